Source: an optimization exercise on an open RTL-to-GDS flow (aim: small area and a short achievable clock period). Production flows keep margins and buffers that such runs may drop.
RTL that was checked went through simulation tests only; none was proved equivalent to the original.
Runs are listed by start time; runs that overlapped did not see each other's results, and the first one shown may already differ from the original design.
Some runs may be left out. An edit can pass the tests and still lose a function that they never use.
No functional check of the RTL was part of runs 1 and 2.
No activity file was given, so power comes from the tool's default toggle rates.

--- flow/design.v ---
module program_counter(clk, rst, pc_in, pc_out);
input clk;                
input rst;                
input [31:0] pc_in;       
output reg [31:0] pc_out; 
    always @(posedge clk) begin
        if (rst) begin
            pc_out <= 32'b00;  
        end else begin
            pc_out <= pc_in;  
        end
    end
endmodule
module pc_adder(pc_in, pc_next);
input [31:0] pc_in;      
output reg [31:0] pc_next;
    always @(*) begin
        pc_next = pc_in + 4;  
    end
endmodule
module pc_mux(pc_in, pc_branch, pc_select, pc_out);
input [31:0] pc_in;       
input [31:0] pc_branch;  
input pc_select;          
output reg[31:0] pc_out; 
   always @(*) begin
        if (pc_select==1'b0) begin
            pc_out = pc_in;  
        end else begin
            pc_out = pc_branch;      
        end
    end
endmodule
module Register_File(clk, rst, RegWrite,Rs1,Rs2, Rd,Write_data,read_data1, read_data2);
input clk, rst, RegWrite;
input [4:0] Rs1,Rs2, Rd;
input [31:0] Write_data;
output [31:0] read_data1, read_data2;
reg [31:0] Registers [31:0];
integer k;
always @(posedge clk) begin
if (rst) 
begin
      for (k = 0; k < 32; k = k + 1) begin
        Registers[k] <= 32'b00;
      end
    end
    else if (RegWrite && (Rd != 5'd0)) begin
      Registers[Rd] <= Write_data;
    end
  end
  assign read_data1 = (Rs1 == 5'd0) ? 32'b0 : Registers[Rs1];
  assign read_data2 = (Rs2 == 5'd0) ? 32'b0 : Registers[Rs2];
endmodule
module main_control_unit(opcode, RegWrite, MemRead, MemWrite, MemToReg, ALUSrc, Branch, ALUOp);
	 input [6:0] opcode;          
    output reg RegWrite;        
    output reg MemRead;         
    output reg MemWrite;         
    output reg MemToReg;        
    output reg ALUSrc;                      
    output reg Branch;                       
    output reg [1:0] ALUOp;       
    always @(*) begin
        case (opcode)
            7'b0110011:   
            begin  {ALUSrc, MemToReg, RegWrite, MemRead, MemWrite, Branch, ALUOp} = {1'b0, 1'b0, 1'b1, 1'b0, 1'b0, 1'b0, 2'b10};end
            7'b0010011:    
            begin {ALUSrc, MemToReg, RegWrite, MemRead, MemWrite, Branch, ALUOp} = {1'b1, 1'b0, 1'b1, 1'b0, 1'b0, 1'b0, 2'b01};end
            7'b0000011:    
            begin {ALUSrc, MemToReg, RegWrite, MemRead, MemWrite, Branch, ALUOp} = {1'b1, 1'b1, 1'b1, 1'b1, 1'b0, 1'b0, 2'b00};end
            7'b0100011:    
            begin {ALUSrc, MemToReg, RegWrite, MemRead, MemWrite, Branch, ALUOp} = {1'b1, 1'b0, 1'b0, 1'b0, 1'b1, 1'b0, 2'b00};end
            7'b1100011:    
            begin {ALUSrc, MemToReg, RegWrite, MemRead, MemWrite, Branch, ALUOp} = {1'b0, 1'b0, 1'b0, 1'b0, 1'b0, 1'b1, 2'b11};end  
            default: 
            begin {ALUSrc, MemToReg, RegWrite, MemRead, MemWrite, Branch, ALUOp} = {1'b0, 1'b0, 1'b0, 1'b0, 1'b0, 1'b0, 2'b00};end  
        endcase
    end
endmodule
module immediate_generator(instruction, imm_out);
    input [31:0] instruction;   
    output reg [31:0] imm_out;  
    always @(*) begin
        case (instruction[6:0]) 
				7'b0010011: imm_out = {{20{instruction[31]}}, instruction[31:20]};  
            7'b0000011: imm_out = {{20{instruction[31]}}, instruction[31:20]};  
            7'b0100011: imm_out = {{20{instruction[31]}}, instruction[31:25], instruction[11:7]};  
            7'b1100011: imm_out = {{20{instruction[31]}}, instruction[7], instruction[30:25], instruction[11:8], 1'b0};  
            default: imm_out = 32'b0;  
        endcase
    end
endmodule
module ALU(A, B, ALUcontrol_In, Result, Zero);
	 input [31:0] A;             
    input [31:0] B;            
    input [3:0] ALUcontrol_In;          
    output reg [31:0] Result;   
    output reg Zero;             
    always @(A or B or ALUcontrol_In) begin
        case (ALUcontrol_In)
            4'b0000: Result = A + B;           		 
            4'b0001: Result = A - B;           		 
            4'b0010: Result = A & B;           		 
            4'b0011: Result = A | B;           		 
            4'b0100: Result = A ^ B;           		 
            default: Result = 32'b0;          		
        endcase
        Zero = (Result == 32'b0) ? 1 : 0;
    end
endmodule
module ALU_Control(funct3, funct7, ALUOp,ALUcontrol_Out);        
	 input [2:0] funct3;         
    input [6:0]funct7;       
    input [1:0] ALUOp;          
    output reg [3:0] ALUcontrol_Out; 
always @(*) begin
  casez ({ALUOp, funct7, funct3})
    12'b10_0000000_000 : ALUcontrol_Out = 4'b0000;     
    12'b00_0000000_000 : ALUcontrol_Out = 4'b0000;     
    12'b00_0000000_001 : ALUcontrol_Out = 4'b0000;     
    12'b00_0000000_010 : ALUcontrol_Out = 4'b0000;     
    12'b10_0100000_000 : ALUcontrol_Out = 4'b0001;     
    12'b10_0000000_111 : ALUcontrol_Out = 4'b0010;     
    12'b10_0000000_110 : ALUcontrol_Out = 4'b0011;     
    12'b10_0000000_100 : ALUcontrol_Out = 4'b0100;     
    12'b01_???????_111 : ALUcontrol_Out = 4'b0010;     
    12'b01_???????_110 : ALUcontrol_Out = 4'b0011;     
    12'b01_???????_100 : ALUcontrol_Out = 4'b0100;     
    12'b11_???????_??? : ALUcontrol_Out = 4'b0001;     
    default            : ALUcontrol_Out = 4'b0000; 
  endcase
end
endmodule
module MUX2to1 (input0, input1, select, out);
	 input [31:0] input0;  
    input [31:0] input1;   
    input select;          
    output [31:0] out;     
    assign out = (select) ? input1 : input0;  
endmodule
module MUX2to1_DataMemory (input0, input1, select, out);
	 input [31:0] input0;  
    input [31:0] input1;
    input select;         
    output [31:0] out;     
    assign out = (select) ? input1 : input0; 
endmodule
module Branch_Adder(PC, offset, branch_target);
    input [31:0] PC;                    
    input [31:0] offset;                 
    output reg [31:0] branch_target;    
    always @(*) begin
        branch_target <= PC + (offset);  
    end
endmodule
module RISCV_Top(
		  input         clk,
		  input         rst,
		  output [31:0] imem_addr,
		  input  [31:0] imem_rdata,
		  output [31:0] dmem_addr,
		  output [31:0] dmem_wdata,
		  output        dmem_we,
		  output        dmem_re,
		  input  [31:0] dmem_rdata
		); 
wire [31:0] pc_out_wire, pc_next_wire, pc_wire, decode_wire, read_data1, regtomux, WB_wire, branch_target, immgen_wire,muxtoAlu,read_data_wire,WB_data_wire;
wire RegWrite,ALUSrc, MemRead,MemWrite,MemToReg,Branch,Zero;
wire [1:0] ALUOp_wire;
wire [3:0] ALUcontrol_wire;
assign imem_addr      = pc_out_wire;
assign decode_wire    = imem_rdata;
assign dmem_addr      = WB_wire;
assign dmem_wdata     = regtomux;
assign dmem_we        = MemWrite;
assign dmem_re        = MemRead;
assign read_data_wire = dmem_rdata;
program_counter PC(.clk(clk),.rst(rst),.pc_in(pc_wire),.pc_out(pc_out_wire));
pc_adder PC_Adder(.pc_in(pc_out_wire),.pc_next(pc_next_wire));
pc_mux pc_mux(.pc_in(pc_next_wire),.pc_branch(branch_target),.pc_select(Branch&Zero),.pc_out(pc_wire));
Register_File Reg_File(.rst(rst), .clk(clk), .RegWrite(RegWrite), .Rs1(decode_wire[19:15]), .Rs2(decode_wire[24:20]), .Rd(decode_wire[11:7]), .Write_data(WB_data_wire), .read_data1(read_data1), .read_data2(regtomux));
main_control_unit Control_Unit(.opcode(decode_wire[6:0]),.RegWrite(RegWrite),.MemRead(MemRead),.MemWrite(MemWrite),.MemToReg(MemToReg),.ALUSrc(ALUSrc),.Branch(Branch),.ALUOp(ALUOp_wire));
ALU_Control ALU_Control(.funct3(decode_wire[14:12]),.funct7(decode_wire[31:25]),.ALUOp(ALUOp_wire),.ALUcontrol_Out(ALUcontrol_wire));
ALU ALU(.A(read_data1),.B(muxtoAlu),.ALUcontrol_In(ALUcontrol_wire),.Result(WB_wire),.Zero(Zero));
immediate_generator Imm_Gen(.instruction(decode_wire),.imm_out(immgen_wire));
MUX2to1 Imm_Mux(.input0(regtomux),.input1(immgen_wire),.select(ALUSrc),.out(muxtoAlu));
MUX2to1_DataMemory WB_Mux(.input0(WB_wire),.input1(read_data_wire),.select(MemToReg),.out(WB_data_wire));
Branch_Adder Branch_Adder(.PC(pc_out_wire), .offset(immgen_wire), .branch_target(branch_target));
endmodule
--- flow/run.sh ---
#!/bin/bash
# synth_recipe.tcl (not shown) runs the flow's synth.tcl, then flattens the netlist and writes it again
# the make line also repeats each setting of config.mk as NAME=value (left out here)
make -C /OpenROAD-flow-scripts/flow DESIGN_CONFIG=/design/flow/config.mk WORK_HOME=/design/flow/orfs CLKGATE_MAP_FILE= SYNTH_SCRIPT=/design/flow/synth_recipe.tcl finish
--- flow/config.mk ---
export PLATFORM = sky130hd
export DESIGN_NAME = RISCV_Top
export DESIGN_NICKNAME = RISCV_Top
export VERILOG_FILES = /design/flow/design.v
export SDC_FILE = /design/flow/constraint.sdc
export NUM_CORES = 4
export LEC_CHECK = 0
export CAP_MARGIN = 20
export CORE_MARGIN = 2
export CORE_UTILIZATION = 40
export PLACE_DENSITY = 0.6
export SETUP_SLACK_MARGIN = 0.3
export SLEW_MARGIN = 20
--- flow/constraint.sdc ---
create_clock -name core_clock -period 10.0 [get_ports {clk}]
set_input_delay 2.0000 -clock core_clock [delete_from_list [all_inputs] [get_ports {clk}]]
set_output_delay 2.0000 -clock core_clock [all_outputs]
set_load 0.01 [all_outputs]
==> impl_metrics.csv, run 1 <==
group,metric,value,unit
sta,timing_max_transition_violations_final,0,
synth,netlist_top_cells_area,"edfxtp_1 50%, mux4_2 16%, nor2_1 6.7%, mux2i_1 5.7%, ha_1 2.6%",
power_and_ir_drop,fin_total_pwr,13.29,mW
synth,synth_enable_flop_cells,1024,
cells_and_area,layout.filler_cells,13510,
sta,finalHoldViolations,0,
setup_path,path_buf_inv,7,
cts,cts_sinks,1056,
cells_and_area,register_area,31390,um2
die,initial_standard_cell_utilization_of_the_core,0.4018,
sta,final.period_utilization,0.9764,
placed_design,place.detailed.hpwl,159.6,mm
die,core-area,153700,um2
synth,async_reset_ff_frac,0,
synth,synth-seq-area-share,0.5083,
cells_and_area,n_antenna_cell,0,
global_route,grt_first_pass_wirelength,346.3,mm
die,design.die.area,157500,um2
sta,worst_slew_margin_rel,0.2344,
setup_path,r2r.worst_path.cells,35,
die,placement_rows,144,
synth,ys_types,97,
synth,avgSynthCellArea,12.34,um2
synth,synth_top_cell_area_share,0.4980,
setup_path,timing.critical_path.to_type,"output pin",
cells_and_area,count_of_nets_after_finishing,5681,
setup_path,startpoint_type,"primary input",
synth,synth_cells,5006,
global_route,via_count_of_the_first_global_routing_pass,47140,
outcome,status,"no timing/DRC/antenna violations",
cells_and_area,post_route_cells_drive_above_1_share,0.2641,
global_route,pin_count_of_the_biggest_net_entering_global_routing,65,
routing,routed_via_density,6.347,
cells_and_area,instances_no_fill,7622,
setup_path,path_class,"primary input to output pin",
die,die_h,396.9,um
die,die_w,396.9,um
cells_and_area,multiInputGateArea,29050,um2
synth,dominantRegCellSynth,"edfxtp_1",
global_route,grt.total_usage,0.3071,
sta,clock.fmax,102.4,MHz
global_route,antenna_found_initial,7,
setup_path,cpPeakStageDelay,0.59,ns
synth,synthesis.area,61750,um2
min_path,min_delay_path_depth,2,
cts,ctsLongestPathBuffers,3,
routing,routedWlPerCell,32.26,um
cts,root_buffer,"clkbuf_16",
min_path,min-delay-start,"PC.pc_out[0]$_SDFFE_PP0P_",
routing,drtPass1Iterations,7,
routing,drt_iter0_drc,6893,
synth,top_cell_type_by_total_area_after_synthesis,"edfxtp_1",
cts,cts.reportedPaths.clkPinSlew,0.06,ns
sta,worst-slew-pin-transition,1.145,ns
cts,cts_max_level,3,
setup_path,crit_path_top_delay_cell,"or4_4",
placed_design,finalWeightedCongestion,0.9666,
synth,ys.warnings.count,9,
setup_path,critPathTopFamily,"simple AND/OR/NAND/NOR gates",
die,io-pin-count,164,
cells_and_area,layout_commonest_cell,"nor2_1",
power_and_ir_drop,vdd_ir_drop_max,154.7,uV
setup_path,required,8.00,ns
placed_design,port_buffers,163,
cts,post_cts_hold_buffer_count,0,
setup_path,crit_arrival,7.76,ns
setup_path,regToRegEndpoint,"PC.pc_out[19]$_SDFF_PP0_",
cts,tritoncts,"built",
setup_path,r2r_start,"Reg_File.Registers[18][0]$_SDFFCE_PN0P_",
power_and_ir_drop,p_per_area,178.3,nW/um2
sta,unrepaired_setup_endpoints_after_global_routing,"true",
cells_and_area,area_growth,20.74,%
cts,clk_latency,0.76,ns
setup_path,max_fo_critical_path,14,
min_path,hold_class,"register to register",
synth,synth_seq_cells,1056,
routing,ant_nets,0,
routing,drcViolationCount,0,
run,max_cap_violations,0,
cts,cts-buffers-inserted,111,
sta,total_of_endpoints_with_negative_setup_slack_in_the_final_report,0,
placed_design,post-place-cells,7372,
cells_and_area,mostFrequentLayoutCells,"1105 x nor2_1, 1024 x edfxtp_1, 549 x buf_4, 433 x mux4_2, 327 x mux2i_1",
global_route,grt_remaining_overflow,0,
sta,final.min_clock_period,9.764,ns
setup_path,r2r_setup_slack,2.51,ns
power_and_ir_drop,power.leakage,28.41,nW
min_path,hold_path_end,"PC.pc_out[0]$_SDFFE_PP0P_",
routing,route.final.wire_length,245.9,mm
routing,via_count_of_the_routed_design,48380,
sta,fin_skew,0.04413,ns
through the flow:
stage               hold WS (ns)  instance area, um2    util  worst slack (ns)  setup TNS (ns)
floorplan                 0.5105               61890       -            0.3654               0
global placement          0.5238               69550  0.4525           -0.7918          -3.663
detailed placement        0.5381               69610  0.4529           -0.6884          -2.842
CTS                       0.5481               74200  0.4828            0.3135               0
global route              0.6186               74560  0.4851           0.03584               0
finish                    0.5469               74560  0.4851            0.2356               0
worst max path at each step:
stage | start | to | slack, ns | cells past startpoint
2_1_floorplan | imem_rdata[15] | dmem_addr[31] | 0.37 | 23
3_5_place_dp | imem_rdata[20] | dmem_addr[31] | -0.69 | 24
3_3_place_gp | imem_rdata[20] | dmem_addr[31] | -0.79 | 25
5_1_grt | imem_rdata[21] | dmem_addr[31] | 0.04 | 33
6_report | imem_rdata[20] | dmem_addr[31] | 0.24 | 28
4_1_cts | imem_rdata[24] | dmem_addr[31] | 0.31 | 31
worst register-to-register path, delay by kind of cell, from the launching register on:
| family | cells | cell delay [ns] |
|---|---|---|
| multiplexers | 2 | 0.68 |
| AO/OA/AOI/OAI | 7 | 1.69 |
| flip-flops | 1 | 0.39 |
| adder cells (fa/ha/maj) | 2 | 0.53 |
| AND/OR/NAND/NOR | 12 | 2.50 |
| buffers and inverters | 11 | 1.62 |
| XOR/XNOR | 1 | 0.06 |
cell usage after synthesis, types with 6 or more instances:
cell type	count
and2_1	23
nand4_1	27
nor2b_1	42
nand3_1	53
a22oi_1	173
buf_6	31
nor4_1	15
mux2i_1	350
a22o_1	8
a31oi_1	16
xnor2_1	60
mux4_2	433
o21a_1	17
nand2b_1	87
nor3b_1	6
a211oi_1	41
buf_4	29
xor2_1	29
o221ai_1	10
buf_1	47
o21ai_0	67
a21oi_1	178
o31ai_1	6
or2_2	15
clkbuf_1	303
nand3b_1	8
nand2_1	186
o22a_1	7
and3_1	20
nor3_1	28
edfxtp_1	1024
nor2_1	1110
or3_1	16
o211ai_1	9
a21o_1	60
ha_1	128
buf_2	49
inv_1	102
or4_1	16
a211o_1	11
o22ai_1	18
dfxtp_1	32
registers in the layout, indices dropped and copies added (netlist names):
name,cells
Reg_File.Registers,1024
PC.pc_out,32
power breakdown:
| part | internal, mW | leakage, nW | switching (mW) |
|---|---|---|---|
| clock network | 2.31 | 1.72 | 1.87 |
| logic | 1.53 | 15.9 | 2.51 |
| registers | 4.99 | 10.8 | 0.0788 |
cell families (layout without fill, tap and decap cells):
group,Yosys count,count (layout),synth area share
and+or+nand+nor,1679,1679,0.1178
DFF,1056,1056,0.5083
muxes,788,788,0.2156
AOI/OAI and AO/OA,700,700,0.07805
buffers and inverters,562,1103,0.04069
adders and majority gates,130,130,0.02658
xor gates and xnor gates,90,90,0.01289
other,1,32,0.00006073
layout make-up:
class	instances	share of cell area
Tap cell	2044	0.03430
Sequential cell	1056	0.4210
Clock inverter	70	0.008794
Clock buffer	136	0.03908
Multi-Input combinational cell	3419	0.3897
Inverter	103	0.005186
Timing Repair Buffer	794	0.1019
what timing repair did:
| action | 4_1_cts | 5_1_grt |
|---|---|---|
| pin swaps | 39 | 15 |
| cloned | 10 | 0 |
| endpoints found under the setup margin | 17 | 13 |
| resized for setup | 115 | 27 |
| buffers inserted | 20 | 4 |
routing by layer:
| layer | vias up | global-route usage | share of wire |
|---|---|---|---|
| met2 | 3445 | 0.4725 | 0.45 |
| met1 | 24430 | 0.4031 | 0.36 |
| li1 | 19810 | - | - |
| met5 | - | 0 | 0.00017 |
| met3 | 689 | 0.08824 | 0.14 |
| met4 | 6 | 0.1378 | 0.052 |
==> inputs of run 2 (changes only) <==
==> flow/design.v (replaced) <==
module Register_File(clk, rst, RegWrite, Rs1, Rs2, Rd, Write_data, read_data1, read_data2);
input clk, rst, RegWrite;
input [4:0] Rs1, Rs2, Rd;
input [31:0] Write_data;
output [31:0] read_data1, read_data2;
wire [31:0] wd = Write_data & {32{~rst}};
wire [31:0] q [0:31];
assign q[0] = 32'b0;
genvar k, b;
generate
  for (k = 1; k < 32; k = k + 1) begin : row
    reg [31:0] r;
    wire en = rst | (RegWrite & (Rd == k));
    always @(posedge clk)
      if (en) r <= wd;
    assign q[k] = r;
  end
endgenerate
wire [31:0] oh1, oh2;
generate
  for (k = 0; k < 32; k = k + 1) begin : dec
    assign oh1[k] = (Rs1 == k);
    assign oh2[k] = (Rs2 == k);
  end
  for (b = 0; b < 32; b = b + 1) begin : rb
    wire [10:0] y1, y2;
    for (k = 0; k < 10; k = k + 1) begin : g
      aoi222 u1(.a1(q[3*k+1][b]), .b1(oh1[3*k+1]), .a2(q[3*k+2][b]), .b2(oh1[3*k+2]),
                .a3(q[3*k+3][b]), .b3(oh1[3*k+3]), .y(y1[k]));
      aoi222 u2(.a1(q[3*k+1][b]), .b1(oh2[3*k+1]), .a2(q[3*k+2][b]), .b2(oh2[3*k+2]),
                .a3(q[3*k+3][b]), .b3(oh2[3*k+3]), .y(y2[k]));
    end
    assign y1[10] = ~(q[31][b] & oh1[31]);
    assign y2[10] = ~(q[31][b] & oh2[31]);
    assign read_data1[b] = ~&y1;
    assign read_data2[b] = ~&y2;
  end
endgenerate
endmodule
module aoi222(a1, b1, a2, b2, a3, b3, y);
input a1, b1, a2, b2, a3, b3;
output y;
assign y = ~((a1 & b1) | (a2 & b2) | (a3 & b3));
endmodule
module RISCV_Top(
		  input         clk,
		  input         rst,
		  output [31:0] imem_addr,
		  input  [31:0] imem_rdata,
		  output [31:0] dmem_addr,
		  output [31:0] dmem_wdata,
		  output        dmem_we,
		  output        dmem_re,
		  input  [31:0] dmem_rdata
		);
wire [31:0] ins = imem_rdata;
wire [6:0]  op  = ins[6:0];
wire [2:0]  f3  = ins[14:12];
wire [6:0]  f7  = ins[31:25];
wire is_r  = (op == 7'b0110011);
wire is_i  = (op == 7'b0010011);
wire is_ld = (op == 7'b0000011);
wire is_st = (op == 7'b0100011);
wire is_br = (op == 7'b1100011);
reg  [31:0] pc;
wire [31:0] rs1v, rs2v;
wire [11:0] mimm = is_st ? {ins[31:25], ins[11:7]} : ins[31:20];
wire [31:0] addr = rs1v + {{20{mimm[11]}}, mimm};
wire [31:0] immI = {{20{ins[31]}}, ins[31:20]};
wire [31:0] opb  = is_r ? rs2v : immI;
wire        f7z  = (f7 == 7'b0000000);
wire        lsel = is_i | f7z;                    
wire        do_sub = is_r & (f7 == 7'b0100000) & (f3 == 3'b000);
wire        do_and = lsel & (f3 == 3'b111);
wire        do_or  = lsel & (f3 == 3'b110);
wire        do_xor = lsel & (f3 == 3'b100);
wire [31:0] sum  = rs1v + (opb ^ {32{do_sub}}) + {31'b0, do_sub};
wire [31:0] alu  = do_and ? (rs1v & opb) :
                   do_or  ? (rs1v | opb) :
                   do_xor ? (rs1v ^ opb) : sum;
wire [31:0] wb   = is_ld ? dmem_rdata : alu;
wire        we   = is_r | is_i | is_ld;
Register_File Reg_File(.clk(clk), .rst(rst), .RegWrite(we),
                       .Rs1(ins[19:15]), .Rs2(ins[24:20]), .Rd(ins[11:7]),
                       .Write_data(wb), .read_data1(rs1v), .read_data2(rs2v));
wire [31:0] immB   = {{20{ins[31]}}, ins[7], ins[30:25], ins[11:8], 1'b0};
wire [31:0] pc_br  = pc + immB;
wire [31:0] pc_4   = {pc[31:2] + 30'd1, pc[1:0]};
wire        taken  = is_br & (rs1v == rs2v);
wire [31:0] pc_nx  = taken ? pc_br : pc_4;
always @(posedge clk)
  if (rst) pc <= 32'b0;
  else     pc <= pc_nx;
assign imem_addr  = pc;
assign dmem_addr  = addr;
assign dmem_wdata = rs2v;
assign dmem_we    = is_st;
assign dmem_re    = is_ld;
endmodule
--- a/flow/config.mk
+++ b/flow/config.mk
@@ -13 +13,2 @@
 export SLEW_MARGIN = 20
+export SYNTH_HIERARCHICAL = 1
==> run 2 against run 1 <==
Fmax increased by 2.9%. Combinational power shrank about 30%. Utilization shrank 0.83 points. Via count decreased by 19%. Sequential share of layout area increased by 10 points. Design area fell by 22%. Clock skew is 0.0080 ns higher. Register-to-register slack improved by 1.6 ns.
==> impl_metrics.csv, run 2 <==
group,metric,value,unit
outcome,status,"no timing/DRC/antenna violations",
synth,synth_cells,3474,
routing,route.final.wire_length,182.9,mm
routing,drt_iter0_drc,8070,
cts,tritoncts,"built",
sta,finalHoldViolations,0,
power_and_ir_drop,fin_total_pwr,12.98,mW
setup_path,crit_arrival,7.49,ns
synth,synth_seq_cells,1023,
sta,fin_skew,0.05218,ns
sta,final.period_utilization,0.9491,
sta,hold_slack,0.5347,ns
setup_path,startpoint_type,"primary input",
synth,top_count_cell_post_synth,"edfxtp_1",
die,die_w,353.4,um
global_route,grt_first_pass_wirelength,260.1,mm
cells_and_area,layout_commonest_cell,"edfxtp_1",
global_route,grt.total_usage,0.2818,
routing,ant_nets,0,
synth,synth_enable_flop_cells,992,
setup_path,worstPathCellList,"dlymetal6s2s_1 -> or2_2 -> buf_4 -> nor2_4 -> buf_4 -> a222oi_1 -> nand2_1 -> a2111o_1 -> ha_1 -> a21o_1 -> a31oi_1 -> o21ai_1 -> a2111oi_1 -> o211ai_1 -> a311o_1 -> a221oi_1 -> buf_4 -> nor2_1 -> a211oi_1 -> clkdlybuf4s50_1",
setup_path,timing.critical_path.to_type,"output pin",
synth,top_cell_type_by_total_area_after_synthesis,"edfxtp_1",
placed_design,post-place-cells,5391,
cts,ctsLongestPathBuffers,3,
sta,clock.fmax,105.4,MHz
synth,ys.warnings.count,8,
cts,cts_max_level,3,
setup_path,path_buf_inv,5,
setup_path,critPathTopFamily,"compound AO/OA/AOI/OAI gates",
global_route,antenna_found_initial,10,
die,io-pin-count,164,
cts,cts.reportedPaths.clkPinSlew,0.06,ns
die,initial_standard_cell_utilization_of_the_core,0.4022,
sta,total_of_endpoints_with_negative_setup_slack_in_the_final_report,0,
cells_and_area,count_of_nets_after_finishing,4111,
routing,drcViolationCount,0,
power_and_ir_drop,p_per_area,224.3,nW/um2
cts,cts_sinks,1023,
cells_and_area,post_route_cells_drive_above_1_share,0.1354,
run,max_cap_violations,0,
sta,worst-slew-pin-transition,1.124,ns
synth,async_reset_ff_frac,0,
cts,root_buffer,"clkbuf_16",
synth,avgSynthCellArea,14.05,um2
cts,clk_latency,0.73,ns
synth,synth_top_cell_area_share,0.6101,
placed_design,port_buffers,162,
sta,fin_tns_setup,0,ns
cells_and_area,instances_no_fill,5601,
die,design.die.area,124900,um2
synth,synthTopCellsByCount,"992 x edfxtp_1, 640 x a222oi_1, 201 x nor2_1",
setup_path,worst_path_most_repeated_cell,"buf_4",
synth,dominantRegCellSynth,"edfxtp_1",
die,placement_rows,128,
global_route,grt_remaining_overflow,0,
synth,synth-seq-area-share,0.6228,
placed_design,place.detailed.hpwl,123.1,mm
cells_and_area,largest_registers,"Reg_File.row.r: 992 flops, pc: 31 flops",
routing,routed_via_density,6.971,
cells_and_area,largest_reg_flops,992,
routing,routedWlPerCell,32.66,um
synth,synthesis.area,48820,um2
routing,drtPass1Iterations,15,
setup_path,cpPeakStageDelay,0.57,ns
cells_and_area,area_growth,18.55,%
global_route,pin_count_of_the_biggest_net_entering_global_routing,51,
power_and_ir_drop,vdd_ir_drop_max,154.5,uV
power_and_ir_drop,power.leakage,20.73,nW
setup_path,path_class,"primary input to output pin",
synth,ys_types,83,
placed_design,finalWeightedCongestion,1.016,
routing,via_count_of_the_routed_design,39040,
sta,unrepaired_setup_endpoints_after_global_routing,"false",
sta,final.min_clock_period,9.491,ns
die,die_h,353.4,um
setup_path,required,8.00,ns
global_route,via_count_of_the_first_global_routing_pass,36850,
cells_and_area,final_core_util,0.4768,
min_path,hold_class,"register to register",
cells_and_area,mostFrequentLayoutCells,"992 x edfxtp_1, 640 x a222oi_1, 205 x buf_4, 175 x nand2_1, 158 x ha_1",
cells_and_area,top_register,"Reg_File.row.r",
cts,post_cts_hold_buffer_count,0,
cts,cts-buffers-inserted,104,
die,core-area,121400,um2
setup_path,max_fo_critical_path,19,
sta,timing_max_transition_violations_final,0,
setup_path,crit_path_top_delay_cell,"clkdlybuf4s50_1",
sta,worst_slew_margin_rel,0.2505,
synth,netlist_top_cells_area,"edfxtp_1 61%, a222oi_1 13%, ha_1 4.0%, nand4_1 1.9%, nor2_1 1.5%",
run 2: changes by cell type after synthesis, moves of 65 or more:
cell | previous run | this run
nor2_1 | 1110 | 201
a222oi_1 | 0 | 640
mux4_2 | 433 | 0
mux2i_1 | 350 | 32
clkbuf_1 | 303 | 59
a22oi_1 | 173 | 2
nand4_1 | 27 | 146
nand2b_1 | 87 | 22
run 2: timing repair:
item	4_1_cts	5_1_grt
gates cloned	1	0
setup buffers	7	4
setup endpoints to repair	6	8
gates resized for setup	12	11
pin swaps	9	5
run 2: path summary, 6_finish.rpt:
check             slack, ns  depth (start not counted)                              end                       startpoint
setup / recovery       0.51                         20                    dmem_addr[31]                   imem_rdata[19]
hold / removal         0.53                          2               pc[1]$_SDFFE_PP0P_               pc[1]$_SDFFE_PP0P_
setup reg to reg       4.10                         19  Reg_File.row[3].r[27]$_DFFE_PP_  Reg_File.row[16].r[6]$_DFFE_PP_
hold reg to reg        0.53                          2               pc[1]$_SDFFE_PP0P_               pc[1]$_SDFFE_PP0P_
run 2: cell families after synthesis:
logic type | count (synthesis) | synth area share
flops | 1023 | 0.6228
compound gates | 1170 | 0.2076
buf+inv | 166 | 0.01397
simple gates | 772 | 0.08008
other cells | 1 | 0.00007681
mux | 40 | 0.008406
fa+ha+maj | 161 | 0.04172
xor+xnor | 141 | 0.02529
run 2: cell type report:
| type | instances | area (um2) |
|---|---|---|
| repair buffers | 373 | 3274 |
| diodes | 3 | 7.507 |
| multi-input cells | 2286 | 18470 |
| inverters | 96 | 360.3 |
| fillers | 10630 | 63510 |
| flip-flops and latches | 1023 | 30410 |
| well taps | 1625 | 2033 |
| clock buffers | 124 | 2699 |
| clock inverters | 71 | 624.3 |
run 2: stage by stage:
step	worst slack (ns)	instance area, um2
finish	0.5093	57880
global route	0.3094	57880
CTS	0.2804	57770
detailed placement	0.01235	54360
global placement	0.05001	54350
floorplan	1.480	48820
run 2: per-module statistics from Yosys (local to each module, per instance):
module / flops+latches / cells inside / times used / cell area (um2)
Register_File: 992 / 1437 / 1 / 32640
aoi222: 0 / 1 / 640 / 10.01
RISCV_Top: 31 / 1397 / 1 / 9774
run 2: report_power, final:
group,switching [mW],internal (mW),total (mW)
Sequential,0.441,5.90,6.34
Clock,1.70,2.12,3.82
Combinational,1.85,0.965,2.82
run 2: routing by layer:
metal / up-vias / part of all wire / track usage
met5: - / 0.00026 / 0
met2: 3107 / 0.45 / 0.4412
li1: 16340 / - / -
met1: 19150 / 0.37 / 0.3777
met3: 440 / 0.14 / 0.07602
met4: 8 / 0.035 / 0.09813
run 2: worst min-delay path, cell delays in order, from the launching register on:
cell	delay, ns
dfxtp_1	0.35
mux2i_1	0.08
nor2_1	0.07
==> inputs of run 3 (changes only) <==
--- a/flow/design.v
+++ b/flow/design.v
@@ -66,9 +66,16 @@
 wire [31:0] rs1v, rs2v;
-wire [11:0] mimm = is_st ? {ins[31:25], ins[11:7]} : ins[31:20];
-wire [31:0] addr = rs1v + {{20{mimm[11]}}, mimm};
+wire [11:0] mimm = ins[5] ? {ins[31:25], ins[11:7]} : ins[31:20];
+wire [12:0] alo  = {1'b0, rs1v[11:0]} + {1'b0, mimm};
+wire [19:0] ahi  = rs1v[31:12];
+wire [19:0] ainc = ahi + 20'd1;
+wire [19:0] adec = ahi - 20'd1;
+wire        msgn = mimm[11];
+wire [19:0] ahi_c1 = msgn ? ahi  : ainc;         
+wire [19:0] ahi_c0 = msgn ? adec : ahi;          
+wire [31:0] addr = {alo[12] ? ahi_c1 : ahi_c0, alo[11:0]};
 wire [31:0] immI = {{20{ins[31]}}, ins[31:20]};
-wire [31:0] opb  = is_r ? rs2v : immI;
+wire [31:0] opb  = ins[5] ? rs2v : immI;         
 wire        f7z  = (f7 == 7'b0000000);
-wire        lsel = is_i | f7z;                    
-wire        do_sub = is_r & (f7 == 7'b0100000) & (f3 == 3'b000);
+wire        lsel = ~ins[5] | f7z;                
+wire        do_sub = ins[5] & (f7 == 7'b0100000) & (f3 == 3'b000);
 wire        do_and = lsel & (f3 == 3'b111);
@@ -77,6 +84,7 @@
 wire [31:0] sum  = rs1v + (opb ^ {32{do_sub}}) + {31'b0, do_sub};
+wire [31:0] x    = rs1v ^ opb;
 wire [31:0] alu  = do_and ? (rs1v & opb) :
                    do_or  ? (rs1v | opb) :
-                   do_xor ? (rs1v ^ opb) : sum;
-wire [31:0] wb   = is_ld ? dmem_rdata : alu;
+                   do_xor ? x : sum;
+wire [31:0] wb   = ins[4] ? alu : dmem_rdata;
 wire        we   = is_r | is_i | is_ld;
@@ -86,6 +94,4 @@
 wire [31:0] immB   = {{20{ins[31]}}, ins[7], ins[30:25], ins[11:8], 1'b0};
-wire [31:0] pc_br  = pc + immB;
-wire [31:0] pc_4   = {pc[31:2] + 30'd1, pc[1:0]};
-wire        taken  = is_br & (rs1v == rs2v);
-wire [31:0] pc_nx  = taken ? pc_br : pc_4;
+wire        taken  = is_br & ~|x;                
+wire [31:0] pc_nx  = pc + (taken ? immB : 32'd4);
 always @(posedge clk)
--- a/flow/config.mk
+++ b/flow/config.mk
@@ -11,3 +11,3 @@
 export PLACE_DENSITY = 0.6
-export SETUP_SLACK_MARGIN = 0.3
+export SETUP_SLACK_MARGIN = 2
 export SLEW_MARGIN = 20
==> run 3 against run 2 <==
Total power decreased by 9.1%. Worst hold slack improved by 0.073 ns. Utilization increased by 2.4 points. Clock power about the same. Die area decreased by 3.2%. Design area increased by 1.8%. Still clean.
==> impl_metrics.csv, run 3 <==
group,metric,value,unit
global_route,via_count_of_the_first_global_routing_pass,37390,
cells_and_area,post_route_cells_drive_above_1_share,0.2156,
synth,synth_seq_cells,1023,
synth,synthesis.area,47250,um2
routing,drcViolationCount,0,
global_route,pin_count_of_the_biggest_net_entering_global_routing,69,
sta,final.period_utilization,0.8186,
sta,clock.fmax,122.2,MHz
cells_and_area,largest_registers,"Reg_File.row.r: 992 flops, pc: 31 flops",
global_route,grt.total_usage,0.3242,
synth,top_cell_type_by_total_area_after_synthesis,"edfxtp_1",
cts,cts-buffers-inserted,103,
cells_and_area,layout_commonest_cell,"edfxtp_1",
global_route,grt_first_pass_wirelength,279.4,mm
die,design.die.area,120900,um2
global_route,antenna_found_initial,11,
cells_and_area,area_growth,24.67,%
setup_path,required,8.00,ns
synth,synth_cells,3247,
synth,synth_enable_flop_cells,992,
cts,root_buffer,"clkbuf_16",
cts,ctsLongestPathBuffers,3,
die,io-pin-count,164,
power_and_ir_drop,p_per_area,200.3,nW/um2
synth,netlist_top_cells_area,"edfxtp_1 63%, a222oi_1 14%, ha_1 3.7%, nand4_1 1.8%, a2111o_1 1.5%",
synth,async_reset_ff_frac,0,
run,max_cap_violations,0,
cells_and_area,mostFrequentLayoutCells,"992 x edfxtp_1, 640 x a222oi_1, 326 x buf_4, 168 x nand2_1, 139 x nand4_1",
synth,synth_top_cell_area_share,0.6304,
sta,unrepaired_setup_endpoints_after_global_routing,"true",
setup_path,cpPeakStageDelay,0.49,ns
cts,cts_max_level,3,
setup_path,startpoint_type,"primary input",
synth,synthTopCellsByCount,"992 x edfxtp_1, 640 x a222oi_1, 171 x nand2_1",
synth,avgSynthCellArea,14.55,um2
placed_design,finalWeightedCongestion,1.029,
sta,finalHoldViolations,0,
setup_path,crit_arrival,6.19,ns
cells_and_area,largest_reg_flops,992,
die,initial_standard_cell_utilization_of_the_core,0.4018,
cts,cts_sinks,1023,
cts,tritoncts,"built",
sta,worst_slew_margin_rel,0.2097,
synth,ys.warnings.count,8,
min_path,hold_class,"register to register",
synth,top_count_cell_post_synth,"edfxtp_1",
placed_design,port_buffers,162,
synth,synth-seq-area-share,0.6435,
synth,dominantRegCellSynth,"edfxtp_1",
die,die_h,347.7,um
placed_design,place.detailed.hpwl,126.0,mm
setup_path,critPathTopFamily,"compound AO/OA/AOI/OAI gates",
synth,ys_types,79,
setup_path,path_class,"primary input to output pin",
routing,ant_nets,0,
cells_and_area,count_of_nets_after_finishing,4075,
sta,timing_max_transition_violations_final,0,
setup_path,path_buf_inv,10,
cts,post_cts_hold_buffer_count,0,
routing,route.final.wire_length,203.8,mm
sta,fin_skew,0.06882,ns
cells_and_area,top_register,"Reg_File.row.r",
sta,total_of_endpoints_with_negative_setup_slack_in_the_final_report,0,
sta,hold_slack,0.6077,ns
setup_path,timing.critical_path.to_type,"output pin",
power_and_ir_drop,power.leakage,21.43,nW
setup_path,max_fo_critical_path,8,
die,die_w,347.7,um
global_route,grt_remaining_overflow,0,
sta,fin_tns_setup,0,ns
die,core-area,117600,um2
sta,final.min_clock_period,8.186,ns
routing,via_count_of_the_routed_design,39700,
outcome,status,"no timing/DRC/antenna violations",
routing,routed_via_density,7.227,
routing,drt_iter0_drc,8923,
die,placement_rows,126,
cts,clk_latency,0.74,ns
sta,worst-slew-pin-transition,1.185,ns
power_and_ir_drop,vdd_ir_drop_max,146.6,uV
routing,drtPass1Iterations,17,
routing,routedWlPerCell,37.10,um
cts,cts.reportedPaths.clkPinSlew,0.05,ns
setup_path,crit_path_top_delay_cell,"a2111o_1",
[run 3: per-stage QoR]
step	setup WS, ns	area (um2)	util	cells	power, mW
2_1_floorplan	2.020	47400	-	3247	6.641
3_3_place_gp	0.2483	53000	0.4507	5094	7.706
3_5_place_dp	0.1447	53010	0.4507	5094	7.730
4_1_cts	1.978	57840	0.4918	5414	11.63
5_1_grt	1.808	58910	0.5009	5491	12.10
6_report	1.814	58910	0.5009	5493	11.80
[run 3: path summary, 6_finish.rpt]
path / slack [ns] / to / start / depth (start not counted)
max: 1.81 / dmem_addr[25] / imem_rdata[18] / 25
min reg2reg: 0.61 / pc[1]$_SDFF_PP0_ / pc[1]$_SDFF_PP0_ / 2
max reg2reg: 3.91 / pc[23]$_SDFF_PP0_ / Reg_File.row[16].r[31]$_DFFE_PP_ / 19
min: 0.61 / pc[1]$_SDFF_PP0_ / pc[1]$_SDFF_PP0_ / 2
[run 3: repair_timing]
item	CTS	global route
gates resized for setup	234	119
buffers inserted	110	72
hold endpoints to repair	0	0
endpoints found under the setup margin	393	507
pin swaps	114	129
cloned	19	2
[run 3: report_power, final]
group          switching (mW)  internal, mW  leakage [nW]
Sequential              0.243          5.35          10.4
Combinational            1.55         0.802          9.47
Clock                    1.72          2.13          1.61
Total                    3.51          8.29          21.4
[run 3: area by class of cell]
type	count	area [um2]
multi-input combinational	2078	17810
sequential	1023	30410
tap	1536	1922
timing repair buffer	563	5101
clock inverter	62	584.3
clock buffer	129	2706
antenna	5	12.51
inverter	97	364.1
fill	9884	58690
[run 3: logic make-up (layout without fill, tap and decap cells)]
family	Yosys count	count (layout)	synth area share
mux	21	21	0.004634
xor+xnor	109	109	0.02020
flops	1023	1023	0.6435
fa+ha+maj	143	143	0.03834
compound gates	1093	1093	0.2041
buf+inv	166	851	0.01435
simple gates	691	711	0.07477
other cells	1	6	0.00007936
[run 3: per-module statistics from Yosys, one instance, submodules excluded]
| module | copies in the design | cells inside | cell area [um2] | flops+latches |
|---|---|---|---|---|
| RISCV_Top | 1 | 1170 | 8204 | 31 |
| Register_File | 1 | 1437 | 32640 | 992 |
| aoi222 | 640 | 1 | 10.01 | 0 |
[run 3: worst min-delay path, cell delays in order, from the launching register on]
cell	delay (ns)
dfxtp_1	0.33
ha_1	0.13
nor2b_1	0.11
[run 3: layer usage]
| layer | wire [um] | GRT usage |
|---|---|---|
| met1 | 72760 | 0.4136 |
| met2 | 87290 | 0.4793 |
| met3 | 31560 | 0.1231 |
| met4 | 12170 | 0.1683 |
| met5 | 35 | 0 |
==> inputs of run 4 (changes only) <==
--- a/flow/design.v
+++ b/flow/design.v
@@ -1,2 +1,2 @@
-module Register_File(clk, rst, RegWrite, Rs1, Rs2, Rd, Write_data, read_data1, read_data2);
+module Register_File(clk, rst, RegWrite, Rs1, Rs2, Rd, Write_data, read_data1_n, read_data2_n);
 input clk, rst, RegWrite;
@@ -4,3 +4,3 @@
 input [31:0] Write_data;
-output [31:0] read_data1, read_data2;
+output [31:0] read_data1_n, read_data2_n;
 wire [31:0] wd = Write_data & {32{~rst}};
@@ -26,2 +26,3 @@
     wire [10:0] y1, y2;
+    wire [2:0]  n1, n2;
     for (k = 0; k < 10; k = k + 1) begin : g
@@ -32,6 +33,12 @@
     end
-    assign y1[10] = ~(q[31][b] & oh1[31]);
-    assign y2[10] = ~(q[31][b] & oh2[31]);
-    assign read_data1[b] = ~&y1;
-    assign read_data2[b] = ~&y2;
+    c_nand2 t1(.a(q[31][b]), .b(oh1[31]), .y(y1[10]));
+    c_nand2 t2(.a(q[31][b]), .b(oh2[31]), .y(y2[10]));
+    c_nand4 a1(.a(y1[0]), .b(y1[1]), .c(y1[2]), .d(y1[3]), .y(n1[0]));
+    c_nand4 b1(.a(y1[4]), .b(y1[5]), .c(y1[6]), .d(y1[7]), .y(n1[1]));
+    c_nand3 c1(.a(y1[8]), .b(y1[9]), .c(y1[10]), .y(n1[2]));
+    c_nor3  d1(.a(n1[0]), .b(n1[1]), .c(n1[2]), .y(read_data1_n[b]));
+    c_nand4 a2(.a(y2[0]), .b(y2[1]), .c(y2[2]), .d(y2[3]), .y(n2[0]));
+    c_nand4 b2(.a(y2[4]), .b(y2[5]), .c(y2[6]), .d(y2[7]), .y(n2[1]));
+    c_nand3 c2(.a(y2[8]), .b(y2[9]), .c(y2[10]), .y(n2[2]));
+    c_nor3  d2(.a(n2[0]), .b(n2[1]), .c(n2[2]), .y(read_data2_n[b]));
   end
@@ -44,2 +51,351 @@
 endmodule
+module ks_add(an, b, bn, cin, s);
+input  [31:0] an, b, bn;
+input  cin;
+output [31:0] s;
+wire p0, p1, p2, p3, p4, p5, p6, p7, p8, p9, p10, p11, p12, p13, p14, p15, p16, p17, p18, p19, p20, p21, p22, p23, p24, p25, p26, p27, p28, p29, p30, p31, g0, g1, g2, g3, g4, g5, g6, g7, g8, g9, g10, g11, g12, g13, g14, g15, g16, g17, g18, g19, g20, g21, g22, g23, g24, g25, g26, g27, g28, g29, g30, g31, G1_1, G1_2, P1_2, G1_3, P1_3, G1_4, P1_4, G1_5, P1_5, G1_6, P1_6, G1_7, P1_7, G1_8, P1_8, G1_9, P1_9, G1_10, P1_10, G1_11, P1_11, G1_12, P1_12, G1_13, P1_13, G1_14, P1_14, G1_15, P1_15, G1_16, P1_16, G1_17, P1_17, G1_18, P1_18, G1_19, P1_19, G1_20, P1_20, G1_21, P1_21, G1_22, P1_22, G1_23, P1_23, G1_24, P1_24, G1_25, P1_25, G1_26, P1_26, G1_27, P1_27, G1_28, P1_28, G1_29, P1_29, G1_30, P1_30, G1_31, P1_31, g0_i, G2_2, G2_3, G2_4, P2_4, G2_5, P2_5, G2_6, P2_6, G2_7, P2_7, G2_8, P2_8, G2_9, P2_9, G2_10, P2_10, G2_11, P2_11, G2_12, P2_12, G2_13, P2_13, G2_14, P2_14, G2_15, P2_15, G2_16, P2_16, G2_17, P2_17, G2_18, P2_18, G2_19, P2_19, G2_20, P2_20, G2_21, P2_21, G2_22, P2_22, G2_23, P2_23, G2_24, P2_24, G2_25, P2_25, G2_26, P2_26, G2_27, P2_27, G2_28, P2_28, G2_29, P2_29, G2_30, P2_30, G2_31, P2_31, G3_4, G1_1_i, G3_5, G3_6, G3_7, G3_8, P3_8, G3_9, P3_9, G3_10, P3_10, G3_11, P3_11, G3_12, P3_12, G3_13, P3_13, G3_14, P3_14, G3_15, P3_15, G3_16, P3_16, G3_17, P3_17, G3_18, P3_18, G3_19, P3_19, G3_20, P3_20, G3_21, P3_21, G3_22, P3_22, G3_23, P3_23, G3_24, P3_24, G3_25, P3_25, G3_26, P3_26, G3_27, P3_27, G3_28, P3_28, G3_29, P3_29, G3_30, P3_30, G3_31, P3_31, G4_8, G4_9, G2_2_i, G4_10, G2_3_i, G4_11, G4_12, G4_13, G4_14, G4_15, G4_16, P4_16, G4_17, P4_17, G4_18, P4_18, G4_19, P4_19, G4_20, P4_20, G4_21, P4_21, G4_22, P4_22, G4_23, P4_23, G4_24, P4_24, G4_25, P4_25, G4_26, P4_26, G4_27, P4_27, G4_28, P4_28, G4_29, P4_29, G4_30, P4_30, G4_31, P4_31, G5_16, G5_17, G5_18, G5_19, G3_4_i, G5_20, G3_5_i, G5_21, G3_6_i, G5_22, G3_7_i, G5_23, G5_24, G5_25, G5_26, G5_27, G5_28, G5_29, G5_30, G5_31;
+  c_xnor2 u1(.a(an[0]), .b(b[0]), .y(p0));
+  c_xnor2 u2(.a(an[1]), .b(b[1]), .y(p1));
+  c_xnor2 u3(.a(an[2]), .b(b[2]), .y(p2));
+  c_xnor2 u4(.a(an[3]), .b(b[3]), .y(p3));
+  c_xnor2 u5(.a(an[4]), .b(b[4]), .y(p4));
+  c_xnor2 u6(.a(an[5]), .b(b[5]), .y(p5));
+  c_xnor2 u7(.a(an[6]), .b(b[6]), .y(p6));
+  c_xnor2 u8(.a(an[7]), .b(b[7]), .y(p7));
+  c_xnor2 u9(.a(an[8]), .b(b[8]), .y(p8));
+  c_xnor2 u10(.a(an[9]), .b(b[9]), .y(p9));
+  c_xnor2 u11(.a(an[10]), .b(b[10]), .y(p10));
+  c_xnor2 u12(.a(an[11]), .b(b[11]), .y(p11));
+  c_xnor2 u13(.a(an[12]), .b(b[12]), .y(p12));
+  c_xnor2 u14(.a(an[13]), .b(b[13]), .y(p13));
+  c_xnor2 u15(.a(an[14]), .b(b[14]), .y(p14));
+  c_xnor2 u16(.a(an[15]), .b(b[15]), .y(p15));
+  c_xnor2 u17(.a(an[16]), .b(b[16]), .y(p16));
+  c_xnor2 u18(.a(an[17]), .b(b[17]), .y(p17));
+  c_xnor2 u19(.a(an[18]), .b(b[18]), .y(p18));
+  c_xnor2 u20(.a(an[19]), .b(b[19]), .y(p19));
+  c_xnor2 u21(.a(an[20]), .b(b[20]), .y(p20));
+  c_xnor2 u22(.a(an[21]), .b(b[21]), .y(p21));
+  c_xnor2 u23(.a(an[22]), .b(b[22]), .y(p22));
+  c_xnor2 u24(.a(an[23]), .b(b[23]), .y(p23));
+  c_xnor2 u25(.a(an[24]), .b(b[24]), .y(p24));
+  c_xnor2 u26(.a(an[25]), .b(b[25]), .y(p25));
+  c_xnor2 u27(.a(an[26]), .b(b[26]), .y(p26));
+  c_xnor2 u28(.a(an[27]), .b(b[27]), .y(p27));
+  c_xnor2 u29(.a(an[28]), .b(b[28]), .y(p28));
+  c_xnor2 u30(.a(an[29]), .b(b[29]), .y(p29));
+  c_xnor2 u31(.a(an[30]), .b(b[30]), .y(p30));
+  c_xnor2 u32(.a(an[31]), .b(b[31]), .y(p31));
+  c_gcin u33(.an(an[0]), .bn(bn[0]), .c(cin), .y(g0));
+  c_nor2 u34(.a(an[1]), .b(bn[1]), .y(g1));
+  c_nor2 u35(.a(an[2]), .b(bn[2]), .y(g2));
+  c_nor2 u36(.a(an[3]), .b(bn[3]), .y(g3));
+  c_nor2 u37(.a(an[4]), .b(bn[4]), .y(g4));
+  c_nor2 u38(.a(an[5]), .b(bn[5]), .y(g5));
+  c_nor2 u39(.a(an[6]), .b(bn[6]), .y(g6));
+  c_nor2 u40(.a(an[7]), .b(bn[7]), .y(g7));
+  c_nor2 u41(.a(an[8]), .b(bn[8]), .y(g8));
+  c_nor2 u42(.a(an[9]), .b(bn[9]), .y(g9));
+  c_nor2 u43(.a(an[10]), .b(bn[10]), .y(g10));
+  c_nor2 u44(.a(an[11]), .b(bn[11]), .y(g11));
+  c_nor2 u45(.a(an[12]), .b(bn[12]), .y(g12));
+  c_nor2 u46(.a(an[13]), .b(bn[13]), .y(g13));
+  c_nor2 u47(.a(an[14]), .b(bn[14]), .y(g14));
+  c_nor2 u48(.a(an[15]), .b(bn[15]), .y(g15));
+  c_nor2 u49(.a(an[16]), .b(bn[16]), .y(g16));
+  c_nor2 u50(.a(an[17]), .b(bn[17]), .y(g17));
+  c_nor2 u51(.a(an[18]), .b(bn[18]), .y(g18));
+  c_nor2 u52(.a(an[19]), .b(bn[19]), .y(g19));
+  c_nor2 u53(.a(an[20]), .b(bn[20]), .y(g20));
+  c_nor2 u54(.a(an[21]), .b(bn[21]), .y(g21));
+  c_nor2 u55(.a(an[22]), .b(bn[22]), .y(g22));
+  c_nor2 u56(.a(an[23]), .b(bn[23]), .y(g23));
+  c_nor2 u57(.a(an[24]), .b(bn[24]), .y(g24));
+  c_nor2 u58(.a(an[25]), .b(bn[25]), .y(g25));
+  c_nor2 u59(.a(an[26]), .b(bn[26]), .y(g26));
+  c_nor2 u60(.a(an[27]), .b(bn[27]), .y(g27));
+  c_nor2 u61(.a(an[28]), .b(bn[28]), .y(g28));
+  c_nor2 u62(.a(an[29]), .b(bn[29]), .y(g29));
+  c_nor2 u63(.a(an[30]), .b(bn[30]), .y(g30));
+  c_nor2 u64(.a(an[31]), .b(bn[31]), .y(g31));
+  c_a21oi u65(.a1(p1), .a2(g0), .b1(g1), .y(G1_1));
+  c_a21oi u66(.a1(p2), .a2(g1), .b1(g2), .y(G1_2));
+  c_nand2 u67(.a(p2), .b(p1), .y(P1_2));
+  c_a21oi u68(.a1(p3), .a2(g2), .b1(g3), .y(G1_3));
+  c_nand2 u69(.a(p3), .b(p2), .y(P1_3));
+  c_a21oi u70(.a1(p4), .a2(g3), .b1(g4), .y(G1_4));
+  c_nand2 u71(.a(p4), .b(p3), .y(P1_4));
+  c_a21oi u72(.a1(p5), .a2(g4), .b1(g5), .y(G1_5));
+  c_nand2 u73(.a(p5), .b(p4), .y(P1_5));
+  c_a21oi u74(.a1(p6), .a2(g5), .b1(g6), .y(G1_6));
+  c_nand2 u75(.a(p6), .b(p5), .y(P1_6));
+  c_a21oi u76(.a1(p7), .a2(g6), .b1(g7), .y(G1_7));
+  c_nand2 u77(.a(p7), .b(p6), .y(P1_7));
+  c_a21oi u78(.a1(p8), .a2(g7), .b1(g8), .y(G1_8));
+  c_nand2 u79(.a(p8), .b(p7), .y(P1_8));
+  c_a21oi u80(.a1(p9), .a2(g8), .b1(g9), .y(G1_9));
+  c_nand2 u81(.a(p9), .b(p8), .y(P1_9));
+  c_a21oi u82(.a1(p10), .a2(g9), .b1(g10), .y(G1_10));
+  c_nand2 u83(.a(p10), .b(p9), .y(P1_10));
+  c_a21oi u84(.a1(p11), .a2(g10), .b1(g11), .y(G1_11));
+  c_nand2 u85(.a(p11), .b(p10), .y(P1_11));
+  c_a21oi u86(.a1(p12), .a2(g11), .b1(g12), .y(G1_12));
+  c_nand2 u87(.a(p12), .b(p11), .y(P1_12));
+  c_a21oi u88(.a1(p13), .a2(g12), .b1(g13), .y(G1_13));
+  c_nand2 u89(.a(p13), .b(p12), .y(P1_13));
+  c_a21oi u90(.a1(p14), .a2(g13), .b1(g14), .y(G1_14));
+  c_nand2 u91(.a(p14), .b(p13), .y(P1_14));
+  c_a21oi u92(.a1(p15), .a2(g14), .b1(g15), .y(G1_15));
+  c_nand2 u93(.a(p15), .b(p14), .y(P1_15));
+  c_a21oi u94(.a1(p16), .a2(g15), .b1(g16), .y(G1_16));
+  c_nand2 u95(.a(p16), .b(p15), .y(P1_16));
+  c_a21oi u96(.a1(p17), .a2(g16), .b1(g17), .y(G1_17));
+  c_nand2 u97(.a(p17), .b(p16), .y(P1_17));
+  c_a21oi u98(.a1(p18), .a2(g17), .b1(g18), .y(G1_18));
+  c_nand2 u99(.a(p18), .b(p17), .y(P1_18));
+  c_a21oi u100(.a1(p19), .a2(g18), .b1(g19), .y(G1_19));
+  c_nand2 u101(.a(p19), .b(p18), .y(P1_19));
+  c_a21oi u102(.a1(p20), .a2(g19), .b1(g20), .y(G1_20));
+  c_nand2 u103(.a(p20), .b(p19), .y(P1_20));
+  c_a21oi u104(.a1(p21), .a2(g20), .b1(g21), .y(G1_21));
+  c_nand2 u105(.a(p21), .b(p20), .y(P1_21));
+  c_a21oi u106(.a1(p22), .a2(g21), .b1(g22), .y(G1_22));
+  c_nand2 u107(.a(p22), .b(p21), .y(P1_22));
+  c_a21oi u108(.a1(p23), .a2(g22), .b1(g23), .y(G1_23));
+  c_nand2 u109(.a(p23), .b(p22), .y(P1_23));
+  c_a21oi u110(.a1(p24), .a2(g23), .b1(g24), .y(G1_24));
+  c_nand2 u111(.a(p24), .b(p23), .y(P1_24));
+  c_a21oi u112(.a1(p25), .a2(g24), .b1(g25), .y(G1_25));
+  c_nand2 u113(.a(p25), .b(p24), .y(P1_25));
+  c_a21oi u114(.a1(p26), .a2(g25), .b1(g26), .y(G1_26));
+  c_nand2 u115(.a(p26), .b(p25), .y(P1_26));
+  c_a21oi u116(.a1(p27), .a2(g26), .b1(g27), .y(G1_27));
+  c_nand2 u117(.a(p27), .b(p26), .y(P1_27));
+  c_a21oi u118(.a1(p28), .a2(g27), .b1(g28), .y(G1_28));
+  c_nand2 u119(.a(p28), .b(p27), .y(P1_28));
+  c_a21oi u120(.a1(p29), .a2(g28), .b1(g29), .y(G1_29));
+  c_nand2 u121(.a(p29), .b(p28), .y(P1_29));
+  c_a21oi u122(.a1(p30), .a2(g29), .b1(g30), .y(G1_30));
+  c_nand2 u123(.a(p30), .b(p29), .y(P1_30));
+  c_a21oi u124(.a1(p31), .a2(g30), .b1(g31), .y(G1_31));
+  c_nand2 u125(.a(p31), .b(p30), .y(P1_31));
+  c_inv u126(.a(g0), .y(g0_i));
+  c_o21ai u127(.a1(P1_2), .a2(g0_i), .b1(G1_2), .y(G2_2));
+  c_o21ai u128(.a1(P1_3), .a2(G1_1), .b1(G1_3), .y(G2_3));
+  c_o21ai u129(.a1(P1_4), .a2(G1_2), .b1(G1_4), .y(G2_4));
+  c_nor2 u130(.a(P1_4), .b(P1_2), .y(P2_4));
+  c_o21ai u131(.a1(P1_5), .a2(G1_3), .b1(G1_5), .y(G2_5));
+  c_nor2 u132(.a(P1_5), .b(P1_3), .y(P2_5));
+  c_o21ai u133(.a1(P1_6), .a2(G1_4), .b1(G1_6), .y(G2_6));
+  c_nor2 u134(.a(P1_6), .b(P1_4), .y(P2_6));
+  c_o21ai u135(.a1(P1_7), .a2(G1_5), .b1(G1_7), .y(G2_7));
+  c_nor2 u136(.a(P1_7), .b(P1_5), .y(P2_7));
+  c_o21ai u137(.a1(P1_8), .a2(G1_6), .b1(G1_8), .y(G2_8));
+  c_nor2 u138(.a(P1_8), .b(P1_6), .y(P2_8));
+  c_o21ai u139(.a1(P1_9), .a2(G1_7), .b1(G1_9), .y(G2_9));
+  c_nor2 u140(.a(P1_9), .b(P1_7), .y(P2_9));
+  c_o21ai u141(.a1(P1_10), .a2(G1_8), .b1(G1_10), .y(G2_10));
+  c_nor2 u142(.a(P1_10), .b(P1_8), .y(P2_10));
+  c_o21ai u143(.a1(P1_11), .a2(G1_9), .b1(G1_11), .y(G2_11));
+  c_nor2 u144(.a(P1_11), .b(P1_9), .y(P2_11));
+  c_o21ai u145(.a1(P1_12), .a2(G1_10), .b1(G1_12), .y(G2_12));
+  c_nor2 u146(.a(P1_12), .b(P1_10), .y(P2_12));
+  c_o21ai u147(.a1(P1_13), .a2(G1_11), .b1(G1_13), .y(G2_13));
+  c_nor2 u148(.a(P1_13), .b(P1_11), .y(P2_13));
+  c_o21ai u149(.a1(P1_14), .a2(G1_12), .b1(G1_14), .y(G2_14));
+  c_nor2 u150(.a(P1_14), .b(P1_12), .y(P2_14));
+  c_o21ai u151(.a1(P1_15), .a2(G1_13), .b1(G1_15), .y(G2_15));
+  c_nor2 u152(.a(P1_15), .b(P1_13), .y(P2_15));
+  c_o21ai u153(.a1(P1_16), .a2(G1_14), .b1(G1_16), .y(G2_16));
+  c_nor2 u154(.a(P1_16), .b(P1_14), .y(P2_16));
+  c_o21ai u155(.a1(P1_17), .a2(G1_15), .b1(G1_17), .y(G2_17));
+  c_nor2 u156(.a(P1_17), .b(P1_15), .y(P2_17));
+  c_o21ai u157(.a1(P1_18), .a2(G1_16), .b1(G1_18), .y(G2_18));
+  c_nor2 u158(.a(P1_18), .b(P1_16), .y(P2_18));
+  c_o21ai u159(.a1(P1_19), .a2(G1_17), .b1(G1_19), .y(G2_19));
+  c_nor2 u160(.a(P1_19), .b(P1_17), .y(P2_19));
+  c_o21ai u161(.a1(P1_20), .a2(G1_18), .b1(G1_20), .y(G2_20));
+  c_nor2 u162(.a(P1_20), .b(P1_18), .y(P2_20));
+  c_o21ai u163(.a1(P1_21), .a2(G1_19), .b1(G1_21), .y(G2_21));
+  c_nor2 u164(.a(P1_21), .b(P1_19), .y(P2_21));
+  c_o21ai u165(.a1(P1_22), .a2(G1_20), .b1(G1_22), .y(G2_22));
+  c_nor2 u166(.a(P1_22), .b(P1_20), .y(P2_22));
+  c_o21ai u167(.a1(P1_23), .a2(G1_21), .b1(G1_23), .y(G2_23));
+  c_nor2 u168(.a(P1_23), .b(P1_21), .y(P2_23));
+  c_o21ai u169(.a1(P1_24), .a2(G1_22), .b1(G1_24), .y(G2_24));
+  c_nor2 u170(.a(P1_24), .b(P1_22), .y(P2_24));
+  c_o21ai u171(.a1(P1_25), .a2(G1_23), .b1(G1_25), .y(G2_25));
+  c_nor2 u172(.a(P1_25), .b(P1_23), .y(P2_25));
+  c_o21ai u173(.a1(P1_26), .a2(G1_24), .b1(G1_26), .y(G2_26));
+  c_nor2 u174(.a(P1_26), .b(P1_24), .y(P2_26));
+  c_o21ai u175(.a1(P1_27), .a2(G1_25), .b1(G1_27), .y(G2_27));
+  c_nor2 u176(.a(P1_27), .b(P1_25), .y(P2_27));
+  c_o21ai u177(.a1(P1_28), .a2(G1_26), .b1(G1_28), .y(G2_28));
+  c_nor2 u178(.a(P1_28), .b(P1_26), .y(P2_28));
+  c_o21ai u179(.a1(P1_29), .a2(G1_27), .b1(G1_29), .y(G2_29));
+  c_nor2 u180(.a(P1_29), .b(P1_27), .y(P2_29));
+  c_o21ai u181(.a1(P1_30), .a2(G1_28), .b1(G1_30), .y(G2_30));
+  c_nor2 u182(.a(P1_30), .b(P1_28), .y(P2_30));
+  c_o21ai u183(.a1(P1_31), .a2(G1_29), .b1(G1_31), .y(G2_31));
+  c_nor2 u184(.a(P1_31), .b(P1_29), .y(P2_31));
+  c_a21oi u185(.a1(P2_4), .a2(g0), .b1(G2_4), .y(G3_4));
+  c_inv u186(.a(G1_1), .y(G1_1_i));
+  c_a21oi u187(.a1(P2_5), .a2(G1_1_i), .b1(G2_5), .y(G3_5));
+  c_a21oi u188(.a1(P2_6), .a2(G2_2), .b1(G2_6), .y(G3_6));
+  c_a21oi u189(.a1(P2_7), .a2(G2_3), .b1(G2_7), .y(G3_7));
+  c_a21oi u190(.a1(P2_8), .a2(G2_4), .b1(G2_8), .y(G3_8));
+  c_nand2 u191(.a(P2_8), .b(P2_4), .y(P3_8));
+  c_a21oi u192(.a1(P2_9), .a2(G2_5), .b1(G2_9), .y(G3_9));
+  c_nand2 u193(.a(P2_9), .b(P2_5), .y(P3_9));
+  c_a21oi u194(.a1(P2_10), .a2(G2_6), .b1(G2_10), .y(G3_10));
+  c_nand2 u195(.a(P2_10), .b(P2_6), .y(P3_10));
+  c_a21oi u196(.a1(P2_11), .a2(G2_7), .b1(G2_11), .y(G3_11));
+  c_nand2 u197(.a(P2_11), .b(P2_7), .y(P3_11));
+  c_a21oi u198(.a1(P2_12), .a2(G2_8), .b1(G2_12), .y(G3_12));
+  c_nand2 u199(.a(P2_12), .b(P2_8), .y(P3_12));
+  c_a21oi u200(.a1(P2_13), .a2(G2_9), .b1(G2_13), .y(G3_13));
+  c_nand2 u201(.a(P2_13), .b(P2_9), .y(P3_13));
+  c_a21oi u202(.a1(P2_14), .a2(G2_10), .b1(G2_14), .y(G3_14));
+  c_nand2 u203(.a(P2_14), .b(P2_10), .y(P3_14));
+  c_a21oi u204(.a1(P2_15), .a2(G2_11), .b1(G2_15), .y(G3_15));
+  c_nand2 u205(.a(P2_15), .b(P2_11), .y(P3_15));
+  c_a21oi u206(.a1(P2_16), .a2(G2_12), .b1(G2_16), .y(G3_16));
+  c_nand2 u207(.a(P2_16), .b(P2_12), .y(P3_16));
+  c_a21oi u208(.a1(P2_17), .a2(G2_13), .b1(G2_17), .y(G3_17));
+  c_nand2 u209(.a(P2_17), .b(P2_13), .y(P3_17));
+  c_a21oi u210(.a1(P2_18), .a2(G2_14), .b1(G2_18), .y(G3_18));
+  c_nand2 u211(.a(P2_18), .b(P2_14), .y(P3_18));
+  c_a21oi u212(.a1(P2_19), .a2(G2_15), .b1(G2_19), .y(G3_19));
+  c_nand2 u213(.a(P2_19), .b(P2_15), .y(P3_19));
+  c_a21oi u214(.a1(P2_20), .a2(G2_16), .b1(G2_20), .y(G3_20));
+  c_nand2 u215(.a(P2_20), .b(P2_16), .y(P3_20));
+  c_a21oi u216(.a1(P2_21), .a2(G2_17), .b1(G2_21), .y(G3_21));
+  c_nand2 u217(.a(P2_21), .b(P2_17), .y(P3_21));
+  c_a21oi u218(.a1(P2_22), .a2(G2_18), .b1(G2_22), .y(G3_22));
+  c_nand2 u219(.a(P2_22), .b(P2_18), .y(P3_22));
+  c_a21oi u220(.a1(P2_23), .a2(G2_19), .b1(G2_23), .y(G3_23));
+  c_nand2 u221(.a(P2_23), .b(P2_19), .y(P3_23));
+  c_a21oi u222(.a1(P2_24), .a2(G2_20), .b1(G2_24), .y(G3_24));
+  c_nand2 u223(.a(P2_24), .b(P2_20), .y(P3_24));
+  c_a21oi u224(.a1(P2_25), .a2(G2_21), .b1(G2_25), .y(G3_25));
+  c_nand2 u225(.a(P2_25), .b(P2_21), .y(P3_25));
+  c_a21oi u226(.a1(P2_26), .a2(G2_22), .b1(G2_26), .y(G3_26));
+  c_nand2 u227(.a(P2_26), .b(P2_22), .y(P3_26));
+  c_a21oi u228(.a1(P2_27), .a2(G2_23), .b1(G2_27), .y(G3_27));
+  c_nand2 u229(.a(P2_27), .b(P2_23), .y(P3_27));
+  c_a21oi u230(.a1(P2_28), .a2(G2_24), .b1(G2_28), .y(G3_28));
+  c_nand2 u231(.a(P2_28), .b(P2_24), .y(P3_28));
+  c_a21oi u232(.a1(P2_29), .a2(G2_25), .b1(G2_29), .y(G3_29));
+  c_nand2 u233(.a(P2_29), .b(P2_25), .y(P3_29));
+  c_a21oi u234(.a1(P2_30), .a2(G2_26), .b1(G2_30), .y(G3_30));
+  c_nand2 u235(.a(P2_30), .b(P2_26), .y(P3_30));
+  c_a21oi u236(.a1(P2_31), .a2(G2_27), .b1(G2_31), .y(G3_31));
+  c_nand2 u237(.a(P2_31), .b(P2_27), .y(P3_31));
+  c_o21ai u238(.a1(P3_8), .a2(g0_i), .b1(G3_8), .y(G4_8));
+  c_o21ai u239(.a1(P3_9), .a2(G1_1), .b1(G3_9), .y(G4_9));
+  c_inv u240(.a(G2_2), .y(G2_2_i));
+  c_o21ai u241(.a1(P3_10), .a2(G2_2_i), .b1(G3_10), .y(G4_10));
+  c_inv u242(.a(G2_3), .y(G2_3_i));
+  c_o21ai u243(.a1(P3_11), .a2(G2_3_i), .b1(G3_11), .y(G4_11));
+  c_o21ai u244(.a1(P3_12), .a2(G3_4), .b1(G3_12), .y(G4_12));
+  c_o21ai u245(.a1(P3_13), .a2(G3_5), .b1(G3_13), .y(G4_13));
+  c_o21ai u246(.a1(P3_14), .a2(G3_6), .b1(G3_14), .y(G4_14));
+  c_o21ai u247(.a1(P3_15), .a2(G3_7), .b1(G3_15), .y(G4_15));
+  c_o21ai u248(.a1(P3_16), .a2(G3_8), .b1(G3_16), .y(G4_16));
+  c_nor2 u249(.a(P3_16), .b(P3_8), .y(P4_16));
+  c_o21ai u250(.a1(P3_17), .a2(G3_9), .b1(G3_17), .y(G4_17));
+  c_nor2 u251(.a(P3_17), .b(P3_9), .y(P4_17));
+  c_o21ai u252(.a1(P3_18), .a2(G3_10), .b1(G3_18), .y(G4_18));
+  c_nor2 u253(.a(P3_18), .b(P3_10), .y(P4_18));
+  c_o21ai u254(.a1(P3_19), .a2(G3_11), .b1(G3_19), .y(G4_19));
+  c_nor2 u255(.a(P3_19), .b(P3_11), .y(P4_19));
+  c_o21ai u256(.a1(P3_20), .a2(G3_12), .b1(G3_20), .y(G4_20));
+  c_nor2 u257(.a(P3_20), .b(P3_12), .y(P4_20));
+  c_o21ai u258(.a1(P3_21), .a2(G3_13), .b1(G3_21), .y(G4_21));
+  c_nor2 u259(.a(P3_21), .b(P3_13), .y(P4_21));
+  c_o21ai u260(.a1(P3_22), .a2(G3_14), .b1(G3_22), .y(G4_22));
+  c_nor2 u261(.a(P3_22), .b(P3_14), .y(P4_22));
+  c_o21ai u262(.a1(P3_23), .a2(G3_15), .b1(G3_23), .y(G4_23));
+  c_nor2 u263(.a(P3_23), .b(P3_15), .y(P4_23));
+  c_o21ai u264(.a1(P3_24), .a2(G3_16), .b1(G3_24), .y(G4_24));
+  c_nor2 u265(.a(P3_24), .b(P3_16), .y(P4_24));
+  c_o21ai u266(.a1(P3_25), .a2(G3_17), .b1(G3_25), .y(G4_25));
+  c_nor2 u267(.a(P3_25), .b(P3_17), .y(P4_25));
+  c_o21ai u268(.a1(P3_26), .a2(G3_18), .b1(G3_26), .y(G4_26));
+  c_nor2 u269(.a(P3_26), .b(P3_18), .y(P4_26));
+  c_o21ai u270(.a1(P3_27), .a2(G3_19), .b1(G3_27), .y(G4_27));
+  c_nor2 u271(.a(P3_27), .b(P3_19), .y(P4_27));
+  c_o21ai u272(.a1(P3_28), .a2(G3_20), .b1(G3_28), .y(G4_28));
+  c_nor2 u273(.a(P3_28), .b(P3_20), .y(P4_28));
+  c_o21ai u274(.a1(P3_29), .a2(G3_21), .b1(G3_29), .y(G4_29));
+  c_nor2 u275(.a(P3_29), .b(P3_21), .y(P4_29));
+  c_o21ai u276(.a1(P3_30), .a2(G3_22), .b1(G3_30), .y(G4_30));
+  c_nor2 u277(.a(P3_30), .b(P3_22), .y(P4_30));
+  c_o21ai u278(.a1(P3_31), .a2(G3_23), .b1(G3_31), .y(G4_31));
+  c_nor2 u279(.a(P3_31), .b(P3_23), .y(P4_31));
+  c_a21oi u280(.a1(P4_16), .a2(g0), .b1(G4_16), .y(G5_16));
+  c_a21oi u281(.a1(P4_17), .a2(G1_1_i), .b1(G4_17), .y(G5_17));
+  c_a21oi u282(.a1(P4_18), .a2(G2_2), .b1(G4_18), .y(G5_18));
+  c_a21oi u283(.a1(P4_19), .a2(G2_3), .b1(G4_19), .y(G5_19));
+  c_inv u284(.a(G3_4), .y(G3_4_i));
+  c_a21oi u285(.a1(P4_20), .a2(G3_4_i), .b1(G4_20), .y(G5_20));
+  c_inv u286(.a(G3_5), .y(G3_5_i));
+  c_a21oi u287(.a1(P4_21), .a2(G3_5_i), .b1(G4_21), .y(G5_21));
+  c_inv u288(.a(G3_6), .y(G3_6_i));
+  c_a21oi u289(.a1(P4_22), .a2(G3_6_i), .b1(G4_22), .y(G5_22));
+  c_inv u290(.a(G3_7), .y(G3_7_i));
+  c_a21oi u291(.a1(P4_23), .a2(G3_7_i), .b1(G4_23), .y(G5_23));
+  c_a21oi u292(.a1(P4_24), .a2(G4_8), .b1(G4_24), .y(G5_24));
+  c_a21oi u293(.a1(P4_25), .a2(G4_9), .b1(G4_25), .y(G5_25));
+  c_a21oi u294(.a1(P4_26), .a2(G4_10), .b1(G4_26), .y(G5_26));
+  c_a21oi u295(.a1(P4_27), .a2(G4_11), .b1(G4_27), .y(G5_27));
+  c_a21oi u296(.a1(P4_28), .a2(G4_12), .b1(G4_28), .y(G5_28));
+  c_a21oi u297(.a1(P4_29), .a2(G4_13), .b1(G4_29), .y(G5_29));
+  c_a21oi u298(.a1(P4_30), .a2(G4_14), .b1(G4_30), .y(G5_30));
+  c_a21oi u299(.a1(P4_31), .a2(G4_15), .b1(G4_31), .y(G5_31));
+  assign s[0] = p0 ^ cin;
+  c_xor2 u300(.a(p1), .b(g0), .y(s[1]));
+  c_xnor2 u301(.a(p2), .b(G1_1), .y(s[2]));
+  c_xor2 u302(.a(p3), .b(G2_2), .y(s[3]));
+  c_xor2 u303(.a(p4), .b(G2_3), .y(s[4]));
+  c_xnor2 u304(.a(p5), .b(G3_4), .y(s[5]));
+  c_xnor2 u305(.a(p6), .b(G3_5), .y(s[6]));
+  c_xnor2 u306(.a(p7), .b(G3_6), .y(s[7]));
+  c_xnor2 u307(.a(p8), .b(G3_7), .y(s[8]));
+  c_xor2 u308(.a(p9), .b(G4_8), .y(s[9]));
+  c_xor2 u309(.a(p10), .b(G4_9), .y(s[10]));
+  c_xor2 u310(.a(p11), .b(G4_10), .y(s[11]));
+  c_xor2 u311(.a(p12), .b(G4_11), .y(s[12]));
+  c_xor2 u312(.a(p13), .b(G4_12), .y(s[13]));
+  c_xor2 u313(.a(p14), .b(G4_13), .y(s[14]));
+  c_xor2 u314(.a(p15), .b(G4_14), .y(s[15]));
+  c_xor2 u315(.a(p16), .b(G4_15), .y(s[16]));
+  c_xnor2 u316(.a(p17), .b(G5_16), .y(s[17]));
+  c_xnor2 u317(.a(p18), .b(G5_17), .y(s[18]));
+  c_xnor2 u318(.a(p19), .b(G5_18), .y(s[19]));
+  c_xnor2 u319(.a(p20), .b(G5_19), .y(s[20]));
+  c_xnor2 u320(.a(p21), .b(G5_20), .y(s[21]));
+  c_xnor2 u321(.a(p22), .b(G5_21), .y(s[22]));
+  c_xnor2 u322(.a(p23), .b(G5_22), .y(s[23]));
+  c_xnor2 u323(.a(p24), .b(G5_23), .y(s[24]));
+  c_xnor2 u324(.a(p25), .b(G5_24), .y(s[25]));
+  c_xnor2 u325(.a(p26), .b(G5_25), .y(s[26]));
+  c_xnor2 u326(.a(p27), .b(G5_26), .y(s[27]));
+  c_xnor2 u327(.a(p28), .b(G5_27), .y(s[28]));
+  c_xnor2 u328(.a(p29), .b(G5_28), .y(s[29]));
+  c_xnor2 u329(.a(p30), .b(G5_29), .y(s[30]));
+  c_xnor2 u330(.a(p31), .b(G5_30), .y(s[31]));
+endmodule
+module c_xor2(a, b, y);   input a, b; output y; assign y = a ^ b; endmodule
+module c_xnor2(a, b, y);  input a, b; output y; assign y = ~(a ^ b); endmodule
+module c_and2(a, b, y);   input a, b; output y; assign y = a & b; endmodule
+module c_nand2(a, b, y);  input a, b; output y; assign y = ~(a & b); endmodule
+module c_nor2(a, b, y);   input a, b; output y; assign y = ~(a | b); endmodule
+module c_inv(a, y);       input a; output y; assign y = ~a; endmodule
+module c_nand3(a, b, c, y); input a, b, c; output y; assign y = ~(a & b & c); endmodule
+module c_nand4(a, b, c, d, y); input a, b, c, d; output y; assign y = ~(a & b & c & d); endmodule
+module c_nor3(a, b, c, y); input a, b, c; output y; assign y = ~(a | b | c); endmodule
+module c_gcin(an, bn, c, y); input an, bn, c; output y; assign y = c ? ~(an & bn) : ~(an | bn); endmodule
+module c_a21oi(a1, a2, b1, y); input a1, a2, b1; output y; assign y = ~((a1 & a2) | b1); endmodule
+module c_o21ai(a1, a2, b1, y); input a1, a2, b1; output y; assign y = ~((a1 | a2) & b1); endmodule
 module RISCV_Top(
@@ -65,12 +421,9 @@
 reg  [31:0] pc;
-wire [31:0] rs1v, rs2v;
+wire [31:0] rs1n, rs2n;              
+wire [31:0] rs1v = ~rs1n;
+wire [31:0] rs2v = ~rs2n;
 wire [11:0] mimm = ins[5] ? {ins[31:25], ins[11:7]} : ins[31:20];
-wire [12:0] alo  = {1'b0, rs1v[11:0]} + {1'b0, mimm};
-wire [19:0] ahi  = rs1v[31:12];
-wire [19:0] ainc = ahi + 20'd1;
-wire [19:0] adec = ahi - 20'd1;
-wire        msgn = mimm[11];
-wire [19:0] ahi_c1 = msgn ? ahi  : ainc;         
-wire [19:0] ahi_c0 = msgn ? adec : ahi;          
-wire [31:0] addr = {alo[12] ? ahi_c1 : ahi_c0, alo[11:0]};
+wire [31:0] aimm = {{20{mimm[11]}}, mimm};
+wire [31:0] addr;
+ks_add add_addr(.an(rs1n), .b(aimm), .bn(~aimm), .cin(1'b0), .s(addr));
 wire [31:0] immI = {{20{ins[31]}}, ins[31:20]};
@@ -83,3 +436,5 @@
 wire        do_xor = lsel & (f3 == 3'b100);
-wire [31:0] sum  = rs1v + (opb ^ {32{do_sub}}) + {31'b0, do_sub};
+wire [31:0] bsum = opb ^ {32{do_sub}};
+wire [31:0] sum;
+ks_add add_alu(.an(rs1n), .b(bsum), .bn(~bsum), .cin(do_sub), .s(sum));
 wire [31:0] x    = rs1v ^ opb;
@@ -92,6 +447,8 @@
                        .Rs1(ins[19:15]), .Rs2(ins[24:20]), .Rd(ins[11:7]),
-                       .Write_data(wb), .read_data1(rs1v), .read_data2(rs2v));
+                       .Write_data(wb), .read_data1_n(rs1n), .read_data2_n(rs2n));
 wire [31:0] immB   = {{20{ins[31]}}, ins[7], ins[30:25], ins[11:8], 1'b0};
+wire [31:0] pc_br  = pc + immB;
+wire [31:0] pc_4   = {pc[31:2] + 30'd1, pc[1:0]};
 wire        taken  = is_br & ~|x;                
-wire [31:0] pc_nx  = pc + (taken ? immB : 32'd4);
+wire [31:0] pc_nx  = taken ? pc_br : pc_4;
 always @(posedge clk)
--- a/flow/config.mk
+++ b/flow/config.mk
@@ -9,5 +9,7 @@
 export CORE_MARGIN = 2
-export CORE_UTILIZATION = 40
-export PLACE_DENSITY = 0.6
-export SETUP_SLACK_MARGIN = 2
+export CORE_UTILIZATION = 50
+export CTS_CLUSTER_DIAMETER = 60
+export CTS_CLUSTER_SIZE = 16
+export PLACE_DENSITY = 0.66
+export SETUP_SLACK_MARGIN = 3
 export SLEW_MARGIN = 20
==> run 4 against run 3 <==
Global-route usage rose by 6.5 points. Design area rose by 7.7%. Cell count rose by 5.8%.
==> impl_metrics.csv, run 4 <==
group,metric,value,unit
synth,synthesis.area,50040,um2
die,core-area,99710,um2
routing,routedWlPerCell,35.73,um
sta,unrepaired_setup_endpoints_after_global_routing,"true",
sta,total_of_endpoints_with_negative_setup_slack_in_the_final_report,0,
sta,worst-slew-pin-transition,1.245,ns
cells_and_area,area_growth,26.80,%
cts,clk_latency,0.71,ns
synth,avgSynthCellArea,13.28,um2
sta,final.period_utilization,0.7693,
placed_design,pre_cts_ws,0.7021,ns
routing,route.final.wire_length,207.5,mm
synth,ys.warnings.count,8,
global_route,pin_count_of_the_biggest_net_entering_global_routing,84,
run,max_cap_violations,0,
cells_and_area,mostFrequentLayoutCells,"992 x edfxtp_1, 640 x a222oi_1, 359 x buf_4, 208 x nand2_1, 175 x inv_1",
setup_path,crit_arrival,5.69,ns
die,die_h,320.3,um
die,design.die.area,102600,um2
cts,post_cts_hold_buffer_count,0,
cells_and_area,largest_registers,"Reg_File.row.r: 992 flops, pc: 31 flops",
setup_path,timing.critical_path.to_type,"output pin",
die,initial_standard_cell_utilization_of_the_core,0.5018,
setup_path,max_fo_critical_path,6,
global_route,antenna_found_initial,6,
sta,hold_slack,0.4795,ns
power_and_ir_drop,p_per_area,197.5,nW/um2
cells_and_area,layout_commonest_cell,"edfxtp_1",
setup_path,required,8.00,ns
sta,fin_skew,0.06127,ns
global_route,grt_remaining_overflow,0,
min_path,hold_class,"register to register",
die,io-pin-count,164,
routing,routed_via_density,7.460,
placed_design,finalWeightedCongestion,1.011,
cells_and_area,largest_reg_flops,992,
placed_design,port_buffers,162,
routing,via_count_of_the_routed_design,43340,
sta,final.min_clock_period,7.693,ns
routing,drt_iter0_drc,10060,
cells_and_area,final_core_util,0.6363,
power_and_ir_drop,power.leakage,23.07,nW
cells_and_area,top_register,"Reg_File.row.r",
die,die_w,320.3,um
routing,drtPass1Iterations,15,
outcome,status,"no timing/DRC/antenna violations",
cts,root_buffer,"clkbuf_16",
routing,ant_nets,0,
cts,cts_sinks,1023,
placed_design,place.detailed.hpwl,126.6,mm
global_route,grt.total_usage,0.3893,
sta,clock.fmax,130.0,MHz
global_route,via_count_of_the_first_global_routing_pass,40780,
cts,cts.reportedPaths.clkPinSlew,0.07,ns
sta,worst_slew_margin_rel,0.1703,
sta,finalHoldViolations,0,
sta,timing_max_transition_violations_final,0,
power_and_ir_drop,vdd_ir_drop_max,182.6,uV
cts,tritoncts,"built",
cts,cts-buffers-inserted,83,
sta,fin_tns_setup,0,ns
cts,cts_max_level,3,
setup_path,path_class,"primary input to output pin",
synth,synth_cells,3769,
cells_and_area,post_route_cells_drive_above_1_share,0.2846,
cells_and_area,count_of_nets_after_finishing,4637,
setup_path,r2r_setup_slack,4.84,ns
setup_path,startpoint_type,"primary input",
die,placement_rows,116,
global_route,grt_first_pass_wirelength,287.6,mm
cts,ctsLongestPathBuffers,3,
sta,finalWorstSetupSlack,2.307,ns
routing,drcViolationCount,0,
power_and_ir_drop,fin_total_pwr,12.53,mW
## run 4: metrics by stage
step / instances / instance area, um2
final: 5809 / 63450
after global routing: 5806 / 63440
after CTS: 5722 / 61920
after detailed placement: 5343 / 55180
after global placement: 5342 / 55150
after floorplan: 3771 / 50360
## run 4: repair_timing
item / 4_1_cts / 5_1_grt
hold endpoints to repair: 0 / 0
endpoints found under the setup margin: 1017 / 801
buffers inserted: 244 / 79
gates cloned: 17 / 5
pin swaps: 229 / 141
resized for setup: 528 / 167
## run 4: critical path, stage by stage
cell	delay (ns)
buf_6	0.12
nand2b_4	0.23
nor3_4	0.06
buf_12	0.15
buf_12	0.14
a222oi_1	0.38
nand4_1	0.60
nor3_2	0.42
buf_6	0.19
xnor2_4	0.15
buf_12	0.15
nand2_4	0.08
nor2_4	0.23
nand2_2	0.11
o21ai_2	0.17
buf_4	0.15
xor2_1	0.17
buf_2	0.16
## run 4: layout make-up
| cell class | instances | area (um2) |
|---|---|---|
| Antenna cell | 3 | 7.507 |
| Clock buffer | 85 | 2085 |
| Clock inverter | 33 | 471.7 |
| Fill cell | 7277 | 36260 |
| Inverter | 181 | 681.9 |
| Multi-Input combinational cell | 2513 | 21560 |
| Sequential cell | 1023 | 30410 |
| Tap cell | 1298 | 1624 |
| Timing Repair Buffer | 673 | 6606 |
## run 4: final timing paths
kind	startpoint	end	cells past startpoint
worst min-delay path	pc[1]$_SDFFE_PP0P_	pc[1]$_SDFFE_PP0P_	2
worst max register to register	Reg_File.row[24].r[3]$_DFFE_PP_	Reg_File.row[15].r[25]$_DFFE_PP_	18
worst min register to register	pc[1]$_SDFFE_PP0P_	pc[1]$_SDFFE_PP0P_	2
worst max-delay path	imem_rdata[18]	dmem_addr[11]	18
## run 4: report_power, final
part | internal [mW] | total (mW) | switching (mW) | leakage (nW)
combinational | 1.26 | 3.44 | 2.18 | 11.4
sequential | 5.51 | 5.81 | 0.298 | 10.5
clock | 1.64 | 3.27 | 1.63 | 1.23
## run 4: routing by layer
metal  share of wire  GRT usage
met5         0.00071          0
met4           0.079     0.2286
met3            0.16     0.1428
met2            0.44     0.5984
met1            0.32     0.4715
==> inputs of run 5 (changes only) <==
==> flow/flow/run.sh (new file) <==
#!/bin/bash
# Own flow: the standard layout (standard.sh, unchanged synthesis), with
#  - the port buffers inserted as buf_2 cells (the resizer sizes them up
#    where timing needs it) instead of the default delay-buffer cell,
#  - clock tree synthesis without dummy balancing loads, with larger sink
#    clusters.
set -euo pipefail
export BUFFER_PORTS_ARGS="-buffer_cell sky130_fd_sc_hd__buf_2"
export CTS_ARGS="-sink_clustering_enable -repair_clock_nets -dont_use_dummy_load -sink_clustering_size 16 -sink_clustering_max_diameter 60"
bash standard.sh synth > synth.log 2>&1
bash standard.sh finish > layout.log 2>&1
==> flow/standard.sh (new file) <==
#!/bin/bash
# synth_recipe.tcl (not shown) runs the flow's synth.tcl, then flattens the netlist and writes it again
# the make line also repeats each setting of config.mk as NAME=value (left out here)
make -C /OpenROAD-flow-scripts/flow DESIGN_CONFIG=/design/flow/config.mk WORK_HOME=/design/flow/orfs CLKGATE_MAP_FILE= SYNTH_SCRIPT=/design/flow/synth_recipe.tcl "${@:-finish}"
--- a/flow/config.mk
+++ b/flow/config.mk
@@ -10,4 +10,2 @@
 export CORE_UTILIZATION = 50
-export CTS_CLUSTER_DIAMETER = 60
-export CTS_CLUSTER_SIZE = 16
 export PLACE_DENSITY = 0.66
removed: flow/run.sh
==> run 5 against run 4 <==
Fmax rose by 1.4%. First-iteration DRC count fell by 2.2%. Critical path type unchanged. Total power fell by 3.6%. Critical endpoint is now dmem_addr[10].
==> impl_metrics.csv, run 5 <==
group,metric,value,unit
sta,clock.fmax,131.8,MHz
cells_and_area,largest_registers,"Reg_File.row.r: 992 flops, pc: 31 flops",
routing,drtPass1Iterations,15,
cts,post_cts_hold_buffer_count,0,
setup_path,r2r_setup_slack,4.78,ns
placed_design,finalWeightedCongestion,0.9500,
global_route,antenna_found_initial,6,
routing,drt_iter0_drc,9836,
cells_and_area,count_of_nets_after_finishing,4585,
global_route,grt.total_usage,0.3922,
placed_design,pre_cts_ws,1.213,ns
cells_and_area,top_register,"Reg_File.row.r",
cells_and_area,layout_commonest_cell,"edfxtp_1",
setup_path,crit_arrival,5.59,ns
cells_and_area,final_core_util,0.6218,
placed_design,port_buffers,162,
synth,synthesis.area,50040,um2
cts,clk_latency,0.72,ns
routing,drcViolationCount,0,
cts,cts-buffers-inserted,86,
die,initial_standard_cell_utilization_of_the_core,0.5018,
sta,fin_skew,0.1346,ns
cells_and_area,largest_reg_flops,992,
min_path,min-delay-start,"pc[1]$_SDFFE_PP0P_",
cells_and_area,register_area,30410,um2
power_and_ir_drop,p_per_area,194.7,nW/um2
die,die_w,320.3,um
synth,avgSynthCellArea,13.28,um2
routing,via_count_of_the_routed_design,43260,
die,design.die.area,102600,um2
cts,root_buffer,"clkbuf_16",
min_path,hold_class,"register to register",
sta,finalWorstSetupSlack,2.414,ns
cells_and_area,post_route_cells_drive_above_1_share,0.2983,
sta,final.min_clock_period,7.586,ns
routing,routed_via_density,7.562,
die,die_h,320.3,um
power_and_ir_drop,power.leakage,22.69,nW
cts,cts_max_level,3,
cells_and_area,multiInputGateArea,21640,um2
cells_and_area,area_growth,23.92,%
cts,tritoncts,"built",
min_path,min_delay_path_depth,2,
sta,fin_tns_setup,0,ns
global_route,pin_count_of_the_biggest_net_entering_global_routing,65,
placed_design,placedInstanceArea,54210,um2
synth,synth_cells,3769,
power_and_ir_drop,vdd_ir_drop_max,155.4,uV
sta,unrepaired_setup_endpoints_after_global_routing,"true",
cts,cts_sinks,1023,
setup_path,r2r.worst_path.cells,16,
die,io-pin-count,164,
setup_path,timing.critical_path.to_type,"output pin",
cells_and_area,mostFrequentLayoutCells,"992 x edfxtp_1, 640 x a222oi_1, 321 x buf_4, 200 x nand2_1, 177 x inv_1",
sta,worst-slew-pin-transition,1.189,ns
cells_and_area,final_cell_area,62000,um2
global_route,grt_remaining_overflow,0,
routing,route.final.wire_length,208.0,mm
global_route,grt_first_pass_wirelength,289.5,mm
setup_path,regToRegEndpoint,"Reg_File.row[10].r[11]$_DFFE_PP_",
sta,finalHoldViolations,0,
cts,cts.reportedPaths.clkPinSlew,0.06,ns
cells_and_area,layout.filler_cells,7417,
sta,timing_max_transition_violations_final,0,
min_path,hold_path_end,"pc[1]$_SDFFE_PP0P_",
die,placement_rows,116,
setup_path,r2r_start,"Reg_File.row[13].r[6]$_DFFE_PP_",
cts,ctsLongestPathBuffers,3,
routing,ant_nets,0,
outcome,status,"no timing/DRC/antenna violations",
run,max_cap_violations,0,
sta,final.period_utilization,0.7586,
sta,total_of_endpoints_with_negative_setup_slack_in_the_final_report,0,
routing,routedWlPerCell,36.36,um
setup_path,max_fo_critical_path,6,
global_route,via_count_of_the_first_global_routing_pass,41190,
setup_path,startpoint_type,"primary input",
setup_path,required,8.00,ns
die,core-area,99710,um2
sta,worst_slew_margin_rel,0.2072,
setup_path,path_class,"primary input to output pin",
synth,ys.warnings.count,8,
placed_design,place.detailed.hpwl,126.8,mm
-- run 5: layer usage --
layer	vias to the layer above	wire [um]	track usage
met5	-	249	0.005201
met4	10	14880	0.2245
met3	896	33890	0.1468
met2	3883	91620	0.6037
met1	21010	67360	0.4740
li1	17460	-	-
-- run 5: area by class of cell --
cell class / count / area share
clock buffers: 86 / 0.03471
inverters: 181 / 0.01096
diodes: 1 / 0.00004036
multi-input cells: 2511 / 0.3490
well taps: 1298 / 0.02619
repair buffers: 620 / 0.08865
flip-flops and latches: 1023 / 0.4904
-- run 5: critical path: stages --
cell and delay, ns:
buf_16 0.11, or3b_4 0.29, nor2_4 0.09, buf_6 0.14, a222oi_1 0.41, nand4_1 0.66
nor3_4 0.34, buf_6 0.18, xnor2_4 0.18, buf_12 0.15, nand2_8 0.06, nor2_4 0.24
nand2_2 0.12, o21ai_4 0.20, buf_6 0.12, xor2_1 0.12, buf_2 0.15
-- run 5: where the power goes --
part           internal [mW]  total (mW)  leakage [nW]  switching (mW)
clock                   1.51        2.97          1.06            1.46
combinational           1.15        3.29          11.2            2.14
sequential              5.51        5.81          10.5           0.298
-- run 5: how the worst max path moves through the flow --
| stage | startpoint | end | slack, ns | depth (start not counted) |
|---|---|---|---|---|
| after floorplan | imem_rdata[24] | Reg_File.row[10].r[31]$_DFFE_PP_ | 3.00 | 21 |
| after global placement | imem_rdata[20] | Reg_File.row[14].r[15]$_DFFE_PP_ | 1.29 | 19 |
| after detailed placement | imem_rdata[20] | Reg_File.row[20].r[15]$_DFFE_PP_ | 1.21 | 20 |
| after CTS | imem_rdata[15] | dmem_addr[31] | 2.71 | 16 |
| after global routing | imem_rdata[16] | dmem_addr[31] | 2.41 | 18 |
| final | imem_rdata[15] | dmem_addr[10] | 2.41 | 17 |
-- run 5: metrics by stage --
step / cells / hold slack, ns / power [mW]
floorplan: 3771 / 0.4964 / 7.343
global placement: 5318 / 0.4961 / 8.379
detailed placement: 5318 / 0.5092 / 8.428
CTS: 5648 / 0.5208 / 11.74
global route: 5720 / 0.5524 / 12.39
finish: 5720 / 0.5047 / 12.07
-- run 5: timing repair --
item	in CTS	in global routing
buffers inserted	221	68
resized for setup	397	128
cloned	23	1
endpoints found under the setup margin	864	789
pin swaps	221	99
==> inputs of run 6 (changes only) <==
--- a/flow/flow/run.sh
+++ b/flow/flow/run.sh
@@ -8,3 +8,3 @@
 export BUFFER_PORTS_ARGS="-buffer_cell sky130_fd_sc_hd__buf_2"
-export CTS_ARGS="-sink_clustering_enable -repair_clock_nets -dont_use_dummy_load -sink_clustering_size 16 -sink_clustering_max_diameter 60"
+export CTS_ARGS="-sink_clustering_enable -repair_clock_nets -dont_use_dummy_load -sink_clustering_size 20 -sink_clustering_max_diameter 70"
 bash standard.sh synth > synth.log 2>&1
--- a/flow/config.mk
+++ b/flow/config.mk
@@ -9,6 +9,7 @@
 export CORE_MARGIN = 2
-export CORE_UTILIZATION = 50
-export PLACE_DENSITY = 0.66
-export SETUP_SLACK_MARGIN = 3
+export CORE_UTILIZATION = 45
+export PLACE_DENSITY = 0.62
+export SETUP_SLACK_MARGIN = 2.5
 export SLEW_MARGIN = 20
 export SYNTH_HIERARCHICAL = 1
+export TNS_END_PERCENT = 5
==> run 6 against run 5 <==
Non-clock buffer count decreased by 94. Sequential power about the same. Fmax decreased by 0.18%. Utilization down 8.1 points. Clock power decreased by 13%. Combinational power shrank about 10%. Flip-flop and latch count is the same. Register-to-register slack lost 0.21 ns. Synthesized cell count did not move. Critical path type unchanged. Critical endpoint is now dmem_addr[31].
==> impl_metrics.csv, run 6 <==
group,metric,value,unit
outcome,status,"no timing/DRC/antenna violations",
cells_and_area,top_register,"Reg_File.row.r",
routing,drtPass1Iterations,14,
die,die_w,337.5,um
sta,finalWorstSetupSlack,2.401,ns
die,io-pin-count,164,
cells_and_area,final_cell_area,59800,um2
cells_and_area,n_antenna_cell,0,
placed_design,place.detailed.hpwl,129.2,mm
cells_and_area,post_route_cells_drive_above_1_share,0.2594,
cts,clk_latency,0.70,ns
cells_and_area,mostFrequentLayoutCells,"992 x edfxtp_1, 640 x a222oi_1, 284 x buf_4, 226 x nand2_1, 182 x nor2_1",
sta,timing_max_transition_violations_final,0,
setup_path,path_depth,19,
global_route,pin_count_of_the_biggest_net_entering_global_routing,85,
sta,fin_tns_setup,0,ns
cells_and_area,largest_reg_flops,992,
setup_path,r2r.worst_path.cells,18,
setup_path,crit_arrival,5.60,ns
power_and_ir_drop,fin_total_pwr,11.33,mW
placed_design,placedInstanceArea,54630,um2
die,placement_rows,122,
synth,avgSynthCellArea,13.28,um2
cts,cts_sinks,1023,
global_route,grt.total_usage,0.3547,
setup_path,startpoint_type,"primary input",
synth,synth_cells,3769,
setup_path,worst_setup_path_startpoint,"imem_rdata[18]",
placed_design,port_buffers,162,
global_route,via_count_of_the_first_global_routing_pass,39210,
setup_path,path_buf_inv,7,
run,max_cap_violations,0,
cells_and_area,instances_no_fill,5805,
placed_design,pre_cts_ws,1.279,ns
sta,total_of_endpoints_with_negative_setup_slack_in_the_final_report,0,
setup_path,worst_path_most_repeated_cell,"buf_12",
power_and_ir_drop,power.leakage,21.53,nW
cells_and_area,area_growth,19.51,%
setup_path,timing.critical_path.to,"dmem_addr[31]",
routing,route.final.wire_length,209.6,mm
placed_design,post-place-cells,5513,
setup_path,timing.critical_path.to_type,"output pin",
sta,worst-slew-pin-transition,1.199,ns
cts,root_buffer,"clkbuf_16",
cells_and_area,count_of_nets_after_finishing,4481,
cts,cts-buffers-inserted,67,
cts,post_cts_hold_buffer_count,0,
cts,cts_max_level,3,
synth,synthesis.area,50040,um2
routing,drcViolationCount,0,
die,die_h,337.5,um
cts,cts.reportedPaths.clkPinSlew,0.06,ns
setup_path,regToRegEndpoint,"Reg_File.row[31].r[30]$_DFFE_PP_",
routing,routed_via_density,7.287,
sta,worst_slew_margin_rel,0.1996,
cells_and_area,layout.filler_cells,9176,
die,initial_standard_cell_utilization_of_the_core,0.4527,
synth,ys.warnings.count,8,
global_route,antenna_found_initial,9,
cells_and_area,layout_commonest_cell,"edfxtp_1",
setup_path,r2r_start,"Reg_File.row[22].r[29]$_DFFE_PP_",
routing,routedWlPerCell,36.11,um
sta,final.period_utilization,0.7599,
global_route,grt_remaining_overflow,0,
setup_path,path_class,"primary input to output pin",
sta,final.min_clock_period,7.599,ns
sta,finalHoldViolations,0,
sta,fin_skew,0.1165,ns
sta,unrepaired_setup_endpoints_after_global_routing,"true",
sta,clock.fmax,131.6,MHz
min_path,hold_class,"register to register",
power_and_ir_drop,p_per_area,189.4,nW/um2
setup_path,critPathTopFamily,"simple AND/OR/NAND/NOR gates",
power_and_ir_drop,vdd_ir_drop_max,132.4,uV
die,design.die.area,113900,um2
cts,ctsLongestPathBuffers,3,
setup_path,max_fo_critical_path,6,
routing,drt_iter0_drc,10070,
setup_path,required,8.00,ns
routing,ant_nets,0,
setup_path,r2r_setup_slack,4.57,ns
global_route,grt_first_pass_wirelength,287.5,mm
setup_path,crit_path_top_delay_cell,"nand4_1",
cts,tritoncts,"built",
setup_path,cpPeakStageDelay,0.67,ns
placed_design,finalWeightedCongestion,1.003,
routing,via_count_of_the_routed_design,42300,
die,core-area,110500,um2
cells_and_area,largest_registers,"Reg_File.row.r: 992 flops, pc: 31 flops",
setup_path,worstPathCellList,"buf_12 -> nand2b_4 -> buf_12 -> nor2_4 -> buf_12 -> buf_12 -> a222oi_1 -> nand4_1 -> nor3_4 -> buf_6 -> buf_6 -> nor2_1 -> a21oi_2 -> o21ai_2 -> a21oi_2 -> o21ai_2 -> a21oi_2 -> xnor2_1 -> buf_2",
[run 6: layout make-up]
cell class                 instances  area (um2)  share of cell area
clock buffer                      67        1677             0.02804
inverter                         181       679.4             0.01136
multi-input combinational       2520       20660              0.3456
sequential                      1023       30410              0.5085
tap                             1488        1862             0.03113
timing repair buffer             526        4508             0.07539
[run 6: worst min-delay path by stage]
stage	start	endpoint	slack, ns	cells after the start
global placement	pc[1]$_SDFFE_PP0P_	pc[1]$_SDFFE_PP0P_	0.46	2
global route	pc[1]$_SDFFE_PP0P_	pc[1]$_SDFFE_PP0P_	0.50	2
floorplan	pc[1]$_SDFFE_PP0P_	pc[1]$_SDFFE_PP0P_	0.50	2
finish	pc[1]$_SDFFE_PP0P_	pc[1]$_SDFFE_PP0P_	0.47	2
detailed placement	pc[1]$_SDFFE_PP0P_	pc[1]$_SDFFE_PP0P_	0.47	2
CTS	pc[1]$_SDFFE_PP0P_	pc[1]$_SDFFE_PP0P_	0.48	2
[run 6: repair_timing]
item	CTS	global route
pin swaps	67	90
endpoints found under the setup margin	477	828
gates resized for setup	105	145
buffers inserted	120	76
cloned	18	11
[run 6: metal layers]
layer / global-route usage / up-vias / share of wire
li1: - / 17260 / -
met1: 0.4674 / 20590 / 0.35
met2: 0.5226 / 3733 / 0.42
met3: 0.1185 / 706 / 0.16
met4: 0.1794 / 6 / 0.062
met5: 0.002128 / - / 0.00018
[run 6: metrics by stage]
step / hold WS, ns / util
6_report: 0.4742 / 0.5411
5_1_grt: 0.5032 / 0.5411
4_1_cts: 0.4760 / 0.5271
3_5_place_dp: 0.4680 / 0.4943
3_3_place_gp: 0.4585 / 0.4942
2_1_floorplan: 0.4964 / -
[run 6: report_power, final]
part | internal (mW) | leakage [nW] | switching, mW | total [mW]
logic | 0.967 | 10.2 | 1.98 | 2.95
clock network | 1.19 | 0.826 | 1.39 | 2.58
registers | 5.51 | 10.5 | 0.293 | 5.80
total | 7.67 | 21.5 | 3.66 | 11.3
[run 6: worst min-delay path: cells and delay by family, from the launching register on]
| kind | cells | cell delay [ns] |
|---|---|---|
| DFF | 1 | 0.32 |
| and+or+nand+nor | 1 | 0.06 |
| AOI/OAI and AO/OA | 1 | 0.05 |
==> inputs of run 7 (changes only) <==
==> flow/design.v: back to that of run 3 <==
==> flow/run.sh (new file) <==
#!/bin/bash
# synth_recipe.tcl (not shown) runs the flow's synth.tcl, then flattens the netlist and writes it again
# the make line also repeats each setting of config.mk as NAME=value (left out here)
make -C /OpenROAD-flow-scripts/flow DESIGN_CONFIG=/design/flow/config.mk WORK_HOME=/design/flow/orfs CLKGATE_MAP_FILE= SYNTH_SCRIPT=/design/flow/synth_recipe.tcl finish
--- a/flow/config.mk
+++ b/flow/config.mk
@@ -10,2 +10,4 @@
 export CORE_UTILIZATION = 45
+export CTS_CLUSTER_DIAMETER = 70
+export CTS_CLUSTER_SIZE = 20
 export PLACE_DENSITY = 0.62
removed: flow/flow/run.sh
removed: flow/standard.sh
==> run 7 against run 6 <==
Total power down 4.5%. Largest cell class unchanged. Synthesized area down 5.6%. Cell count down 11%. Global-route usage down 1.9 points. Clock power up 16%. Worst hold slack better by 0.12 ns. Critical path depth up 2. Combinational power down 24%. Sequential power down 3.6%. Sequential share of layout area up 2.5 points.
==> impl_metrics.csv, run 7 <==
group,metric,value,unit
outcome,status,"no timing/DRC/antenna violations",
setup_path,r2r_start,"Reg_File.row[18].r[0]$_DFFE_PP_",
sta,clock.fmax,121.9,MHz
cts,ctsLongestPathBuffers,3,
sta,fin_skew,0.03976,ns
cells_and_area,area_growth,20.73,%
routing,route.final.wire_length,187.3,mm
synth,ys_types,79,
die,design.die.area,107600,um2
synth,synth_top_cell_area_share,0.6304,
synth,ys.warnings.count,8,
min_path,min-delay-start,"pc[1]$_SDFF_PP0_",
global_route,pin_count_of_the_biggest_net_entering_global_routing,70,
setup_path,path_buf_inv,7,
setup_path,crit_path_top_delay_cell,"a222oi_1",
synth,dominantRegCellSynth,"edfxtp_1",
synth,synth_seq_cells,1023,
setup_path,r2r.worst_path.cells,21,
cts,tritoncts,"built",
sta,worst-slew-pin-transition,1.223,ns
cells_and_area,post_route_cells_drive_above_1_share,0.1968,
setup_path,worst_setup_path_startpoint,"imem_rdata[18]",
min_path,hold_class,"register to register",
cells_and_area,mostFrequentLayoutCells,"992 x edfxtp_1, 640 x a222oi_1, 282 x buf_4, 168 x nand2_1, 139 x nand4_1",
cells_and_area,largest_reg_flops,992,
global_route,met2_resource_use_gr,0.5008,
die,die_w,328.1,um
die,core-area,103800,um2
cts,post_cts_hold_buffer_count,0,
routing,ant_nets,0,
placed_design,finalWeightedCongestion,0.9711,
sta,final.period_utilization,0.8200,
synth,synth_cells,3247,
setup_path,critPathTopFamily,"compound AO/OA/AOI/OAI gates",
cells_and_area,layout.filler_cells,8353,
placed_design,port_buffers,162,
setup_path,startpoint_type,"primary input",
placed_design,place.detailed.hpwl,122.2,mm
power_and_ir_drop,p_per_area,189.7,nW/um2
sta,finalHoldViolations,0,
die,placement_rows,118,
global_route,grt.total_usage,0.3357,
cells_and_area,register_area,30410,um2
global_route,gr-usage-met1,0.4545,
synth,top_count_cell_post_synth,"edfxtp_1",
global_route,grt_remaining_overflow,0,
setup_path,path_class,"primary input to output pin",
routing,drcViolationCount,0,
setup_path,worstPathCellList,"buf_8 -> or3b_4 -> buf_4 -> nor2_4 -> buf_4 -> a222oi_1 -> nand4_1 -> a2111o_1 -> ha_4 -> o21a_1 -> nor2_2 -> a21oi_2 -> a211oi_4 -> buf_12 -> nor3_4 -> buf_6 -> buf_6 -> nand4_1 -> o21ai_1 -> xnor2_1 -> buf_2",
sta,timing_max_transition_violations_final,0,
cells_and_area,top_register,"Reg_File.row.r",
sta,fin_tns_setup,0,ns
die,initial_standard_cell_utilization_of_the_core,0.4553,
setup_path,max_fo_critical_path,8,
routing,drtPass1Iterations,15,
global_route,antenna_found_initial,9,
sta,unrepaired_setup_endpoints_after_global_routing,"true",
global_route,groute.layer.met3.usage,0.07506,
cts,cts-buffers-inserted,70,
sta,worst_slew_margin_rel,0.1838,
cells_and_area,final_cell_area,57050,um2
setup_path,timing.critical_path.to_type,"output pin",
setup_path,cpPeakStageDelay,0.56,ns
cts,cts_max_level,3,
setup_path,path_depth,21,
synth,netlist_top_cells_area,"edfxtp_1 63%, a222oi_1 14%, ha_1 3.7%, nand4_1 1.8%, a2111o_1 1.5%",
routing,routedWlPerCell,36.17,um
die,die_h,328.1,um
cells_and_area,count_of_nets_after_finishing,3969,
synth,synthTopCellsByCount,"992 x edfxtp_1, 640 x a222oi_1, 171 x nand2_1",
routing,drt_iter0_drc,9346,
cells_and_area,multiInputGateArea,17820,um2
min_path,min_delay_path_depth,2,
routing,routed_via_density,7.452,
synth,synthesis.area,47250,um2
synth,synth_enable_flop_cells,992,
run,max_cap_violations,0,
synth,synth-seq-area-share,0.6435,
cts,cts.reportedPaths.clkPinSlew,0.06,ns
sta,hold_slack,0.5969,ns
sta,final.min_clock_period,8.200,ns
global_route,grt_first_pass_wirelength,261.3,mm
power_and_ir_drop,vdd_ir_drop_max,173.0,uV
setup_path,crit_arrival,6.20,ns
synth,async_reset_ff_frac,0,
cts,root_buffer,"clkbuf_16",
die,io-pin-count,164,
cells_and_area,layout_commonest_cell,"edfxtp_1",
global_route,gr-max-usage-layer,"met2",
cts,clk_latency,0.67,ns
synth,top_cell_type_by_total_area_after_synthesis,"edfxtp_1",
power_and_ir_drop,power.leakage,20.54,nW
synth,avgSynthCellArea,14.55,um2
placed_design,placedInstanceArea,52430,um2
cts,cts_sinks,1023,
cells_and_area,largest_registers,"Reg_File.row.r: 992 flops, pc: 31 flops",
global_route,via_count_of_the_first_global_routing_pass,36530,
setup_path,required,8.00,ns
routing,via_count_of_the_routed_design,38600,
sta,total_of_endpoints_with_negative_setup_slack_in_the_final_report,0,
==> run 7: where the power goes <==
group / internal (mW) / switching, mW
combinational: 0.780 / 1.46
sequential: 5.35 / 0.247
clock: 1.45 / 1.53
total: 7.58 / 3.24
==> run 7: area by class of cell <==
cell class,count,share of cell area
multi-input combinational,2073,0.3123
inverter,97,0.006382
tap,1380,0.03027
sequential,1023,0.5330
antenna,4,0.0001755
clock buffer,80,0.03266
timing repair buffer,495,0.07909
clock inverter,27,0.006097
==> run 7: per-stage QoR <==
step                      setup WS (ns)  total power [mW]    util  instances
after floorplan                   2.475             6.651       -       3247
after global placement           0.2676             7.622  0.5051       4901
after detailed placement         0.2056             7.644  0.5052       4901
after CTS                         1.946             10.69  0.5421       5118
after global routing              1.731             11.13  0.5496       5175
final                             1.800             10.82  0.5497       5179
==> run 7: logic make-up after synthesis <==
family / synth area share
muxes: 0.004634
and+or+nand+nor: 0.07477
buffers and inverters: 0.01435
other: 0.00007936
DFF: 0.6435
adders and majority gates: 0.03834
AOI/OAI and AO/OA: 0.2041
xor gates and xnor gates: 0.02020
==> run 7: path summary, 6_finish.rpt <==
| path | slack, ns | to |
|---|---|---|
| max | 1.80 | dmem_addr[20] |
| max reg2reg | 3.95 | pc[31]$_SDFF_PP0_ |
| min reg2reg | 0.60 | pc[1]$_SDFF_PP0_ |
| min | 0.60 | pc[1]$_SDFF_PP0_ |
==> run 7: worst min-delay path: stages (launching register included) <==
cell,delay (ns)
dfxtp_1,0.33
ha_1,0.13
nor2b_1,0.10
==> run 7: per-module statistics from Yosys, one instance, submodules excluded <==
module / flops+latches / times used / cell area [um2] / cells
Register_File: 992 / 1 / 32640 / 1437
RISCV_Top: 31 / 1 / 8204 / 1170
aoi222: 0 / 640 / 10.01 / 1
==> run 7: metal layers <==
layer	vias to the layer above	part of all wire
li1	15650	-
met4	8	0.069
met1	19090	0.36
met2	3263	0.43
met5	-	0.00031
met3	581	0.14
==> run 7: timing repair <==
item | 4_1_cts | 5_1_grt
gates cloned | 11 | 6
pin swaps | 142 | 72
setup endpoints to repair | 896 | 530
buffers inserted | 99 | 49
resized for setup | 301 | 42
==> inputs of run 8 (changes only) <==
--- a/flow/design.v
+++ b/flow/design.v
@@ -1,2 +1,2 @@
-module Register_File(clk, rst, RegWrite, Rs1, Rs2, Rd, Write_data, read_data1, read_data2);
+module Register_File(clk, rst, RegWrite, Rs1, Rs2, Rd, Write_data, read_data1_n, read_data2_n);
 input clk, rst, RegWrite;
@@ -4,3 +4,3 @@
 input [31:0] Write_data;
-output [31:0] read_data1, read_data2;
+output [31:0] read_data1_n, read_data2_n;
 wire [31:0] wd = Write_data & {32{~rst}};
@@ -26,2 +26,3 @@
     wire [10:0] y1, y2;
+    wire [2:0]  n1, n2;
     for (k = 0; k < 10; k = k + 1) begin : g
@@ -32,6 +33,12 @@
     end
-    assign y1[10] = ~(q[31][b] & oh1[31]);
-    assign y2[10] = ~(q[31][b] & oh2[31]);
-    assign read_data1[b] = ~&y1;
-    assign read_data2[b] = ~&y2;
+    c_nand2 t1(.a(q[31][b]), .b(oh1[31]), .y(y1[10]));
+    c_nand2 t2(.a(q[31][b]), .b(oh2[31]), .y(y2[10]));
+    c_nand4 a1(.a(y1[0]), .b(y1[1]), .c(y1[2]), .d(y1[3]), .y(n1[0]));
+    c_nand4 b1(.a(y1[4]), .b(y1[5]), .c(y1[6]), .d(y1[7]), .y(n1[1]));
+    c_nand3 c1(.a(y1[8]), .b(y1[9]), .c(y1[10]), .y(n1[2]));
+    c_nor3  d1(.a(n1[0]), .b(n1[1]), .c(n1[2]), .y(read_data1_n[b]));
+    c_nand4 a2(.a(y2[0]), .b(y2[1]), .c(y2[2]), .d(y2[3]), .y(n2[0]));
+    c_nand4 b2(.a(y2[4]), .b(y2[5]), .c(y2[6]), .d(y2[7]), .y(n2[1]));
+    c_nand3 c2(.a(y2[8]), .b(y2[9]), .c(y2[10]), .y(n2[2]));
+    c_nor3  d2(.a(n2[0]), .b(n2[1]), .c(n2[2]), .y(read_data2_n[b]));
   end
@@ -44,2 +51,593 @@
 endmodule
+module ks_add(an, b, bn, cin, s);
+input  [31:0] an, b, bn;
+input  cin;
+output [31:0] s;
+wire p0, p1, p2, p3, p4, p5, p6, p7, p8, p9, p10, p11, p12, p13, p14, p15, p16, p17, p18, p19, p20, p21, p22, p23, p24, p25, p26, p27, p28, p29, p30, p31, g0, g1, g2, g3, g4, g5, g6, g7, g8, g9, g10, g11, g12, g13, g14, g15, g16, g17, g18, g19, g20, g21, g22, g23, g24, g25, g26, g27, g28, g29, g30, g31, G1_1, G1_2, P1_2, G1_3, P1_3, G1_4, P1_4, G1_5, P1_5, G1_6, P1_6, G1_7, P1_7, G1_8, P1_8, G1_9, P1_9, G1_10, P1_10, G1_11, P1_11, G1_12, P1_12, G1_13, P1_13, G1_14, P1_14, G1_15, P1_15, G1_16, P1_16, G1_17, P1_17, G1_18, P1_18, G1_19, P1_19, G1_20, P1_20, G1_21, P1_21, G1_22, P1_22, G1_23, P1_23, G1_24, P1_24, G1_25, P1_25, G1_26, P1_26, G1_27, P1_27, G1_28, P1_28, G1_29, P1_29, G1_30, P1_30, G1_31, P1_31, g0_i, G2_2, G2_3, G2_4, P2_4, G2_5, P2_5, G2_6, P2_6, G2_7, P2_7, G2_8, P2_8, G2_9, P2_9, G2_10, P2_10, G2_11, P2_11, G2_12, P2_12, G2_13, P2_13, G2_14, P2_14, G2_15, P2_15, G2_16, P2_16, G2_17, P2_17, G2_18, P2_18, G2_19, P2_19, G2_20, P2_20, G2_21, P2_21, G2_22, P2_22, G2_23, P2_23, G2_24, P2_24, G2_25, P2_25, G2_26, P2_26, G2_27, P2_27, G2_28, P2_28, G2_29, P2_29, G2_30, P2_30, G2_31, P2_31, G3_4, G1_1_i, G3_5, G3_6, G3_7, G3_8, P3_8, G3_9, P3_9, G3_10, P3_10, G3_11, P3_11, G3_12, P3_12, G3_13, P3_13, G3_14, P3_14, G3_15, P3_15, G3_16, P3_16, G3_17, P3_17, G3_18, P3_18, G3_19, P3_19, G3_20, P3_20, G3_21, P3_21, G3_22, P3_22, G3_23, P3_23, G3_24, P3_24, G3_25, P3_25, G3_26, P3_26, G3_27, P3_27, G3_28, P3_28, G3_29, P3_29, G3_30, P3_30, G3_31, P3_31, G4_8, G4_9, G2_2_i, G4_10, G2_3_i, G4_11, G4_12, G4_13, G4_14, G4_15, G4_16, P4_16, G4_17, P4_17, G4_18, P4_18, G4_19, P4_19, G4_20, P4_20, G4_21, P4_21, G4_22, P4_22, G4_23, P4_23, G4_24, P4_24, G4_25, P4_25, G4_26, P4_26, G4_27, P4_27, G4_28, P4_28, G4_29, P4_29, G4_30, P4_30, G4_31, P4_31, G5_16, G5_17, G5_18, G5_19, G3_4_i, G5_20, G3_5_i, G5_21, G3_6_i, G5_22, G3_7_i, G5_23, G5_24, G5_25, G5_26, G5_27, G5_28, G5_29, G5_30, G5_31;
+  c_xnor2 u1(.a(an[0]), .b(b[0]), .y(p0));
+  c_xnor2 u2(.a(an[1]), .b(b[1]), .y(p1));
+  c_xnor2 u3(.a(an[2]), .b(b[2]), .y(p2));
+  c_xnor2 u4(.a(an[3]), .b(b[3]), .y(p3));
+  c_xnor2 u5(.a(an[4]), .b(b[4]), .y(p4));
+  c_xnor2 u6(.a(an[5]), .b(b[5]), .y(p5));
+  c_xnor2 u7(.a(an[6]), .b(b[6]), .y(p6));
+  c_xnor2 u8(.a(an[7]), .b(b[7]), .y(p7));
+  c_xnor2 u9(.a(an[8]), .b(b[8]), .y(p8));
+  c_xnor2 u10(.a(an[9]), .b(b[9]), .y(p9));
+  c_xnor2 u11(.a(an[10]), .b(b[10]), .y(p10));
+  c_xnor2 u12(.a(an[11]), .b(b[11]), .y(p11));
+  c_xnor2 u13(.a(an[12]), .b(b[12]), .y(p12));
+  c_xnor2 u14(.a(an[13]), .b(b[13]), .y(p13));
+  c_xnor2 u15(.a(an[14]), .b(b[14]), .y(p14));
+  c_xnor2 u16(.a(an[15]), .b(b[15]), .y(p15));
+  c_xnor2 u17(.a(an[16]), .b(b[16]), .y(p16));
+  c_xnor2 u18(.a(an[17]), .b(b[17]), .y(p17));
+  c_xnor2 u19(.a(an[18]), .b(b[18]), .y(p18));
+  c_xnor2 u20(.a(an[19]), .b(b[19]), .y(p19));
+  c_xnor2 u21(.a(an[20]), .b(b[20]), .y(p20));
+  c_xnor2 u22(.a(an[21]), .b(b[21]), .y(p21));
+  c_xnor2 u23(.a(an[22]), .b(b[22]), .y(p22));
+  c_xnor2 u24(.a(an[23]), .b(b[23]), .y(p23));
+  c_xnor2 u25(.a(an[24]), .b(b[24]), .y(p24));
+  c_xnor2 u26(.a(an[25]), .b(b[25]), .y(p25));
+  c_xnor2 u27(.a(an[26]), .b(b[26]), .y(p26));
+  c_xnor2 u28(.a(an[27]), .b(b[27]), .y(p27));
+  c_xnor2 u29(.a(an[28]), .b(b[28]), .y(p28));
+  c_xnor2 u30(.a(an[29]), .b(b[29]), .y(p29));
+  c_xnor2 u31(.a(an[30]), .b(b[30]), .y(p30));
+  c_xnor2 u32(.a(an[31]), .b(b[31]), .y(p31));
+  c_gcin u33(.an(an[0]), .bn(bn[0]), .c(cin), .y(g0));
+  c_nor2 u34(.a(an[1]), .b(bn[1]), .y(g1));
+  c_nor2 u35(.a(an[2]), .b(bn[2]), .y(g2));
+  c_nor2 u36(.a(an[3]), .b(bn[3]), .y(g3));
+  c_nor2 u37(.a(an[4]), .b(bn[4]), .y(g4));
+  c_nor2 u38(.a(an[5]), .b(bn[5]), .y(g5));
+  c_nor2 u39(.a(an[6]), .b(bn[6]), .y(g6));
+  c_nor2 u40(.a(an[7]), .b(bn[7]), .y(g7));
+  c_nor2 u41(.a(an[8]), .b(bn[8]), .y(g8));
+  c_nor2 u42(.a(an[9]), .b(bn[9]), .y(g9));
+  c_nor2 u43(.a(an[10]), .b(bn[10]), .y(g10));
+  c_nor2 u44(.a(an[11]), .b(bn[11]), .y(g11));
+  c_nor2 u45(.a(an[12]), .b(bn[12]), .y(g12));
+  c_nor2 u46(.a(an[13]), .b(bn[13]), .y(g13));
+  c_nor2 u47(.a(an[14]), .b(bn[14]), .y(g14));
+  c_nor2 u48(.a(an[15]), .b(bn[15]), .y(g15));
+  c_nor2 u49(.a(an[16]), .b(bn[16]), .y(g16));
+  c_nor2 u50(.a(an[17]), .b(bn[17]), .y(g17));
+  c_nor2 u51(.a(an[18]), .b(bn[18]), .y(g18));
+  c_nor2 u52(.a(an[19]), .b(bn[19]), .y(g19));
+  c_nor2 u53(.a(an[20]), .b(bn[20]), .y(g20));
+  c_nor2 u54(.a(an[21]), .b(bn[21]), .y(g21));
+  c_nor2 u55(.a(an[22]), .b(bn[22]), .y(g22));
+  c_nor2 u56(.a(an[23]), .b(bn[23]), .y(g23));
+  c_nor2 u57(.a(an[24]), .b(bn[24]), .y(g24));
+  c_nor2 u58(.a(an[25]), .b(bn[25]), .y(g25));
+  c_nor2 u59(.a(an[26]), .b(bn[26]), .y(g26));
+  c_nor2 u60(.a(an[27]), .b(bn[27]), .y(g27));
+  c_nor2 u61(.a(an[28]), .b(bn[28]), .y(g28));
+  c_nor2 u62(.a(an[29]), .b(bn[29]), .y(g29));
+  c_nor2 u63(.a(an[30]), .b(bn[30]), .y(g30));
+  c_nor2 u64(.a(an[31]), .b(bn[31]), .y(g31));
+  c_a21oi u65(.a1(p1), .a2(g0), .b1(g1), .y(G1_1));
+  c_a21oi u66(.a1(p2), .a2(g1), .b1(g2), .y(G1_2));
+  c_nand2 u67(.a(p2), .b(p1), .y(P1_2));
+  c_a21oi u68(.a1(p3), .a2(g2), .b1(g3), .y(G1_3));
+  c_nand2 u69(.a(p3), .b(p2), .y(P1_3));
+  c_a21oi u70(.a1(p4), .a2(g3), .b1(g4), .y(G1_4));
+  c_nand2 u71(.a(p4), .b(p3), .y(P1_4));
+  c_a21oi u72(.a1(p5), .a2(g4), .b1(g5), .y(G1_5));
+  c_nand2 u73(.a(p5), .b(p4), .y(P1_5));
+  c_a21oi u74(.a1(p6), .a2(g5), .b1(g6), .y(G1_6));
+  c_nand2 u75(.a(p6), .b(p5), .y(P1_6));
+  c_a21oi u76(.a1(p7), .a2(g6), .b1(g7), .y(G1_7));
+  c_nand2 u77(.a(p7), .b(p6), .y(P1_7));
+  c_a21oi u78(.a1(p8), .a2(g7), .b1(g8), .y(G1_8));
+  c_nand2 u79(.a(p8), .b(p7), .y(P1_8));
+  c_a21oi u80(.a1(p9), .a2(g8), .b1(g9), .y(G1_9));
+  c_nand2 u81(.a(p9), .b(p8), .y(P1_9));
+  c_a21oi u82(.a1(p10), .a2(g9), .b1(g10), .y(G1_10));
+  c_nand2 u83(.a(p10), .b(p9), .y(P1_10));
+  c_a21oi u84(.a1(p11), .a2(g10), .b1(g11), .y(G1_11));
+  c_nand2 u85(.a(p11), .b(p10), .y(P1_11));
+  c_a21oi u86(.a1(p12), .a2(g11), .b1(g12), .y(G1_12));
+  c_nand2 u87(.a(p12), .b(p11), .y(P1_12));
+  c_a21oi u88(.a1(p13), .a2(g12), .b1(g13), .y(G1_13));
+  c_nand2 u89(.a(p13), .b(p12), .y(P1_13));
+  c_a21oi u90(.a1(p14), .a2(g13), .b1(g14), .y(G1_14));
+  c_nand2 u91(.a(p14), .b(p13), .y(P1_14));
+  c_a21oi u92(.a1(p15), .a2(g14), .b1(g15), .y(G1_15));
+  c_nand2 u93(.a(p15), .b(p14), .y(P1_15));
+  c_a21oi u94(.a1(p16), .a2(g15), .b1(g16), .y(G1_16));
+  c_nand2 u95(.a(p16), .b(p15), .y(P1_16));
+  c_a21oi u96(.a1(p17), .a2(g16), .b1(g17), .y(G1_17));
+  c_nand2 u97(.a(p17), .b(p16), .y(P1_17));
+  c_a21oi u98(.a1(p18), .a2(g17), .b1(g18), .y(G1_18));
+  c_nand2 u99(.a(p18), .b(p17), .y(P1_18));
+  c_a21oi u100(.a1(p19), .a2(g18), .b1(g19), .y(G1_19));
+  c_nand2 u101(.a(p19), .b(p18), .y(P1_19));
+  c_a21oi u102(.a1(p20), .a2(g19), .b1(g20), .y(G1_20));
+  c_nand2 u103(.a(p20), .b(p19), .y(P1_20));
+  c_a21oi u104(.a1(p21), .a2(g20), .b1(g21), .y(G1_21));
+  c_nand2 u105(.a(p21), .b(p20), .y(P1_21));
+  c_a21oi u106(.a1(p22), .a2(g21), .b1(g22), .y(G1_22));
+  c_nand2 u107(.a(p22), .b(p21), .y(P1_22));
+  c_a21oi u108(.a1(p23), .a2(g22), .b1(g23), .y(G1_23));
+  c_nand2 u109(.a(p23), .b(p22), .y(P1_23));
+  c_a21oi u110(.a1(p24), .a2(g23), .b1(g24), .y(G1_24));
+  c_nand2 u111(.a(p24), .b(p23), .y(P1_24));
+  c_a21oi u112(.a1(p25), .a2(g24), .b1(g25), .y(G1_25));
+  c_nand2 u113(.a(p25), .b(p24), .y(P1_25));
+  c_a21oi u114(.a1(p26), .a2(g25), .b1(g26), .y(G1_26));
+  c_nand2 u115(.a(p26), .b(p25), .y(P1_26));
+  c_a21oi u116(.a1(p27), .a2(g26), .b1(g27), .y(G1_27));
+  c_nand2 u117(.a(p27), .b(p26), .y(P1_27));
+  c_a21oi u118(.a1(p28), .a2(g27), .b1(g28), .y(G1_28));
+  c_nand2 u119(.a(p28), .b(p27), .y(P1_28));
+  c_a21oi u120(.a1(p29), .a2(g28), .b1(g29), .y(G1_29));
+  c_nand2 u121(.a(p29), .b(p28), .y(P1_29));
+  c_a21oi u122(.a1(p30), .a2(g29), .b1(g30), .y(G1_30));
+  c_nand2 u123(.a(p30), .b(p29), .y(P1_30));
+  c_a21oi u124(.a1(p31), .a2(g30), .b1(g31), .y(G1_31));
+  c_nand2 u125(.a(p31), .b(p30), .y(P1_31));
+  c_inv u126(.a(g0), .y(g0_i));
+  c_o21ai u127(.a1(P1_2), .a2(g0_i), .b1(G1_2), .y(G2_2));
+  c_o21ai u128(.a1(P1_3), .a2(G1_1), .b1(G1_3), .y(G2_3));
+  c_o21ai u129(.a1(P1_4), .a2(G1_2), .b1(G1_4), .y(G2_4));
+  c_nor2 u130(.a(P1_4), .b(P1_2), .y(P2_4));
+  c_o21ai u131(.a1(P1_5), .a2(G1_3), .b1(G1_5), .y(G2_5));
+  c_nor2 u132(.a(P1_5), .b(P1_3), .y(P2_5));
+  c_o21ai u133(.a1(P1_6), .a2(G1_4), .b1(G1_6), .y(G2_6));
+  c_nor2 u134(.a(P1_6), .b(P1_4), .y(P2_6));
+  c_o21ai u135(.a1(P1_7), .a2(G1_5), .b1(G1_7), .y(G2_7));
+  c_nor2 u136(.a(P1_7), .b(P1_5), .y(P2_7));
+  c_o21ai u137(.a1(P1_8), .a2(G1_6), .b1(G1_8), .y(G2_8));
+  c_nor2 u138(.a(P1_8), .b(P1_6), .y(P2_8));
+  c_o21ai u139(.a1(P1_9), .a2(G1_7), .b1(G1_9), .y(G2_9));
+  c_nor2 u140(.a(P1_9), .b(P1_7), .y(P2_9));
+  c_o21ai u141(.a1(P1_10), .a2(G1_8), .b1(G1_10), .y(G2_10));
+  c_nor2 u142(.a(P1_10), .b(P1_8), .y(P2_10));
+  c_o21ai u143(.a1(P1_11), .a2(G1_9), .b1(G1_11), .y(G2_11));
+  c_nor2 u144(.a(P1_11), .b(P1_9), .y(P2_11));
+  c_o21ai u145(.a1(P1_12), .a2(G1_10), .b1(G1_12), .y(G2_12));
+  c_nor2 u146(.a(P1_12), .b(P1_10), .y(P2_12));
+  c_o21ai u147(.a1(P1_13), .a2(G1_11), .b1(G1_13), .y(G2_13));
+  c_nor2 u148(.a(P1_13), .b(P1_11), .y(P2_13));
+  c_o21ai u149(.a1(P1_14), .a2(G1_12), .b1(G1_14), .y(G2_14));
+  c_nor2 u150(.a(P1_14), .b(P1_12), .y(P2_14));
+  c_o21ai u151(.a1(P1_15), .a2(G1_13), .b1(G1_15), .y(G2_15));
+  c_nor2 u152(.a(P1_15), .b(P1_13), .y(P2_15));
+  c_o21ai u153(.a1(P1_16), .a2(G1_14), .b1(G1_16), .y(G2_16));
+  c_nor2 u154(.a(P1_16), .b(P1_14), .y(P2_16));
+  c_o21ai u155(.a1(P1_17), .a2(G1_15), .b1(G1_17), .y(G2_17));
+  c_nor2 u156(.a(P1_17), .b(P1_15), .y(P2_17));
+  c_o21ai u157(.a1(P1_18), .a2(G1_16), .b1(G1_18), .y(G2_18));
+  c_nor2 u158(.a(P1_18), .b(P1_16), .y(P2_18));
+  c_o21ai u159(.a1(P1_19), .a2(G1_17), .b1(G1_19), .y(G2_19));
+  c_nor2 u160(.a(P1_19), .b(P1_17), .y(P2_19));
+  c_o21ai u161(.a1(P1_20), .a2(G1_18), .b1(G1_20), .y(G2_20));
+  c_nor2 u162(.a(P1_20), .b(P1_18), .y(P2_20));
+  c_o21ai u163(.a1(P1_21), .a2(G1_19), .b1(G1_21), .y(G2_21));
+  c_nor2 u164(.a(P1_21), .b(P1_19), .y(P2_21));
+  c_o21ai u165(.a1(P1_22), .a2(G1_20), .b1(G1_22), .y(G2_22));
+  c_nor2 u166(.a(P1_22), .b(P1_20), .y(P2_22));
+  c_o21ai u167(.a1(P1_23), .a2(G1_21), .b1(G1_23), .y(G2_23));
+  c_nor2 u168(.a(P1_23), .b(P1_21), .y(P2_23));
+  c_o21ai u169(.a1(P1_24), .a2(G1_22), .b1(G1_24), .y(G2_24));
+  c_nor2 u170(.a(P1_24), .b(P1_22), .y(P2_24));
+  c_o21ai u171(.a1(P1_25), .a2(G1_23), .b1(G1_25), .y(G2_25));
+  c_nor2 u172(.a(P1_25), .b(P1_23), .y(P2_25));
+  c_o21ai u173(.a1(P1_26), .a2(G1_24), .b1(G1_26), .y(G2_26));
+  c_nor2 u174(.a(P1_26), .b(P1_24), .y(P2_26));
+  c_o21ai u175(.a1(P1_27), .a2(G1_25), .b1(G1_27), .y(G2_27));
+  c_nor2 u176(.a(P1_27), .b(P1_25), .y(P2_27));
+  c_o21ai u177(.a1(P1_28), .a2(G1_26), .b1(G1_28), .y(G2_28));
+  c_nor2 u178(.a(P1_28), .b(P1_26), .y(P2_28));
+  c_o21ai u179(.a1(P1_29), .a2(G1_27), .b1(G1_29), .y(G2_29));
+  c_nor2 u180(.a(P1_29), .b(P1_27), .y(P2_29));
+  c_o21ai u181(.a1(P1_30), .a2(G1_28), .b1(G1_30), .y(G2_30));
+  c_nor2 u182(.a(P1_30), .b(P1_28), .y(P2_30));
+  c_o21ai u183(.a1(P1_31), .a2(G1_29), .b1(G1_31), .y(G2_31));
+  c_nor2 u184(.a(P1_31), .b(P1_29), .y(P2_31));
+  c_a21oi u185(.a1(P2_4), .a2(g0), .b1(G2_4), .y(G3_4));
+  c_inv u186(.a(G1_1), .y(G1_1_i));
+  c_a21oi u187(.a1(P2_5), .a2(G1_1_i), .b1(G2_5), .y(G3_5));
+  c_a21oi u188(.a1(P2_6), .a2(G2_2), .b1(G2_6), .y(G3_6));
+  c_a21oi u189(.a1(P2_7), .a2(G2_3), .b1(G2_7), .y(G3_7));
+  c_a21oi u190(.a1(P2_8), .a2(G2_4), .b1(G2_8), .y(G3_8));
+  c_nand2 u191(.a(P2_8), .b(P2_4), .y(P3_8));
+  c_a21oi u192(.a1(P2_9), .a2(G2_5), .b1(G2_9), .y(G3_9));
+  c_nand2 u193(.a(P2_9), .b(P2_5), .y(P3_9));
+  c_a21oi u194(.a1(P2_10), .a2(G2_6), .b1(G2_10), .y(G3_10));
+  c_nand2 u195(.a(P2_10), .b(P2_6), .y(P3_10));
+  c_a21oi u196(.a1(P2_11), .a2(G2_7), .b1(G2_11), .y(G3_11));
+  c_nand2 u197(.a(P2_11), .b(P2_7), .y(P3_11));
+  c_a21oi u198(.a1(P2_12), .a2(G2_8), .b1(G2_12), .y(G3_12));
+  c_nand2 u199(.a(P2_12), .b(P2_8), .y(P3_12));
+  c_a21oi u200(.a1(P2_13), .a2(G2_9), .b1(G2_13), .y(G3_13));
+  c_nand2 u201(.a(P2_13), .b(P2_9), .y(P3_13));
+  c_a21oi u202(.a1(P2_14), .a2(G2_10), .b1(G2_14), .y(G3_14));
+  c_nand2 u203(.a(P2_14), .b(P2_10), .y(P3_14));
+  c_a21oi u204(.a1(P2_15), .a2(G2_11), .b1(G2_15), .y(G3_15));
+  c_nand2 u205(.a(P2_15), .b(P2_11), .y(P3_15));
+  c_a21oi u206(.a1(P2_16), .a2(G2_12), .b1(G2_16), .y(G3_16));
+  c_nand2 u207(.a(P2_16), .b(P2_12), .y(P3_16));
+  c_a21oi u208(.a1(P2_17), .a2(G2_13), .b1(G2_17), .y(G3_17));
+  c_nand2 u209(.a(P2_17), .b(P2_13), .y(P3_17));
+  c_a21oi u210(.a1(P2_18), .a2(G2_14), .b1(G2_18), .y(G3_18));
+  c_nand2 u211(.a(P2_18), .b(P2_14), .y(P3_18));
+  c_a21oi u212(.a1(P2_19), .a2(G2_15), .b1(G2_19), .y(G3_19));
+  c_nand2 u213(.a(P2_19), .b(P2_15), .y(P3_19));
+  c_a21oi u214(.a1(P2_20), .a2(G2_16), .b1(G2_20), .y(G3_20));
+  c_nand2 u215(.a(P2_20), .b(P2_16), .y(P3_20));
+  c_a21oi u216(.a1(P2_21), .a2(G2_17), .b1(G2_21), .y(G3_21));
+  c_nand2 u217(.a(P2_21), .b(P2_17), .y(P3_21));
+  c_a21oi u218(.a1(P2_22), .a2(G2_18), .b1(G2_22), .y(G3_22));
+  c_nand2 u219(.a(P2_22), .b(P2_18), .y(P3_22));
+  c_a21oi u220(.a1(P2_23), .a2(G2_19), .b1(G2_23), .y(G3_23));
+  c_nand2 u221(.a(P2_23), .b(P2_19), .y(P3_23));
+  c_a21oi u222(.a1(P2_24), .a2(G2_20), .b1(G2_24), .y(G3_24));
+  c_nand2 u223(.a(P2_24), .b(P2_20), .y(P3_24));
+  c_a21oi u224(.a1(P2_25), .a2(G2_21), .b1(G2_25), .y(G3_25));
+  c_nand2 u225(.a(P2_25), .b(P2_21), .y(P3_25));
+  c_a21oi u226(.a1(P2_26), .a2(G2_22), .b1(G2_26), .y(G3_26));
+  c_nand2 u227(.a(P2_26), .b(P2_22), .y(P3_26));
+  c_a21oi u228(.a1(P2_27), .a2(G2_23), .b1(G2_27), .y(G3_27));
+  c_nand2 u229(.a(P2_27), .b(P2_23), .y(P3_27));
+  c_a21oi u230(.a1(P2_28), .a2(G2_24), .b1(G2_28), .y(G3_28));
+  c_nand2 u231(.a(P2_28), .b(P2_24), .y(P3_28));
+  c_a21oi u232(.a1(P2_29), .a2(G2_25), .b1(G2_29), .y(G3_29));
+  c_nand2 u233(.a(P2_29), .b(P2_25), .y(P3_29));
+  c_a21oi u234(.a1(P2_30), .a2(G2_26), .b1(G2_30), .y(G3_30));
+  c_nand2 u235(.a(P2_30), .b(P2_26), .y(P3_30));
+  c_a21oi u236(.a1(P2_31), .a2(G2_27), .b1(G2_31), .y(G3_31));
+  c_nand2 u237(.a(P2_31), .b(P2_27), .y(P3_31));
+  c_o21ai u238(.a1(P3_8), .a2(g0_i), .b1(G3_8), .y(G4_8));
+  c_o21ai u239(.a1(P3_9), .a2(G1_1), .b1(G3_9), .y(G4_9));
+  c_inv u240(.a(G2_2), .y(G2_2_i));
+  c_o21ai u241(.a1(P3_10), .a2(G2_2_i), .b1(G3_10), .y(G4_10));
+  c_inv u242(.a(G2_3), .y(G2_3_i));
+  c_o21ai u243(.a1(P3_11), .a2(G2_3_i), .b1(G3_11), .y(G4_11));
+  c_o21ai u244(.a1(P3_12), .a2(G3_4), .b1(G3_12), .y(G4_12));
+  c_o21ai u245(.a1(P3_13), .a2(G3_5), .b1(G3_13), .y(G4_13));
+  c_o21ai u246(.a1(P3_14), .a2(G3_6), .b1(G3_14), .y(G4_14));
+  c_o21ai u247(.a1(P3_15), .a2(G3_7), .b1(G3_15), .y(G4_15));
+  c_o21ai u248(.a1(P3_16), .a2(G3_8), .b1(G3_16), .y(G4_16));
+  c_nor2 u249(.a(P3_16), .b(P3_8), .y(P4_16));
+  c_o21ai u250(.a1(P3_17), .a2(G3_9), .b1(G3_17), .y(G4_17));
+  c_nor2 u251(.a(P3_17), .b(P3_9), .y(P4_17));
+  c_o21ai u252(.a1(P3_18), .a2(G3_10), .b1(G3_18), .y(G4_18));
+  c_nor2 u253(.a(P3_18), .b(P3_10), .y(P4_18));
+  c_o21ai u254(.a1(P3_19), .a2(G3_11), .b1(G3_19), .y(G4_19));
+  c_nor2 u255(.a(P3_19), .b(P3_11), .y(P4_19));
+  c_o21ai u256(.a1(P3_20), .a2(G3_12), .b1(G3_20), .y(G4_20));
+  c_nor2 u257(.a(P3_20), .b(P3_12), .y(P4_20));
+  c_o21ai u258(.a1(P3_21), .a2(G3_13), .b1(G3_21), .y(G4_21));
+  c_nor2 u259(.a(P3_21), .b(P3_13), .y(P4_21));
+  c_o21ai u260(.a1(P3_22), .a2(G3_14), .b1(G3_22), .y(G4_22));
+  c_nor2 u261(.a(P3_22), .b(P3_14), .y(P4_22));
+  c_o21ai u262(.a1(P3_23), .a2(G3_15), .b1(G3_23), .y(G4_23));
+  c_nor2 u263(.a(P3_23), .b(P3_15), .y(P4_23));
+  c_o21ai u264(.a1(P3_24), .a2(G3_16), .b1(G3_24), .y(G4_24));
+  c_nor2 u265(.a(P3_24), .b(P3_16), .y(P4_24));
+  c_o21ai u266(.a1(P3_25), .a2(G3_17), .b1(G3_25), .y(G4_25));
+  c_nor2 u267(.a(P3_25), .b(P3_17), .y(P4_25));
+  c_o21ai u268(.a1(P3_26), .a2(G3_18), .b1(G3_26), .y(G4_26));
+  c_nor2 u269(.a(P3_26), .b(P3_18), .y(P4_26));
+  c_o21ai u270(.a1(P3_27), .a2(G3_19), .b1(G3_27), .y(G4_27));
+  c_nor2 u271(.a(P3_27), .b(P3_19), .y(P4_27));
+  c_o21ai u272(.a1(P3_28), .a2(G3_20), .b1(G3_28), .y(G4_28));
+  c_nor2 u273(.a(P3_28), .b(P3_20), .y(P4_28));
+  c_o21ai u274(.a1(P3_29), .a2(G3_21), .b1(G3_29), .y(G4_29));
+  c_nor2 u275(.a(P3_29), .b(P3_21), .y(P4_29));
+  c_o21ai u276(.a1(P3_30), .a2(G3_22), .b1(G3_30), .y(G4_30));
+  c_nor2 u277(.a(P3_30), .b(P3_22), .y(P4_30));
+  c_o21ai u278(.a1(P3_31), .a2(G3_23), .b1(G3_31), .y(G4_31));
+  c_nor2 u279(.a(P3_31), .b(P3_23), .y(P4_31));
+  c_a21oi u280(.a1(P4_16), .a2(g0), .b1(G4_16), .y(G5_16));
+  c_a21oi u281(.a1(P4_17), .a2(G1_1_i), .b1(G4_17), .y(G5_17));
+  c_a21oi u282(.a1(P4_18), .a2(G2_2), .b1(G4_18), .y(G5_18));
+  c_a21oi u283(.a1(P4_19), .a2(G2_3), .b1(G4_19), .y(G5_19));
+  c_inv u284(.a(G3_4), .y(G3_4_i));
+  c_a21oi u285(.a1(P4_20), .a2(G3_4_i), .b1(G4_20), .y(G5_20));
+  c_inv u286(.a(G3_5), .y(G3_5_i));
+  c_a21oi u287(.a1(P4_21), .a2(G3_5_i), .b1(G4_21), .y(G5_21));
+  c_inv u288(.a(G3_6), .y(G3_6_i));
+  c_a21oi u289(.a1(P4_22), .a2(G3_6_i), .b1(G4_22), .y(G5_22));
+  c_inv u290(.a(G3_7), .y(G3_7_i));
+  c_a21oi u291(.a1(P4_23), .a2(G3_7_i), .b1(G4_23), .y(G5_23));
+  c_a21oi u292(.a1(P4_24), .a2(G4_8), .b1(G4_24), .y(G5_24));
+  c_a21oi u293(.a1(P4_25), .a2(G4_9), .b1(G4_25), .y(G5_25));
+  c_a21oi u294(.a1(P4_26), .a2(G4_10), .b1(G4_26), .y(G5_26));
+  c_a21oi u295(.a1(P4_27), .a2(G4_11), .b1(G4_27), .y(G5_27));
+  c_a21oi u296(.a1(P4_28), .a2(G4_12), .b1(G4_28), .y(G5_28));
+  c_a21oi u297(.a1(P4_29), .a2(G4_13), .b1(G4_29), .y(G5_29));
+  c_a21oi u298(.a1(P4_30), .a2(G4_14), .b1(G4_30), .y(G5_30));
+  c_a21oi u299(.a1(P4_31), .a2(G4_15), .b1(G4_31), .y(G5_31));
+  assign s[0] = p0 ^ cin;
+  c_xor2 u300(.a(p1), .b(g0), .y(s[1]));
+  c_xnor2 u301(.a(p2), .b(G1_1), .y(s[2]));
+  c_xor2 u302(.a(p3), .b(G2_2), .y(s[3]));
+  c_xor2 u303(.a(p4), .b(G2_3), .y(s[4]));
+  c_xnor2 u304(.a(p5), .b(G3_4), .y(s[5]));
+  c_xnor2 u305(.a(p6), .b(G3_5), .y(s[6]));
+  c_xnor2 u306(.a(p7), .b(G3_6), .y(s[7]));
+  c_xnor2 u307(.a(p8), .b(G3_7), .y(s[8]));
+  c_xor2 u308(.a(p9), .b(G4_8), .y(s[9]));
+  c_xor2 u309(.a(p10), .b(G4_9), .y(s[10]));
+  c_xor2 u310(.a(p11), .b(G4_10), .y(s[11]));
+  c_xor2 u311(.a(p12), .b(G4_11), .y(s[12]));
+  c_xor2 u312(.a(p13), .b(G4_12), .y(s[13]));
+  c_xor2 u313(.a(p14), .b(G4_13), .y(s[14]));
+  c_xor2 u314(.a(p15), .b(G4_14), .y(s[15]));
+  c_xor2 u315(.a(p16), .b(G4_15), .y(s[16]));
+  c_xnor2 u316(.a(p17), .b(G5_16), .y(s[17]));
+  c_xnor2 u317(.a(p18), .b(G5_17), .y(s[18]));
+  c_xnor2 u318(.a(p19), .b(G5_18), .y(s[19]));
+  c_xnor2 u319(.a(p20), .b(G5_19), .y(s[20]));
+  c_xnor2 u320(.a(p21), .b(G5_20), .y(s[21]));
+  c_xnor2 u321(.a(p22), .b(G5_21), .y(s[22]));
+  c_xnor2 u322(.a(p23), .b(G5_22), .y(s[23]));
+  c_xnor2 u323(.a(p24), .b(G5_23), .y(s[24]));
+  c_xnor2 u324(.a(p25), .b(G5_24), .y(s[25]));
+  c_xnor2 u325(.a(p26), .b(G5_25), .y(s[26]));
+  c_xnor2 u326(.a(p27), .b(G5_26), .y(s[27]));
+  c_xnor2 u327(.a(p28), .b(G5_27), .y(s[28]));
+  c_xnor2 u328(.a(p29), .b(G5_28), .y(s[29]));
+  c_xnor2 u329(.a(p30), .b(G5_29), .y(s[30]));
+  c_xnor2 u330(.a(p31), .b(G5_30), .y(s[31]));
+endmodule
+module hc_add(an, b, bn, cin, s);
+input  [31:0] an, b, bn;
+input  cin;
+output [31:0] s;
+wire p0, p1, p2, p3, p4, p5, p6, p7, p8, p9, p10, p11, p12, p13, p14, p15, p16, p17, p18, p19, p20, p21, p22, p23, p24, p25, p26, p27, p28, p29, p30, p31, g0, g1, g2, g3, g4, g5, g6, g7, g8, g9, g10, g11, g12, g13, g14, g15, g16, g17, g18, g19, g20, g21, g22, g23, g24, g25, g26, g27, g28, g29, g30, g31, G1_1, G1_3, P1_3, G1_5, P1_5, G1_7, P1_7, G1_9, P1_9, G1_11, P1_11, G1_13, P1_13, G1_15, P1_15, G1_17, P1_17, G1_19, P1_19, G1_21, P1_21, G1_23, P1_23, G1_25, P1_25, G1_27, P1_27, G1_29, P1_29, G1_31, P1_31, G2_3, G2_5, P2_5, G2_7, P2_7, G2_9, P2_9, G2_11, P2_11, G2_13, P2_13, G2_15, P2_15, G2_17, P2_17, G2_19, P2_19, G2_21, P2_21, G2_23, P2_23, G2_25, P2_25, G2_27, P2_27, G2_29, P2_29, G2_31, P2_31, G1_1_i, G3_5, G3_7, G3_9, P3_9, G3_11, P3_11, G3_13, P3_13, G3_15, P3_15, G3_17, P3_17, G3_19, P3_19, G3_21, P3_21, G3_23, P3_23, G3_25, P3_25, G3_27, P3_27, G3_29, P3_29, G3_31, P3_31, G4_9, G2_3_i, G4_11, G4_13, G4_15, G4_17, P4_17, G4_19, P4_19, G4_21, P4_21, G4_23, P4_23, G4_25, P4_25, G4_27, P4_27, G4_29, P4_29, G4_31, P4_31, G5_17, G5_19, G3_5_i, G5_21, G3_7_i, G5_23, G5_25, G5_27, G5_29, G5_31, G6_2, G6_4, G6_6, G6_8, G6_10, G6_12, G6_14, G6_16, G5_17_i, G6_18, G5_19_i, G6_20, G5_21_i, G6_22, G5_23_i, G6_24, G5_25_i, G6_26, G5_27_i, G6_28, G5_29_i, G6_30;
+  c_xnor2 u1(.a(an[0]), .b(b[0]), .y(p0));
+  c_xnor2 u2(.a(an[1]), .b(b[1]), .y(p1));
+  c_xnor2 u3(.a(an[2]), .b(b[2]), .y(p2));
+  c_xnor2 u4(.a(an[3]), .b(b[3]), .y(p3));
+  c_xnor2 u5(.a(an[4]), .b(b[4]), .y(p4));
+  c_xnor2 u6(.a(an[5]), .b(b[5]), .y(p5));
+  c_xnor2 u7(.a(an[6]), .b(b[6]), .y(p6));
+  c_xnor2 u8(.a(an[7]), .b(b[7]), .y(p7));
+  c_xnor2 u9(.a(an[8]), .b(b[8]), .y(p8));
+  c_xnor2 u10(.a(an[9]), .b(b[9]), .y(p9));
+  c_xnor2 u11(.a(an[10]), .b(b[10]), .y(p10));
+  c_xnor2 u12(.a(an[11]), .b(b[11]), .y(p11));
+  c_xnor2 u13(.a(an[12]), .b(b[12]), .y(p12));
+  c_xnor2 u14(.a(an[13]), .b(b[13]), .y(p13));
+  c_xnor2 u15(.a(an[14]), .b(b[14]), .y(p14));
+  c_xnor2 u16(.a(an[15]), .b(b[15]), .y(p15));
+  c_xnor2 u17(.a(an[16]), .b(b[16]), .y(p16));
+  c_xnor2 u18(.a(an[17]), .b(b[17]), .y(p17));
+  c_xnor2 u19(.a(an[18]), .b(b[18]), .y(p18));
+  c_xnor2 u20(.a(an[19]), .b(b[19]), .y(p19));
+  c_xnor2 u21(.a(an[20]), .b(b[20]), .y(p20));
+  c_xnor2 u22(.a(an[21]), .b(b[21]), .y(p21));
+  c_xnor2 u23(.a(an[22]), .b(b[22]), .y(p22));
+  c_xnor2 u24(.a(an[23]), .b(b[23]), .y(p23));
+  c_xnor2 u25(.a(an[24]), .b(b[24]), .y(p24));
+  c_xnor2 u26(.a(an[25]), .b(b[25]), .y(p25));
+  c_xnor2 u27(.a(an[26]), .b(b[26]), .y(p26));
+  c_xnor2 u28(.a(an[27]), .b(b[27]), .y(p27));
+  c_xnor2 u29(.a(an[28]), .b(b[28]), .y(p28));
+  c_xnor2 u30(.a(an[29]), .b(b[29]), .y(p29));
+  c_xnor2 u31(.a(an[30]), .b(b[30]), .y(p30));
+  c_xnor2 u32(.a(an[31]), .b(b[31]), .y(p31));
+  c_gcin u33(.an(an[0]), .bn(bn[0]), .c(cin), .y(g0));
+  c_nor2 u34(.a(an[1]), .b(bn[1]), .y(g1));
+  c_nor2 u35(.a(an[2]), .b(bn[2]), .y(g2));
+  c_nor2 u36(.a(an[3]), .b(bn[3]), .y(g3));
+  c_nor2 u37(.a(an[4]), .b(bn[4]), .y(g4));
+  c_nor2 u38(.a(an[5]), .b(bn[5]), .y(g5));
+  c_nor2 u39(.a(an[6]), .b(bn[6]), .y(g6));
+  c_nor2 u40(.a(an[7]), .b(bn[7]), .y(g7));
+  c_nor2 u41(.a(an[8]), .b(bn[8]), .y(g8));
+  c_nor2 u42(.a(an[9]), .b(bn[9]), .y(g9));
+  c_nor2 u43(.a(an[10]), .b(bn[10]), .y(g10));
+  c_nor2 u44(.a(an[11]), .b(bn[11]), .y(g11));
+  c_nor2 u45(.a(an[12]), .b(bn[12]), .y(g12));
+  c_nor2 u46(.a(an[13]), .b(bn[13]), .y(g13));
+  c_nor2 u47(.a(an[14]), .b(bn[14]), .y(g14));
+  c_nor2 u48(.a(an[15]), .b(bn[15]), .y(g15));
+  c_nor2 u49(.a(an[16]), .b(bn[16]), .y(g16));
+  c_nor2 u50(.a(an[17]), .b(bn[17]), .y(g17));
+  c_nor2 u51(.a(an[18]), .b(bn[18]), .y(g18));
+  c_nor2 u52(.a(an[19]), .b(bn[19]), .y(g19));
+  c_nor2 u53(.a(an[20]), .b(bn[20]), .y(g20));
+  c_nor2 u54(.a(an[21]), .b(bn[21]), .y(g21));
+  c_nor2 u55(.a(an[22]), .b(bn[22]), .y(g22));
+  c_nor2 u56(.a(an[23]), .b(bn[23]), .y(g23));
+  c_nor2 u57(.a(an[24]), .b(bn[24]), .y(g24));
+  c_nor2 u58(.a(an[25]), .b(bn[25]), .y(g25));
+  c_nor2 u59(.a(an[26]), .b(bn[26]), .y(g26));
+  c_nor2 u60(.a(an[27]), .b(bn[27]), .y(g27));
+  c_nor2 u61(.a(an[28]), .b(bn[28]), .y(g28));
+  c_nor2 u62(.a(an[29]), .b(bn[29]), .y(g29));
+  c_nor2 u63(.a(an[30]), .b(bn[30]), .y(g30));
+  c_nor2 u64(.a(an[31]), .b(bn[31]), .y(g31));
+  c_a21oi u65(.a1(p1), .a2(g0), .b1(g1), .y(G1_1));
+  c_a21oi u66(.a1(p3), .a2(g2), .b1(g3), .y(G1_3));
+  c_nand2 u67(.a(p3), .b(p2), .y(P1_3));
+  c_a21oi u68(.a1(p5), .a2(g4), .b1(g5), .y(G1_5));
+  c_nand2 u69(.a(p5), .b(p4), .y(P1_5));
+  c_a21oi u70(.a1(p7), .a2(g6), .b1(g7), .y(G1_7));
+  c_nand2 u71(.a(p7), .b(p6), .y(P1_7));
+  c_a21oi u72(.a1(p9), .a2(g8), .b1(g9), .y(G1_9));
+  c_nand2 u73(.a(p9), .b(p8), .y(P1_9));
+  c_a21oi u74(.a1(p11), .a2(g10), .b1(g11), .y(G1_11));
+  c_nand2 u75(.a(p11), .b(p10), .y(P1_11));
+  c_a21oi u76(.a1(p13), .a2(g12), .b1(g13), .y(G1_13));
+  c_nand2 u77(.a(p13), .b(p12), .y(P1_13));
+  c_a21oi u78(.a1(p15), .a2(g14), .b1(g15), .y(G1_15));
+  c_nand2 u79(.a(p15), .b(p14), .y(P1_15));
+  c_a21oi u80(.a1(p17), .a2(g16), .b1(g17), .y(G1_17));
+  c_nand2 u81(.a(p17), .b(p16), .y(P1_17));
+  c_a21oi u82(.a1(p19), .a2(g18), .b1(g19), .y(G1_19));
+  c_nand2 u83(.a(p19), .b(p18), .y(P1_19));
+  c_a21oi u84(.a1(p21), .a2(g20), .b1(g21), .y(G1_21));
+  c_nand2 u85(.a(p21), .b(p20), .y(P1_21));
+  c_a21oi u86(.a1(p23), .a2(g22), .b1(g23), .y(G1_23));
+  c_nand2 u87(.a(p23), .b(p22), .y(P1_23));
+  c_a21oi u88(.a1(p25), .a2(g24), .b1(g25), .y(G1_25));
+  c_nand2 u89(.a(p25), .b(p24), .y(P1_25));
+  c_a21oi u90(.a1(p27), .a2(g26), .b1(g27), .y(G1_27));
+  c_nand2 u91(.a(p27), .b(p26), .y(P1_27));
+  c_a21oi u92(.a1(p29), .a2(g28), .b1(g29), .y(G1_29));
+  c_nand2 u93(.a(p29), .b(p28), .y(P1_29));
+  c_a21oi u94(.a1(p31), .a2(g30), .b1(g31), .y(G1_31));
+  c_nand2 u95(.a(p31), .b(p30), .y(P1_31));
+  c_o21ai u96(.a1(P1_3), .a2(G1_1), .b1(G1_3), .y(G2_3));
+  c_o21ai u97(.a1(P1_5), .a2(G1_3), .b1(G1_5), .y(G2_5));
+  c_nor2 u98(.a(P1_5), .b(P1_3), .y(P2_5));
+  c_o21ai u99(.a1(P1_7), .a2(G1_5), .b1(G1_7), .y(G2_7));
+  c_nor2 u100(.a(P1_7), .b(P1_5), .y(P2_7));
+  c_o21ai u101(.a1(P1_9), .a2(G1_7), .b1(G1_9), .y(G2_9));
+  c_nor2 u102(.a(P1_9), .b(P1_7), .y(P2_9));
+  c_o21ai u103(.a1(P1_11), .a2(G1_9), .b1(G1_11), .y(G2_11));
+  c_nor2 u104(.a(P1_11), .b(P1_9), .y(P2_11));
+  c_o21ai u105(.a1(P1_13), .a2(G1_11), .b1(G1_13), .y(G2_13));
+  c_nor2 u106(.a(P1_13), .b(P1_11), .y(P2_13));
+  c_o21ai u107(.a1(P1_15), .a2(G1_13), .b1(G1_15), .y(G2_15));
+  c_nor2 u108(.a(P1_15), .b(P1_13), .y(P2_15));
+  c_o21ai u109(.a1(P1_17), .a2(G1_15), .b1(G1_17), .y(G2_17));
+  c_nor2 u110(.a(P1_17), .b(P1_15), .y(P2_17));
+  c_o21ai u111(.a1(P1_19), .a2(G1_17), .b1(G1_19), .y(G2_19));
+  c_nor2 u112(.a(P1_19), .b(P1_17), .y(P2_19));
+  c_o21ai u113(.a1(P1_21), .a2(G1_19), .b1(G1_21), .y(G2_21));
+  c_nor2 u114(.a(P1_21), .b(P1_19), .y(P2_21));
+  c_o21ai u115(.a1(P1_23), .a2(G1_21), .b1(G1_23), .y(G2_23));
+  c_nor2 u116(.a(P1_23), .b(P1_21), .y(P2_23));
+  c_o21ai u117(.a1(P1_25), .a2(G1_23), .b1(G1_25), .y(G2_25));
+  c_nor2 u118(.a(P1_25), .b(P1_23), .y(P2_25));
+  c_o21ai u119(.a1(P1_27), .a2(G1_25), .b1(G1_27), .y(G2_27));
+  c_nor2 u120(.a(P1_27), .b(P1_25), .y(P2_27));
+  c_o21ai u121(.a1(P1_29), .a2(G1_27), .b1(G1_29), .y(G2_29));
+  c_nor2 u122(.a(P1_29), .b(P1_27), .y(P2_29));
+  c_o21ai u123(.a1(P1_31), .a2(G1_29), .b1(G1_31), .y(G2_31));
+  c_nor2 u124(.a(P1_31), .b(P1_29), .y(P2_31));
+  c_inv u125(.a(G1_1), .y(G1_1_i));
+  c_a21oi u126(.a1(P2_5), .a2(G1_1_i), .b1(G2_5), .y(G3_5));
+  c_a21oi u127(.a1(P2_7), .a2(G2_3), .b1(G2_7), .y(G3_7));
+  c_a21oi u128(.a1(P2_9), .a2(G2_5), .b1(G2_9), .y(G3_9));
+  c_nand2 u129(.a(P2_9), .b(P2_5), .y(P3_9));
+  c_a21oi u130(.a1(P2_11), .a2(G2_7), .b1(G2_11), .y(G3_11));
+  c_nand2 u131(.a(P2_11), .b(P2_7), .y(P3_11));
+  c_a21oi u132(.a1(P2_13), .a2(G2_9), .b1(G2_13), .y(G3_13));
+  c_nand2 u133(.a(P2_13), .b(P2_9), .y(P3_13));
+  c_a21oi u134(.a1(P2_15), .a2(G2_11), .b1(G2_15), .y(G3_15));
+  c_nand2 u135(.a(P2_15), .b(P2_11), .y(P3_15));
+  c_a21oi u136(.a1(P2_17), .a2(G2_13), .b1(G2_17), .y(G3_17));
+  c_nand2 u137(.a(P2_17), .b(P2_13), .y(P3_17));
+  c_a21oi u138(.a1(P2_19), .a2(G2_15), .b1(G2_19), .y(G3_19));
+  c_nand2 u139(.a(P2_19), .b(P2_15), .y(P3_19));
+  c_a21oi u140(.a1(P2_21), .a2(G2_17), .b1(G2_21), .y(G3_21));
+  c_nand2 u141(.a(P2_21), .b(P2_17), .y(P3_21));
+  c_a21oi u142(.a1(P2_23), .a2(G2_19), .b1(G2_23), .y(G3_23));
+  c_nand2 u143(.a(P2_23), .b(P2_19), .y(P3_23));
+  c_a21oi u144(.a1(P2_25), .a2(G2_21), .b1(G2_25), .y(G3_25));
+  c_nand2 u145(.a(P2_25), .b(P2_21), .y(P3_25));
+  c_a21oi u146(.a1(P2_27), .a2(G2_23), .b1(G2_27), .y(G3_27));
+  c_nand2 u147(.a(P2_27), .b(P2_23), .y(P3_27));
+  c_a21oi u148(.a1(P2_29), .a2(G2_25), .b1(G2_29), .y(G3_29));
+  c_nand2 u149(.a(P2_29), .b(P2_25), .y(P3_29));
+  c_a21oi u150(.a1(P2_31), .a2(G2_27), .b1(G2_31), .y(G3_31));
+  c_nand2 u151(.a(P2_31), .b(P2_27), .y(P3_31));
+  c_o21ai u152(.a1(P3_9), .a2(G1_1), .b1(G3_9), .y(G4_9));
+  c_inv u153(.a(G2_3), .y(G2_3_i));
+  c_o21ai u154(.a1(P3_11), .a2(G2_3_i), .b1(G3_11), .y(G4_11));
+  c_o21ai u155(.a1(P3_13), .a2(G3_5), .b1(G3_13), .y(G4_13));
+  c_o21ai u156(.a1(P3_15), .a2(G3_7), .b1(G3_15), .y(G4_15));
+  c_o21ai u157(.a1(P3_17), .a2(G3_9), .b1(G3_17), .y(G4_17));
+  c_nor2 u158(.a(P3_17), .b(P3_9), .y(P4_17));
+  c_o21ai u159(.a1(P3_19), .a2(G3_11), .b1(G3_19), .y(G4_19));
+  c_nor2 u160(.a(P3_19), .b(P3_11), .y(P4_19));
+  c_o21ai u161(.a1(P3_21), .a2(G3_13), .b1(G3_21), .y(G4_21));
+  c_nor2 u162(.a(P3_21), .b(P3_13), .y(P4_21));
+  c_o21ai u163(.a1(P3_23), .a2(G3_15), .b1(G3_23), .y(G4_23));
+  c_nor2 u164(.a(P3_23), .b(P3_15), .y(P4_23));
+  c_o21ai u165(.a1(P3_25), .a2(G3_17), .b1(G3_25), .y(G4_25));
+  c_nor2 u166(.a(P3_25), .b(P3_17), .y(P4_25));
+  c_o21ai u167(.a1(P3_27), .a2(G3_19), .b1(G3_27), .y(G4_27));
+  c_nor2 u168(.a(P3_27), .b(P3_19), .y(P4_27));
+  c_o21ai u169(.a1(P3_29), .a2(G3_21), .b1(G3_29), .y(G4_29));
+  c_nor2 u170(.a(P3_29), .b(P3_21), .y(P4_29));
+  c_o21ai u171(.a1(P3_31), .a2(G3_23), .b1(G3_31), .y(G4_31));
+  c_nor2 u172(.a(P3_31), .b(P3_23), .y(P4_31));
+  c_a21oi u173(.a1(P4_17), .a2(G1_1_i), .b1(G4_17), .y(G5_17));
+  c_a21oi u174(.a1(P4_19), .a2(G2_3), .b1(G4_19), .y(G5_19));
+  c_inv u175(.a(G3_5), .y(G3_5_i));
+  c_a21oi u176(.a1(P4_21), .a2(G3_5_i), .b1(G4_21), .y(G5_21));
+  c_inv u177(.a(G3_7), .y(G3_7_i));
+  c_a21oi u178(.a1(P4_23), .a2(G3_7_i), .b1(G4_23), .y(G5_23));
+  c_a21oi u179(.a1(P4_25), .a2(G4_9), .b1(G4_25), .y(G5_25));
+  c_a21oi u180(.a1(P4_27), .a2(G4_11), .b1(G4_27), .y(G5_27));
+  c_a21oi u181(.a1(P4_29), .a2(G4_13), .b1(G4_29), .y(G5_29));
+  c_a21oi u182(.a1(P4_31), .a2(G4_15), .b1(G4_31), .y(G5_31));
+  c_a21oi u183(.a1(p2), .a2(G1_1_i), .b1(g2), .y(G6_2));
+  c_a21oi u184(.a1(p4), .a2(G2_3), .b1(g4), .y(G6_4));
+  c_a21oi u185(.a1(p6), .a2(G3_5_i), .b1(g6), .y(G6_6));
+  c_a21oi u186(.a1(p8), .a2(G3_7_i), .b1(g8), .y(G6_8));
+  c_a21oi u187(.a1(p10), .a2(G4_9), .b1(g10), .y(G6_10));
+  c_a21oi u188(.a1(p12), .a2(G4_11), .b1(g12), .y(G6_12));
+  c_a21oi u189(.a1(p14), .a2(G4_13), .b1(g14), .y(G6_14));
+  c_a21oi u190(.a1(p16), .a2(G4_15), .b1(g16), .y(G6_16));
+  c_inv u191(.a(G5_17), .y(G5_17_i));
+  c_a21oi u192(.a1(p18), .a2(G5_17_i), .b1(g18), .y(G6_18));
+  c_inv u193(.a(G5_19), .y(G5_19_i));
+  c_a21oi u194(.a1(p20), .a2(G5_19_i), .b1(g20), .y(G6_20));
+  c_inv u195(.a(G5_21), .y(G5_21_i));
+  c_a21oi u196(.a1(p22), .a2(G5_21_i), .b1(g22), .y(G6_22));
+  c_inv u197(.a(G5_23), .y(G5_23_i));
+  c_a21oi u198(.a1(p24), .a2(G5_23_i), .b1(g24), .y(G6_24));
+  c_inv u199(.a(G5_25), .y(G5_25_i));
+  c_a21oi u200(.a1(p26), .a2(G5_25_i), .b1(g26), .y(G6_26));
+  c_inv u201(.a(G5_27), .y(G5_27_i));
+  c_a21oi u202(.a1(p28), .a2(G5_27_i), .b1(g28), .y(G6_28));
+  c_inv u203(.a(G5_29), .y(G5_29_i));
+  c_a21oi u204(.a1(p30), .a2(G5_29_i), .b1(g30), .y(G6_30));
+  assign s[0] = p0 ^ cin;
+  c_xor2 u205(.a(p1), .b(g0), .y(s[1]));
+  c_xnor2 u206(.a(p2), .b(G1_1), .y(s[2]));
+  c_xnor2 u207(.a(p3), .b(G6_2), .y(s[3]));
+  c_xor2 u208(.a(p4), .b(G2_3), .y(s[4]));
+  c_xnor2 u209(.a(p5), .b(G6_4), .y(s[5]));
+  c_xnor2 u210(.a(p6), .b(G3_5), .y(s[6]));
+  c_xnor2 u211(.a(p7), .b(G6_6), .y(s[7]));
+  c_xnor2 u212(.a(p8), .b(G3_7), .y(s[8]));
+  c_xnor2 u213(.a(p9), .b(G6_8), .y(s[9]));
+  c_xor2 u214(.a(p10), .b(G4_9), .y(s[10]));
+  c_xnor2 u215(.a(p11), .b(G6_10), .y(s[11]));
+  c_xor2 u216(.a(p12), .b(G4_11), .y(s[12]));
+  c_xnor2 u217(.a(p13), .b(G6_12), .y(s[13]));
+  c_xor2 u218(.a(p14), .b(G4_13), .y(s[14]));
+  c_xnor2 u219(.a(p15), .b(G6_14), .y(s[15]));
+  c_xor2 u220(.a(p16), .b(G4_15), .y(s[16]));
+  c_xnor2 u221(.a(p17), .b(G6_16), .y(s[17]));
+  c_xnor2 u222(.a(p18), .b(G5_17), .y(s[18]));
+  c_xnor2 u223(.a(p19), .b(G6_18), .y(s[19]));
+  c_xnor2 u224(.a(p20), .b(G5_19), .y(s[20]));
+  c_xnor2 u225(.a(p21), .b(G6_20), .y(s[21]));
+  c_xnor2 u226(.a(p22), .b(G5_21), .y(s[22]));
+  c_xnor2 u227(.a(p23), .b(G6_22), .y(s[23]));
+  c_xnor2 u228(.a(p24), .b(G5_23), .y(s[24]));
+  c_xnor2 u229(.a(p25), .b(G6_24), .y(s[25]));
+  c_xnor2 u230(.a(p26), .b(G5_25), .y(s[26]));
+  c_xnor2 u231(.a(p27), .b(G6_26), .y(s[27]));
+  c_xnor2 u232(.a(p28), .b(G5_27), .y(s[28]));
+  c_xnor2 u233(.a(p29), .b(G6_28), .y(s[29]));
+  c_xnor2 u234(.a(p30), .b(G5_29), .y(s[30]));
+  c_xnor2 u235(.a(p31), .b(G6_30), .y(s[31]));
+endmodule
+module c_xor2(a, b, y);   input a, b; output y; assign y = a ^ b; endmodule
+module c_xnor2(a, b, y);  input a, b; output y; assign y = ~(a ^ b); endmodule
+module c_and2(a, b, y);   input a, b; output y; assign y = a & b; endmodule
+module c_nand2(a, b, y);  input a, b; output y; assign y = ~(a & b); endmodule
+module c_nor2(a, b, y);   input a, b; output y; assign y = ~(a | b); endmodule
+module c_inv(a, y);       input a; output y; assign y = ~a; endmodule
+module c_nand3(a, b, c, y); input a, b, c; output y; assign y = ~(a & b & c); endmodule
+module c_nand4(a, b, c, d, y); input a, b, c, d; output y; assign y = ~(a & b & c & d); endmodule
+module c_nor3(a, b, c, y); input a, b, c; output y; assign y = ~(a | b | c); endmodule
+module c_gcin(an, bn, c, y); input an, bn, c; output y; assign y = c ? ~(an & bn) : ~(an | bn); endmodule
+module c_a21oi(a1, a2, b1, y); input a1, a2, b1; output y; assign y = ~((a1 & a2) | b1); endmodule
+module c_o21ai(a1, a2, b1, y); input a1, a2, b1; output y; assign y = ~((a1 | a2) & b1); endmodule
 module RISCV_Top(
@@ -65,12 +663,9 @@
 reg  [31:0] pc;
-wire [31:0] rs1v, rs2v;
+wire [31:0] rs1n, rs2n;              
+wire [31:0] rs1v = ~rs1n;
+wire [31:0] rs2v = ~rs2n;
 wire [11:0] mimm = ins[5] ? {ins[31:25], ins[11:7]} : ins[31:20];
-wire [12:0] alo  = {1'b0, rs1v[11:0]} + {1'b0, mimm};
-wire [19:0] ahi  = rs1v[31:12];
-wire [19:0] ainc = ahi + 20'd1;
-wire [19:0] adec = ahi - 20'd1;
-wire        msgn = mimm[11];
-wire [19:0] ahi_c1 = msgn ? ahi  : ainc;         
-wire [19:0] ahi_c0 = msgn ? adec : ahi;          
-wire [31:0] addr = {alo[12] ? ahi_c1 : ahi_c0, alo[11:0]};
+wire [31:0] aimm = {{20{mimm[11]}}, mimm};
+wire [31:0] addr;
+ks_add add_addr(.an(rs1n), .b(aimm), .bn(~aimm), .cin(1'b0), .s(addr));
 wire [31:0] immI = {{20{ins[31]}}, ins[31:20]};
@@ -83,3 +678,5 @@
 wire        do_xor = lsel & (f3 == 3'b100);
-wire [31:0] sum  = rs1v + (opb ^ {32{do_sub}}) + {31'b0, do_sub};
+wire [31:0] bsum = opb ^ {32{do_sub}};
+wire [31:0] sum;
+hc_add add_alu(.an(rs1n), .b(bsum), .bn(~bsum), .cin(do_sub), .s(sum));
 wire [31:0] x    = rs1v ^ opb;
@@ -92,6 +689,8 @@
                        .Rs1(ins[19:15]), .Rs2(ins[24:20]), .Rd(ins[11:7]),
-                       .Write_data(wb), .read_data1(rs1v), .read_data2(rs2v));
+                       .Write_data(wb), .read_data1_n(rs1n), .read_data2_n(rs2n));
 wire [31:0] immB   = {{20{ins[31]}}, ins[7], ins[30:25], ins[11:8], 1'b0};
+wire [31:0] pc_br  = pc + immB;
+wire [31:0] pc_4   = {pc[31:2] + 30'd1, pc[1:0]};
 wire        taken  = is_br & ~|x;                
-wire [31:0] pc_nx  = pc + (taken ? immB : 32'd4);
+wire [31:0] pc_nx  = taken ? pc_br : pc_4;
 always @(posedge clk)
==> flow/flow/run.sh (new file) <==
#!/bin/bash
# Own flow: the standard layout (standard.sh, unchanged synthesis), with
#  - the port buffers inserted as buf_2 cells (the resizer sizes them up
#    where timing needs it) instead of the default delay-buffer cell,
#  - clock tree synthesis without dummy balancing loads, with larger sink
#    clusters.
set -euo pipefail
export BUFFER_PORTS_ARGS="-buffer_cell sky130_fd_sc_hd__buf_2"
export CTS_ARGS="-sink_clustering_enable -repair_clock_nets -dont_use_dummy_load -sink_clustering_size 20 -sink_clustering_max_diameter 70"
bash standard.sh synth > synth.log 2>&1
bash standard.sh finish > layout.log 2>&1
==> flow/standard.sh (new file) <==
#!/bin/bash
# synth_recipe.tcl (not shown) runs the flow's synth.tcl, then flattens the netlist and writes it again
# the make line also repeats each setting of config.mk as NAME=value (left out here)
make -C /OpenROAD-flow-scripts/flow DESIGN_CONFIG=/design/flow/config.mk WORK_HOME=/design/flow/orfs CLKGATE_MAP_FILE= SYNTH_SCRIPT=/design/flow/synth_recipe.tcl "${@:-finish}"
--- a/flow/config.mk
+++ b/flow/config.mk
@@ -10,4 +10,2 @@
 export CORE_UTILIZATION = 45
-export CTS_CLUSTER_DIAMETER = 70
-export CTS_CLUSTER_SIZE = 20
 export PLACE_DENSITY = 0.62
@@ -16,2 +14,2 @@
 export SYNTH_HIERARCHICAL = 1
-export TNS_END_PERCENT = 5
+export TNS_END_PERCENT = 0
removed: flow/run.sh
==> run 8 against run 7 <==
Utilization is 0.65 points lower. Routed wire length is 2.8% higher. Critical path depth is 3 lower. Global-route usage is 0.90 points lower. Cell count is 9.0% higher. Via count is 5.8% higher. First-iteration DRC count is 3.3% lower. Sequential power is 4% higher. Combinational power is 26% higher. Design area is 3.8% higher. Critical path type unchanged. Critical endpoint is now dmem_addr[28]. Largest power group unchanged. Highest routed layer unchanged.
==> impl_metrics.csv, run 8 <==
group,metric,value,unit
synth,ys.warnings.count,8,
cells_and_area,largest_registers,"Reg_File.row.r: 992 flops, pc: 31 flops",
sta,fin_tns_setup,0,ns
die,io-pin-count,164,
routing,route.final.wire_length,192.6,mm
cts,cts_max_level,3,
sta,final.period_utilization,0.7631,
synth,synth_cells,3674,
sta,fin_skew,0.08308,ns
cts,cts_sinks,1023,
cts,cts.reportedPaths.clkPinSlew,0.08,ns
synth,synthesis.area,49540,um2
sta,final.min_clock_period,7.631,ns
outcome,status,"no timing/DRC/antenna violations",
cells_and_area,top_register,"Reg_File.row.r",
power_and_ir_drop,p_per_area,189.5,nW/um2
cells_and_area,count_of_nets_after_finishing,4396,
die,die_h,335.8,um
global_route,grt_remaining_overflow,0,
min_path,hold_path_end,"pc[1]$_SDFFE_PP0P_",
cells_and_area,layout_commonest_cell,"edfxtp_1",
routing,drtPass1Iterations,15,
synth,avgSynthCellArea,13.48,um2
die,placement_rows,121,
sta,clock.fmax,131.0,MHz
placed_design,placedInstanceArea,53620,um2
routing,ant_nets,0,
run,max_cap_violations,0,
setup_path,r2r.worst_path.cells,18,
setup_path,path_class,"primary input to output pin",
cts,ctsLongestPathBuffers,3,
setup_path,startpoint_type,"primary input",
placed_design,port_buffers,162,
global_route,via_count_of_the_first_global_routing_pass,37270,
sta,total_of_endpoints_with_negative_setup_slack_in_the_final_report,0,
cts,clk_latency,0.67,ns
die,initial_standard_cell_utilization_of_the_core,0.4544,
global_route,pin_count_of_the_biggest_net_entering_global_routing,83,
die,core-area,109000,um2
cts,root_buffer,"clkbuf_16",
cells_and_area,area_growth,19.52,%
power_and_ir_drop,vdd_ir_drop_max,121.2,uV
setup_path,max_fo_critical_path,7,
setup_path,crit_arrival,5.63,ns
global_route,antenna_found_initial,2,
sta,worst_slew_margin_rel,0.2157,
routing,drcViolationCount,0,
sta,unrepaired_setup_endpoints_after_global_routing,"true",
routing,via_count_of_the_routed_design,40830,
placed_design,pre_cts_ws,1.371,ns
setup_path,r2r_start,"Reg_File.row[22].r[6]$_DFFE_PP_",
sta,worst-slew-pin-transition,1.176,ns
min_path,min-delay-start,"pc[1]$_SDFFE_PP0P_",
cts,tritoncts,"built",
min_path,min_delay_path_depth,2,
die,die_w,335.8,um
sta,timing_max_transition_violations_final,0,
die,design.die.area,112700,um2
setup_path,regToRegEndpoint,"Reg_File.row[31].r[28]$_DFFE_PP_",
routing,routedWlPerCell,34.11,um
cells_and_area,mostFrequentLayoutCells,"992 x edfxtp_1, 640 x a222oi_1, 294 x buf_4, 194 x nand2_1, 180 x inv_1",
global_route,grt_first_pass_wirelength,267.6,mm
setup_path,r2r_setup_slack,4.57,ns
placed_design,place.detailed.hpwl,120.2,mm
routing,routed_via_density,7.231,
cells_and_area,post_route_cells_drive_above_1_share,0.2628,
min_path,hold_class,"register to register",
sta,finalHoldViolations,0,
placed_design,finalWeightedCongestion,0.9257,
global_route,grt.total_usage,0.3267,
setup_path,required,8.00,ns
cells_and_area,layout.filler_cells,8895,
routing,drt_iter0_drc,9040,
cts,cts-buffers-inserted,68,
power_and_ir_drop,power.leakage,21.37,nW
setup_path,timing.critical_path.to_type,"output pin",
sta,finalWorstSetupSlack,2.369,ns
cts,post_cts_hold_buffer_count,0,
cells_and_area,final_cell_area,59200,um2
cells_and_area,largest_reg_flops,992,
-- run 8: repair_timing --
item	4_1_cts	5_1_grt
hold endpoints to repair	0	0
resized for setup	160	147
setup endpoints to repair	552	762
pin swaps	92	127
setup buffers	130	114
gates cloned	19	8
-- run 8: area by class of cell --
cell class                 count  area, um2  share of cell area
sequential                  1023      30410              0.5136
antenna                        1      2.502          0.00004227
tap                         1414       1769             0.02988
multi-input combinational   2423      20290              0.3427
timing repair buffer         534       4343             0.07336
inverter                     184      690.7             0.01167
clock buffer                  68       1702             0.02874
-- run 8: worst max-delay path by stage --
stage	start	endpoint	slack [ns]
after floorplan	imem_rdata[19]	dmem_addr[31]	2.25
after global placement	imem_rdata[15]	dmem_addr[15]	1.40
final	imem_rdata[18]	dmem_addr[28]	2.37
after detailed placement	imem_rdata[15]	dmem_addr[27]	1.37
after global routing	imem_rdata[18]	dmem_addr[26]	2.38
after CTS	imem_rdata[15]	dmem_addr[30]	2.46
-- run 8: metal layers --
layer | wire (um) | up-vias | global-route usage
met5 | 47 | - | 0
met1 | 69330 | 20200 | 0.4373
met2 | 86430 | 3234 | 0.5044
li1 | - | 16930 | -
met4 | 8376 | 4 | 0.1092
met3 | 28420 | 470 | 0.1033
-- run 8: stage by stage --
stage          hold WS (ns)  total power, mW    util  instances
6_report             0.5405            11.22  0.5431       5647
5_1_grt              0.5546            11.57  0.5431       5646
4_1_cts              0.5354            10.97  0.5277       5524
3_5_place_dp         0.5257            8.270  0.4919       5307
3_3_place_gp         0.5148            8.220  0.4916       5307
2_1_floorplan        0.4964            7.241       -       3676
-- run 8: report_power, final --
group	internal [mW]	switching (mW)
logic	0.968	1.86
registers	5.50	0.286
clock network	1.21	1.39
-- run 8: critical path, cell delays in order --
cell and delay, ns:
buf_6 0.12, nand2b_4 0.15, buf_12 0.13, nor2_4 0.04
buf_4 0.17, buf_4 0.18, a222oi_1 0.36, nand4_1 0.58
nor3_2 0.30, buf_6 0.21, xnor2_2 0.20, nand2_2 0.17
nor2_2 0.20, nand2_1 0.16, o21ai_2 0.24, a21oi_2 0.11
xnor2_1 0.15, buf_2 0.15
==> inputs of run 9 (changes only) <==
==> flow/design.v: back to that of run 4 <==
--- a/flow/config.mk
+++ b/flow/config.mk
@@ -11,3 +11,3 @@
 export PLACE_DENSITY = 0.62
-export SETUP_SLACK_MARGIN = 2.5
+export SETUP_SLACK_MARGIN = 3
 export SLEW_MARGIN = 20
==> run 9 against run 8 <==
Critical endpoint is now dmem_addr[13]. Fmax shrank 0.19%. Clock skew grew 0.037 ns. Still clean. Flip-flop and latch count is the same. Sequential share of layout area shrank 0.12 points.
==> impl_metrics.csv, run 9 <==
group,metric,value,unit
sta,finalWorstSetupSlack,2.354,ns
cells_and_area,mostFrequentLayoutCells,"992 x edfxtp_1, 640 x a222oi_1, 306 x buf_4, 223 x nand2_1, 179 x nor2_1",
cts,clk_latency,0.69,ns
sta,fin_skew,0.1203,ns
cells_and_area,count_of_nets_after_finishing,4465,
sta,worst-slew-pin-transition,1.115,ns
cts,cts.reportedPaths.clkPinSlew,0.06,ns
die,io-pin-count,164,
global_route,grt_first_pass_wirelength,279.0,mm
sta,final.min_clock_period,7.646,ns
cells_and_area,layout_commonest_cell,"edfxtp_1",
setup_path,critPathTopFamily,"simple AND/OR/NAND/NOR gates",
sta,clock.fmax,130.8,MHz
cts,tritoncts,"built",
die,design.die.area,113900,um2
sta,final.period_utilization,0.7646,
sta,finalHoldViolations,0,
run,max_cap_violations,0,
synth,ys.warnings.count,8,
power_and_ir_drop,sequential_power_share,0.511,
placed_design,place.detailed.hpwl,128.7,mm
global_route,via_count_of_the_first_global_routing_pass,38770,
cells_and_area,largest_registers,"Reg_File.row.r: 992 flops, pc: 31 flops",
global_route,pin_count_of_the_biggest_net_entering_global_routing,65,
global_route,grt_remaining_overflow,0,
cts,ctsLongestPathBuffers,3,
sta,hold_slack,0.4738,ns
synth,synth_cells,3769,
synth,avgSynthCellArea,13.28,um2
power_and_ir_drop,power.clock.fraction,0.230,
cells_and_area,instances_no_fill,5792,
outcome,status,"no timing/DRC/antenna violations",
die,placement_rows,122,
cts,cts_max_level,3,
power_and_ir_drop,p_per_area,191.5,nW/um2
routing,route.final.wire_length,202.1,mm
sta,fin_tns_setup,0,ns
cells_and_area,area_growth,18.60,%
cts,cts_sinks,1023,
sta,unrepaired_setup_endpoints_after_global_routing,"true",
global_route,antenna_found_initial,7,
cells_and_area,final_core_util,0.5369,
setup_path,timing.critical_path.to,"dmem_addr[13]",
sta,timing_max_transition_violations_final,0,
sta,total_of_endpoints_with_negative_setup_slack_in_the_final_report,0,
cells_and_area,post_route_cells_drive_above_1_share,0.2565,
setup_path,crit_path_top_delay_cell,"nand4_1",
setup_path,crit_arrival,5.65,ns
setup_path,regToRegEndpoint,"Reg_File.row[11].r[24]$_DFFE_PP_",
setup_path,path_class,"primary input to output pin",
cts,post_cts_hold_buffer_count,0,
power_and_ir_drop,vdd_ir_drop_max,123.5,uV
routing,routedWlPerCell,34.89,um
setup_path,path_depth,17,
placed_design,port_buffers,162,
cts,cts-buffers-inserted,69,
global_route,grt.total_usage,0.3438,
routing,routed_via_density,7.227,
setup_path,path_buf_inv,6,
setup_path,cpPeakStageDelay,0.54,ns
power_and_ir_drop,share_of_total_power_consumed_by_net_switching,0.3224,
power_and_ir_drop,p_sw,3.664,mW
setup_path,r2r.worst_path.cells,18,
placed_design,post-place-cells,5524,
die,initial_standard_cell_utilization_of_the_core,0.4527,
cells_and_area,layout.filler_cells,9179,
power_and_ir_drop,combinationalPowerShare,0.259,
setup_path,max_fo_critical_path,6,
setup_path,timing.critical_path.to_type,"output pin",
placed_design,pre_cts_ws,1.367,ns
setup_path,r2r_start,"Reg_File.row[13].r[22]$_DFFE_PP_",
die,core-area,110500,um2
setup_path,required,8.00,ns
cells_and_area,largest_reg_flops,992,
power_and_ir_drop,cell_internal_pwr,7.700,mW
routing,drcViolationCount,0,
cts,root_buffer,"clkbuf_16",
die,die_h,337.5,um
routing,drt_iter0_drc,9667,
placed_design,finalWeightedCongestion,0.9773,
synth,synthesis.area,50040,um2
routing,via_count_of_the_routed_design,41860,
routing,drtPass1Iterations,13,
min_path,hold_class,"register to register",
power_and_ir_drop,power.leakage,21.36,nW
setup_path,worst_setup_path_startpoint,"imem_rdata[15]",
setup_path,r2r_setup_slack,4.50,ns
routing,ant_nets,0,
setup_path,startpoint_type,"primary input",
setup_path,worst_path_most_repeated_cell,"buf_4",
sta,worst_slew_margin_rel,0.2565,
die,die_w,337.5,um
cells_and_area,top_register,"Reg_File.row.r",
setup_path,worstPathCellList,"buf_16 -> or3b_4 -> buf_4 -> nor2_4 -> a222oi_1 -> nand4_1 -> nor3_4 -> buf_4 -> buf_4 -> nor2_1 -> a21oi_2 -> o21ai_1 -> a21oi_4 -> o21ai_2 -> buf_4 -> xor2_1 -> buf_2",
==> run 9: cell count changes in the layout (fill, tap and decap cells not counted), moves of 10 or more <==
cell,change
buf_6,-15
nor2_1,+19
nor3_2,+10
buf_4,+12
nand2_1,+29
a21oi_2,+22
o21ai_1,+30
nor3_4,-10
==> run 9: worst min path at each step <==
stage                       startpoint                  to  slack, ns  cells after the start
floorplan           pc[1]$_SDFFE_PP0P_  pc[1]$_SDFFE_PP0P_       0.50                      2
global placement    pc[1]$_SDFFE_PP0P_  pc[1]$_SDFFE_PP0P_       0.46                      2
detailed placement  pc[1]$_SDFFE_PP0P_  pc[1]$_SDFFE_PP0P_       0.47                      2
CTS                 pc[1]$_SDFFE_PP0P_  pc[1]$_SDFFE_PP0P_       0.47                      2
global route        pc[1]$_SDFFE_PP0P_  pc[1]$_SDFFE_PP0P_       0.50                      2
finish              pc[1]$_SDFFE_PP0P_  pc[1]$_SDFFE_PP0P_       0.47                      2
==> run 9: per-stage QoR <==
stage,power (mW),instance area (um2)
after detailed placement,8.452,54630
after CTS,11.16,58500
after floorplan,7.342,50330
after global routing,11.72,59330
final,11.36,59340
after global placement,8.421,54610
==> run 9: metal layers <==
layer,share of wire,track usage
met1,0.35,0.4464
met3,0.16,0.1256
met5,0.0011,0.002979
met2,0.43,0.5163
met4,0.055,0.1515
==> run 9: final cells by class <==
cell class | count | area [um2] | area share
inverters | 181 | 679.4 | 0.01145
flip-flops and latches | 1023 | 30410 | 0.5125
well taps | 1488 | 1862 | 0.03137
clock buffers | 69 | 1727 | 0.02910
diodes | 3 | 7.507 | 0.0001265
multi-input cells | 2503 | 20500 | 0.3455
repair buffers | 525 | 4151 | 0.06996
==> run 9: what timing repair did <==
item / in CTS / in global routing
cloned: 10 / 0
pin swaps: 85 / 78
resized for setup: 146 / 101
buffers inserted: 139 / 47
setup endpoints to repair: 944 / 953
==> run 9: worst min-delay path, delay by kind of cell, from the launching register on <==
kind,cells,cell delay (ns)
compound gates,1,0.05
simple gates,1,0.05
flops,1,0.32
==> run 9: power groups by stage <==
stage                     Combinational, mW  Sequential (mW)  Clock (mW)
final                                  2.94             5.81        2.61
after global routing                   3.11             5.86        2.76
after CTS                              2.76             5.79        2.62
after detailed placement               2.57             5.88           0
after global placement                 2.56             5.86           0
after floorplan                        1.54             5.80           0
==> inputs of run 10 (changes only) <==
==> flow/design.v: back to that of run 8 <==
--- a/flow/flow/run.sh
+++ b/flow/flow/run.sh
@@ -8,3 +8,3 @@
 export BUFFER_PORTS_ARGS="-buffer_cell sky130_fd_sc_hd__buf_2"
-export CTS_ARGS="-sink_clustering_enable -repair_clock_nets -dont_use_dummy_load -sink_clustering_size 20 -sink_clustering_max_diameter 70"
+export CTS_ARGS="-sink_clustering_enable -repair_clock_nets -dont_use_dummy_load -sink_clustering_size 24 -sink_clustering_max_diameter 80"
 bash standard.sh synth > synth.log 2>&1
--- a/flow/config.mk
+++ b/flow/config.mk
@@ -9,5 +9,5 @@
 export CORE_MARGIN = 2
-export CORE_UTILIZATION = 45
-export PLACE_DENSITY = 0.62
-export SETUP_SLACK_MARGIN = 3
+export CORE_UTILIZATION = 48
+export PLACE_DENSITY = 0.64
+export SETUP_SLACK_MARGIN = 2.5
 export SLEW_MARGIN = 20
==> run 10 against run 9 <==
Clock power fell by 11%. Largest cell class unchanged. Cell count is 4.1% lower. Non-clock buffer count decreased by 9. Die area down 7.1%.
==> impl_metrics.csv, run 10 <==
group,metric,value,unit
sta,final.min_clock_period,7.575,ns
sta,hold_slack,0.4879,ns
cts,cts-buffers-inserted,55,
placed_design,place.detailed.hpwl,120.4,mm
global_route,antenna_found_initial,5,
setup_path,worst_setup_path_startpoint,"imem_rdata[18]",
die,placement_rows,117,
setup_path,regToRegEndpoint,"Reg_File.row[30].r[28]$_DFFE_PP_",
synth,synthesis.area,49540,um2
die,io-pin-count,164,
cts,post_cts_hold_buffer_count,0,
global_route,via_count_of_the_first_global_routing_pass,38170,
routing,ant_nets,0,
global_route,grt_first_pass_wirelength,269.5,mm
setup_path,r2r.worst_path.cells,18,
cts,root_buffer,"clkbuf_16",
global_route,grt.total_usage,0.3506,
power_and_ir_drop,vdd_ir_drop_max,136.3,uV
cells_and_area,area_growth,18.45,%
routing,routed_via_density,7.337,
cts,clk_latency,0.74,ns
routing,drtPass1Iterations,14,
sta,timing_max_transition_violations_final,0,
cts,cts.reportedPaths.clkPinSlew,0.06,ns
die,initial_standard_cell_utilization_of_the_core,0.4855,
cts,ctsLongestPathBuffers,3,
placed_design,port_buffers,162,
die,design.die.area,105800,um2
sta,fin_tns_setup,0,ns
routing,routedWlPerCell,35.15,um
setup_path,timing.critical_path.to_type,"output pin",
sta,fin_skew,0.1192,ns
placed_design,finalWeightedCongestion,0.9709,
synth,synth_cells,3674,
routing,drt_iter0_drc,9005,
setup_path,path_class,"primary input to output pin",
synth,ys.warnings.count,8,
cells_and_area,mostFrequentLayoutCells,"992 x edfxtp_1, 640 x a222oi_1, 269 x buf_4, 194 x nand2_1, 183 x inv_1",
sta,total_of_endpoints_with_negative_setup_slack_in_the_final_report,0,
routing,route.final.wire_length,195.3,mm
cells_and_area,largest_registers,"Reg_File.row.r: 992 flops, pc: 31 flops",
global_route,grt_remaining_overflow,0,
power_and_ir_drop,p_per_area,186.3,nW/um2
sta,worst-slew-pin-transition,1.221,ns
setup_path,startpoint_type,"primary input",
die,core-area,102000,um2
die,die_w,325.2,um
cts,cts_max_level,2,
synth,avgSynthCellArea,13.48,um2
setup_path,r2r_setup_slack,4.37,ns
cells_and_area,count_of_nets_after_finishing,4352,
cells_and_area,post_route_cells_drive_above_1_share,0.2560,
cells_and_area,layout.filler_cells,8078,
sta,worst_slew_margin_rel,0.1860,
outcome,status,"no timing/DRC/antenna violations",
cells_and_area,layout_commonest_cell,"edfxtp_1",
setup_path,timing.critical_path.to,"dmem_addr[31]",
power_and_ir_drop,power.leakage,21.13,nW
die,die_h,325.2,um
cts,tritoncts,"built",
sta,unrepaired_setup_endpoints_after_global_routing,"true",
routing,via_count_of_the_routed_design,40770,
min_path,hold_class,"register to register",
sta,clock.fmax,132.0,MHz
setup_path,max_fo_critical_path,23,
sta,finalHoldViolations,0,
cells_and_area,largest_reg_flops,992,
sta,final.period_utilization,0.7575,
setup_path,r2r_start,"Reg_File.row[16].r[8]$_DFFE_PP_",
run,max_cap_violations,0,
cells_and_area,top_register,"Reg_File.row.r",
setup_path,required,8.00,ns
routing,drcViolationCount,0,
setup_path,crit_arrival,5.58,ns
global_route,pin_count_of_the_biggest_net_entering_global_routing,76,
cts,cts_sinks,1023,
[run 10: cell types whose count changed in the layout (fill, tap and decap cells not counted), moves of 11 or more]
cell	before	now
buf_4	306	269
buf_6	26	38
nand2_1	223	194
nor2_2	16	27
a21oi_2	139	111
o21ai_1	78	44
nor2_1	179	154
[run 10: worst max-delay path, cell delays in order]
cell,delay [ns]
buf_8,0.12
nand2b_4,0.18
buf_4,0.16
nor3_4,0.30
buf_4,0.43
a222oi_1,0.14
nand4_1,0.48
nor3_4,0.08
buf_6,0.14
buf_4,0.13
xnor2_2,0.30
nand2_2,0.16
nor2_2,0.19
nand2_1,0.13
nor2_1,0.18
a21oi_2,0.08
xnor2_1,0.18
buf_2,0.16
[run 10: final cells by class]
cell class / count / area (um2) / share of cell area
diodes: 1 / 2.502 / 0.00004265
clock buffers: 55 / 1376 / 0.02346
inverters: 184 / 690.7 / 0.01177
multi-input cells: 2410 / 20180 / 0.3439
flip-flops and latches: 1023 / 30410 / 0.5183
well taps: 1368 / 1712 / 0.02917
repair buffers: 516 / 4309 / 0.07344
[run 10: power breakdown]
part / leakage [nW] / total, mW / internal [mW] / switching, mW
Combinational: 10.0 / 2.84 / 0.968 / 1.87
Clock: 0.678 / 2.31 / 0.974 / 1.33
Sequential: 10.5 / 5.79 / 5.50 / 0.284
[run 10: repair_timing]
action	4_1_cts	5_1_grt
endpoints found under the setup margin	366	770
resized for setup	106	202
cloned	7	10
pin swaps	68	119
setup buffers	109	96
[run 10: how the worst min path moves through the flow]
stage / cells after the start / slack, ns / start / to
finish: 2 / 0.49 / pc[1]$_SDFFE_PP0P_ / pc[1]$_SDFFE_PP0P_
global route: 2 / 0.51 / pc[1]$_SDFFE_PP0P_ / pc[1]$_SDFFE_PP0P_
CTS: 2 / 0.48 / pc[1]$_SDFFE_PP0P_ / pc[1]$_SDFFE_PP0P_
detailed placement: 2 / 0.48 / pc[1]$_SDFFE_PP0P_ / pc[1]$_SDFFE_PP0P_
global placement: 2 / 0.46 / pc[1]$_SDFFE_PP0P_ / pc[1]$_SDFFE_PP0P_
floorplan: 2 / 0.50 / pc[1]$_SDFFE_PP0P_ / pc[1]$_SDFFE_PP0P_
[run 10: routing by layer]
| metal | track usage | share of wire |
|---|---|---|
| met1 | 0.4412 | 0.34 |
| met3 | 0.1150 | 0.15 |
| met2 | 0.5460 | 0.45 |
| met4 | 0.1700 | 0.059 |
| met5 | 0 | 0.00013 |
[run 10: stage by stage]
| step | setup WS (ns) | total power, mW | instance area [um2] | utilization | instances |
|---|---|---|---|---|---|
| global route | 2.362 | 11.26 | 58670 | 0.5750 | 5556 |
| finish | 2.425 | 10.93 | 58680 | 0.5751 | 5557 |
| detailed placement | 1.318 | 8.257 | 53690 | 0.5262 | 5279 |
| global placement | 1.306 | 8.214 | 53680 | 0.5261 | 5279 |
| CTS | 2.428 | 10.62 | 56780 | 0.5565 | 5450 |
| floorplan | 2.253 | 7.241 | 49620 | - | 3676 |

re-timing with driven ports:
How much do the figures lean on ideal ports? The routed layouts below were timed once more, with nothing changed but the port constraints. Step 1 assumes that a clkbuf_16 drives the clock port and a buf_2 every other input. Step 2, shift: input delay + t, output delay - t, t = (earliest + latest rising clock arrival at the registers) / 2. This alone moves slack from input paths to output paths. Slacks: ideal / step 1 / step 2; pairs: ideal / step 1.
| run | t (ns) | setup WS [ns] | worst setup path at the end |
|---|---|---|---|
| run 1 | 0.823 | 0.236 / 0.180 / 0.180 | input to output |
| run 2 | 0.777 | 0.509 / 0.363 / 0.363 | input to output |
| run 3 | 0.776 | 1.814 / 1.666 / 1.272 | input to register |
| run 4 | 0.750 | 2.307 / 2.262 / 2.262 | input to output |
| run 5 | 0.718 | 2.414 / 2.287 / 2.234 | input to register |
| run 6 | 0.715 | 2.401 / 2.269 / 1.811 | input to register |
| run 7 | 0.726 | 1.800 / 1.742 / 1.442 | input to register |
| run 8 | 0.709 | 2.369 / 2.288 / 1.978 | input to register |
| run 9 | 0.712 | 2.354 / 2.251 / 1.745 | input to register |
| run 10 | 0.747 | 2.425 / 2.279 / 1.741 | input to register |
After both steps setup and hold are still met in every run listed. The setup slack of run 10, which loses most, moves by -0.146 ns with the drivers and by -0.684 ns with both steps.
